This design comes from an exercise in tuning for small area on the open sky130 flow, not from production work. RTL that was checked went through simulation tests only; none was proved equivalent to the original. The runs stand in the order in which they began. Some may have run side by side, so a run need not build on the results above it, and the first need not be the original design. Not every run is shown, and edits may drop behaviour that the tests do not exercise. Function not checked in runs 3 to 5, 12 and 13: the RTL went through the layout flow alone.

<file path="flow/run.sh">
#!/bin/bash
# synth_recipe.tcl (not shown) runs the flow's synth.tcl, then flattens the netlist and writes it again
# the make line also repeats each setting of config.mk as NAME=value (left out here)
make -C /OpenROAD-flow-scripts/flow DESIGN_CONFIG=/design/flow/config.mk WORK_HOME=/design/flow/orfs CLKGATE_MAP_FILE= SYNTH_SCRIPT=/design/flow/synth_recipe.tcl finish
</file>
<file path="flow/constraint.sdc">
create_clock -name core_clock -period 10.0 [get_ports {i_clk}]
set_input_delay 2.0000 -clock core_clock [delete_from_list [all_inputs] [get_ports {i_clk}]]
set_output_delay 2.0000 -clock core_clock [all_outputs]
set_load 0.01 [all_outputs]
</file>
<file path="flow/config.mk">
export PLATFORM = sky130hd
export DESIGN_NAME = violet_top
export DESIGN_NICKNAME = violet_top
export VERILOG_FILES = /design/flow/design.v
export SDC_FILE = /design/flow/constraint.sdc
export NUM_CORES = 4
export LEC_CHECK = 0
export CAP_MARGIN = 20
export CORE_MARGIN = 2
export CORE_UTILIZATION = 40
export SLEW_MARGIN = 20
</file>
<file path="flow/design.v">
`default_nettype none
module rx #(parameter OVERSAMP = 16, parameter BAUD_DIV = 2)
  (
    input wire i_clk,
    input wire i_rst,
    input wire i_rx,
    input wire i_ack,
    output reg [7:0] o_data,
    output reg o_err,
    output reg o_avail
  );
  localparam CLK_PER_BIT = BAUD_DIV / OVERSAMP;
  reg [15:0] baud_cnt, oversamp_cnt;
  reg [7:0] data_reg;
  reg [3:0] bits_to_receive;
  reg [3:0] currentState;
  localparam state_reset = 3'd0;
  localparam state_idle = 3'd1;
  localparam state_startbit = 3'd2;
  localparam state_rx = 3'd3;
  localparam state_stopbit = 3'd4;
  reg r_rx_d, r_rx;
  always @(posedge i_clk)
  begin
    r_rx_d <= i_rx;
    r_rx <= r_rx_d;
    if(!i_rst)
    begin
      case (currentState)
        state_reset :
        begin
          o_data <= 0;
          o_avail <= 0;
          o_err <= 0;
          currentState <= state_idle;
        end
        state_idle :
        begin
          data_reg <= 0;
          if(i_ack)
          begin
            o_avail <= 0;
            o_err <= 0;
          end
          if(!r_rx)
          begin
            bits_to_receive <= 8;
            baud_cnt <= 1;
            oversamp_cnt <= 1;
            currentState <= state_startbit;
          end
        end
        state_startbit :
        begin
          if(baud_cnt == CLK_PER_BIT)
          begin
            baud_cnt <= 1;
            if(oversamp_cnt == OVERSAMP)
            begin
              oversamp_cnt <= 1;
              bits_to_receive <= bits_to_receive - 1;
              currentState <= state_rx;
            end
            else
            begin
              oversamp_cnt <= oversamp_cnt+1;
              if(oversamp_cnt == OVERSAMP >> 1 && r_rx)
              begin
                o_err <= 1;
                currentState <= state_idle;
              end
            end
          end
          else
            baud_cnt <= baud_cnt + 1;
        end
        state_rx:
        begin
          if(baud_cnt == CLK_PER_BIT)
          begin
            baud_cnt <= 1;
            if(oversamp_cnt == OVERSAMP)
            begin
              oversamp_cnt <= 1;
              if(bits_to_receive != 0)
                bits_to_receive <= bits_to_receive - 1;
              else
                currentState <= state_stopbit;
            end
            else
            begin
              if(oversamp_cnt == OVERSAMP >> 1)
                data_reg <= {r_rx, data_reg[7:1]};
              oversamp_cnt <= oversamp_cnt + 1;
            end
          end
          else
            baud_cnt <= baud_cnt + 1;
        end
        state_stopbit:
        begin
          if(baud_cnt == CLK_PER_BIT)
          begin
            baud_cnt <= 1;
            if(oversamp_cnt == OVERSAMP)
            begin
              oversamp_cnt <= 1;
              currentState <= state_idle;
              if(!o_err)
              begin
                o_data <= data_reg;
                o_avail <= 1;
              end
            end
            else
            begin
              if(oversamp_cnt == OVERSAMP >> 1 && !r_rx)
                o_err <= 1;
              oversamp_cnt <= oversamp_cnt+1;
            end
          end
          else
            baud_cnt <= baud_cnt + 1;
        end
        default:
          currentState <= state_reset;
      endcase
    end
    else
      currentState <= state_reset;
  end
endmodule
`default_nettype none
module tx #(parameter BAUD_DIV = 217)
  (
    input wire i_clk,
    input wire i_rst,
    input wire i_go,
    input wire [7:0] i_data,
    output reg o_tx,
    output reg o_ready
  );
  localparam state_reset = 3'd0;
  localparam state_idle = 3'd1;
  localparam state_startbit = 3'd2;
  localparam state_tx = 3'd3;
  localparam state_stopbit = 3'd4;
  reg [7:0] data_reg;
  reg [3:0] currentState;
  reg [3:0] bits_to_send;
  reg [15:0] baud_cnt;
  always @(posedge i_clk)
  begin
    if(!i_rst)
    begin
      case (currentState)
        state_reset:  
        begin
          o_ready <= 1;
          currentState <= state_idle;
          o_tx <= 1;
        end
        state_idle:  
        begin
          if(i_go)
          begin
            bits_to_send <= 8;
            o_ready <= 0;
            baud_cnt <= 1;
            data_reg <= i_data;
            o_tx <= 0;  
            currentState <= state_startbit;
          end
          else
            currentState <= state_idle;
        end
        state_startbit :
        begin
          if(baud_cnt == BAUD_DIV)
          begin
            o_tx <= data_reg[0];
            data_reg <= data_reg >> 1;
            bits_to_send <= bits_to_send - 1;
            currentState <= state_tx;
            baud_cnt <= 1;
          end
          else
            baud_cnt <= baud_cnt + 1;
        end
        state_tx:
        begin
          if(baud_cnt == BAUD_DIV)
          begin
            if(bits_to_send != 0)
            begin
              o_tx <= data_reg[0];
              data_reg <= data_reg >> 1;
              bits_to_send <= bits_to_send - 1;
              currentState <= state_tx;
            end
            else
            begin
              currentState <= state_stopbit;
              o_tx <= 1;  
            end
            baud_cnt <= 1;
          end
          else
            baud_cnt <= baud_cnt + 1;
        end
        state_stopbit:
        begin
          if(baud_cnt == BAUD_DIV)
          begin
            o_ready <= 1;
            currentState <= state_idle;
          end
          else
            baud_cnt <= baud_cnt + 1;
        end
        default:
          currentState <= state_reset;
      endcase
    end
    else
    begin
      currentState <= state_reset;
      o_ready <= 0;
    end
  end
endmodule
`default_nettype none
module command_rx #(parameter BAUD_DIV = 128)
  (
    input wire i_clk,
    input wire rst,
    input wire uart_rx,
    output reg cmd_en,
    output reg [7:0] cmd_addr,
    output reg [15:0] cmd_data
  );
  wire rx_err, rx_avail;
  reg rx_ack;
  wire [7:0] rx_data;
  rx #(.BAUD_DIV(BAUD_DIV)) u_rx (i_clk, rst, uart_rx, rx_ack, rx_data, rx_err, rx_avail);
  localparam state_reset  = 4'd0;
  localparam state_idle   = 4'd1;
  localparam state_ack_r  = 4'd2;
  localparam state_wait_d = 4'd3;
  localparam state_ack_d  = 4'd4;
  reg [3:0] currentState;
  reg [1:0] bytes_to_receive;
  always @(posedge i_clk)
  begin
    if(!rst)
    begin
      case (currentState)
        state_reset :
        begin
          rx_ack <= 0;
          cmd_en <= 0;
          cmd_addr <= 0;
          cmd_data <= 0;
          currentState <= state_idle;
        end
        state_idle :
        begin
          cmd_en <= 0;
          if (rx_avail)
          begin
            rx_ack <= 1;
            cmd_addr <= rx_data;
            currentState <= state_ack_r;
            bytes_to_receive <= 2;
          end
          else
            currentState <= state_idle;
        end
        state_ack_r :
        begin
          rx_ack <= 0;
          currentState <= state_wait_d;
        end
        state_wait_d :
        begin
          if (rx_avail)
          begin
            rx_ack <= 1;
            bytes_to_receive <= bytes_to_receive - 1;
            cmd_data <= {rx_data, cmd_data[15:8]};
            currentState <= state_ack_d;
          end
          else
            currentState <= state_wait_d;
        end
        state_ack_d :
        begin
          rx_ack <= 0;
          if(bytes_to_receive == 0)
          begin
            currentState <= state_idle;
            cmd_en <= 1;
          end
          else
            currentState <= state_wait_d;
        end
        default :
          currentState <= state_reset;
      endcase
    end
    else
    begin
      currentState <= state_reset;
      cmd_en <= 0;
    end
  end
endmodule
`default_nettype none
module violet #(parameter BAUD_DIV=128)
  (
    input wire i_clk,
    input wire rst,
    input wire [15:0] leds,
    input wire [15:0] display,
    output reg [15:0] buttons,
    input wire uart_rx,
    output wire uart_tx
  );
  reg [15:0] requested_reg, out_reg;
  reg [7:0] tx_data;
  wire tx_ready;
  reg tx_go;
  tx #(.BAUD_DIV(BAUD_DIV)) u_tx(i_clk, rst, tx_go, tx_data, uart_tx, tx_ready);
  localparam cmd_leds = 8'd1;
  localparam cmd_display = 8'd3;
  localparam cmd_btn = 8'd2;
  wire cmd_en;  
  wire [15:0] cmd_data;  
  wire [7:0] cmd_addr;  
  command_rx #(.BAUD_DIV(BAUD_DIV)) cmd(i_clk, rst, uart_rx, cmd_en, cmd_addr, cmd_data);
  reg tx_request;
  always @(posedge i_clk)
  begin
    if(!rst)
    begin
      if (cmd_en)
      begin
        case (cmd_addr)
          cmd_leds :
          begin
            requested_reg <= leds;
            tx_request <= 1;
          end
          cmd_display :
          begin
            requested_reg <= display;
            tx_request <= 1;
          end
          cmd_btn :
          begin
            buttons <= cmd_data;
            tx_request <= 0;
          end
          default:
            tx_request <= 0;
        endcase
      end
      else
        tx_request <= 0;
    end
    else
    begin
      buttons <= 0;
      tx_request <= 0;
    end
  end
  localparam state_reset  = 4'd0;
  localparam state_idle   = 4'd1;
  localparam state_tx  = 4'd2;
  localparam state_wait = 4'd3;
  reg [3:0] currentState;
  reg [1:0] bytes_to_send;
  always @(posedge i_clk)
  begin
    if(!rst)
    begin
      case (currentState)
        state_reset:
        begin
          tx_go <= 0;
          tx_data <= 0;
          currentState <= state_idle;
        end
        state_idle:
        begin
          if(tx_request)
          begin
            currentState <= state_tx;
            out_reg <= requested_reg;
            bytes_to_send <= 2;
          end
          else
            currentState <= state_idle;
        end
        state_tx:
        begin
          tx_data <= out_reg[7:0];
          bytes_to_send <= bytes_to_send - 1;
          tx_go <= 1;
          currentState <= state_wait;
        end
        state_wait:
        begin
          if(tx_ready)
          begin
            tx_go <= 0;
            if(bytes_to_send == 0)
              currentState <= state_idle;
            else
            begin
              out_reg <= {0, out_reg[15:8]};
              currentState <= state_tx;
            end
          end
          else
            currentState <= state_wait;
        end
        default:
          currentState <= state_reset;
      endcase
    end
    else
    begin
      currentState <= state_reset;
    end
  end
endmodule
`default_nettype none
module violet_top
  (
    input wire i_clk,
    input wire rst,
    input wire [15:0] leds,
    input wire [15:0] display,
    output wire [15:0] buttons,
    input wire uart_rx,
    output wire uart_tx
  );
  violet #(.BAUD_DIV(25000000 / 9600)) u_vio(i_clk, rst, leds, display, buttons, uart_rx, uart_tx);
endmodule
</file>
==> impl_metrics.csv, run 1 <==
group,metric,value,unit
drt,wl_per_cell,13.6,microns
die,core_area,20800,sq um
placed_design,io_buffers,51,
finish,nNetsFinal,782,
clock_tree,worstSkewPairLatency,0.43,ns
global_routing,grt_max_degree,46,
clock_tree,htree_levels,4,
clock_tree,postCtsSetupRepairBufs,0,
worst_setup_path,crit_required,10.06,ns
worst_setup_path,arrival,3.53,ns
synth,synth_fp_nets,732,
worst_setup_path,start_kind,"primary input",
die,die_w,149,microns
synth,ys_ff_latch,185,
clock_tree,cts_buffer_depth,2,
drt,vias_per_cell,4.88,
sta,setup_tns,0,ns
sta,slew_headroom,33.5,%
sta,min_period,3.47,ns
placed_design,dp_hpwl,9660,microns
drt,drt_iter0_drc,302,
synth,yosysWarnings,4,
worst_setup_path,end_kind,"flop",
sta,setup_violations,0,
global_routing,grt-ovfl-total,0,
global_routing,grt_use_total,13.1,%
clock_tree,hold_buffers,0,
sta,finalClockSkew,0.00903,ns
finish,drive_gt1_share,11.2,%
clock_tree,cts_resized,0,
finish,antennaDiodeCount,0,
synth,yosysSeqAreaShare,62.3,%
finish,multiInputGateArea,2970,sq um
die,num_rows,53,
synth,postSynth.asyncResetShare,0,%
finish,seqCellArea,5240,sq um
drt,wl,14000,microns
sta,max_freq,0.288,GHz
placed_design,place.gp.congestion,0.793,
die,dieArea,22200,sq um
clock_tree,cts_tree,"built",
clock_tree,root_buffer,"clkbuf_16",
min_path,hp-class,"reg -> reg",
drt,vias,4999,
drt,dr.pass1.iters,5,
worst_setup_path,crit_chain,"buf_2 -> nor2_1 -> buf_4 -> and2_1",
finish,n_fill_cell,1883,
clock_tree,clock_sinks,185,
clock_tree,clk_pin_slew,0.07,ns
finish,syn2layout_area_growth,16.3,%
synth,synth_cell_type_count,64,
worst_setup_path,crit_type,"in -> reg",
worst_setup_path,max_stage_delay,0.66,ns
sta,rsz0062_at_grt,"false",
die,die_y,149,microns
run,cap_violations,0,
global_routing,grt_pass1_vias,4872,
drt,postRouteAntennaNets,0,
global_routing,grt_pass1_wl,23000,microns
worst_setup_path,path_max_fanout,45,
synth,netlist_area,8400,sq um
synth,synth_flop_cell,"edfxtp_1",
worst_setup_path,r2r_slack,7.24,ns
finish,final_cell_mix,"edfxtp_1, nor2_1, and2_1",
synth,synth_cells,687,
sta,drv_slew,0,
synth,synth_edf_count,153,
drt,drc_errors,0,
sta,tightest_slew,0.989,ns
synth,synth.avg_cell_area,12.2,sq um
worst_setup_path,worst_path_max_delay_cell,"and2_1",
global_routing,antenna_found_initial,1,
run_status,status,"finished clean",
die,start_util,40.4,%
sta,min_period_over_period,34.7,%
finish,final_common_cell,"edfxtp_1",
die,pin_count,52,
sta,finalHoldViolCount,0,
sta,hold_slack,0.343,ns
clock_tree,cts_made_buffers,17,
## per-stage QoR
stage	setup slack (ns)	std cells	cell area [sq um]	utilization [%]
CTS	6.52	1025	9760	46.9
global route	6.37	1025	9770	46.9
floorplan	5.95	687	8400	-
global placement	6.12	991	9150	44.0
finish	6.53	1025	9770	46.9
detailed placement	6.04	993	9170	44.0
## Yosys cell counts, drive strengths merged, types with 9 or more instances
cell    count  share of area, %
clkbuf     15              0.67
a21oi      20               1.2
xnor2      17               1.8
xor2       28               2.9
and3       15               1.1
dfxtp      32               7.6
nand2      53               2.4
nor2       91               4.1
buf        10              0.85
mux2i      19               2.3
nand3      25               1.6
nand2b      9              0.67
edfxtp    153                55
ha         10               1.5
nor3       18               1.3
mux2       24               3.2
and2       60               4.5
inv        22              0.98
## worst max-delay path: cells and delay by family
family	cells	cell delay, ns
buf+inv	2	0.64
simple gates	2	0.87
## routing by layer
layer | vias to the layer above | global-route usage, % | wire (microns)
met3 | 18 | 3.79 | 475
li1 | 2526 | - | -
met2 | 70 | 21.5 | 6860
met4 | 0 | 4.43 | 189
met1 | 2385 | 16.6 | 6450
met5 | - | 0 | 0
## path summary, 6_finish.rpt
kind                                                      from                              end  depth (start not counted)
worst max-delay path                                       rst  u_vio.cmd.u_rx.oversamp_cnt[11]                          4
worst max register to register  u_vio.cmd.u_rx.currentState[2]  u_vio.cmd.u_rx.oversamp_cnt[11]                          6
worst min register to register           u_vio.cmd.u_rx.r_rx_d              u_vio.cmd.u_rx.r_rx                          0
worst min-delay path                     u_vio.cmd.u_rx.r_rx_d              u_vio.cmd.u_rx.r_rx                          0
## cell type report
type                    count  share of cell area [%]
clock buffers              17                    4.35
clock inverters            15                    1.70
inverters                  22                   0.845
multi-input cells         455                    30.4
flip-flops and latches    185                    53.6
well taps                 275                    3.52
repair buffers             56                    5.57
## cell families after synthesis
| kind of cell | share of synthesized area (%) |
|---|---|
| buffers and inverters | 2.50 |
| multiplexers | 5.48 |
| adder cells (fa/ha/maj) | 1.49 |
| AND/OR/NAND/NOR | 20.4 |
| flip-flops | 62.3 |
| XOR/XNOR | 4.69 |
| AO/OA/AOI/OAI | 3.16 |
Power of run 1 is not shown: the default activity estimate is doubtful for this run.
==> run 2: changes to the inputs <==
==> flow/design.v (replaced) <==
`default_nettype none
module violet_top
  (
    input wire i_clk,
    input wire rst,
    input wire [15:0] leds,
    input wire [15:0] display,
    output wire [15:0] buttons,
    input wire uart_rx,
    output wire uart_tx
  );
  violet_core #(.BAUD_DIV(25000000 / 9600)) u_vio(i_clk, rst, leds, display, buttons, uart_rx, uart_tx);
endmodule
module violet_core #(parameter BAUD_DIV = 2604)
  (
    input wire i_clk,
    input wire rst,
    input wire [15:0] leds,
    input wire [15:0] display,
    output reg [15:0] buttons,
    input wire uart_rx,
    output wire uart_tx
  );
  localparam [7:0]  RX_LOAD = BAUD_DIV / 16 - 1;
  localparam [11:0] TX_LOAD = BAUD_DIV - 1;
  reg rx_d, rx_s;
  always @(posedge i_clk) begin
    rx_d <= uart_rx;
    rx_s <= rst | rx_d;
  end
  reg       rx_busy;
  reg [7:0] rx_b;       
  reg [7:0] rx_p;       
  reg [7:0] rx_sh;      
  reg [7:0] rx_data;    
  reg       rx_avail, rx_err;
  wire      rx_ack;
  wire rx_tick = rx_busy && rx_b == 8'd0;
  wire rx_mid  = rx_p[3:0] == 4'd7;
  always @(posedge i_clk) begin
    if (rst) begin
      rx_busy  <= 1'b0;
      rx_avail <= 1'b0;
      rx_err   <= 1'b0;
    end else if (!rx_busy) begin
      if (rx_ack) begin
        rx_avail <= 1'b0;
        rx_err   <= 1'b0;
      end
      if (!rx_s) begin
        rx_busy <= 1'b1;
        rx_b    <= RX_LOAD;
        rx_p    <= 8'd0;
      end
    end else if (rx_tick) begin
      rx_b <= RX_LOAD;
      rx_p <= rx_p + 8'd1;
      if (rx_p == 8'd159) begin
        rx_busy <= 1'b0;
        if (!rx_err) begin
          rx_data  <= rx_sh;
          rx_avail <= 1'b1;
        end
      end
      if (rx_mid) begin
        if (rx_p[7:4] == 4'd0) begin
          if (rx_s) begin
            rx_err  <= 1'b1;
            rx_busy <= 1'b0;
          end
        end else if (rx_p[7:4] == 4'd9) begin
          if (!rx_s)
            rx_err <= 1'b1;
        end else
          rx_sh <= {rx_s, rx_sh[7:1]};
      end
    end else
      rx_b <= rx_b - 8'd1;
  end
  localparam D_IDLE = 3'd0, D_ACKR = 3'd1, D_W1 = 3'd2, D_A1 = 3'd3,
             D_W2 = 3'd4, D_A2 = 3'd5, D_EN = 3'd6;
  reg [2:0]  dst;
  reg [1:0]  cls;         
  reg [15:0] cmd_data;
  assign rx_ack = dst == D_ACKR || dst == D_A1 || dst == D_A2;
  wire cmd_en = dst == D_EN;
  always @(posedge i_clk) begin
    if (rst)
      dst <= D_IDLE;
    else
      case (dst)
        D_IDLE, D_EN:
          if (rx_avail) begin
            cls <= rx_data[7:2] == 6'd0 ? rx_data[1:0] : 2'b00;
            dst <= D_ACKR;
          end else
            dst <= D_IDLE;
        D_ACKR: dst <= D_W1;
        D_W1, D_W2:
          if (rx_avail) begin
            cmd_data <= {rx_data, cmd_data[15:8]};
            dst <= dst + 3'd1;
          end
        D_A1: dst <= D_W2;
        D_A2: dst <= D_EN;
        default: dst <= D_IDLE;
      endcase
  end
  localparam V_IDLE = 3'd0, V_REQ = 3'd1, V_TX1 = 3'd2, V_W1 = 3'd3,
             V_TX2 = 3'd4, V_W2 = 3'd5;
  reg [2:0]  vst;
  reg [15:0] out;
  wire       tx_idle;
  wire v_free = vst == V_IDLE || (vst == V_W2 && tx_idle);
  wire accept = cmd_en && cls[0] && v_free;
  wire tx_start = (vst == V_W1 || vst == V_W2) && tx_idle;
  always @(posedge i_clk) begin
    if (rst)
      buttons <= 16'd0;
    else if (cmd_en && cls == 2'b10)
      buttons <= cmd_data;
    if (accept)
      out <= cls[1] ? display : leds;
    else if (vst == V_W1 && tx_idle)
      out[7:0] <= out[15:8];
    if (rst)
      vst <= V_IDLE;
    else if (accept)
      vst <= V_REQ;
    else
      case (vst)
        V_REQ: vst <= V_TX1;
        V_TX1: vst <= V_W1;
        V_W1:  if (tx_idle) vst <= V_TX2;
        V_TX2: vst <= V_W2;
        V_W2:  if (tx_idle) vst <= V_IDLE;
        default: vst <= V_IDLE;
      endcase
  end
  reg [9:0]  tsh;
  reg [11:0] tb;
  assign tx_idle = tsh == 10'd0;
  assign uart_tx = tsh[0] | tx_idle;
  always @(posedge i_clk) begin
    if (rst)
      tsh <= 10'd0;
    else if (tx_start) begin
      tsh <= {1'b1, out[7:0], 1'b0};
      tb  <= TX_LOAD;
    end else if (!tx_idle) begin
      if (tb == 12'd0) begin
        tsh <= tsh >> 1;
        tb  <= TX_LOAD;
      end else
        tb <= tb - 12'd1;
    end
  end
endmodule
==> impl_metrics.csv, run 2 <==
group,metric,value,unit
run_status,status,"finished clean",
synth,synth-simple-area-share,17.8,%
worst_setup_path,rr_startpoint,"u_vio.rx_b[2]",
global_routing,grt_max_degree,42,
synth,synth_xor_area_share,3.34,%
die,dieArea,13400,sq um
drt,postRouteAntennaNets,0,
min_path,holdCritStartpoint,"u_vio.rx_d",
clock_tree,root_buffer,"clkbuf_16",
synth,yosysWarnings,1,
run,cap_violations,0,
drt,wl_per_cell,12.5,microns
finish,nNetsFinal,533,
min_path,holdPathStages,1,
global_routing,grt_pass1_wl,13900,microns
synth,postSynth.asyncResetShare,0,%
drt,wl_met1,4030,microns
global_routing,grt-ovfl-total,0,
finish,drive_gt1_share,13.0,%
placed_design,io_buffers,51,
sta,slew_headroom,36.7,%
die,die_y,116,microns
drt,vias_per_cell,4.87,
synth,yosysMostFrequentCell,"edfxtp_1",
sta,drv_slew,0,
synth,synth_edf_count,78,
worst_setup_path,r2r_slack,7.41,ns
synth,yosysTopAreaCell,"edfxtp_1",
sta,finalClockSkew,0.00940,ns
synth,synth.avg_cell_area,11.4,sq um
drt,routed-wl-met2,3860,microns
finish,antennaDiodeCount,0,
sta,rsz0062_at_grt,"false",
sta,tightest_slew,0.942,ns
finish,final_common_cell,"edfxtp_1",
clock_tree,hold_buffers,0,
sta,min_period_over_period,41.5,%
die,die_w,116,microns
min_path,whs_endpoint,"u_vio.rx_s",
worst_setup_path,end_kind,"primary output",
synth,synth_common_cells,"edfxtp_1, nand2_1, dfxtp_1",
clock_tree,cts_tree,"built",
synth,synthMuxAreaShare,6.22,%
synth,synthTopCellsByArea,"edfxtp_1, dfxtp_1, nand2_1",
die,start_util,41.2,%
synth,ys_ff_latch,115,
die,core_area,12100,sq um
worst_setup_path,r2r_cells,4,
sta,max_freq,0.241,GHz
finish,syn2layout_area_growth,25.2,%
drt,dr.pass1.iters,4,
worst_setup_path,start_kind,"flop",
drt,vias,3260,
clock_tree,cts_resized,0,
placed_design,dp_hpwl,5560,microns
sta,setup_violations,0,
die,num_rows,40,
min_path,hp-class,"reg -> reg",
drt,routed.top_layer,"met4",
synth,synth_compound_area_share,6.22,%
clock_tree,clock_sinks,115,
drt,drt_iter0_drc,179,
finish,reg_top3,"u_vio.buttons x16, u_vio.cmd_data x16, u_vio.out x16",
clock_tree,cts_buffer_depth,2,
synth,synth-adder-area-share,2.26,%
clock_tree,cts_made_buffers,17,
worst_setup_path,crit_type,"reg -> out",
worst_setup_path,startpoint,"u_vio.tsh[3]",
synth,netlist_area,4990,sq um
worst_setup_path,path_max_fanout,9,
die,pin_count,52,
synth,synth_top_area_share,47.0,%
finish,final_cell_mix,"edfxtp_1, nand2_1, clkdlybuf4s50_1",
clock_tree,worstSkewPairLatency,0.41,ns
clock_tree,clk_pin_slew,0.05,ns
synth,synth_cell_type_count,44,
drt,wl_met3,362,microns
global_routing,grt_pass1_vias,3009,
synth,yosysSeqAreaShare,61.8,%
sta,setup_tns,0,ns
drt,wl,8370,microns
sta,min_period,4.15,ns
drt,drc_errors,0,
global_routing,grt_use_total,13.4,%
synth,synth_flop_cell,"edfxtp_1",
synth,synth_fp_nets,480,
global_routing,antenna_found_initial,0,
worst_setup_path,arrival,2.15,ns
synth,synth_top_family_by_area,"simple AND/OR/NAND/NOR gates",
clock_tree,postCtsSetupRepairBufs,0,
sta,finalHoldViolCount,0,
worst_setup_path,reg2reg_to,"u_vio.rx_sh[6]",
placed_design,place.gp.congestion,0.778,
synth,synth_cells,436,
clock_tree,htree_levels,4,
worst_setup_path,crit_required,8.00,ns
-- run 2: cells by family (layout without fill, tap and decap cells) --
| logic type | after synthesis | count (layout) |
|---|---|---|
| AND/OR/NAND/NOR | 184 | 184 |
| buffers and inverters | 29 | 94 |
| flip-flops | 115 | 115 |
| AO/OA/AOI/OAI | 52 | 52 |
| adder cells (fa/ha/maj) | 9 | 9 |
| XOR/XNOR | 19 | 19 |
| multiplexers | 28 | 28 |
-- run 2: final cells by class --
type	instances	area (sq um)
multi-input cells	292	1800
repair buffers	53	526
clock buffers	24	513
clock inverters	7	71.3
well taps	168	210
fillers	1114	5870
flip-flops and latches	115	3080
inverters	10	37.5
-- run 2: worst max-delay path by stage --
stage / to / slack, ns / cells past startpoint
detailed placement: u_vio.cmd_data[6] / 5.81 / 4
CTS: uart_tx / 5.85 / 4
finish: uart_tx / 5.85 / 4
floorplan: u_vio.rx_data[0] / 6.51 / 2
global placement: u_vio.cmd_data[5] / 5.85 / 4
global route: uart_tx / 5.69 / 4
-- run 2: worst max-delay path: stages, from the launching register on --
cell and delay [ns]:
dfxtp_1 0.32, nor4_1 0.34, and3_1 0.40, or2_2 0.17, clkdlybuf4s50_1 0.52
-- run 2: stage by stage --
| step | setup slack, ns | utilization, % | hold WS [ns] | cells | instance area [sq um] |
|---|---|---|---|---|---|
| 2_1_floorplan | 6.51 | - | 0.389 | 436 | 4990 |
| 5_1_grt | 5.69 | 51.5 | 0.424 | 669 | 6240 |
| 6_report | 5.85 | 51.5 | 0.407 | 669 | 6240 |
| 3_5_place_dp | 5.81 | 46.6 | 0.398 | 638 | 5650 |
| 4_1_cts | 5.85 | 51.4 | 0.411 | 669 | 6230 |
| 3_3_place_gp | 5.85 | 46.6 | 0.401 | 638 | 5650 |
-- run 2: layer usage --
layer | track usage (%) | up-vias
met5 | 0 | -
met4 | 5.48 | 0
met3 | 4.86 | 10
met2 | 20.4 | 78
met1 | 17.4 | 1514
li1 | - | 1658
Power of run 2 is not shown: the default activity estimate is doubtful for this run.
==> run 3: changes to the inputs <==
==> flow/design.v (replaced) <==
`default_nettype none
module violet_top
  (
    input wire i_clk,
    input wire rst,
    input wire [15:0] leds,
    input wire [15:0] display,
    output wire [15:0] buttons,
    input wire uart_rx,
    output wire uart_tx
  );
  violet_core #(.BAUD_DIV(25000000 / 9600)) u_vio(i_clk, rst, leds, display, buttons, uart_rx, uart_tx);
endmodule
module violet_core #(parameter BAUD_DIV = 2604)
  (
    input wire i_clk,
    input wire rst,
    input wire [15:0] leds,
    input wire [15:0] display,
    output reg [15:0] buttons,
    input wire uart_rx,
    output wire uart_tx
  );
  function [11:0] lfsr_step(input [11:0] s);
    lfsr_step = {s[10:0], ~(s[11] ^ s[10] ^ s[9] ^ s[3])};
  endfunction
  function [11:0] lfsr_after(input integer n);
    integer i;
    begin
      lfsr_after = 12'd0;
      for (i = 0; i < n; i = i + 1)
        lfsr_after = lfsr_step(lfsr_after);
    end
  endfunction
  localparam RX_HALF = (BAUD_DIV / 16) * 8;
  localparam [11:0] RX_MID = lfsr_after(RX_HALF - 1);
  localparam [11:0] RX_END = lfsr_after(2 * RX_HALF - 1);
  localparam [11:0] TX_END = lfsr_after(BAUD_DIV - 1);
  reg rx_d, rx_s;
  always @(posedge i_clk) begin
    rx_d <= uart_rx;
    rx_s <= rst | rx_d;
  end
  reg [11:0] rx_t;      
  reg [9:0]  rx_sh;     
  reg        rx_stop;   
  reg [7:0]  rx_data;   
  reg        rx_avail, rx_err;
  wire       rx_ack;
  wire rx_idle  = rx_sh == 10'd0;
  wire rx_start = rx_sh[8:0] == 9'd0;    
  wire rx_mid   = rx_t == RX_MID;
  wire rx_end   = rx_t == RX_END;
  always @(posedge i_clk) begin
    if (rx_idle || rx_end)
      rx_t <= 12'd0;
    else
      rx_t <= lfsr_step(rx_t);
    if (rst) begin
      rx_sh    <= 10'd0;
      rx_stop  <= 1'b0;
      rx_avail <= 1'b0;
      rx_err   <= 1'b0;
    end else if (rx_idle) begin
      if (rx_ack) begin
        rx_avail <= 1'b0;
        rx_err   <= 1'b0;
      end
      if (!rx_s)
        rx_sh <= 10'h200;
    end else if (rx_stop) begin
      if (rx_mid && !rx_s)
        rx_err <= 1'b1;
      if (rx_end) begin
        rx_sh   <= 10'd0;
        rx_stop <= 1'b0;
        if (!rx_err) begin
          rx_data  <= rx_sh[9:2];
          rx_avail <= 1'b1;
        end
      end
    end else if (rx_start && rx_mid && rx_s) begin
      rx_err <= 1'b1;
      rx_sh  <= 10'd0;
    end else begin
      if (rx_mid && !rx_sh[0])
        rx_sh <= {rx_s, rx_sh[9:1]};
      if (rx_end && rx_sh[0])
        rx_stop <= 1'b1;
    end
  end
  localparam D_IDLE = 3'd0, D_ACKR = 3'd1, D_W1 = 3'd2, D_A1 = 3'd3,
             D_W2 = 3'd4, D_A2 = 3'd5, D_EN = 3'd6;
  reg [2:0]  dst;
  reg [1:0]  cls;         
  reg [15:0] cmd_data;
  assign rx_ack = dst == D_ACKR || dst == D_A1 || dst == D_A2;
  wire cmd_en = dst == D_EN;
  always @(posedge i_clk) begin
    if (rst)
      dst <= D_IDLE;
    else
      case (dst)
        D_IDLE, D_EN:
          if (rx_avail) begin
            cls <= rx_data[7:2] == 6'd0 ? rx_data[1:0] : 2'b00;
            dst <= D_ACKR;
          end else
            dst <= D_IDLE;
        D_ACKR: dst <= D_W1;
        D_W1, D_W2:
          if (rx_avail) begin
            cmd_data <= {rx_data, cmd_data[15:8]};
            dst <= dst + 3'd1;
          end
        D_A1: dst <= D_W2;
        D_A2: dst <= D_EN;
        default: dst <= D_IDLE;
      endcase
  end
  localparam V_IDLE = 3'd0, V_REQ = 3'd1, V_TX1 = 3'd2, V_W1 = 3'd3,
             V_W2 = 3'd4;
  reg [2:0]  vst;
  reg [15:0] out;
  wire       tx_idle;
  wire v_free = vst == V_IDLE || (vst == V_W2 && tx_idle);
  wire accept = cmd_en && cls[0] && v_free;
  wire tx_go  = (vst == V_W1 || vst == V_W2) && tx_idle;
  always @(posedge i_clk) begin
    if (rst)
      buttons <= 16'd0;
    else if (cmd_en && cls == 2'b10)
      buttons <= cmd_data;
    if (accept)
      out <= cls[1] ? display : leds;
    else if (vst == V_W1 && tx_idle)
      out[7:0] <= out[15:8];
    if (rst)
      vst <= V_IDLE;
    else if (accept)
      vst <= V_REQ;
    else
      case (vst)
        V_REQ: vst <= V_TX1;
        V_TX1: vst <= V_W1;
        V_W1:  if (tx_idle) vst <= V_W2;
        V_W2:  if (tx_idle) vst <= V_IDLE;
        default: vst <= V_IDLE;
      endcase
  end
  reg [9:0]  tsh;
  reg [11:0] tx_t;
  assign tx_idle = tsh == 10'd0;
  assign uart_tx = tsh[0] | tx_idle;
  wire tx_end = tx_t == TX_END;
  always @(posedge i_clk) begin
    if (tx_go || tx_end)
      tx_t <= 12'd0;
    else
      tx_t <= lfsr_step(tx_t);
    if (rst)
      tsh <= 10'd0;
    else if (tx_go)
      tsh <= {1'b1, out[7:0], 1'b0};
    else if (tx_end)
      tsh <= tsh >> 1;
  end
endmodule
--- a/flow/config.mk
+++ b/flow/config.mk
@@ -8,4 +8,7 @@
 export CAP_MARGIN = 20
 export CORE_MARGIN = 2
 export CORE_UTILIZATION = 40
+export CTS_BUF_LIST = sky130_fd_sc_hd__clkbuf_4
+export CTS_CLUSTER_DIAMETER = 100
+export CTS_CLUSTER_SIZE = 30
 export SLEW_MARGIN = 20
==> impl_metrics.csv, run 3 <==
group,metric,value,unit
synth,yosysTopAreaCell,"dfxtp_1",
finish,fin_cells,631,
die,num_rows,39,
clock_tree,cts_resized,0,
sta,min_period_over_period,41.2,%
synth,synth-adder-area-share,2.16,%
worst_setup_path,crit_type,"reg -> out",
drt,routed-wl-met2,4040,microns
worst_setup_path,end_kind,"primary output",
drt,routed.top_layer,"met4",
synth,yosysSeqAreaShare,57.8,%
synth,postSynth.asyncResetShare,0,%
clock_tree,clock_sinks,113,
clock_tree,clk_pin_slew,0.09,ns
sta,hold_slack,0.418,ns
worst_setup_path,r2r_slack,7.62,ns
worst_setup_path,rr_startpoint,"u_vio.rx_t[10]",
placed_design,dp_hpwl,5620,microns
synth,synth_edf_count,42,
finish,reg_top3,"u_vio.buttons x16, u_vio.cmd_data x16, u_vio.out x16",
die,dieArea,12500,sq um
worst_setup_path,arrival,2.12,ns
drt,drt_iter0_drc,159,
finish,nNetsFinal,518,
synth,netlist_area,4640,sq um
worst_setup_path,endpoint,"uart_tx",
finish,antennaDiodeCount,0,
synth,synth_cells,424,
clock_tree,root_buffer,"clkbuf_4",
global_routing,grt_pass1_wl,14600,microns
drt,vias_per_cell,5.01,
clock_tree,worstSkewPairLatency,0.50,ns
worst_setup_path,cp_num_cells,4,
clock_tree,cts_tree,"built",
sta,finalClockSkew,0.0184,ns
drt,wl_per_cell,13.3,microns
finish,syn2layout_area_growth,19.0,%
synth,yosysWarnings,1,
die,pin_count,52,
drt,drc_errors,0,
synth,synth_cell_type_count,58,
synth,synth_top_family_by_area,"simple AND/OR/NAND/NOR gates",
die,core_area,11400,sq um
worst_setup_path,path_max_fanout,5,
synth,synth.avg_cell_area,11.0,sq um
worst_setup_path,start_kind,"flop",
die,start_util,40.8,%
synth,synth_top_area_share,30.6,%
sta,setup_violations,0,
sta,finalHoldViolCount,0,
sta,max_freq,0.243,GHz
synth,synth_compound_area_share,9.08,%
finish,final_cell_mix,"dfxtp_1, nand2_1, clkdlybuf4s50_1",
placed_design,io_buffers,51,
global_routing,grt_use_total,14.6,%
die,die_w,112,microns
clock_tree,htree_levels,4,
synth,synth_flop_cell,"dfxtp_1",
clock_tree,postCtsSetupRepairBufs,0,
synth,yosysMostFrequentCell,"dfxtp_1",
sta,tightest_slew,0.965,ns
worst_setup_path,r2r_cells,6,
placed_design,dp.cells,599,
drt,wl_met3,289,microns
worst_setup_path,worst_path_max_delay_cell,"clkdlybuf4s50_1",
run_status,status,"finished clean",
finish,drive_gt1_share,12.1,%
sta,slew_headroom,35.2,%
sta,min_period,4.12,ns
global_routing,grt-ovfl-total,0,
synth,synth_fp_nets,467,
worst_setup_path,reg2reg_to,"u_vio.rx_data[5]",
placed_design,place.gp.congestion,0.712,
drt,dr.pass1.iters,4,
synth,synth_common_cells,"dfxtp_1, nand2_1, a21oi_1, edfxtp_1, nor2_1",
global_routing,grt_max_degree,54,
clock_tree,cts_made_buffers,17,
drt,wl_met1,4010,microns
run,cap_violations,0,
drt,vias,3162,
drt,wl,8420,microns
synth,synth_xor_area_share,0.754,%
synth,synthMuxAreaShare,6.68,%
drt,postRouteAntennaNets,0,
synth,synthTopCellsByArea,"dfxtp_1, edfxtp_1, mux2i_1",
sta,drv_slew,0,
worst_setup_path,crit_required,8.00,ns
clock_tree,hold_buffers,0,
finish,final_common_cell,"dfxtp_1",
min_path,hp-class,"reg -> reg",
clock_tree,cts_buffer_depth,2,
finish,utilization,48.6,%
die,die_y,112,microns
worst_setup_path,startpoint,"u_vio.tsh[1]",
global_routing,grt_pass1_vias,3074,
worst_setup_path,max_stage_delay,0.53,ns
global_routing,antenna_found_initial,0,
synth,ys_ff_latch,113,
sta,rsz0062_at_grt,"false",
worst_setup_path,worst_path_dominant_cell_family,"simple AND/OR/NAND/NOR gates",
sta,setup_tns,0,ns
synth,synth-simple-area-share,20.4,%
worst_setup_path,crit_chain,"nor4_4 -> nand3_4 -> or2b_1 -> clkdlybuf4s50_1",
worst_setup_path,worst-path-buf-inv,1,
-- run 3: metrics by stage --
step	worst slack (ns)	instance area, sq um
6_report	5.88	5530
5_1_grt	5.72	5530
4_1_cts	5.81	5520
3_5_place_dp	6.02	5230
3_3_place_gp	6.10	5230
2_1_floorplan	6.42	4640
-- run 3: how the worst min path moves through the flow --
stage	slack [ns]	cells past startpoint	start	end
3_3_place_gp	0.40	1	u_vio.rx_d	u_vio.rx_s
3_5_place_dp	0.40	1	u_vio.rx_d	u_vio.rx_s
6_report	0.42	1	u_vio.rx_d	u_vio.rx_s
5_1_grt	0.45	1	u_vio.rx_d	u_vio.rx_s
4_1_cts	0.42	1	u_vio.rx_d	u_vio.rx_s
2_1_floorplan	0.39	1	u_vio.rx_d	u_vio.rx_s
-- run 3: logic make-up (layout without fill, tap and decap cells) --
group,Yosys count,after routing
xor gates and xnor gates,4,4
AOI/OAI and AO/OA,68,68
adders and majority gates,8,8
buffers and inverters,30,94
muxes,30,30
and+or+nand+nor,171,171
DFF,113,113
-- run 3: worst register-to-register path, cell delays in order (launching register included) --
cell	delay, ns
dfxtp_1	0.33
inv_1	0.07
ha_1	0.17
and4_1	0.18
and3_1	0.35
nand3b_1	0.11
nor3_1	0.80
-- run 3: layout make-up --
cell class,instances,area [sq um]
clock inverter,12,143
clock buffer,20,150
timing repair buffer,53,520
fill,1080,5840
multi-input combinational,281,1820
sequential,113,2680
inverter,9,33.8
tap,143,179
-- run 3: per-layer routing --
metal  up-vias  track usage, %
met1      1499            18.5
met5         -               0
met3         8            5.28
met2        51            23.1
met4         0            5.02
li1       1604               -
Power of run 3 is not shown: the default activity estimate is doubtful for this run.
==> run 4: changes to the inputs <==
==> flow/flow/run.sh (new file) <==
#!/bin/bash
# Standard ORFS layout, with minimum-size port buffers and a clock tree of
# small buffers without dummy loads. make's full output goes to flow.log.
set -euo pipefail
bash standard.sh \
  "BUFFER_PORTS_ARGS=-buffer_cell sky130_fd_sc_hd__buf_1" \
  "CTS_ARGS=-sink_clustering_enable -repair_clock_nets -buf_list sky130_fd_sc_hd__clkbuf_8 -sink_clustering_size 30 -sink_clustering_max_diameter 100 -dont_use_dummy_load" \
  finish > flow.log 2>&1
==> flow/standard.sh (new file) <==
#!/bin/bash
# synth_recipe.tcl (not shown) runs the flow's synth.tcl, then flattens the netlist and writes it again
# the make line also repeats each setting of config.mk as NAME=value (left out here)
make -C /OpenROAD-flow-scripts/flow DESIGN_CONFIG=/design/flow/config.mk WORK_HOME=/design/flow/orfs CLKGATE_MAP_FILE= SYNTH_SCRIPT=/design/flow/synth_recipe.tcl "${@:-finish}"
removed: flow/run.sh
==> impl_metrics.csv, run 4 <==
group,metric,value,unit
finish,seqCellArea,2680,sq um
die,num_rows,39,
sta,finalClockSkew,0.0150,ns
finish,n_fill_cell,1086,
die,core_area,11400,sq um
drt,drt_iter0_drc,124,
placed_design,place.gp.congestion,0.772,
die,die_w,112,microns
global_routing,grt-ovfl-total,0,
sta,setup_tns,0,ns
worst_setup_path,end_kind,"primary output",
drt,dr.pass1.iters,6,
drt,wl,8090,microns
drt,vias_per_cell,5.08,
run,cap_violations,0,
clock_tree,root_buffer,"clkbuf_8",
die,start_util,40.8,%
synth,synth_fp_nets,467,
placed_design,io_buffers,51,
clock_tree,cts_buffer_depth,2,
worst_setup_path,start_kind,"flop",
synth,synth_compound_area_share,9.08,%
global_routing,antenna_found_initial,0,
synth,synthTopCellsByArea,"dfxtp_1, edfxtp_1, mux2i_1",
sta,slew_headroom,36.4,%
sta,tightest_slew,0.947,ns
sta,max_freq,0.273,GHz
die,pin_count,52,
clock_tree,cts_made_buffers,17,
worst_setup_path,path_max_fanout,5,
synth,synth_cell_type_count,58,
synth,yosysMostFrequentCell,"dfxtp_1",
finish,final_area,5150,sq um
clock_tree,clk_pin_slew,0.06,ns
sta,setup_ws,6.34,ns
clock_tree,cts_tree,"built",
global_routing,grt_pass1_wl,13900,microns
run_status,status,"finished clean",
drt,postRouteAntennaNets,0,
finish,antennaDiodeCount,0,
sta,min_period,3.66,ns
worst_setup_path,crit_chain,"nor4_4 -> nand3_4 -> or2b_1 -> buf_1",
worst_setup_path,crit_type,"reg -> out",
synth,synth.avg_cell_area,11.0,sq um
worst_setup_path,max_stage_delay,0.38,ns
worst_setup_path,crit_required,8.00,ns
synth,synthMuxAreaShare,6.68,%
placed_design,dp.cells,599,
synth,synth_top_area_share,30.6,%
synth,netlist_area,4640,sq um
synth,postSynth.asyncResetShare,0,%
clock_tree,cts_resized,0,
sta,finalHoldViolCount,0,
drt,wl_per_cell,13.1,microns
finish,fin_cells,616,
finish,multiInputGateArea,1820,sq um
worst_setup_path,worst_path_max_delay_cell,"nor4_4",
sta,drv_slew,0,
synth,synth-adder-area-share,2.16,%
clock_tree,worstSkewPairLatency,0.43,ns
synth,synth_xor_area_share,0.754,%
sta,min_period_over_period,36.6,%
die,die_y,112,microns
global_routing,grt_pass1_vias,3080,
synth,synth_top_family_by_area,"simple AND/OR/NAND/NOR gates",
sta,rsz0062_at_grt,"false",
drt,vias,3129,
finish,final_common_cell,"dfxtp_1",
synth,synth_cells,424,
finish,drive_gt1_share,9.73,%
synth,synth_flop_cell,"dfxtp_1",
placed_design,place_area,4920,sq um
clock_tree,htree_levels,4,
synth,yosysSeqAreaShare,57.8,%
synth,yosysTopAreaCell,"dfxtp_1",
clock_tree,postCtsSetupRepairBufs,0,
worst_setup_path,arrival,1.66,ns
finish,nNetsFinal,518,
finish,final_cell_mix,"dfxtp_1, nand2_1, buf_1",
finish,reg_top3,"u_vio.buttons x16, u_vio.cmd_data x16, u_vio.out x16",
global_routing,grt_use_total,14.0,%
synth,yosysWarnings,1,
clock_tree,hold_buffers,0,
synth,synth_common_cells,"dfxtp_1, nand2_1, a21oi_1, edfxtp_1, nor2_1",
drt,drc_errors,0,
synth,synth_edf_count,42,
placed_design,pre_cts_slack,6.07,ns
global_routing,grt_max_degree,54,
clock_tree,clock_sinks,113,
min_path,hp-class,"reg -> reg",
placed_design,dp_hpwl,5530,microns
sta,setup_violations,0,
synth,synth-simple-area-share,20.4,%
synth,ys_ff_latch,113,
finish,syn2layout_area_growth,11.0,%
die,dieArea,12500,sq um
run 4: path summary, 6_finish.rpt:
check	start	end	slack, ns	cells past startpoint
worst max-delay path	u_vio.tsh[7]	uart_tx	6.34	4
worst min-delay path	u_vio.rx_d	u_vio.rx_s	0.40	1
worst max register to register	u_vio.rx_t[10]	u_vio.rx_data[4]	7.65	6
worst min register to register	u_vio.rx_d	u_vio.rx_s	0.40	1
run 4: metal layers:
| layer | GRT usage (%) | part of all wire (%) | wire length, microns | vias to the layer above |
|---|---|---|---|---|
| met5 | 0 | 0 | 0 | - |
| met4 | 6.42 | 1.6 | 133 | 0 |
| met3 | 5.12 | 3.8 | 307 | 13 |
| met1 | 17.4 | 47 | 3820 | 1480 |
| li1 | - | - | - | 1586 |
| met2 | 22.0 | 47 | 3820 | 50 |
run 4: final cells by class:
type | instances | share of cell area [%]
Sequential cell | 113 | 52.0
Multi-Input combinational cell | 281 | 35.3
Clock buffer | 17 | 4.54
Timing Repair Buffer | 53 | 4.03
Tap cell | 143 | 3.47
Inverter | 9 | 0.655
run 4: cells by family (layout without fill, tap and decap cells):
logic type      Yosys count  after routing
compound gates           68             68
xor+xnor                  4              4
fa+ha+maj                 8              8
buf+inv                  30             79
flops                   113            113
mux                      30             30
simple gates            171            171
run 4: through the flow:
stage          util, %  hold WS, ns
5_1_grt           45.3        0.421
4_1_cts           45.3        0.407
3_3_place_gp      43.3        0.396
6_report          45.3        0.405
3_5_place_dp      43.3        0.400
2_1_floorplan        -        0.389
run 4: worst max-delay path: cells and delay by family (launching register included):
kind                   cells  cell delay (ns)
AND/OR/NAND/NOR            3             0.74
flip-flops                 1             0.34
buffers and inverters      1             0.16
Power of run 4 is not shown: the default activity estimate is doubtful for this run.
==> run 5: changes to the inputs <==
==> flow/flow/run.sh (replaced) <==
#!/bin/bash
# Standard ORFS layout, with minimum-size port buffers and a clock tree of
# small buffers without dummy loads. make's full output goes to flow.log.
set -euo pipefail
bash standard.sh \
  "BUFFER_PORTS_ARGS=-buffer_cell sky130_fd_sc_hd__buf_1" \
  "CTS_ARGS=-sink_clustering_enable -repair_clock_nets -buf_list sky130_fd_sc_hd__clkbuf_4 -sink_clustering_size 30 -sink_clustering_max_diameter 100 -dont_use_dummy_load" \
  finish > flow.log 2>&1
==> impl_metrics.csv, run 5 <==
group,metric,value,unit
placed_design,pre_cts_slack,6.07,ns
synth,yosysMostFrequentCell,"dfxtp_1",
finish,multiInputGateArea,1820,sq um
finish,drive_gt1_share,9.73,%
finish,syn2layout_area_growth,8.70,%
placed_design,io_buffers,51,
sta,setup_tns,0,ns
min_path,holdPathStages,1,
finish,final_common_cell,"dfxtp_1",
global_routing,antenna_found_initial,0,
worst_setup_path,crit_required,8.00,ns
worst_setup_path,arrival,1.75,ns
finish,utilization,44.4,%
sta,rsz0062_at_grt,"false",
worst_setup_path,crit_type,"reg -> out",
synth,ys_ff_latch,113,
sta,tightest_slew,0.953,ns
sta,min_period_over_period,37.5,%
placed_design,place_area,4920,sq um
drt,wl,8030,microns
sta,finalClockSkew,0.0248,ns
synth,yosysTopAreaCell,"dfxtp_1",
clock_tree,cts_resized,0,
clock_tree,worstSkewPairLatency,0.51,ns
clock_tree,cts_tree,"built",
global_routing,grt_pass1_vias,3093,
finish,n_fill_cell,1092,
synth,netlist_area,4640,sq um
clock_tree,postCtsSetupRepairBufs,0,
synth,yosysWarnings,1,
synth,synth_top_area_share,30.6,%
drt,postRouteAntennaNets,0,
finish,reg_top3,"u_vio.buttons x16, u_vio.cmd_data x16, u_vio.out x16",
synth,synth.avg_cell_area,11.0,sq um
run,cap_violations,0,
clock_tree,cts_buffer_depth,2,
finish,antennaDiodeCount,0,
die,die_y,112,microns
clock_tree,htree_levels,4,
min_path,hp-class,"reg -> reg",
drt,vias,3118,
finish,seqCellArea,2680,sq um
drt,drt_iter0_drc,140,
finish,final_cell_mix,"dfxtp_1, nand2_1, buf_1",
worst_setup_path,r2r_slack,7.66,ns
die,num_rows,39,
sta,max_freq,0.267,GHz
worst_setup_path,end_kind,"primary output",
worst_setup_path,rr_startpoint,"u_vio.rx_t[10]",
worst_setup_path,start_kind,"flop",
sta,setup_ws,6.25,ns
sta,finalHoldViolCount,0,
worst_setup_path,r2r_cells,6,
drt,vias_per_cell,5.06,
synth,synthTopCellsByArea,"dfxtp_1, edfxtp_1, mux2i_1",
clock_tree,clock_sinks,113,
die,core_area,11400,sq um
finish,final_area,5050,sq um
min_path,holdCritStartpoint,"u_vio.rx_d",
global_routing,grt-ovfl-total,0,
synth,synth_cell_type_count,58,
drt,dr.pass1.iters,4,
worst_setup_path,path_max_fanout,5,
clock_tree,clk_pin_slew,0.08,ns
sta,setup_violations,0,
worst_setup_path,startpoint,"u_vio.tsh[7]",
synth,synth_fp_nets,467,
synth,synth_cells,424,
clock_tree,hold_buffers,0,
clock_tree,root_buffer,"clkbuf_4",
synth,yosysSeqAreaShare,57.8,%
finish,nNetsFinal,518,
drt,drc_errors,0,
synth,synth_common_cells,"dfxtp_1, nand2_1, a21oi_1, edfxtp_1, nor2_1",
die,die_w,112,microns
synth,synth_flop_cell,"dfxtp_1",
global_routing,grt_max_degree,54,
placed_design,dp_hpwl,5530,microns
sta,slew_headroom,36.0,%
synth,postSynth.asyncResetShare,0,%
placed_design,place.gp.congestion,0.772,
die,pin_count,52,
die,start_util,40.8,%
worst_setup_path,reg2reg_to,"u_vio.rx_data[4]",
sta,drv_slew,0,
global_routing,grt_use_total,14.0,%
drt,wl_per_cell,13.0,microns
global_routing,grt_pass1_wl,13900,microns
synth,synth_edf_count,42,
die,dieArea,12500,sq um
min_path,whs_endpoint,"u_vio.rx_s",
clock_tree,cts_made_buffers,17,
run_status,status,"finished clean",
sta,min_period,3.75,ns
run 5: area by class of cell:
class,count,share of cell area [%]
repair buffers,53,4.11
flip-flops and latches,113,53.1
clock buffers,17,2.53
inverters,9,0.669
well taps,143,3.54
multi-input cells,281,36.0
run 5: critical path, stage by stage, from the launching register on:
cell and delay [ns]:
dfxtp_1 0.35, nor4_4 0.38, nand3_4 0.15, or2b_1 0.20
buf_1 0.15
run 5: per-layer routing:
metal  GRT usage [%]  part of all wire, %
met2            22.1                   48
met5               0                    0
met4            6.17                  1.8
met1            17.2                   46
met3            5.12                  4.0
run 5: cell families after synthesis:
family                   count (synthesis)  synth area share [%]
AO/OA/AOI/OAI                           68                  9.08
XOR/XNOR                                 4                 0.754
adder cells (fa/ha/maj)                  8                  2.16
buffers and inverters                   30                  3.15
flip-flops                             113                  57.8
multiplexers                            30                  6.68
AND/OR/NAND/NOR                        171                  20.4
run 5: how the worst max path moves through the flow:
stage	end	slack, ns	cells past startpoint
2_1_floorplan	u_vio.cmd_data[0]	6.42	4
3_3_place_gp	u_vio.cmd_data[5]	6.13	4
3_5_place_dp	u_vio.cmd_data[6]	6.07	4
4_1_cts	uart_tx	6.18	4
5_1_grt	uart_tx	6.12	4
6_report	uart_tx	6.25	4
run 5: metrics by stage:
step / cells / hold WS (ns)
5_1_grt: 616 / 0.426
2_1_floorplan: 424 / 0.389
6_report: 616 / 0.408
4_1_cts: 616 / 0.409
3_3_place_gp: 599 / 0.396
3_5_place_dp: 599 / 0.400
Power of run 5 is not shown: the default activity estimate is doubtful for this run.
==> run 6: changes to the inputs <==
--- a/flow/design.v
+++ b/flow/design.v
@@ -89,37 +89,28 @@
         rx_stop <= 1'b1;
     end
   end
-  localparam D_IDLE = 3'd0, D_ACKR = 3'd1, D_W1 = 3'd2, D_A1 = 3'd3,
-             D_W2 = 3'd4, D_A2 = 3'd5, D_EN = 3'd6;
   reg [2:0]  dst;
   reg [1:0]  cls;         
   reg [15:0] cmd_data;
-  assign rx_ack = dst == D_ACKR || dst == D_A1 || dst == D_A2;
-  wire cmd_en = dst == D_EN;
+  assign rx_ack = dst[2];
+  wire cmd_en = dst == 3'b011;
+  wire d_read = !dst[2] && rx_avail;
   always @(posedge i_clk) begin
+    if (d_read && (dst[1:0] == 2'd0 || dst[1:0] == 2'd3))
+      cls <= rx_data[7:2] == 6'd0 ? rx_data[1:0] : 2'b00;
+    if (d_read && (dst[1:0] == 2'd1 || dst[1:0] == 2'd2))
+      cmd_data <= {rx_data, cmd_data[15:8]};
     if (rst)
-      dst <= D_IDLE;
-    else
-      case (dst)
-        D_IDLE, D_EN:
-          if (rx_avail) begin
-            cls <= rx_data[7:2] == 6'd0 ? rx_data[1:0] : 2'b00;
-            dst <= D_ACKR;
-          end else
-            dst <= D_IDLE;
-        D_ACKR: dst <= D_W1;
-        D_W1, D_W2:
-          if (rx_avail) begin
-            cmd_data <= {rx_data, cmd_data[15:8]};
-            dst <= dst + 3'd1;
-          end
-        D_A1: dst <= D_W2;
-        D_A2: dst <= D_EN;
-        default: dst <= D_IDLE;
-      endcase
+      dst <= 3'b000;
+    else if (dst[2])
+      dst <= {1'b0, dst[1:0] + 2'd1};
+    else if (rx_avail)
+      dst <= {1'b1, dst[1:0] == 2'd3 ? 2'd0 : dst[1:0]};
+    else if (dst[1:0] == 2'd3)
+      dst <= 3'b000;
   end
-  localparam V_IDLE = 3'd0, V_REQ = 3'd1, V_TX1 = 3'd2, V_W1 = 3'd3,
-             V_W2 = 3'd4;
+  localparam V_IDLE = 3'b000, V_REQ = 3'b001, V_TX1 = 3'b011, V_W1 = 3'b110,
+             V_W2 = 3'b100;
   reg [2:0]  vst;
   reg [15:0] out;
   wire       tx_idle;
==> impl_metrics.csv, run 6 <==
group,metric,value,unit
synth,synth_compound_area_share,8.14,%
synth,postSynth.asyncResetShare,0,%
synth,synth_common_cells,"dfxtp_1, nand2_1, edfxtp_1",
clock_tree,postCtsSetupRepairBufs,0,
synth,ys_ff_latch,113,
finish,drive_gt1_share,8.26,%
worst_setup_path,start_kind,"flop",
min_path,holdCritStartpoint,"u_vio.rx_d",
die,core_area,10700,sq um
worst_setup_path,arrival,1.68,ns
global_routing,grt_use_total,14.5,%
die,start_util,40.6,%
synth,synth-adder-area-share,1.15,%
synth,synth_top_family_by_area,"simple AND/OR/NAND/NOR gates",
die,die_y,108,microns
worst_setup_path,crit_required,8.00,ns
synth,yosysTopAreaCell,"dfxtp_1",
worst_setup_path,crit_chain,"nor4_1 -> nand3_1 -> nand2b_1 -> buf_1",
min_path,holdPathStages,1,
clock_tree,cts_made_buffers,17,
clock_tree,cts_resized,0,
drt,dr.pass1.iters,4,
worst_setup_path,max_stage_delay,0.34,ns
sta,slew_headroom,37.4,%
drt,drt_iter0_drc,135,
drt,drc_errors,0,
synth,synth_fp_nets,431,
worst_setup_path,path_max_fanout,6,
sta,max_freq,0.272,GHz
sta,min_period_over_period,36.8,%
clock_tree,root_buffer,"clkbuf_4",
run,cap_violations,0,
synth,synth_cells,392,
worst_setup_path,crit_type,"reg -> out",
clock_tree,hold_buffers,0,
clock_tree,htree_levels,4,
finish,antennaDiodeCount,0,
worst_setup_path,r2r_slack,7.51,ns
finish,syn2layout_area_growth,10.5,%
finish,nNetsFinal,489,
finish,utilization,44.9,%
synth,synth_xor_area_share,0.803,%
finish,final_common_cell,"dfxtp_1",
clock_tree,clock_sinks,113,
drt,vias_per_cell,4.96,
synth,synth_edf_count,42,
synth,yosysSeqAreaShare,61.5,%
synth,yosysMostFrequentCell,"dfxtp_1",
synth,yosysWarnings,1,
synth,synthTopCellsByArea,"dfxtp_1, edfxtp_1, nand2_1",
min_path,hp-class,"reg -> reg",
clock_tree,clk_pin_slew,0.08,ns
drt,wl_per_cell,12.9,microns
sta,min_period,3.68,ns
finish,final_area,4830,sq um
sta,drv_slew,0,
worst_setup_path,r2r_cells,5,
run_status,status,"finished clean",
synth,synth_top_area_share,32.6,%
sta,rsz0062_at_grt,"false",
worst_setup_path,worst_path_max_delay_cell,"dfxtp_1",
global_routing,antenna_found_initial,0,
worst_setup_path,end_kind,"primary output",
worst_setup_path,reg2reg_to,"u_vio.out[6]",
global_routing,grt_max_degree,42,
synth,synth.avg_cell_area,11.1,sq um
global_routing,grt_pass1_vias,2893,
sta,tightest_slew,0.937,ns
min_path,whs_endpoint,"u_vio.rx_s",
finish,final_cell_mix,"dfxtp_1, nand2_1, buf_1",
synth,synth_cell_type_count,49,
global_routing,grt_pass1_wl,13100,microns
clock_tree,cts_buffer_depth,2,
clock_tree,worstSkewPairLatency,0.48,ns
sta,setup_violations,0,
drt,postRouteAntennaNets,0,
synth,synthMuxAreaShare,7.80,%
sta,setup_tns,0,ns
die,pin_count,52,
placed_design,place_area,4690,sq um
sta,finalClockSkew,0.0269,ns
placed_design,place.gp.congestion,0.802,
sta,finalHoldViolCount,0,
placed_design,dp_hpwl,5310,microns
finish,reg_top3,"u_vio.buttons x16, u_vio.cmd_data x16, u_vio.out x16",
die,dieArea,11800,sq um
synth,netlist_area,4370,sq um
global_routing,grt-ovfl-total,0,
worst_setup_path,rr_startpoint,"u_vio.tsh[5]",
die,num_rows,38,
die,die_w,108,microns
synth,synth_flop_cell,"dfxtp_1",
clock_tree,cts_tree,"built",
drt,wl,7600,microns
drt,vias,2914,
placed_design,io_buffers,51,
synth,synth-simple-area-share,18.4,%
## run 6: cell count changes in the layout (fill, tap and decap cells not counted), sizes merged, moves of 3 or more
cell / delta
mux2i: +3
a21oi: -10
nor3: -8
and4bb: -3
and3: +5
o21a: -3
nand2: +14
o21ai: +3
ha: -4
nor2: -14
nor2b: -5
## run 6: kinds of logic after synthesis
group / Yosys count
compound gates: 57
simple gates: 157
flops: 113
mux: 33
fa+ha+maj: 4
xor+xnor: 4
buf+inv: 24
## run 6: routing by layer
metal | vias to the layer above | global-route usage, % | part of all wire [%]
li1 | 1501 | - | -
met1 | 1364 | 17.5 | 46
met2 | 44 | 23.4 | 49
met3 | 5 | 5.49 | 3.8
met4 | 0 | 5.49 | 0.92
met5 | - | 0 | 0
## run 6: worst max path at each step
stage / endpoint / from / cells after the start
after floorplan: u_vio.rx_data[0] / rst / 1
after global placement: u_vio.rx_sh[3] / rst / 4
after detailed placement: u_vio.rx_sh[2] / rst / 4
after CTS: uart_tx / u_vio.tsh[5] / 4
after global routing: uart_tx / u_vio.tsh[1] / 4
final: uart_tx / u_vio.tsh[5] / 4
## run 6: final cells by class
| class | count | area, sq um |
|---|---|---|
| Fill cell | 1078 | 5920 |
| Timing Repair Buffer | 53 | 208 |
| Tap cell | 140 | 175 |
| Clock buffer | 17 | 128 |
| Inverter | 10 | 37.5 |
| Sequential cell | 113 | 2680 |
| Multi-Input combinational cell | 255 | 1600 |
## run 6: worst max-delay path: cells and delay by family, from the launching register on
kind          cells  cell delay, ns
flops             1            0.34
buf+inv           1            0.15
simple gates      3            0.73
## run 6: metrics by stage
step | std cells | worst slack [ns] | hold WS, ns
final | 588 | 6.32 | 0.429
after global routing | 588 | 6.17 | 0.451
after CTS | 588 | 6.27 | 0.434
after detailed placement | 571 | 6.31 | 0.400
after global placement | 571 | 6.38 | 0.398
after floorplan | 392 | 6.66 | 0.389
Power of run 6 is not shown: the default activity estimate is doubtful for this run.
==> run 7: changes to the inputs <==
--- a/flow/design.v
+++ b/flow/design.v
@@ -42,52 +42,35 @@
     rx_s <= rst | rx_d;
   end
   reg [11:0] rx_t;      
-  reg [9:0]  rx_sh;     
-  reg        rx_stop;   
+  reg [10:0] rx_sh;
   reg [7:0]  rx_data;   
   reg        rx_avail, rx_err;
   wire       rx_ack;
-  wire rx_idle  = rx_sh == 10'd0;
-  wire rx_start = rx_sh[8:0] == 9'd0;    
+  wire rx_first = rx_sh[9:0] == 10'd0;         
+  wire rx_idle  = rx_first && !rx_sh[10];
   wire rx_mid   = rx_t == RX_MID;
   wire rx_end   = rx_t == RX_END;
+  wire rx_bad   = rx_first && rx_sh[10] && rx_mid && rx_s;   
+  wire rx_done  = rx_end && rx_sh[0];           
+  wire rx_clr   = rst || rx_bad || rx_done;
+  wire rx_shift = rx_idle ? !rx_s : rx_mid;
   always @(posedge i_clk) begin
     if (rx_idle || rx_end)
       rx_t <= 12'd0;
     else
       rx_t <= lfsr_step(rx_t);
-    if (rst) begin
-      rx_sh    <= 10'd0;
-      rx_stop  <= 1'b0;
+    if (rx_clr || rx_shift)
+      rx_sh <= {rx_idle | rx_s, rx_sh[10:1]} & {11{!rx_clr}};
+    if (rx_done && !rx_err && rx_sh[10])
+      rx_data <= rx_sh[9:2];
+    if (rst || (rx_idle && rx_ack))
       rx_avail <= 1'b0;
-      rx_err   <= 1'b0;
-    end else if (rx_idle) begin
-      if (rx_ack) begin
-        rx_avail <= 1'b0;
-        rx_err   <= 1'b0;
-      end
-      if (!rx_s)
-        rx_sh <= 10'h200;
-    end else if (rx_stop) begin
-      if (rx_mid && !rx_s)
-        rx_err <= 1'b1;
-      if (rx_end) begin
-        rx_sh   <= 10'd0;
-        rx_stop <= 1'b0;
-        if (!rx_err) begin
-          rx_data  <= rx_sh[9:2];
-          rx_avail <= 1'b1;
-        end
-      end
-    end else if (rx_start && rx_mid && rx_s) begin
+    else if (rx_done && !rx_err && rx_sh[10])
+      rx_avail <= 1'b1;
+    if (rst || (rx_idle && rx_ack))
+      rx_err <= 1'b0;
+    else if (rx_bad || (rx_done && !rx_sh[10]))
       rx_err <= 1'b1;
-      rx_sh  <= 10'd0;
-    end else begin
-      if (rx_mid && !rx_sh[0])
-        rx_sh <= {rx_s, rx_sh[9:1]};
-      if (rx_end && rx_sh[0])
-        rx_stop <= 1'b1;
-    end
   end
   reg [2:0]  dst;
   reg [1:0]  cls;         
==> flow/flow/run.sh (replaced) <==
#!/bin/bash
# Standard ORFS layout with three changes:
#  - synthesis maps the logic with an area-oriented ABC script (flow/area.abc);
#    everything else in synthesis, registers included, is the standard one
#  - port buffers are the smallest buffer cell
#  - the clock tree uses small buffers and no dummy loads
# make's full output goes to flow.log; ORFS keeps each step's log under orfs/logs.
set -euo pipefail
export MY_ABC_SCRIPT=$PWD/flow/area.abc
bash standard.sh \
  "SYNTH_SCRIPT=$PWD/flow/synth.tcl" \
  "BUFFER_PORTS_ARGS=-buffer_cell sky130_fd_sc_hd__buf_1" \
  "CTS_ARGS=-sink_clustering_enable -repair_clock_nets -buf_list sky130_fd_sc_hd__clkbuf_4 -sink_clustering_size 30 -sink_clustering_max_diameter 100 -dont_use_dummy_load" \
  finish > flow.log 2>&1
==> flow/flow/area.abc (new file) <==
strash
dc2
dch -f
amap
topo
dnsize -c
==> flow/flow/synth.tcl (new file) <==
proc synth {args} { yosys synth -nofsm -noshare {*}$args }
proc abc {args} {
  set i [lsearch -exact $args -script]
  if {$i >= 0 && [info exists ::env(MY_ABC_SCRIPT)]} { lset args [expr {$i + 1}] $::env(MY_ABC_SCRIPT) }
  yosys abc {*}$args
}
source $::env(SCRIPTS_DIR)/synth.tcl
# left out here: clear keep_hierarchy, flatten, clean up, hide names made inside functions, write 1_2_yosys.v
==> impl_metrics.csv, run 7 <==
group,metric,value,unit
die,start_util,41.3,%
placed_design,place.gp.congestion,0.807,
drt,wl_per_cell,13.2,microns
die,die_w,105,microns
synth,yosysTopAreaCell,"edfxtp_1",
run,cap_violations,0,
synth,synth_common_cells,"dfxtp_1, edfxtp_1, nor2_1",
min_path,hp-class,"reg -> reg",
die,die_y,105,microns
finish,seqCellArea,2790,sq um
drt,drt_iter0_drc,162,
global_routing,antenna_found_initial,0,
finish,drive_gt1_share,5.28,%
drt,drc_errors,0,
global_routing,grt-busiest-layer,"met2",
worst_setup_path,end_kind,"flop",
clock_tree,worstSkewPairLatency,0.49,ns
synth,yosysWarnings,1,
sta,finalHoldViolCount,0,
clock_tree,cts_buffer_depth,2,
finish,nNetsFinal,439,
worst_setup_path,start_kind,"primary input",
global_routing,grt_max_degree,20,
run_status,status,"finished clean",
worst_setup_path,rr_startpoint,"u_vio.cls[1]",
global_routing,grtUsageMet2,20.8,%
worst_setup_path,startpoint,"rst",
drt,vias,2652,
synth,synth_flop_cell,"dfxtp_1",
sta,drv_slew,0,
sta,setup_tns,0,ns
die,core_area,9770,sq um
finish,n_fill_cell,916,
worst_setup_path,r2r_slack,6.42,ns
synth,synth_fp_nets,366,
clock_tree,cts_made_buffers,17,
sta,slew_headroom,29.4,%
synth,synth_top_area_share,39.4,%
global_routing,met1_usage,17.2,%
synth,synth_cells,327,
finish,reg_top3,"u_vio.buttons x16, u_vio.cmd_data x16, u_vio.out x16",
finish,final_cell_mix,"dfxtp_1, edfxtp_1, nor2_1, buf_1, clkinv_1",
placed_design,dp_hpwl,4900,microns
synth,netlist_area,4040,sq um
synth,yosysMostFrequentCell,"dfxtp_1",
clock_tree,root_buffer,"clkbuf_4",
worst_setup_path,reg2reg_to,"u_vio.buttons[9]",
synth,postSynth.asyncResetShare,0,%
global_routing,grt_pass1_wl,11500,microns
worst_setup_path,path_max_fanout,19,
global_routing,grt_pass1_vias,2558,
synth,ys_ff_latch,113,
finish,final_common_cell,"dfxtp_1",
drt,postRouteAntennaNets,0,
sta,tightest_slew,1.05,ns
finish,syn2layout_area_growth,12.7,%
die,pin_count,52,
worst_setup_path,arrival,4.31,ns
drt,dr.pass1.iters,5,
worst_setup_path,crit_chain,"buf_1 -> clkinv_1 -> nand3_1 -> a211o_1",
clock_tree,hold_buffers,0,
clock_tree,postCtsSetupRepairBufs,0,
worst_setup_path,crit_required,10.09,ns
sta,max_freq,0.237,GHz
clock_tree,cts_resized,0,
die,num_rows,36,
sta,min_period_over_period,42.2,%
synth,synth_edf_count,53,
clock_tree,htree_levels,4,
finish,multiInputGateArea,1130,sq um
clock_tree,cts_tree,"built",
global_routing,grt.met3_usage,4.57,%
placed_design,io_buffers,51,
clock_tree,clock_sinks,113,
worst_setup_path,endpoint,"u_vio.rx_sh[9]",
sta,finalClockSkew,0.0469,ns
drt,wl,7030,microns
finish,antennaDiodeCount,0,
worst_setup_path,crit_type,"in -> reg",
synth,synthTopCellsByArea,"edfxtp_1, dfxtp_1, nor2_1",
sta,setup_violations,0,
global_routing,grt-ovfl-total,0,
synth,synth.avg_cell_area,12.4,sq um
global_routing,grt_use_total,13.6,%
clock_tree,clk_pin_slew,0.11,ns
drt,vias_per_cell,4.99,
worst_setup_path,r2r_cells,4,
synth,yosysSeqAreaShare,69.1,%
synth,synth_cell_type_count,25,
worst_setup_path,worst_path_max_delay_cell,"clkinv_1",
sta,rsz0062_at_grt,"false",
die,dieArea,10900,sq um
sta,min_period,4.22,ns
worst_setup_path,max_stage_delay,0.69,ns
==> run 7: critical path, delay by kind of cell <==
| family | cells | cell delay, ns |
|---|---|---|
| buffers and inverters | 2 | 1.29 |
| AND/OR/NAND/NOR | 1 | 0.56 |
| AO/OA/AOI/OAI | 1 | 0.44 |
==> run 7: cell type report <==
class / count / area share, %
Clock buffer: 17 / 2.80
Inverter: 33 / 2.72
Multi-Input combinational cell: 181 / 24.8
Sequential cell: 113 / 61.3
Tap cell: 133 / 3.65
Timing Repair Buffer: 54 / 4.70
==> run 7: cells by family after synthesis <==
kind of cell,Yosys count,share of synthesized area (%)
DFF,113,69.1
and+or+nand+nor,114,13.6
buffers and inverters,33,3.07
AOI/OAI and AO/OA,63,13.0
adders and majority gates,4,1.24
==> run 7: through the flow <==
| step | hold slack, ns | cells | setup slack (ns) | instance area (sq um) | utilization, % |
|---|---|---|---|---|---|
| floorplan | 0.391 | 327 | 6.57 | 4040 | - |
| global placement | 0.418 | 514 | 5.40 | 4430 | 45.3 |
| detailed placement | 0.427 | 514 | 5.31 | 4430 | 45.3 |
| CTS | 0.412 | 531 | 5.74 | 4550 | 46.6 |
| global route | 0.438 | 531 | 5.59 | 4550 | 46.6 |
| finish | 0.409 | 531 | 5.78 | 4550 | 46.6 |
==> run 7: routing by layer <==
layer / part of all wire [%] / vias up
met4: 0.60 / 0
li1: - / 1356
met1: 48 / 1246
met3: 3.2 / 4
met5: 0 / -
met2: 49 / 46
==> run 7: worst min-delay path by stage <==
stage	endpoint	slack (ns)	start	cells after the start
2_1_floorplan	u_vio.rx_s	0.39	u_vio.rx_d	1
3_3_place_gp	u_vio.tx_t[11]	0.42	u_vio.tx_t[10]	2
3_5_place_dp	u_vio.tx_t[11]	0.43	u_vio.tx_t[10]	2
4_1_cts	u_vio.cmd_data[3]	0.41	u_vio.cmd_data[11]	0
5_1_grt	u_vio.cmd_data[9]	0.44	u_vio.rx_data[1]	0
6_report	u_vio.cmd_data[3]	0.41	u_vio.cmd_data[11]	0
Power of run 7 is not shown: the default activity estimate is doubtful for this run.
==> run 8: changes to the inputs <==
==> flow/config.mk (replaced) <==
export PLATFORM = sky130hd
export DESIGN_NAME = violet_top
export DESIGN_NICKNAME = violet_top
export VERILOG_FILES = /design/flow/design.v
export SDC_FILE = /design/flow/constraint.sdc
export NUM_CORES = 4
export LEC_CHECK = 0
export CAP_MARGIN = 20
export CORE_MARGIN = 2
export CORE_UTILIZATION = 70
export PLACE_DENSITY = 0.85
export SLEW_MARGIN = 20
==> impl_metrics.csv, run 8 <==
group,metric,value,unit
placed_design,io_buffers,51,
clock_tree,postCtsSetupRepairBufs,0,
global_routing,grt_pass1_wl,11300,microns
clock_tree,root_buffer,"clkbuf_4",
worst_setup_path,end_kind,"primary output",
worst_setup_path,r2r_cells,4,
synth,synthTopCellsByArea,"edfxtp_1, dfxtp_1, nor2_1",
synth,netlist_area,4040,sq um
drt,postRouteAntennaNets,0,
synth,yosysMostFrequentCell,"dfxtp_1",
clock_tree,cts_resized,0,
sta,max_freq,0.234,GHz
die,pin_count,52,
min_path,hp-class,"reg -> reg",
sta,finalHoldViolCount,0,
worst_setup_path,crit_required,8.00,ns
finish,final_common_cell,"dfxtp_1",
synth,yosysWarnings,1,
run,cap_violations,0,
synth,ys_ff_latch,113,
die,num_rows,27,
synth,synth_cell_type_count,25,
die,start_util,72.9,%
sta,min_period_over_period,42.7,%
global_routing,grt_pass1_vias,2622,
global_routing,grt_use_total,23.6,%
worst_setup_path,arrival,2.27,ns
clock_tree,hold_buffers,0,
finish,final_cell_mix,"dfxtp_1, edfxtp_1, nor2_1, buf_1, clkinv_1",
sta,setup_violations,0,
die,core_area,5540,sq um
clock_tree,htree_levels,4,
drt,wl_per_cell,14.8,microns
sta,rsz0062_at_grt,"false",
sta,finalClockSkew,0.0318,ns
worst_setup_path,rr_startpoint,"u_vio.cls[1]",
global_routing,grt_max_degree,20,
worst_setup_path,r2r_slack,6.43,ns
die,dieArea,6400,sq um
sta,tightest_slew,1.04,ns
global_routing,antenna_found_initial,0,
placed_design,dp_hpwl,4850,microns
drt,dr.pass1.iters,5,
min_path,holdCritStartpoint,"u_vio.tx_t[10]",
finish,antennaDiodeCount,0,
finish,syn2layout_area_growth,11.0,%
synth,synth_common_cells,"dfxtp_1, edfxtp_1, nor2_1",
synth,synth_top_area_share,39.4,%
sta,min_period,4.27,ns
clock_tree,worstSkewPairLatency,0.49,ns
placed_design,place.gp.congestion,0.775,
clock_tree,clock_sinks,113,
synth,synth_fp_nets,366,
die,die_w,80.0,microns
finish,nNetsFinal,440,
clock_tree,cts_buffer_depth,2,
worst_setup_path,crit_type,"reg -> out",
sta,drv_slew,0,
finish,reg_top3,"u_vio.buttons x16, u_vio.cmd_data x16, u_vio.out x16",
synth,synth_flop_cell,"dfxtp_1",
drt,wl,6970,microns
min_path,whs_endpoint,"u_vio.tx_t[11]",
drt,drt_iter0_drc,209,
synth,synth_edf_count,53,
synth,yosysTopAreaCell,"edfxtp_1",
finish,drive_gt1_share,5.51,%
min_path,holdPathStages,2,
die,die_y,80.0,microns
drt,drc_errors,0,
drt,vias_per_cell,5.85,
sta,slew_headroom,30.4,%
global_routing,grt-ovfl-total,0,
synth,synth.avg_cell_area,12.4,sq um
synth,synth_cells,327,
clock_tree,cts_made_buffers,17,
clock_tree,clk_pin_slew,0.08,ns
clock_tree,cts_tree,"built",
run_status,status,"finished clean",
worst_setup_path,reg2reg_to,"u_vio.buttons[13]",
finish,n_fill_cell,358,
drt,vias,2753,
worst_setup_path,start_kind,"flop",
worst_setup_path,path_max_fanout,4,
synth,yosysSeqAreaShare,69.1,%
sta,setup_tns,0,ns
synth,postSynth.asyncResetShare,0,%
-- run 8: critical path, cell delays in order (launching register included) --
cell	delay (ns)
dfxtp_1	0.33
or4_1	0.53
nor4_1	0.61
or2_0	0.18
buf_1	0.15
-- run 8: metal layers --
layer | vias up | global-route usage [%] | share of wire, %
met5 | - | 0 | 0
met4 | 0 | 10.3 | 1.5
met3 | 11 | 7.13 | 4.9
met2 | 88 | 37.3 | 49
met1 | 1290 | 30.1 | 44
li1 | 1364 | - | -
-- run 8: area by class of cell --
class,instances,area [sq um],share of cell area (%)
well taps,72,90.1,2.01
repair buffers,55,221,4.94
multi-input cells,181,1130,25.2
inverters,33,124,2.76
clock buffers,17,128,2.85
flip-flops and latches,113,2790,62.3
-- run 8: worst max path at each step --
stage / startpoint / endpoint / slack [ns] / cells after the start
4_1_cts: u_vio.tsh[7] / uart_tx / 5.72 / 4
3_3_place_gp: rst / u_vio.rx_sh[6] / 6.04 / 5
3_5_place_dp: rst / u_vio.rx_sh[6] / 6.00 / 5
5_1_grt: u_vio.tsh[7] / uart_tx / 5.63 / 4
6_report: u_vio.tsh[7] / uart_tx / 5.73 / 4
2_1_floorplan: u_vio.tsh[7] / uart_tx / 6.57 / 3
-- run 8: through the flow --
step	util, %	hold WS (ns)	std cells	setup WS, ns	area (sq um)
after global routing	80.9	0.449	471	5.63	4480
after CTS	80.9	0.437	471	5.72	4480
after global placement	78.6	0.416	454	6.04	4360
after floorplan	-	0.391	327	6.57	4040
after detailed placement	78.6	0.414	454	6.00	4360
final	80.9	0.433	471	5.73	4480
-- run 8: logic make-up (layout without fill, tap and decap cells) --
group | after synthesis | count (layout) | share of synthesized area [%]
AND/OR/NAND/NOR | 114 | 114 | 13.6
flip-flops | 113 | 113 | 69.1
AO/OA/AOI/OAI | 63 | 63 | 13.0
buffers and inverters | 33 | 105 | 3.07
adder cells (fa/ha/maj) | 4 | 4 | 1.24
Power of run 8 is not shown: the default activity estimate is doubtful for this run.
==> run 9: changes to the inputs <==
--- a/flow/design.v
+++ b/flow/design.v
@@ -22,7 +22,7 @@
     output wire uart_tx
   );
   function [11:0] lfsr_step(input [11:0] s);
-    lfsr_step = {s[10:0], ~(s[11] ^ s[10] ^ s[9] ^ s[3])};
+    lfsr_step = {s[10:0], ~(s[11] ^ s[10])};
   endfunction
   function [11:0] lfsr_after(input integer n);
     integer i;
@@ -32,6 +32,7 @@
         lfsr_after = lfsr_step(lfsr_after);
     end
   endfunction
+  localparam [11:0] T_MASK = 12'b101010101010;
   localparam RX_HALF = (BAUD_DIV / 16) * 8;
   localparam [11:0] RX_MID = lfsr_after(RX_HALF - 1);
   localparam [11:0] RX_END = lfsr_after(2 * RX_HALF - 1);
@@ -41,7 +42,8 @@
     rx_d <= uart_rx;
     rx_s <= rst | rx_d;
   end
-  reg [11:0] rx_t;      
+  reg [11:0] rx_tr;     
+  wire [11:0] rx_t = rx_tr ^ T_MASK;
   reg [10:0] rx_sh;
   reg [7:0]  rx_data;   
   reg        rx_avail, rx_err;
@@ -56,9 +58,9 @@
   wire rx_shift = rx_idle ? !rx_s : rx_mid;
   always @(posedge i_clk) begin
     if (rx_idle || rx_end)
-      rx_t <= 12'd0;
+      rx_tr <= T_MASK;
     else
-      rx_t <= lfsr_step(rx_t);
+      rx_tr <= lfsr_step(rx_t) ^ T_MASK;
     if (rx_clr || rx_shift)
       rx_sh <= {rx_idle | rx_s, rx_sh[10:1]} & {11{!rx_clr}};
     if (rx_done && !rx_err && rx_sh[10])
@@ -76,23 +78,21 @@
   reg [1:0]  cls;         
   reg [15:0] cmd_data;
   assign rx_ack = dst[2];
-  wire cmd_en = dst == 3'b011;
+  wire cmd_en = dst == 3'b010;
   wire d_read = !dst[2] && rx_avail;
   always @(posedge i_clk) begin
-    if (d_read && (dst[1:0] == 2'd0 || dst[1:0] == 2'd3))
+    if (d_read && !dst[0])
       cls <= rx_data[7:2] == 6'd0 ? rx_data[1:0] : 2'b00;
-    if (d_read && (dst[1:0] == 2'd1 || dst[1:0] == 2'd2))
+    if (d_read && dst[0])
       cmd_data <= {rx_data, cmd_data[15:8]};
     if (rst)
       dst <= 3'b000;
     else if (dst[2])
-      dst <= {1'b0, dst[1:0] + 2'd1};
-    else if (rx_avail)
-      dst <= {1'b1, dst[1:0] == 2'd3 ? 2'd0 : dst[1:0]};
-    else if (dst[1:0] == 2'd3)
-      dst <= 3'b000;
+      dst <= {1'b0, dst[0], !dst[1]};
+    else
+      dst <= {rx_avail, dst[1] & dst[0], dst[0]};
   end
-  localparam V_IDLE = 3'b000, V_REQ = 3'b001, V_TX1 = 3'b011, V_W1 = 3'b110,
+  localparam V_IDLE = 3'b000, V_REQ = 3'b011, V_TX1 = 3'b010, V_W1 = 3'b110,
              V_W2 = 3'b100;
   reg [2:0]  vst;
   reg [15:0] out;
@@ -123,15 +123,16 @@
       endcase
   end
   reg [9:0]  tsh;
-  reg [11:0] tx_t;
+  reg [11:0] tx_tr;
+  wire [11:0] tx_t = tx_tr ^ T_MASK;
   assign tx_idle = tsh == 10'd0;
   assign uart_tx = tsh[0] | tx_idle;
   wire tx_end = tx_t == TX_END;
   always @(posedge i_clk) begin
     if (tx_go || tx_end)
-      tx_t <= 12'd0;
+      tx_tr <= T_MASK;
     else
-      tx_t <= lfsr_step(tx_t);
+      tx_tr <= lfsr_step(tx_t) ^ T_MASK;
     if (rst)
       tsh <= 10'd0;
     else if (tx_go)
==> flow/config.mk (replaced) <==
export PLATFORM = sky130hd
export DESIGN_NAME = violet_top
export DESIGN_NICKNAME = violet_top
export VERILOG_FILES = /design/flow/design.v
export SDC_FILE = /design/flow/constraint.sdc
export NUM_CORES = 4
export LEC_CHECK = 0
export CAP_MARGIN = 0
export CORE_MARGIN = 2
export CORE_UTILIZATION = 40
export SLEW_MARGIN = 0
==> impl_metrics.csv, run 9 <==
group,metric,value,unit
synth,synth_edf_count,53,
clock_tree,root_buffer,"clkbuf_4",
synth,yosysWarnings,1,
sta,drv_slew,0,
placed_design,place.gp.congestion,0.735,
finish,seqCellArea,2790,sq um
clock_tree,cts_made_buffers,17,
global_routing,grt_max_degree,20,
clock_tree,cts_resized,0,
synth,yosysTopAreaCell,"edfxtp_1",
clock_tree,cts_tree,"built",
worst_setup_path,crit_chain,"buf_1 -> clkinv_1 -> nand3_1 -> a211o_1",
global_routing,antenna_found_initial,0,
synth,postSynth.asyncResetShare,0,%
clock_tree,postCtsSetupRepairBufs,0,
worst_setup_path,crit_type,"in -> reg",
clock_tree,htree_levels,4,
synth,synth.avg_cell_area,12.9,sq um
synth,netlist_area,3920,sq um
min_path,holdPathStages,1,
min_path,hp-class,"reg -> reg",
clock_tree,cts_buffer_depth,2,
finish,n_fill_cell,942,
synth,yosysSeqAreaShare,71.3,%
global_routing,grt-ovfl-total,0,
run,cap_violations,0,
sta,min_period,4.13,ns
die,die_w,103,microns
worst_setup_path,rr_startpoint,"u_vio.cls[1]",
finish,antennaDiodeCount,0,
synth,synth_xor_area_share,0,%
worst_setup_path,worst_path_max_delay_cell,"clkinv_1",
synth,synth_fp_nets,341,
finish,nNetsFinal,413,
drt,dr.pass1.iters,4,
clock_tree,worstSkewPairLatency,0.47,ns
sta,tightest_slew,1.26,ns
synth,synth_top_family_by_area,"simple AND/OR/NAND/NOR gates",
die,dieArea,10600,sq um
die,core_area,9640,sq um
sta,slew_headroom,15.1,%
synth,synthTopCellsByArea,"edfxtp_1, dfxtp_1, o221a_1",
finish,final_common_cell,"dfxtp_1",
synth,yosysMostFrequentCell,"dfxtp_1",
worst_setup_path,r2r_cells,4,
clock_tree,clk_pin_slew,0.08,ns
synth,ys_ff_latch,113,
finish,drive_gt1_share,5.36,%
worst_setup_path,max_stage_delay,0.68,ns
global_routing,grt_pass1_wl,11000,microns
drt,drt_iter0_drc,96,
clock_tree,clock_sinks,113,
worst_setup_path,end_kind,"flop",
worst_setup_path,path_max_fanout,18,
sta,max_freq,0.242,GHz
drt,postRouteAntennaNets,0,
synth,synth_compound_area_share,12.7,%
drt,vias,2506,
worst_setup_path,startpoint,"rst",
run_status,status,"finished clean",
clock_tree,hold_buffers,0,
sta,rsz0062_at_grt,"false",
finish,final_cell_mix,"dfxtp_1, edfxtp_1, buf_1",
sta,finalHoldViolCount,0,
synth,synth_top_area_share,40.6,%
drt,wl,6660,microns
die,pin_count,52,
worst_setup_path,r2r_slack,6.30,ns
min_path,holdCritStartpoint,"u_vio.tx_tr[2]",
die,start_util,40.6,%
synth,synth_cell_type_count,30,
drt,wl_per_cell,13.2,microns
finish,multiInputGateArea,1050,sq um
synth,synth_flop_cell,"dfxtp_1",
sta,setup_violations,0,
finish,syn2layout_area_growth,12.9,%
global_routing,grt_use_total,13.9,%
sta,finalClockSkew,0.0255,ns
die,num_rows,36,
placed_design,io_buffers,51,
drt,drc_errors,0,
worst_setup_path,reg2reg_to,"u_vio.buttons[14]",
synth,synthMuxAreaShare,0,%
min_path,whs_endpoint,"u_vio.tx_tr[3]",
synth,synth-adder-area-share,0.958,%
placed_design,dp_hpwl,4570,microns
drt,vias_per_cell,4.95,
sta,min_period_over_period,41.3,%
worst_setup_path,crit_required,10.11,ns
global_routing,grt_pass1_vias,2449,
sta,setup_tns,0,ns
die,die_y,103,microns
synth,synth-simple-area-share,13.0,%
sta,hold_slack,0.383,ns
worst_setup_path,arrival,4.24,ns
worst_setup_path,start_kind,"primary input",
synth,synth_cells,303,
synth,synth_common_cells,"dfxtp_1, edfxtp_1, nor2_1",
finish,reg_top3,"u_vio.buttons x16, u_vio.cmd_data x16, u_vio.out x16",
[run 9: cell families after synthesis]
group / after synthesis
and+or+nand+nor: 107
buffers and inverters: 22
AOI/OAI and AO/OA: 58
DFF: 113
adders and majority gates: 3
[run 9: final cells by class]
| type | count | area share (%) |
|---|---|---|
| clock buffers | 17 | 2.89 |
| multi-input cells | 168 | 23.7 |
| well taps | 133 | 3.76 |
| repair buffers | 53 | 4.67 |
| inverters | 22 | 1.87 |
| flip-flops and latches | 113 | 63.1 |
[run 9: per-layer routing]
layer  share of wire, %  vias up  track usage, %
li1                   -     1283               -
met1                 48     1177            16.7
met2                 48       41            21.9
met3                3.5        5            4.88
met4               0.65        0            7.59
met5                  0        -               0
[run 9: worst max-delay path, delay by kind of cell]
| family | cells | cell delay, ns |
|---|---|---|
| compound gates | 1 | 0.43 |
| buf+inv | 2 | 1.25 |
| simple gates | 1 | 0.54 |
[run 9: worst max-delay path by stage]
stage	to	slack (ns)	depth (start not counted)
after floorplan	uart_tx	6.62	3
after global placement	u_vio.rx_sh[7]	5.37	4
after detailed placement	u_vio.rx_sh[7]	5.34	4
after CTS	uart_tx	5.80	4
after global routing	uart_tx	5.58	4
final	u_vio.rx_sh[0]	5.87	4
[run 9: through the flow]
step	setup WS (ns)	instance area, sq um	util [%]	instances
final	5.87	4420	45.9	506
after global routing	5.58	4420	45.9	506
after CTS	5.80	4420	45.9	506
after detailed placement	5.34	4300	44.6	489
after global placement	5.37	4300	44.6	489
after floorplan	6.62	3920	-	303
Power of run 9 is not shown: the default activity estimate is doubtful for this run.
==> run 10: changes to the inputs <==
--- a/flow/design.v
+++ b/flow/design.v
@@ -22,7 +22,7 @@
     output wire uart_tx
   );
   function [11:0] lfsr_step(input [11:0] s);
-    lfsr_step = {s[10:0], ~(s[11] ^ s[10])};
+    lfsr_step = {s[10:0], ~(s[11] ^ s[0])};
   endfunction
   function [11:0] lfsr_after(input integer n);
     integer i;
==> impl_metrics.csv, run 10 <==
group,metric,value,unit
placed_design,pre_cts_slack,5.25,ns
synth,synth_flop_cell,"dfxtp_1",
synth,synth_cell_type_count,27,
clock_tree,cts_tree,"built",
synth,postSynth.asyncResetShare,0,%
global_routing,grt_use_total,13.9,%
synth,yosysMostFrequentCell,"dfxtp_1",
global_routing,grt_pass1_vias,2317,
synth,yosysWarnings,1,
global_routing,grt_max_degree,21,
drt,vias,2481,
drt,dr.pass1.iters,4,
clock_tree,clock_sinks,113,
finish,final_common_cell,"dfxtp_1",
drt,postRouteAntennaNets,0,
clock_tree,clk_pin_slew,0.09,ns
drt,wl_per_cell,13.2,microns
clock_tree,cts_resized,0,
worst_setup_path,crit_required,10.08,ns
sta,min_period_over_period,41.9,%
worst_setup_path,start_kind,"primary input",
run_status,status,"finished clean",
synth,yosysSeqAreaShare,72.2,%
finish,reg_top3,"u_vio.buttons x16, u_vio.cmd_data x16, u_vio.out x16",
die,core_area,9330,sq um
sta,min_period,4.19,ns
finish,nNetsFinal,410,
clock_tree,cts_made_buffers,17,
synth,netlist_area,3870,sq um
placed_design,place.gp.congestion,0.765,
global_routing,antenna_found_initial,0,
sta,slew_headroom,23.0,%
synth,synth.avg_cell_area,12.8,sq um
clock_tree,worstSkewPairLatency,0.49,ns
die,die_w,102,microns
placed_design,dp_hpwl,4680,microns
clock_tree,cts_buffer_depth,2,
sta,max_freq,0.239,GHz
sta,finalClockSkew,0.0353,ns
clock_tree,hold_buffers,0,
global_routing,grt_pass1_wl,10800,microns
synth,synth_fp_nets,337,
synth,ys_ff_latch,113,
drt,wl,6640,microns
drt,drt_iter0_drc,154,
sta,setup_violations,0,
sta,drv_slew,0,
die,die_y,102,microns
worst_setup_path,end_kind,"flop",
synth,synth_edf_count,53,
synth,yosysTopAreaCell,"edfxtp_1",
die,start_util,41.5,%
finish,final_cell_mix,"dfxtp_1, edfxtp_1, buf_1",
die,num_rows,35,
sta,finalHoldViolCount,0,
worst_setup_path,arrival,4.27,ns
synth,synth_common_cells,"dfxtp_1, edfxtp_1, nor2_1",
min_path,hp-class,"reg -> reg",
finish,antennaDiodeCount,0,
run,cap_violations,0,
die,pin_count,52,
synth,synthTopCellsByArea,"edfxtp_1, dfxtp_1, o221a_1",
die,dieArea,10500,sq um
clock_tree,htree_levels,4,
sta,setup_tns,0,ns
synth,synth_top_area_share,41.1,%
worst_setup_path,crit_type,"in -> reg",
worst_setup_path,path_max_fanout,18,
drt,drc_errors,0,
sta,rsz0062_at_grt,"false",
clock_tree,root_buffer,"clkbuf_4",
drt,vias_per_cell,4.94,
finish,syn2layout_area_growth,13.1,%
global_routing,grt-ovfl-total,0,
clock_tree,postCtsSetupRepairBufs,0,
finish,drive_gt1_share,5.63,%
sta,setup_ws,5.81,ns
placed_design,io_buffers,51,
sta,tightest_slew,1.15,ns
synth,synth_cells,302,
run 10: worst max-delay path: stages:
cell      delay [ns]
buf_1           0.55
clkinv_1        0.65
nand3_1         0.53
clkinv_1        0.13
o221ai_1        0.39
run 10: area by class of cell:
| class | instances | area (sq um) |
|---|---|---|
| inverters | 24 | 90.1 |
| repair buffers | 54 | 214 |
| clock buffers | 17 | 128 |
| multi-input cells | 165 | 991 |
| well taps | 129 | 161 |
| fillers | 870 | 4950 |
| flip-flops and latches | 113 | 2790 |
run 10: per-stage QoR:
stage / cell area [sq um] / utilization, % / hold slack [ns] / instances
finish: 4380 / 46.9 / 0.369 / 502
global placement: 4250 / 45.6 / 0.363 / 485
global route: 4380 / 46.9 / 0.382 / 502
detailed placement: 4250 / 45.6 / 0.368 / 485
floorplan: 3870 / - / 0.353 / 302
CTS: 4380 / 46.9 / 0.371 / 502
run 10: layer usage:
metal / up-vias / routed length, microns / part of all wire (%) / global-route usage, %
met5: - / 0 / 0 / 0
met4: 0 / 46 / 0.69 / 6.15
met3: 2 / 301 / 4.5 / 5.95
met2: 50 / 3110 / 47 / 19.7
met1: 1149 / 3180 / 48 / 18.7
li1: 1280 / - / - / -
run 10: kinds of logic after synthesis:
| kind of cell | share of synthesized area, % |
|---|---|
| AOI/OAI and AO/OA | 12.8 |
| buffers and inverters | 2.33 |
| DFF | 72.2 |
| and+or+nand+nor | 12.7 |
run 10: worst paths after layout:
| path | from | end | slack (ns) | depth (start not counted) |
|---|---|---|---|---|
| max reg2reg | u_vio.cls[1] | u_vio.buttons[13] | 6.40 | 4 |
| min reg2reg | u_vio.tx_tr[10] | u_vio.tx_tr[11] | 0.37 | 1 |
| max | rst | u_vio.rx_sh[2] | 5.81 | 5 |
| min | u_vio.tx_tr[10] | u_vio.tx_tr[11] | 0.37 | 1 |
Power of run 10 is not shown: the default activity estimate is doubtful for this run.
==> run 11: changes to the inputs <==
--- a/flow/design.v
+++ b/flow/design.v
@@ -45,7 +45,8 @@
   reg [11:0] rx_tr;     
   wire [11:0] rx_t = rx_tr ^ T_MASK;
   reg [10:0] rx_sh;
-  reg [7:0]  rx_data;   
+  reg [7:0]  rx_data_n;   
+  wire [7:0] rx_data = ~rx_data_n;
   reg        rx_avail, rx_err;
   wire       rx_ack;
   wire rx_first = rx_sh[9:0] == 10'd0;         
@@ -61,10 +62,12 @@
       rx_tr <= T_MASK;
     else
       rx_tr <= lfsr_step(rx_t) ^ T_MASK;
-    if (rx_clr || rx_shift)
-      rx_sh <= {rx_idle | rx_s, rx_sh[10:1]} & {11{!rx_clr}};
+    if (rx_clr)
+      rx_sh <= 11'd0;
+    else if (rx_shift)
+      rx_sh <= {rx_idle | rx_s, rx_sh[10:1]};
     if (rx_done && !rx_err && rx_sh[10])
-      rx_data <= rx_sh[9:2];
+      rx_data_n <= ~rx_sh[9:2];
     if (rst || (rx_idle && rx_ack))
       rx_avail <= 1'b0;
     else if (rx_done && !rx_err && rx_sh[10])
@@ -76,7 +79,8 @@
   end
   reg [2:0]  dst;
   reg [1:0]  cls;         
-  reg [15:0] cmd_data;
+  reg [15:0] cmd_data_n;    
+  wire [15:0] cmd_data = ~cmd_data_n;
   assign rx_ack = dst[2];
   wire cmd_en = dst == 3'b010;
   wire d_read = !dst[2] && rx_avail;
@@ -84,7 +88,7 @@
     if (d_read && !dst[0])
       cls <= rx_data[7:2] == 6'd0 ? rx_data[1:0] : 2'b00;
     if (d_read && dst[0])
-      cmd_data <= {rx_data, cmd_data[15:8]};
+      cmd_data_n <= ~{rx_data, cmd_data[15:8]};
     if (rst)
       dst <= 3'b000;
     else if (dst[2])
@@ -95,7 +99,8 @@
   localparam V_IDLE = 3'b000, V_REQ = 3'b011, V_TX1 = 3'b010, V_W1 = 3'b110,
              V_W2 = 3'b100;
   reg [2:0]  vst;
-  reg [15:0] out;
+  reg [15:0] out_r;       
+  wire [15:0] out = out_r ^ 16'hff00;
   wire       tx_idle;
   wire v_free = vst == V_IDLE || (vst == V_W2 && tx_idle);
   wire accept = cmd_en && cls[0] && v_free;
@@ -106,9 +111,9 @@
     else if (cmd_en && cls == 2'b10)
       buttons <= cmd_data;
     if (accept)
-      out <= cls[1] ? display : leds;
+      out_r <= (cls[1] ? display : leds) ^ 16'hff00;
     else if (vst == V_W1 && tx_idle)
-      out[7:0] <= out[15:8];
+      out_r[7:0] <= out[15:8];
     if (rst)
       vst <= V_IDLE;
     else if (accept)
==> impl_metrics.csv, run 11 <==
group,metric,value,unit
clock_tree,cts_buffer_depth,2,
worst_setup_path,end_kind,"primary output",
finish,n_fill_cell,874,
sta,rsz0062_at_grt,"false",
sta,max_freq,0.239,GHz
drt,wl_per_cell,13.3,microns
finish,drive_gt1_share,5.45,%
clock_tree,cts_tree,"built",
global_routing,antenna_found_initial,0,
synth,synth_flop_cell,"dfxtp_1",
run,cap_violations,0,
global_routing,grt-ovfl-total,0,
sta,setup_tns,0,ns
clock_tree,cts_resized,0,
synth,postSynth.asyncResetShare,0,%
die,die_w,101,microns
placed_design,io_buffers,51,
finish,final_area,4250,sq um
drt,drt_iter0_drc,167,
sta,tightest_slew,1.15,ns
synth,yosysSeqAreaShare,71.3,%
sta,min_period,4.19,ns
finish,antennaDiodeCount,0,
synth,yosysWarnings,1,
global_routing,grt_max_degree,33,
placed_design,place_area,4120,sq um
clock_tree,clock_sinks,113,
placed_design,dp_hpwl,4550,microns
run_status,status,"finished clean",
clock_tree,hold_buffers,0,
drt,vias_per_cell,5.24,
clock_tree,worstSkewPairLatency,0.47,ns
sta,slew_headroom,22.7,%
synth,synth.avg_cell_area,12.0,sq um
synth,synth_cell_type_count,26,
worst_setup_path,start_kind,"flop",
drt,dr.pass1.iters,4,
sta,finalClockSkew,0.0433,ns
drt,wl,6600,microns
finish,final_cell_mix,"dfxtp_1, buf_1, nor2_1, edfxtp_1, clkinv_1",
die,pin_count,52,
worst_setup_path,arrival,2.19,ns
die,start_util,40.9,%
worst_setup_path,path_max_fanout,4,
sta,setup_violations,0,
finish,syn2layout_area_growth,12.9,%
die,die_y,101,microns
drt,postRouteAntennaNets,0,
die,core_area,9200,sq um
sta,min_period_over_period,41.9,%
global_routing,grt_use_total,14.3,%
worst_setup_path,crit_required,8.00,ns
clock_tree,postCtsSetupRepairBufs,0,
clock_tree,root_buffer,"clkbuf_4",
drt,drc_errors,0,
die,num_rows,35,
synth,yosysTopAreaCell,"dfxtp_1",
worst_setup_path,crit_type,"reg -> out",
synth,synth_edf_count,42,
global_routing,grt_pass1_wl,11200,microns
clock_tree,cts_made_buffers,17,
finish,nNetsFinal,422,
die,dieArea,10200,sq um
synth,synthTopCellsByArea,"dfxtp_1, edfxtp_1, nor2_1",
synth,synth_cells,314,
drt,vias,2601,
finish,reg_top3,"u_vio.buttons x16, u_vio.cmd_data_n x16, u_vio.out_r x16",
clock_tree,clk_pin_slew,0.11,ns
synth,yosysMostFrequentCell,"dfxtp_1",
synth,ys_ff_latch,113,
synth,synth_top_area_share,37.8,%
sta,finalHoldViolCount,0,
finish,final_common_cell,"dfxtp_1",
synth,synth_common_cells,"dfxtp_1, edfxtp_1, nor2_1",
synth,netlist_area,3760,sq um
clock_tree,htree_levels,4,
min_path,hp-class,"reg -> reg",
sta,drv_slew,0,
placed_design,place.gp.congestion,0.782,
synth,synth_fp_nets,349,
global_routing,grt_pass1_vias,2490,
run 11: changes by cell type in the layout (fill, tap and decap cells not counted), sizes merged, moves of 7 or more:
| cell | delta |
|---|---|
| a221oi | +7 |
| o21ai | +9 |
| a22o | -8 |
| dfxtp | +11 |
| o22ai | +16 |
| o221a | -15 |
| a21oi | +19 |
| nand2 | -13 |
| edfxtp | -11 |
run 11: cell families (layout without fill, tap and decap cells):
family	after synthesis	after routing	share of synthesized area, %
buffers and inverters	25	96	2.49
DFF	113	113	71.3
and+or+nand+nor	88	88	11.1
AOI/OAI and AO/OA	88	88	15.2
run 11: metal layers:
metal	global-route usage (%)	wire length, microns
met5	0	0
met4	4.99	61
met3	6.87	250
met2	22.7	3290
met1	17.0	2990
run 11: cell type report:
class                   instances  area, sq um  area share [%]
inverters                      25         93.8            2.21
multi-input cells             176          993            23.4
clock buffers                  17          128            3.00
well taps                     111          139            3.27
flip-flops and latches        113         2680            63.1
repair buffers                 54          214            5.03
run 11: worst max-delay path, cell delays in order (launching register included):
cell and delay (ns):
dfxtp_1 0.33, or4_1 0.51, nor4_1 0.52, or2_0 0.20
buf_1 0.16
run 11: path summary, 6_finish.rpt:
kind                                      from              to  slack, ns  cells after the start
worst min register to register  u_vio.tx_tr[6]  u_vio.tx_tr[7]       0.35                      1
worst max register to register    u_vio.tsh[0]    u_vio.tsh[6]       7.01                      7
worst max-delay path              u_vio.tsh[0]         uart_tx       5.81                      4
worst min-delay path            u_vio.tx_tr[6]  u_vio.tx_tr[7]       0.35                      1
run 11: metrics by stage:
step                      util, %  cells  worst slack (ns)  hold slack (ns)
after floorplan                 -    314              6.57            0.353
after global placement       44.8    479              5.92            0.363
after detailed placement     44.8    479              5.89            0.370
after global routing         46.2    496              5.55            0.372
after CTS                    46.2    496              5.73            0.350
final                        46.2    496              5.81            0.351
Power of run 11 is not shown: the default activity estimate is doubtful for this run.
==> run 12: changes to the inputs <==
--- a/flow/design.v
+++ b/flow/design.v
@@ -44,37 +44,40 @@
   end
   reg [11:0] rx_tr;     
   wire [11:0] rx_t = rx_tr ^ T_MASK;
-  reg [10:0] rx_sh;
+  reg [9:0]  rx_sh;
   reg [7:0]  rx_data_n;   
   wire [7:0] rx_data = ~rx_data_n;
   reg        rx_avail, rx_err;
   wire       rx_ack;
-  wire rx_first = rx_sh[9:0] == 10'd0;         
-  wire rx_idle  = rx_first && !rx_sh[10];
+  wire rx_first = rx_sh[8:0] == 9'd0;          
+  wire rx_idle  = rx_first && !rx_sh[9];
   wire rx_mid   = rx_t == RX_MID;
   wire rx_end   = rx_t == RX_END;
-  wire rx_bad   = rx_first && rx_sh[10] && rx_mid && rx_s;   
-  wire rx_done  = rx_end && rx_sh[0];           
+  wire rx_bad   = rx_first && rx_sh[9] && rx_mid && rx_s;   
+  wire rx_smid  = rx_mid && rx_sh[0];           
+  wire rx_done  = rx_end && rx_sh[1] && rx_sh[0];   
   wire rx_clr   = rst || rx_bad || rx_done;
-  wire rx_shift = rx_idle ? !rx_s : rx_mid;
+  wire rx_shift = rx_idle ? !rx_s : rx_mid && !rx_sh[0];
   always @(posedge i_clk) begin
     if (rx_idle || rx_end)
       rx_tr <= T_MASK;
     else
       rx_tr <= lfsr_step(rx_t) ^ T_MASK;
     if (rx_clr)
-      rx_sh <= 11'd0;
+      rx_sh <= 10'd0;
     else if (rx_shift)
-      rx_sh <= {rx_idle | rx_s, rx_sh[10:1]};
-    if (rx_done && !rx_err && rx_sh[10])
+      rx_sh <= {rx_idle | rx_s, rx_sh[9:1]};
+    else if (rx_smid)
+      rx_sh[1] <= 1'b1;
+    if (rx_done && !rx_err)
       rx_data_n <= ~rx_sh[9:2];
     if (rst || (rx_idle && rx_ack))
       rx_avail <= 1'b0;
-    else if (rx_done && !rx_err && rx_sh[10])
+    else if (rx_done && !rx_err)
       rx_avail <= 1'b1;
     if (rst || (rx_idle && rx_ack))
       rx_err <= 1'b0;
-    else if (rx_bad || (rx_done && !rx_sh[10]))
+    else if (rx_bad || (rx_smid && !rx_s))
       rx_err <= 1'b1;
   end
   reg [2:0]  dst;
--- a/flow/flow/run.sh
+++ b/flow/flow/run.sh
@@ -10,5 +10,5 @@
 bash standard.sh \
   "SYNTH_SCRIPT=$PWD/flow/synth.tcl" \
   "BUFFER_PORTS_ARGS=-buffer_cell sky130_fd_sc_hd__buf_1" \
-  "CTS_ARGS=-sink_clustering_enable -repair_clock_nets -buf_list sky130_fd_sc_hd__clkbuf_4 -sink_clustering_size 30 -sink_clustering_max_diameter 100 -dont_use_dummy_load" \
+  "CTS_ARGS=-sink_clustering_enable -repair_clock_nets -buf_list {sky130_fd_sc_hd__clkbuf_4 sky130_fd_sc_hd__clkbuf_8} -sink_clustering_size 30 -sink_clustering_max_diameter 100 -dont_use_dummy_load" \
   finish > flow.log 2>&1
==> impl_metrics.csv, run 12 <==
group,metric,value,unit
die,pin_count,52,
clock_tree,root_buffer,"clkbuf_8",
die,die_w,101,microns
synth,postSynth.asyncResetShare,0,%
global_routing,grt_max_degree,33,
synth,synth_flop_cell,"dfxtp_1",
sta,max_freq,0.244,GHz
finish,drive_gt1_share,3.67,%
finish,nNetsFinal,418,
finish,final_cell_mix,"dfxtp_1, buf_1, nor2_1",
finish,final_common_cell,"dfxtp_1",
synth,synthTopCellsByArea,"dfxtp_1, edfxtp_1, nor2_1",
die,die_y,101,microns
synth,synth.avg_cell_area,11.9,sq um
synth,synth_cells,317,
finish,reg_top3,"u_vio.buttons x16, u_vio.cmd_data_n x16, u_vio.out_r x16",
clock_tree,cts_tree,"built",
min_path,hp-class,"reg -> reg",
drt,wl_per_cell,13.4,microns
sta,min_period,4.09,ns
clock_tree,cts_made_buffers,9,
synth,yosysWarnings,1,
clock_tree,clk_pin_slew,0.08,ns
drt,drc_errors,0,
synth,ys_ff_latch,112,
die,num_rows,35,
global_routing,grt_pass1_wl,11000,microns
drt,postRouteAntennaNets,0,
placed_design,io_buffers,51,
clock_tree,htree_levels,3,
placed_design,dp_hpwl,4660,microns
synth,yosysSeqAreaShare,70.8,%
sta,slew_headroom,35.7,%
clock_tree,postCtsSetupRepairBufs,0,
run_status,status,"finished clean",
sta,rsz0062_at_grt,"false",
drt,dr.pass1.iters,5,
sta,setup_violations,0,
finish,syn2layout_area_growth,13.0,%
clock_tree,clock_sinks,112,
finish,n_fill_cell,850,
drt,drt_iter0_drc,141,
worst_setup_path,r2r_slack,6.98,ns
sta,min_period_over_period,40.9,%
synth,yosysTopAreaCell,"dfxtp_1",
clock_tree,cts_buffer_depth,2,
synth,synth_top_area_share,37.3,%
global_routing,antenna_found_initial,0,
synth,synth_common_cells,"dfxtp_1, nor2_1, edfxtp_1",
die,core_area,9200,sq um
sta,finalClockSkew,0.0233,ns
drt,vias,2571,
global_routing,grtUsageMet2,23.5,%
die,start_util,40.9,%
global_routing,grt-busiest-layer,"met2",
global_routing,grt-ovfl-total,0,
global_routing,grt_pass1_vias,2497,
clock_tree,hold_buffers,0,
sta,hold_slack,0.384,ns
worst_setup_path,end_kind,"primary output",
placed_design,place.gp.congestion,0.807,
run,cap_violations,0,
worst_setup_path,start_kind,"flop",
synth,synth_cell_type_count,27,
synth,synth_edf_count,42,
sta,finalHoldViolCount,0,
drt,wl,6600,microns
clock_tree,cts_resized,0,
sta,drv_slew,0,
finish,antennaDiodeCount,0,
synth,netlist_area,3760,sq um
worst_setup_path,crit_required,8.00,ns
clock_tree,worstSkewPairLatency,0.35,ns
sta,tightest_slew,0.961,ns
global_routing,grt_use_total,13.6,%
die,dieArea,10200,sq um
synth,yosysMostFrequentCell,"dfxtp_1",
global_routing,grt.met3_usage,4.30,%
worst_setup_path,path_max_fanout,4,
worst_setup_path,crit_type,"reg -> out",
sta,setup_tns,0,ns
drt,vias_per_cell,5.23,
synth,synth_fp_nets,352,
global_routing,met1_usage,15.9,%
worst_setup_path,arrival,2.09,ns
[run 12: cell types whose count changed after synthesis, sizes merged, moves of 2 or more]
cell,delta
a221oi,-2
nand2b,-4
nand3,+4
nor4,+3
[run 12: per-stage QoR]
stage / cells / utilization, % / area [sq um] / setup slack [ns]
final: 492 / 46.2 / 4250 / 5.91
after global routing: 492 / 46.2 / 4250 / 5.83
after CTS: 492 / 46.2 / 4250 / 5.89
after detailed placement: 483 / 44.9 / 4130 / 6.22
after global placement: 483 / 44.9 / 4130 / 6.27
after floorplan: 317 / - / 3760 / 6.57
[run 12: area by class of cell]
cell class	instances	area [sq um]	area share [%]
multi-input cells	181	1010	23.8
clock buffers	9	124	2.91
flip-flops and latches	112	2660	62.6
well taps	111	139	3.27
inverters	24	90.1	2.12
repair buffers	55	221	5.21
[run 12: layer usage]
layer	part of all wire [%]	wire length, microns
met4	1.6	106
met3	2.5	168
met1	46	3070
met5	0	0
met2	49	3250
[run 12: kinds of logic (layout without fill, tap and decap cells)]
| kind of cell | count (synthesis) | after routing | synth area share, % |
|---|---|---|---|
| buffers and inverters | 24 | 88 | 2.40 |
| AND/OR/NAND/NOR | 93 | 93 | 11.7 |
| AO/OA/AOI/OAI | 88 | 88 | 15.1 |
| flip-flops | 112 | 112 | 70.8 |
[run 12: path summary, 6_finish.rpt]
path                    endpoint  cells past startpoint           start
setup / recovery         uart_tx                      4    u_vio.tsh[7]
hold / removal    u_vio.tx_tr[9]                      1  u_vio.tx_tr[8]
setup reg to reg  u_vio.rx_sh[7]                      9  u_vio.rx_sh[0]
hold reg to reg   u_vio.tx_tr[9]                      1  u_vio.tx_tr[8]
[run 12: critical path, stage by stage (launching register included)]
cell	delay, ns
dfxtp_1	0.32
or4_1	0.51
nor4_1	0.61
or2_0	0.18
buf_1	0.15
Power of run 12 is not shown: the default activity estimate is doubtful for this run.
==> run 13: changes to the inputs <==
--- a/flow/flow/run.sh
+++ b/flow/flow/run.sh
@@ -10,5 +10,5 @@
 bash standard.sh \
   "SYNTH_SCRIPT=$PWD/flow/synth.tcl" \
   "BUFFER_PORTS_ARGS=-buffer_cell sky130_fd_sc_hd__buf_1" \
-  "CTS_ARGS=-sink_clustering_enable -repair_clock_nets -buf_list {sky130_fd_sc_hd__clkbuf_4 sky130_fd_sc_hd__clkbuf_8} -sink_clustering_size 30 -sink_clustering_max_diameter 100 -dont_use_dummy_load" \
+  "CTS_ARGS=-sink_clustering_enable -repair_clock_nets -buf_list sky130_fd_sc_hd__clkbuf_8 -sink_clustering_size 30 -sink_clustering_max_diameter 100 -dont_use_dummy_load" \
   finish > flow.log 2>&1
==> impl_metrics.csv, run 13 <==
group,metric,value,unit
drt,drt_iter0_drc,141,
worst_setup_path,path_max_fanout,4,
clock_tree,cts_made_buffers,9,
sta,min_period,4.09,ns
clock_tree,clock_sinks,112,
sta,finalHoldViolCount,0,
placed_design,io_buffers,51,
clock_tree,hold_buffers,0,
drt,drc_errors,0,
clock_tree,worstSkewPairLatency,0.35,ns
placed_design,pre_cts_slack,6.22,ns
die,die_y,101,microns
sta,setup_ws,5.91,ns
worst_setup_path,reg2reg_to,"u_vio.rx_sh[7]",
drt,wl_per_cell,13.4,microns
clock_tree,cts_tree,"built",
worst_setup_path,crit_required,8.00,ns
sta,drv_slew,0,
clock_tree,postCtsSetupRepairBufs,0,
synth,postSynth.asyncResetShare,0,%
synth,synth_flop_cell,"dfxtp_1",
worst_setup_path,r2r_slack,6.98,ns
clock_tree,clk_pin_slew,0.08,ns
drt,vias,2571,
drt,vias_per_cell,5.23,
synth,synth_common_cells,"dfxtp_1, nor2_1, edfxtp_1",
synth,synth_top_area_share,37.3,%
sta,slew_headroom,35.7,%
die,core_area,9200,sq um
finish,drive_gt1_share,3.67,%
finish,utilization,46.2,%
run,cap_violations,0,
sta,min_period_over_period,40.9,%
synth,synth_cell_type_count,27,
die,die_w,101,microns
synth,synthTopCellsByArea,"dfxtp_1, edfxtp_1, nor2_1",
worst_setup_path,rr_startpoint,"u_vio.rx_sh[0]",
finish,final_common_cell,"dfxtp_1",
worst_setup_path,crit_chain,"or4_1 -> nor4_1 -> or2_0 -> buf_1",
worst_setup_path,arrival,2.09,ns
die,num_rows,35,
min_path,whs_endpoint,"u_vio.tx_tr[9]",
die,start_util,40.9,%
synth,synth_cells,317,
finish,antennaDiodeCount,0,
synth,synth.avg_cell_area,11.9,sq um
die,pin_count,52,
global_routing,grt_max_degree,33,
clock_tree,cts_buffer_depth,2,
synth,synth_edf_count,42,
min_path,hp-class,"reg -> reg",
synth,yosysSeqAreaShare,70.8,%
worst_setup_path,max_stage_delay,0.61,ns
synth,yosysMostFrequentCell,"dfxtp_1",
synth,yosysTopAreaCell,"dfxtp_1",
global_routing,grt_use_total,13.6,%
clock_tree,cts_resized,0,
worst_setup_path,r2r_cells,9,
synth,ys_ff_latch,112,
min_path,holdPathStages,1,
synth,netlist_area,3760,sq um
sta,setup_violations,0,
global_routing,grt_pass1_vias,2497,
sta,finalClockSkew,0.0233,ns
synth,synth_fp_nets,352,
drt,postRouteAntennaNets,0,
placed_design,dp_hpwl,4660,microns
global_routing,grt_pass1_wl,11000,microns
worst_setup_path,worst_path_max_delay_cell,"nor4_1",
placed_design,place.gp.congestion,0.807,
finish,syn2layout_area_growth,13.0,%
min_path,holdCritStartpoint,"u_vio.tx_tr[8]",
worst_setup_path,crit_type,"reg -> out",
clock_tree,root_buffer,"clkbuf_8",
drt,dr.pass1.iters,5,
worst_setup_path,start_kind,"flop",
synth,yosysWarnings,1,
die,dieArea,10200,sq um
sta,rsz0062_at_grt,"false",
finish,reg_top3,"u_vio.buttons x16, u_vio.cmd_data_n x16, u_vio.out_r x16",
clock_tree,htree_levels,3,
sta,tightest_slew,0.961,ns
finish,final_cell_mix,"dfxtp_1, buf_1, nor2_1",
finish,nNetsFinal,418,
global_routing,grt-ovfl-total,0,
sta,max_freq,0.244,GHz
drt,wl,6600,microns
global_routing,antenna_found_initial,0,
run_status,status,"finished clean",
worst_setup_path,end_kind,"primary output",
sta,setup_tns,0,ns
[run 13: worst max-delay path: cells and delay by family (launching register included)]
kind                   cells  cell delay, ns
buffers and inverters      1            0.15
flip-flops                 1            0.32
AND/OR/NAND/NOR            3            1.30
[run 13: stage by stage]
step / cells / cell area [sq um] / hold WS [ns]
floorplan: 317 / 3760 / 0.353
global placement: 483 / 4130 / 0.363
detailed placement: 483 / 4130 / 0.363
CTS: 492 / 4250 / 0.389
global route: 492 / 4250 / 0.403
finish: 492 / 4250 / 0.384
[run 13: cell families (layout without fill, tap and decap cells)]
family                 Yosys count  count (layout)  synth area share, %
flip-flops                     112             112                 70.8
AND/OR/NAND/NOR                 93              93                 11.7
AO/OA/AOI/OAI                   88              88                 15.1
buffers and inverters           24              88                 2.40
[run 13: area by class of cell]
| class | instances | area [sq um] |
|---|---|---|
| clock buffers | 9 | 124 |
| fillers | 850 | 4950 |
| flip-flops and latches | 112 | 2660 |
| multi-input cells | 181 | 1010 |
| repair buffers | 55 | 221 |
| well taps | 111 | 139 |
| inverters | 24 | 90.1 |
[run 13: per-layer routing]
metal	global-route usage (%)	share of wire, %	vias up
li1	-	-	1324
met1	15.9	46	1209
met2	23.5	49	29
met3	4.30	2.5	9
met4	4.78	1.6	0
met5	0	0	-
[run 13: how the worst max path moves through the flow]
stage / start / end / slack, ns / cells past startpoint
after detailed placement: rst / u_vio.buttons[11] / 6.22 / 4
final: u_vio.tsh[7] / uart_tx / 5.91 / 4
after CTS: u_vio.tsh[7] / uart_tx / 5.89 / 4
after global routing: u_vio.tsh[7] / uart_tx / 5.83 / 4
after floorplan: u_vio.tsh[7] / uart_tx / 6.57 / 3
after global placement: u_vio.tsh[7] / uart_tx / 6.27 / 4
Power of run 13 is not shown: the default activity estimate is doubtful for this run.
==> run 14: changes to the inputs <==
--- a/flow/design.v
+++ b/flow/design.v
@@ -44,40 +44,37 @@
   end
   reg [11:0] rx_tr;     
   wire [11:0] rx_t = rx_tr ^ T_MASK;
-  reg [9:0]  rx_sh;
+  reg [10:0] rx_sh;
   reg [7:0]  rx_data_n;   
   wire [7:0] rx_data = ~rx_data_n;
   reg        rx_avail, rx_err;
   wire       rx_ack;
-  wire rx_first = rx_sh[8:0] == 9'd0;          
-  wire rx_idle  = rx_first && !rx_sh[9];
+  wire rx_first = rx_sh[9:0] == 10'd0;         
+  wire rx_idle  = rx_first && !rx_sh[10];
   wire rx_mid   = rx_t == RX_MID;
   wire rx_end   = rx_t == RX_END;
-  wire rx_bad   = rx_first && rx_sh[9] && rx_mid && rx_s;   
-  wire rx_smid  = rx_mid && rx_sh[0];           
-  wire rx_done  = rx_end && rx_sh[1] && rx_sh[0];   
+  wire rx_bad   = rx_first && rx_sh[10] && rx_mid && rx_s;   
+  wire rx_done  = rx_end && rx_sh[0];           
   wire rx_clr   = rst || rx_bad || rx_done;
-  wire rx_shift = rx_idle ? !rx_s : rx_mid && !rx_sh[0];
+  wire rx_shift = rx_idle ? !rx_s : rx_mid;
   always @(posedge i_clk) begin
     if (rx_idle || rx_end)
       rx_tr <= T_MASK;
     else
       rx_tr <= lfsr_step(rx_t) ^ T_MASK;
     if (rx_clr)
-      rx_sh <= 10'd0;
+      rx_sh <= 11'd0;
     else if (rx_shift)
-      rx_sh <= {rx_idle | rx_s, rx_sh[9:1]};
-    else if (rx_smid)
-      rx_sh[1] <= 1'b1;
-    if (rx_done && !rx_err)
+      rx_sh <= {rx_idle | rx_s, rx_sh[10:1]};
+    if (rx_done && !rx_err && rx_sh[10])
       rx_data_n <= ~rx_sh[9:2];
     if (rst || (rx_idle && rx_ack))
       rx_avail <= 1'b0;
-    else if (rx_done && !rx_err)
+    else if (rx_done && !rx_err && rx_sh[10])
       rx_avail <= 1'b1;
     if (rst || (rx_idle && rx_ack))
       rx_err <= 1'b0;
-    else if (rx_bad || (rx_smid && !rx_s))
+    else if (rx_bad || (rx_done && !rx_sh[10]))
       rx_err <= 1'b1;
   end
   reg [2:0]  dst;
--- a/flow/flow/run.sh
+++ b/flow/flow/run.sh
@@ -10,5 +10,5 @@
 bash standard.sh \
   "SYNTH_SCRIPT=$PWD/flow/synth.tcl" \
   "BUFFER_PORTS_ARGS=-buffer_cell sky130_fd_sc_hd__buf_1" \
-  "CTS_ARGS=-sink_clustering_enable -repair_clock_nets -buf_list sky130_fd_sc_hd__clkbuf_8 -sink_clustering_size 30 -sink_clustering_max_diameter 100 -dont_use_dummy_load" \
+  "CTS_ARGS=-sink_clustering_enable -repair_clock_nets -buf_list sky130_fd_sc_hd__clkbuf_4 -sink_clustering_size 30 -sink_clustering_max_diameter 100 -dont_use_dummy_load" \
   finish > flow.log 2>&1
--- a/flow/config.mk
+++ b/flow/config.mk
@@ -8,4 +8,5 @@
 export CAP_MARGIN = 0
 export CORE_MARGIN = 2
 export CORE_UTILIZATION = 40
+export GPL_TIMING_DRIVEN = 0
 export SLEW_MARGIN = 0
==> impl_metrics.csv, run 14 <==
group,metric,value,unit
die,die_y,101,microns
synth,synth.avg_cell_area,12.0,sq um
worst_setup_path,endpoint,"uart_tx",
finish,n_fill_cell,858,
synth,yosysTopAreaCell,"dfxtp_1",
drt,vias,2591,
global_routing,grt_pass1_vias,2590,
synth,synth_xor_area_share,0,%
placed_design,place.gp.congestion,0.751,
worst_setup_path,start_kind,"flop",
drt,vias_per_cell,5.24,
worst_setup_path,r2r_cells,7,
global_routing,grt_pass1_wl,11500,microns
finish,syn2layout_area_growth,12.8,%
worst_setup_path,crit_required,8.00,ns
sta,finalHoldViolCount,0,
clock_tree,postCtsSetupRepairBufs,0,
synth,synthMuxAreaShare,0,%
synth,synthTopCellsByArea,"dfxtp_1, edfxtp_1, nor2_1",
synth,yosysMostFrequentCell,"dfxtp_1",
synth,synth_top_area_share,37.8,%
clock_tree,cts_resized,0,
clock_tree,root_buffer,"clkbuf_4",
synth,synth-simple-area-share,11.1,%
clock_tree,clk_pin_slew,0.10,ns
global_routing,grt_use_total,14.6,%
finish,final_common_cell,"dfxtp_1",
clock_tree,worstSkewPairLatency,0.48,ns
sta,tightest_slew,1.06,ns
die,pin_count,52,
synth,synth_cell_type_count,26,
clock_tree,cts_tree,"built",
worst_setup_path,startpoint,"u_vio.tsh[0]",
synth,synth_fp_nets,349,
drt,dr.pass1.iters,6,
synth,synth_flop_cell,"dfxtp_1",
sta,finalClockSkew,0.0323,ns
sta,rsz0062_at_grt,"false",
run,cap_violations,0,
finish,drive_gt1_share,5.48,%
synth,yosysSeqAreaShare,71.3,%
synth,synth_top_family_by_area,"compound AO/OA/AOI/OAI gates",
sta,min_period_over_period,42.6,%
synth,netlist_area,3760,sq um
clock_tree,cts_buffer_depth,2,
clock_tree,cts_made_buffers,17,
worst_setup_path,arrival,2.26,ns
worst_setup_path,end_kind,"primary output",
finish,nNetsFinal,420,
finish,final_area,4250,sq um
finish,reg_top3,"u_vio.buttons x16, u_vio.cmd_data_n x16, u_vio.out_r x16",
placed_design,place_area,4120,sq um
synth,synth_compound_area_share,15.2,%
die,start_util,40.9,%
sta,max_freq,0.235,GHz
global_routing,antenna_found_initial,0,
run_status,status,"finished clean",
synth,synth-adder-area-share,0,%
min_path,hp-class,"reg -> reg",
finish,final_cell_mix,"dfxtp_1, buf_1, edfxtp_1",
global_routing,grt-ovfl-total,0,
placed_design,io_buffers,51,
die,dieArea,10200,sq um
sta,drv_slew,0,
clock_tree,hold_buffers,0,
drt,wl,6700,microns
finish,antennaDiodeCount,0,
sta,setup_tns,0,ns
drt,drc_errors,0,
die,num_rows,35,
sta,min_period,4.26,ns
drt,drt_iter0_drc,126,
synth,yosysWarnings,1,
min_path,holdPathStages,1,
drt,wl_per_cell,13.6,microns
die,die_w,101,microns
worst_setup_path,reg2reg_to,"u_vio.tsh[7]",
worst_setup_path,rr_startpoint,"u_vio.tsh[0]",
sta,slew_headroom,28.6,%
worst_setup_path,crit_type,"reg -> out",
synth,synth_edf_count,42,
drt,postRouteAntennaNets,0,
synth,postSynth.asyncResetShare,0,%
synth,ys_ff_latch,113,
global_routing,grt_max_degree,19,
synth,synth_cells,314,
sta,setup_violations,0,
clock_tree,clock_sinks,113,
synth,synth_common_cells,"dfxtp_1, edfxtp_1, nor2_1",
die,core_area,9200,sq um
worst_setup_path,r2r_slack,6.86,ns
worst_setup_path,path_max_fanout,4,
clock_tree,htree_levels,4,
placed_design,dp_hpwl,4530,microns
## run 14: changes by cell type after synthesis, moves of 2 or more
cell | previous run | this run
nand3_1 | 9 | 5
a221oi_1 | 6 | 8
nor4_1 | 4 | 1
nand2b_1 | 1 | 5
## run 14: worst min path at each step
stage	startpoint	to	slack, ns
2_1_floorplan	u_vio.tx_tr[10]	u_vio.tx_tr[11]	0.35
3_3_place_gp	u_vio.tx_tr[8]	u_vio.tx_tr[9]	0.36
3_5_place_dp	u_vio.tx_tr[10]	u_vio.tx_tr[11]	0.37
4_1_cts	u_vio.tx_tr[8]	u_vio.tx_tr[9]	0.39
5_1_grt	u_vio.rx_tr[6]	u_vio.rx_tr[7]	0.41
6_report	u_vio.tx_tr[8]	u_vio.tx_tr[9]	0.39
## run 14: stage by stage
step | util [%] | hold WS [ns] | instances | worst slack, ns
after detailed placement | 44.8 | 0.365 | 477 | 5.73
after floorplan | - | 0.353 | 314 | 6.57
final | 46.2 | 0.387 | 494 | 5.74
after CTS | 46.2 | 0.391 | 494 | 5.65
after global routing | 46.2 | 0.411 | 494 | 5.56
after global placement | 44.5 | 0.362 | 476 | 5.82
## run 14: cell type report
class / count / area [sq um] / share of cell area [%]
clock buffers: 17 / 128 / 3.00
multi-input cells: 176 / 1000 / 23.6
flip-flops and latches: 113 / 2680 / 63.2
repair buffers: 52 / 203 / 4.77
well taps: 111 / 139 / 3.27
inverters: 25 / 93.8 / 2.21
## run 14: cells by family (layout without fill, tap and decap cells)
group,count (synthesis),after routing
buffers and inverters,25,94
DFF,113,113
AOI/OAI and AO/OA,88,88
and+or+nand+nor,88,88
## run 14: layer usage
metal	track usage [%]	part of all wire [%]	up-vias
met2	23.3	49	48
met4	6.65	0.88	0
met3	5.89	4.2	6
met5	0	0	-
li1	-	-	1321
met1	17.4	46	1216
## run 14: critical path, cell delays in order, from the launching register on
cell and delay [ns]:
dfxtp_1 0.34, or4_1 0.51, nor4_1 0.59, or2_0 0.18, buf_1 0.15
Power of run 14 is not shown: the default activity estimate is doubtful for this run.
==> run 15: changes to the inputs <==
--- a/flow/flow/synth.tcl
+++ b/flow/flow/synth.tcl
@@ -1,3 +1,6 @@
+# The standard synthesis (synth_recipe.tcl), except that ORFS's abc call
+# gets the area-oriented script named by MY_ABC_SCRIPT (set by run.sh).
+# Only the combinational mapping changes; registers are mapped as before.
 proc synth {args} { yosys synth -nofsm -noshare {*}$args }
 proc abc {args} {
   set i [lsearch -exact $args -script]
--- a/flow/config.mk
+++ b/flow/config.mk
@@ -8,5 +8,4 @@
 export CAP_MARGIN = 0
 export CORE_MARGIN = 2
 export CORE_UTILIZATION = 40
-export GPL_TIMING_DRIVEN = 0
 export SLEW_MARGIN = 0
==> impl_metrics.csv, run 15 <==
group,metric,value,unit
clock_tree,postCtsSetupRepairBufs,0,
sta,min_period,4.19,ns
drt,drc_errors,0,
clock_tree,clock_sinks,113,
worst_setup_path,arrival,2.19,ns
synth,synthTopCellsByArea,"dfxtp_1, edfxtp_1, nor2_1",
sta,finalHoldViolCount,0,
synth,yosysTopAreaCell,"dfxtp_1",
worst_setup_path,path_max_fanout,4,
die,dieArea,10200,sq um
finish,drive_gt1_share,5.45,%
synth,synth_cells,314,
drt,vias,2601,
worst_setup_path,worst_path_dominant_cell_family,"simple AND/OR/NAND/NOR gates",
sta,min_period_over_period,41.9,%
run,cap_violations,0,
synth,synth_edf_count,42,
die,pin_count,52,
global_routing,grt_pass1_vias,2490,
finish,n_fill_cell,874,
worst_setup_path,worst-path-buf-inv,1,
global_routing,grt_max_degree,33,
clock_tree,cts_tree,"built",
finish,reg_top3,"u_vio.buttons x16, u_vio.cmd_data_n x16, u_vio.out_r x16",
sta,max_freq,0.239,GHz
global_routing,grt_use_total,14.3,%
finish,antennaDiodeCount,0,
min_path,holdCritStartpoint,"u_vio.tx_tr[6]",
die,start_util,40.9,%
placed_design,place_area,4120,sq um
finish,final_area,4250,sq um
finish,final_common_cell,"dfxtp_1",
finish,fin_cells,496,
worst_setup_path,crit_type,"reg -> out",
synth,postSynth.asyncResetShare,0,%
drt,drt_iter0_drc,167,
global_routing,antenna_found_initial,0,
synth,synth.avg_cell_area,12.0,sq um
worst_setup_path,max_stage_delay,0.52,ns
clock_tree,hold_buffers,0,
die,num_rows,35,
finish,syn2layout_area_growth,12.9,%
placed_design,place.gp.congestion,0.782,
min_path,hp-class,"reg -> reg",
worst_setup_path,r2r_slack,7.01,ns
worst_setup_path,end_kind,"primary output",
global_routing,grt_pass1_wl,11200,microns
drt,wl,6600,microns
drt,wl_per_cell,13.3,microns
global_routing,grt-ovfl-total,0,
placed_design,dp_hpwl,4550,microns
sta,setup_violations,0,
clock_tree,cts_made_buffers,17,
synth,netlist_area,3760,sq um
synth,synth_cell_type_count,26,
worst_setup_path,start_kind,"flop",
synth,synth_common_cells,"dfxtp_1, edfxtp_1, nor2_1",
sta,rsz0062_at_grt,"false",
sta,finalClockSkew,0.0433,ns
clock_tree,root_buffer,"clkbuf_4",
worst_setup_path,crit_required,8.00,ns
drt,dr.pass1.iters,4,
die,die_w,101,microns
worst_setup_path,worst_path_max_delay_cell,"nor4_1",
synth,yosysSeqAreaShare,71.3,%
clock_tree,clk_pin_slew,0.11,ns
clock_tree,worstSkewPairLatency,0.47,ns
synth,yosysMostFrequentCell,"dfxtp_1",
drt,vias_per_cell,5.24,
die,die_y,101,microns
die,core_area,9200,sq um
worst_setup_path,crit_chain,"or4_1 -> nor4_1 -> or2_0 -> buf_1",
synth,synth_fp_nets,349,
finish,nNetsFinal,422,
placed_design,io_buffers,51,
sta,slew_headroom,22.7,%
synth,ys_ff_latch,113,
finish,final_cell_mix,"dfxtp_1, buf_1, nor2_1, edfxtp_1, clkinv_1",
worst_setup_path,rr_startpoint,"u_vio.tsh[0]",
sta,tightest_slew,1.15,ns
sta,setup_tns,0,ns
clock_tree,cts_buffer_depth,2,
synth,synth_flop_cell,"dfxtp_1",
clock_tree,htree_levels,4,
clock_tree,cts_resized,0,
sta,drv_slew,0,
drt,postRouteAntennaNets,0,
placed_design,dp.cells,479,
synth,synth_top_area_share,37.8,%
worst_setup_path,startpoint,"u_vio.tsh[0]",
synth,yosysWarnings,1,
run_status,status,"finished clean",
## run 15: changes by cell type in the layout (fill, tap and decap cells not counted)
cell | previous run | this run
nor2_1 | 41 | 42
buf_4 | 0 | 3
buf_6 | 1 | 0
nor4b_2 | 1 | 0
nor2_2 | 1 | 0
nor4b_1 | 0 | 1
## run 15: layout make-up
cell class / instances / area (sq um) / share of cell area (%)
multi-input cells: 176 / 993 / 23.4
flip-flops and latches: 113 / 2680 / 63.1
clock buffers: 17 / 128 / 3.00
repair buffers: 54 / 214 / 5.03
inverters: 25 / 93.8 / 2.21
well taps: 111 / 139 / 3.27
## run 15: worst paths after layout
| kind | end | cells past startpoint |
|---|---|---|
| setup reg to reg | u_vio.tsh[6] | 7 |
| hold reg to reg | u_vio.tx_tr[7] | 1 |
| setup / recovery | uart_tx | 4 |
| hold / removal | u_vio.tx_tr[7] | 1 |
## run 15: metal layers
metal	vias to the layer above	share of wire [%]	GRT usage [%]
met4	0	0.92	4.99
met5	-	0	0
li1	1323	-	-
met2	35	50	22.7
met3	4	3.8	6.87
met1	1239	45	17.0
## run 15: cells by family (layout without fill, tap and decap cells)
family          after synthesis  after routing  share of synthesized area, %
flops                       113            113                          71.3
compound gates               88             88                          15.2
simple gates                 88             88                          11.1
buf+inv                      25             96                          2.49
## run 15: metrics by stage
stage / hold WS, ns / setup WS, ns / utilization [%]
after floorplan: 0.353 / 6.57 / -
after global placement: 0.363 / 5.92 / 44.8
after detailed placement: 0.370 / 5.89 / 44.8
after CTS: 0.350 / 5.73 / 46.2
after global routing: 0.372 / 5.55 / 46.2
final: 0.351 / 5.81 / 46.2
## run 15: worst register-to-register path, delay by kind of cell (launching register included)
kind,cells,cell delay [ns]
AOI/OAI and AO/OA,1,0.34
DFF,1,0.33
and+or+nand+nor,6,2.13
Power of run 15 is not shown: the default activity estimate is doubtful for this run.
==> run 16: changes to the inputs <==
--- a/flow/design.v
+++ b/flow/design.v
@@ -131,7 +131,7 @@
   reg [11:0] tx_tr;
   wire [11:0] tx_t = tx_tr ^ T_MASK;
   assign tx_idle = tsh == 10'd0;
-  assign uart_tx = tsh[0] | tx_idle;
+  assign uart_tx = tsh[0] | (tsh[9:1] == 9'd0);
   wire tx_end = tx_t == TX_END;
   always @(posedge i_clk) begin
     if (tx_go || tx_end)
==> impl_metrics.csv, run 16 <==
group,metric,value,unit
synth,synth-adder-area-share,0,%
sta,drv_slew,0,
synth,synth_top_family_by_area,"compound AO/OA/AOI/OAI gates",
drt,wl,6720,microns
global_routing,antenna_found_initial,0,
global_routing,grt_use_total,14.7,%
drt,dr.pass1.iters,4,
drt,vias_per_cell,5.22,
finish,fin_cells,502,
sta,finalHoldViolCount,0,
run_status,status,"finished clean",
finish,syn2layout_area_growth,13.4,%
sta,finalClockSkew,0.0506,ns
synth,synth_top_area_share,37.6,%
sta,rsz0062_at_grt,"false",
synth,synth_fp_nets,352,
finish,final_cell_mix,"dfxtp_1, buf_1, nor2_1",
synth,yosysSeqAreaShare,71.0,%
placed_design,dp_hpwl,4610,microns
die,dieArea,10200,sq um
worst_setup_path,startpoint,"rst",
placed_design,dp.cells,485,
worst_setup_path,rr_startpoint,"u_vio.rx_tr[1]",
synth,synth-simple-area-share,11.6,%
clock_tree,cts_buffer_depth,2,
finish,utilization,46.6,%
sta,setup_violations,0,
synth,yosysTopAreaCell,"dfxtp_1",
synth,synth_compound_area_share,14.8,%
synth,synth_flop_cell,"dfxtp_1",
sta,min_period,3.70,ns
synth,synth_edf_count,42,
sta,max_freq,0.270,GHz
clock_tree,hold_buffers,0,
synth,ys_ff_latch,113,
finish,seqCellArea,2680,sq um
finish,multiInputGateArea,1000,sq um
placed_design,place.gp.congestion,0.774,
worst_setup_path,path_max_fanout,19,
worst_setup_path,start_kind,"primary input",
synth,synth_common_cells,"dfxtp_1, nor2_1, edfxtp_1",
min_path,holdCritStartpoint,"u_vio.tx_tr[8]",
synth,synthTopCellsByArea,"dfxtp_1, edfxtp_1, nor2_1",
clock_tree,cts_made_buffers,17,
sta,slew_headroom,26.8,%
synth,synth_xor_area_share,0,%
drt,drc_errors,0,
clock_tree,root_buffer,"clkbuf_4",
clock_tree,worstSkewPairLatency,0.49,ns
sta,tightest_slew,1.09,ns
synth,yosysWarnings,1,
finish,antennaDiodeCount,0,
die,pin_count,52,
drt,vias,2622,
worst_setup_path,arrival,4.04,ns
die,die_y,101,microns
clock_tree,cts_tree,"built",
die,num_rows,35,
drt,drt_iter0_drc,143,
sta,min_period_over_period,37.0,%
synth,netlist_area,3780,sq um
global_routing,grt_pass1_vias,2517,
drt,postRouteAntennaNets,0,
worst_setup_path,crit_type,"in -> reg",
die,start_util,41.1,%
die,die_w,101,microns
clock_tree,htree_levels,4,
synth,synthMuxAreaShare,0,%
finish,n_fill_cell,866,
global_routing,grt-ovfl-total,0,
clock_tree,cts_resized,0,
finish,reg_top3,"u_vio.buttons x16, u_vio.cmd_data_n x16, u_vio.out_r x16",
finish,drive_gt1_share,6.14,%
worst_setup_path,crit_required,10.33,ns
drt,wl_per_cell,13.4,microns
clock_tree,clk_pin_slew,0.07,ns
clock_tree,clock_sinks,113,
synth,synth_cells,317,
die,core_area,9200,sq um
global_routing,grt_pass1_wl,11600,microns
synth,synth.avg_cell_area,11.9,sq um
placed_design,io_buffers,51,
finish,nNetsFinal,428,
sta,setup_tns,0,ns
synth,postSynth.asyncResetShare,0,%
global_routing,grt_max_degree,33,
run,cap_violations,0,
min_path,hp-class,"reg -> reg",
synth,yosysMostFrequentCell,"dfxtp_1",
synth,synth_cell_type_count,28,
finish,final_common_cell,"dfxtp_1",
worst_setup_path,end_kind,"flop",
clock_tree,postCtsSetupRepairBufs,0,
## run 16: cell count changes after synthesis, moves of 2 or more
cell / delta
or4_1: -2
nand2_1: -2
nor4_1: +2
nor2_1: +4
a21oi_1: -2
nor3_1: +2
## run 16: metal layers
metal  wire [microns]  GRT usage, %  vias to the layer above
li1                 -             -                     1339
met1             3320          19.5                     1224
met2             3060          21.5                       48
met3              217          5.24                       11
met4              118          6.86                        0
met5                0             0                        -
## run 16: cell type report
class / count / area share [%]
Sequential cell: 113 / 62.6
Multi-Input combinational cell: 178 / 23.4
Timing Repair Buffer: 57 / 5.52
Tap cell: 111 / 3.24
Clock buffer: 17 / 2.98
Inverter: 26 / 2.28
## run 16: kinds of logic after synthesis
kind of cell	Yosys count
simple gates	93
flops	113
compound gates	85
buf+inv	26
## run 16: through the flow
stage / instance area [sq um] / worst slack, ns / hold slack [ns]
after floorplan: 3780 / 7.10 / 0.358
after global placement: 4160 / 5.87 / 0.366
after detailed placement: 4160 / 5.81 / 0.371
after CTS: 4290 / 6.30 / 0.386
after global routing: 4290 / 6.03 / 0.412
final: 4290 / 6.30 / 0.378
## run 16: critical path, stage by stage
cell and delay, ns:
buf_1 0.59, clkinv_1 0.64, nand3_1 0.50, clkinv_1 0.14, o21ai_0 0.10, a21oi_1 0.06
## run 16: path summary, 6_finish.rpt
path                                        to  slack (ns)  cells after the start
worst min register to register  u_vio.tx_tr[9]        0.38                      1
worst max-delay path            u_vio.rx_sh[0]        6.30                      6
worst min-delay path            u_vio.tx_tr[9]        0.38                      1
worst max register to register  u_vio.rx_sh[8]        7.05                      6
Power of run 16 is not shown: the default activity estimate is doubtful for this run.
==> run 17: changes to the inputs <==
--- a/flow/config.mk
+++ b/flow/config.mk
@@ -8,4 +8,5 @@
 export CAP_MARGIN = 0
 export CORE_MARGIN = 2
 export CORE_UTILIZATION = 40
+export GPL_TIMING_DRIVEN = 0
 export SLEW_MARGIN = 0
==> impl_metrics.csv, run 17 <==
group,metric,value,unit
sta,finalClockSkew,0.0572,ns
drt,dr.pass1.iters,5,
clock_tree,cts_tree,"built",
finish,multiInputGateArea,1020,sq um
die,core_area,9200,sq um
synth,synth_cells,317,
sta,finalHoldViolCount,0,
sta,rsz0062_at_grt,"false",
synth,ys_ff_latch,113,
clock_tree,cts_buffer_depth,2,
global_routing,grt_pass1_vias,2572,
worst_setup_path,path_max_fanout,19,
clock_tree,cts_resized,0,
drt,drt_iter0_drc,143,
clock_tree,htree_levels,4,
placed_design,place.gp.congestion,0.773,
worst_setup_path,crit_required,10.32,ns
synth,yosysTopAreaCell,"dfxtp_1",
clock_tree,clk_pin_slew,0.07,ns
die,num_rows,35,
synth,yosysMostFrequentCell,"dfxtp_1",
synth,synth_flop_cell,"dfxtp_1",
global_routing,grt-ovfl-total,0,
synth,synth.avg_cell_area,11.9,sq um
sta,min_period,3.79,ns
synth,synth_top_area_share,37.6,%
run_status,status,"finished clean",
drt,vias,2591,
sta,min_period_over_period,37.9,%
synth,yosysWarnings,1,
clock_tree,hold_buffers,0,
sta,drv_slew,0,
synth,netlist_area,3780,sq um
placed_design,place_area,4140,sq um
clock_tree,root_buffer,"clkbuf_4",
global_routing,grt_max_degree,20,
global_routing,grt_use_total,14.7,%
die,die_y,101,microns
finish,final_cell_mix,"dfxtp_1, buf_1, nor2_1",
drt,postRouteAntennaNets,0,
min_path,hp-class,"reg -> reg",
finish,seqCellArea,2680,sq um
clock_tree,postCtsSetupRepairBufs,0,
die,die_w,101,microns
finish,final_area,4270,sq um
die,start_util,41.1,%
global_routing,antenna_found_initial,0,
synth,synth_edf_count,42,
run,cap_violations,0,
worst_setup_path,end_kind,"flop",
synth,synth_cell_type_count,28,
sta,max_freq,0.264,GHz
worst_setup_path,arrival,4.11,ns
worst_setup_path,start_kind,"primary input",
finish,syn2layout_area_growth,13.2,%
synth,yosysSeqAreaShare,71.0,%
synth,postSynth.asyncResetShare,0,%
clock_tree,clock_sinks,113,
finish,final_common_cell,"dfxtp_1",
die,dieArea,10200,sq um
synth,synth_common_cells,"dfxtp_1, nor2_1, edfxtp_1",
synth,synthTopCellsByArea,"dfxtp_1, edfxtp_1, nor2_1",
finish,n_fill_cell,880,
sta,setup_violations,0,
synth,synth_fp_nets,352,
clock_tree,worstSkewPairLatency,0.49,ns
finish,antennaDiodeCount,0,
finish,nNetsFinal,424,
placed_design,dp_hpwl,4580,microns
sta,setup_tns,0,ns
drt,drc_errors,0,
sta,tightest_slew,1.13,ns
sta,slew_headroom,24.4,%
drt,wl_per_cell,13.4,microns
drt,wl,6690,microns
drt,vias_per_cell,5.20,
finish,drive_gt1_share,5.94,%
placed_design,io_buffers,51,
die,pin_count,52,
global_routing,grt_pass1_wl,11600,microns
clock_tree,cts_made_buffers,17,
finish,reg_top3,"u_vio.buttons x16, u_vio.cmd_data_n x16, u_vio.out_r x16",
worst_setup_path,crit_type,"in -> reg",
[run 17: cell types whose count changed in the layout (fill, tap and decap cells not counted)]
cell     delta
nor4b_2     +1
nor4_1      -1
buf_6       +1
nor4_2      +1
nor2_1      -1
nor4b_1     -1
buf_4       -5
nor2_2      +1
[run 17: per-layer routing]
| metal | GRT usage, % | routed length (microns) | up-vias |
|---|---|---|---|
| met4 | 6.86 | 61 | 0 |
| met5 | 0 | 0 | - |
| met1 | 19.1 | 3220 | 1205 |
| met2 | 22.2 | 3140 | 54 |
| met3 | 5.18 | 271 | 4 |
| li1 | - | - | 1328 |
[run 17: area by class of cell]
| class | instances | share of cell area, % |
|---|---|---|
| flip-flops and latches | 113 | 62.8 |
| multi-input cells | 178 | 23.8 |
| repair buffers | 53 | 4.92 |
| well taps | 111 | 3.25 |
| clock buffers | 17 | 2.99 |
| inverters | 26 | 2.28 |
[run 17: path summary, 6_finish.rpt]
check | from | endpoint | slack (ns) | cells past startpoint
min reg2reg | u_vio.tx_tr[10] | u_vio.tx_tr[11] | 0.37 | 1
max reg2reg | u_vio.rx_tr[1] | u_vio.rx_sh[1] | 7.06 | 6
max | rst | u_vio.rx_sh[0] | 6.21 | 6
min | u_vio.tx_tr[10] | u_vio.tx_tr[11] | 0.37 | 1
[run 17: critical path: stages]
cell and delay [ns]:
buf_1 0.60, clkinv_1 0.68, nand3_1 0.52, clkinv_1 0.14, o21ai_0 0.10, a21oi_1 0.06
[run 17: kinds of logic after synthesis]
kind of cell	after synthesis	share of synthesized area, %
AOI/OAI and AO/OA	85	14.8
DFF	113	71.0
buffers and inverters	26	2.58
and+or+nand+nor	93	11.6
[run 17: through the flow]
stage                     worst slack, ns  util (%)  hold WS [ns]  std cells
after floorplan                      7.10         -         0.358        317
after global placement               5.76      44.7         0.365        479
after detailed placement             5.73      45.1         0.372        481
after CTS                            6.18      46.4         0.377        498
after global routing                 5.97      46.5         0.397        498
final                                6.21      46.5         0.372        498
Power of run 17 is not shown: the default activity estimate is doubtful for this run.
==> run 18: changes to the inputs <==
--- a/flow/design.v
+++ b/flow/design.v
@@ -131,7 +131,8 @@
   reg [11:0] tx_tr;
   wire [11:0] tx_t = tx_tr ^ T_MASK;
   assign tx_idle = tsh == 10'd0;
-  assign uart_tx = tsh[0] | (tsh[9:1] == 9'd0);
+  reg txo;
+  assign uart_tx = txo;
   wire tx_end = tx_t == TX_END;
   always @(posedge i_clk) begin
     if (tx_go || tx_end)
@@ -144,5 +145,11 @@
       tsh <= {1'b1, out[7:0], 1'b0};
     else if (tx_end)
       tsh <= tsh >> 1;
+    if (rst)
+      txo <= 1'b1;
+    else if (tx_go)
+      txo <= 1'b0;
+    else if (tx_end)
+      txo <= tsh[1] | (tsh[9:2] == 8'd0);
   end
 endmodule
--- a/flow/config.mk
+++ b/flow/config.mk
@@ -8,5 +8,4 @@
 export CAP_MARGIN = 0
 export CORE_MARGIN = 2
 export CORE_UTILIZATION = 40
-export GPL_TIMING_DRIVEN = 0
 export SLEW_MARGIN = 0
==> impl_metrics.csv, run 18 <==
group,metric,value,unit
synth,ys_ff_latch,114,
run_status,status,"finished clean",
die,dieArea,10400,sq um
worst_setup_path,worst-path-buf-inv,1,
finish,final_common_cell,"dfxtp_1",
synth,synth_top_area_share,37.7,%
sta,max_freq,0.335,GHz
drt,wl_per_cell,13.0,microns
synth,netlist_area,3820,sq um
drt,drt_iter0_drc,128,
clock_tree,htree_levels,4,
sta,setup_violations,0,
worst_setup_path,max_stage_delay,0.36,ns
drt,drc_errors,0,
synth,synth_fp_nets,355,
global_routing,grt_pass1_vias,2501,
run,cap_violations,0,
synth,synth_edf_count,42,
worst_setup_path,startpoint,"u_vio.buttons[10]",
sta,drv_slew,0,
global_routing,antenna_found_initial,0,
synth,synth_common_cells,"dfxtp_1, edfxtp_1, nor2_1",
synth,synth_compound_area_share,15.5,%
synth,postSynth.asyncResetShare,0,%
sta,slew_headroom,25.2,%
min_path,holdCritStartpoint,"u_vio.tx_tr[4]",
worst_setup_path,crit_required,8.00,ns
synth,synth_top_family_by_area,"compound AO/OA/AOI/OAI gates",
finish,reg_top3,"u_vio.buttons x16, u_vio.cmd_data_n x16, u_vio.out_r x16",
drt,wl,6750,microns
die,num_rows,35,
die,die_w,102,microns
worst_setup_path,rr_startpoint,"u_vio.rx_sh[8]",
worst_setup_path,path_max_fanout,2,
global_routing,grt_pass1_wl,11200,microns
finish,syn2layout_area_growth,13.5,%
clock_tree,cts_buffer_depth,2,
clock_tree,clk_pin_slew,0.09,ns
drt,wl_met3,256,microns
clock_tree,cts_tree,"built",
worst_setup_path,crit_chain,"buf_1",
placed_design,place.gp.congestion,0.785,
clock_tree,worstSkewPairLatency,0.47,ns
die,core_area,9240,sq um
sta,min_period_over_period,29.9,%
drt,dr.pass1.iters,4,
sta,tightest_slew,1.11,ns
drt,vias,2671,
clock_tree,cts_resized,0,
drt,vias_per_cell,5.13,
synth,synth-simple-area-share,11.6,%
global_routing,grt_max_degree,33,
synth,synth_cell_type_count,30,
synth,yosysTopAreaCell,"dfxtp_1",
placed_design,dp_hpwl,4710,microns
drt,wl_met1,3150,microns
placed_design,io_buffers,51,
worst_setup_path,worst_path_dominant_cell_family,"flip-flops",
synth,synthTopCellsByArea,"dfxtp_1, edfxtp_1, nor2_1",
worst_setup_path,arrival,0.99,ns
drt,routed-wl-met2,3280,microns
worst_setup_path,start_kind,"flop",
synth,synth_cells,320,
finish,nNetsFinal,429,
worst_setup_path,worst_path_max_delay_cell,"dfxtp_1",
drt,postRouteAntennaNets,0,
synth,synth_xor_area_share,0,%
clock_tree,root_buffer,"clkbuf_4",
min_path,hp-class,"reg -> reg",
sta,finalHoldViolCount,0,
finish,drive_gt1_share,5.61,%
die,die_y,102,microns
clock_tree,clock_sinks,114,
sta,rsz0062_at_grt,"false",
synth,yosysMostFrequentCell,"dfxtp_1",
clock_tree,hold_buffers,0,
synth,synth_flop_cell,"dfxtp_1",
synth,synth-adder-area-share,0,%
synth,synth.avg_cell_area,11.9,sq um
finish,antennaDiodeCount,0,
clock_tree,cts_made_buffers,17,
finish,final_cell_mix,"dfxtp_1, buf_1, edfxtp_1",
die,pin_count,52,
global_routing,grt_use_total,14.1,%
worst_setup_path,crit_type,"reg -> out",
drt,routed.top_layer,"met4",
synth,yosysWarnings,1,
die,start_util,41.4,%
sta,min_period,2.99,ns
synth,yosysSeqAreaShare,70.7,%
global_routing,grt-ovfl-total,0,
synth,synthMuxAreaShare,0,%
worst_setup_path,end_kind,"primary output",
sta,finalClockSkew,0.0229,ns
sta,setup_tns,0,ns
clock_tree,postCtsSetupRepairBufs,0,
run 18: metrics by stage:
stage                     worst slack (ns)  area, sq um  utilization (%)  hold WS (ns)  cells
after CTS                             6.97         4340             46.9         0.389    521
after global placement                6.79         4210             45.6         0.364    504
final                                 7.01         4340             46.9         0.385    521
after global routing                  6.80         4340             46.9         0.410    521
after detailed placement              6.72         4210             45.6         0.367    504
after floorplan                       7.10         3820                -         0.358    320
run 18: logic make-up (layout without fill, tap and decap cells):
logic type             count (synthesis)  in the layout
AO/OA/AOI/OAI                         90             90
buffers and inverters                 23             95
flip-flops                           114            114
AND/OR/NAND/NOR                       93             93
run 18: layer usage:
metal | up-vias | GRT usage, %
met5 | - | 0
met4 | 0 | 7.28
met3 | 5 | 5.04
met2 | 43 | 21.6
met1 | 1271 | 17.6
li1 | 1352 | -
run 18: final cells by class:
cell class,count,area (sq um)
Fill cell,858,4900
Tap cell,129,161
Inverter,23,86.3
Clock buffer,17,128
Timing Repair Buffer,55,221
Multi-Input combinational cell,183,1040
Sequential cell,114,2700
run 18: final timing paths:
kind | endpoint | cells past startpoint | slack (ns)
setup / recovery | buttons[10] | 1 | 7.01
setup reg to reg | u_vio.rx_sh[0] | 10 | 7.22
hold reg to reg | u_vio.tx_tr[5] | 1 | 0.39
hold / removal | u_vio.tx_tr[5] | 1 | 0.39
Power of run 18 is not shown: the default activity estimate is doubtful for this run.

==> port drivers added, routing unchanged <==
In the flow no input, the clock included, has a driving cell. The finished layouts below were timed again as built, in two steps.
Step 1 sets driving cells, clkbuf_16 on the clock port and buf_2 on the other inputs (assumed; they add their load-dependent delay and slew).
Step 2 moves the port delays by t, midway between the first and last clock arrival at a register: inputs arrive t later, outputs are due t later. That takes back most of the time a late clock gives input paths.
Slacks: no drivers / after step 1 / after step 2; pairs: no drivers / after step 1.
run | shift t [ns] | setup slack, ns | pins driven straight from the clock port
run 1 | 0.467 | 6.533 / 6.540 / 6.073 | 1
run 2 | 0.439 | 5.851 / 5.812 / 6.100 | 1
run 3 | 0.522 | 5.881 / 5.851 / 6.373 | 1
run 4 | 0.450 | 6.341 / 6.309 / 6.412 | 1
run 5 | 0.530 | 6.251 / 6.220 / 6.419 | 1
run 6 | 0.488 | 6.321 / 6.292 / 6.319 | 1
run 7 | 0.492 | 5.781 / 5.766 / 5.279 | 1
run 8 | 0.502 | 5.728 / 5.702 / 5.974 | 1
run 9 | 0.487 | 5.867 / 5.850 / 5.380 | 1
run 10 | 0.496 | 5.808 / 5.811 / 5.314 | 1
run 11 | 0.482 | 5.809 / 5.780 / 5.900 | 1
run 12 | 0.368 | 5.905 / 5.875 / 6.243 | 1
run 13 | 0.368 | 5.905 / 5.875 / 6.243 | 1
run 14 | 0.497 | 5.743 / 5.713 / 5.744 | 1
run 15 | 0.482 | 5.809 / 5.780 / 5.900 | 1
run 16 | 0.490 | 6.297 / 6.288 / 5.799 | 1
run 17 | 0.490 | 6.209 / 6.198 / 5.708 | 1
run 18 | 0.491 | 7.011 / 6.978 / 6.724 | 1
After both steps every run listed still meets setup and hold. For run 7, which loses most, drivers alone change the setup slack by -0.015 ns; drivers and shift together by -0.502 ns.
